Source: an optimization exercise on an open RTL-to-GDS flow (aim: small area). Production flows keep margins and buffers that such runs may drop.
Function was checked by simulation only, so behaviour that the tests miss may differ from the original.
Order is by start time. A run may have started before the one above it ended, and the first run may already hold edits.
Some runs may be left out. An edit can pass the tests and still lose a function that they never use.
Power figures rest on the tool's default switching activity, not on a simulated workload.

--- design/flow/config.mk ---
export PLATFORM = sky130hd
export DESIGN_NAME = lagtester_video
export DESIGN_NICKNAME = lagtester_video
export VERILOG_FILES = /design/flow/design.v
export SDC_FILE = /design/flow/constraint.sdc
export NUM_CORES = 4
export LEC_CHECK = 0
export CAP_MARGIN = 20
export CORE_MARGIN = 2
export CORE_UTILIZATION = 40
export SLEW_MARGIN = 20
--- design/flow/constraint.sdc ---
create_clock -name core_clock -period 6.7 [get_ports {clock}]
set_input_delay 1.3400 -clock core_clock [delete_from_list [all_inputs] [get_ports {clock}]]
set_output_delay 1.3400 -clock core_clock [all_outputs]
set_load 0.01 [all_outputs]
--- design/flow/run.sh ---
#!/bin/bash
# synth_recipe.tcl (not shown) runs the flow's synth.tcl, then flattens the netlist and writes it again
# the make line also repeats each setting of config.mk as NAME=value (left out here)
make -C /OpenROAD-flow-scripts/flow DESIGN_CONFIG=/design/flow/config.mk WORK_HOME=/design/flow/orfs CLKGATE_MAP_FILE= SYNTH_SCRIPT=/design/flow/synth_recipe.tcl finish
--- design/flow/design.v ---
package my_types;
typedef struct packed {
    reg [7:0] id;
    reg [11:0] h_total;
    reg [11:0] h_active;
    reg [11:0] h_front_porch;
    reg [11:0] h_sync;
    reg [11:0] h_back_porch;
    reg h_sync_pol;
    reg [11:0] v_active;
    reg [11:0] v_front_porch;
    reg [11:0] v_sync;
    reg [11:0] v_total_1;
    reg [11:0] v_back_porch_1;
    reg [11:0] v_pxl_offset_1;
    reg [11:0] v_total_2;
    reg [11:0] v_back_porch_2;
    reg [11:0] v_pxl_offset_2;
    reg v_sync_pol;
    reg [11:0] h_field_start;
    reg [11:0] h_field_end;
    reg [11:0] v_field1_start;
    reg [11:0] v_field1_end;
    reg [11:0] v_field2_start;
    reg [11:0] v_field2_end;
    reg [11:0] v_field3_start;
    reg [11:0] v_field3_end;
    reg [3:0] h_res_divider;
    reg [3:0] v_res_divider;
    reg [11:0] h_res_start;
    reg [3:0] h_lag_divider;
    reg [3:0] v_lag_divider;
    reg [11:0] h_lag_start;
    reg [11:0] v_lag_start;
} VideoMode;
endpackage
module tmds_encoder(
           input clk,
           input DE,
           input [7:0]D,
           input C1,
           input C0,
           output reg[9:0] q_out
       );
parameter LEGACY_DVI_CONTROL_LUT = 0;
function [3:0] N0;
    input [7:0] d;
    integer i;
    begin
        N0 = 0;
        for (i = 0; i < 8; i = i +1)
            N0 = N0 + !d[i];
    end
endfunction
function [3:0] N1;
    input [7:0] d;
    integer i;
    begin
        N1 = 0;
        for (i = 0; i < 8; i = i +1)
            N1 = N1 + d[i];
    end
endfunction
reg signed [7:0] cnt_prev;
reg signed [7:0] cnt;
reg [8:0] q_m;
always @(*) begin
    if ( (N1(D) > 4) | (N1(D) == 4) & (D[0] == 0) ) begin
        q_m[0] =           D[0];
        q_m[1] = q_m[0] ~^ D[1];
        q_m[2] = q_m[1] ~^ D[2];
        q_m[3] = q_m[2] ~^ D[3];
        q_m[4] = q_m[3] ~^ D[4];
        q_m[5] = q_m[4] ~^ D[5];
        q_m[6] = q_m[5] ~^ D[6];
        q_m[7] = q_m[6] ~^ D[7];
        q_m[8] = 1'b0;
    end else begin
        q_m[0] =          D[0];
        q_m[1] = q_m[0] ^ D[1];
        q_m[2] = q_m[1] ^ D[2];
        q_m[3] = q_m[2] ^ D[3];
        q_m[4] = q_m[3] ^ D[4];
        q_m[5] = q_m[4] ^ D[5];
        q_m[6] = q_m[5] ^ D[6];
        q_m[7] = q_m[6] ^ D[7];
        q_m[8] = 1'b1;
    end  
end
always @(posedge clk) begin
    if (DE) begin
       if ((cnt_prev == 0) | (N1(q_m[7:0]) == N0(q_m[7:0]))) begin
            q_out[9]   <= ~q_m[8];
            q_out[8]   <=  q_m[8];
            q_out[7:0] <= q_m[8] ? q_m[7:0] : ~q_m[7:0];
            if (q_m[8] == 0) begin
                cnt = cnt_prev + (N0(q_m[7:0]) - N1(q_m[7:0]));
            end else begin
                cnt = cnt_prev + (N1(q_m[7:0]) - N0(q_m[7:0]));
            end  
      end  else begin
            if ( (cnt_prev > 0 & (N1(q_m[7:0]) > N0(q_m[7:0]))) |
                    (cnt_prev < 0 & (N0(q_m[7:0]) > N1(q_m[7:0]))) ) begin
                q_out[9] <= 1;
                q_out[8] <= q_m[8];
                q_out[7:0] <= ~q_m[7:0];
                cnt = cnt_prev + 2*q_m[8] + (N0(q_m[7:0]) - N1(q_m[7:0]));
            end else begin
                q_out[9] <= 0;
                q_out[8] <= q_m[8];
                q_out[7:0] <= q_m[7:0];
                cnt = cnt_prev - {~q_m[8], 1'b0} + (N1(q_m[7:0]) - N0(q_m[7:0]));
            end 
        end  
    end else begin
        cnt = 0;
        case ({C1, C0})
            2'b00: q_out <= 10'b1101010100;
            2'b01: q_out <= 10'b0010101011;
            2'b10: q_out <= 10'b0101010100;
            2'b11: q_out <= 10'b1010101011;
        endcase
    end  
  cnt_prev <= cnt;
end
endmodule
`timescale 1 ns / 1 ns
module char_rom (
    input clock,
    input [7:0] address,
    output [7:0] q
);
reg[7:0] q_reg;
reg[7:0] q_reg_2;
assign q = q_reg_2;
always @(posedge clock) begin
    case (address)
        0000: q_reg <= 8'b00000000;
        0001: q_reg <= 8'b00000000;
        0002: q_reg <= 8'b00111100;
        0003: q_reg <= 8'b01000010;
        0004: q_reg <= 8'b01000010;
        0005: q_reg <= 8'b01000110;
        0006: q_reg <= 8'b01001010;
        0007: q_reg <= 8'b01010010;
        0008: q_reg <= 8'b01100010;
        0009: q_reg <= 8'b01000010;
        0010: q_reg <= 8'b01000010;
        0011: q_reg <= 8'b01000010;
        0012: q_reg <= 8'b00111100;
        0013: q_reg <= 8'b00000000;
        0014: q_reg <= 8'b00000000;
        0015: q_reg <= 8'b00000000;
        0016: q_reg <= 8'b00000000;
        0017: q_reg <= 8'b00000000;
        0018: q_reg <= 8'b00011000;
        0019: q_reg <= 8'b00101000;
        0020: q_reg <= 8'b00001000;
        0021: q_reg <= 8'b00001000;
        0022: q_reg <= 8'b00001000;
        0023: q_reg <= 8'b00001000;
        0024: q_reg <= 8'b00001000;
        0025: q_reg <= 8'b00001000;
        0026: q_reg <= 8'b00001000;
        0027: q_reg <= 8'b00001000;
        0028: q_reg <= 8'b00111110;
        0029: q_reg <= 8'b00000000;
        0030: q_reg <= 8'b00000000;
        0031: q_reg <= 8'b00000000;
        0032: q_reg <= 8'b00000000;
        0033: q_reg <= 8'b00000000;
        0034: q_reg <= 8'b00111100;
        0035: q_reg <= 8'b01000010;
        0036: q_reg <= 8'b00000010;
        0037: q_reg <= 8'b00000010;
        0038: q_reg <= 8'b00000010;
        0039: q_reg <= 8'b00000010;
        0040: q_reg <= 8'b00111100;
        0041: q_reg <= 8'b01000000;
        0042: q_reg <= 8'b01000000;
        0043: q_reg <= 8'b01000000;
        0044: q_reg <= 8'b01111110;
        0045: q_reg <= 8'b00000000;
        0046: q_reg <= 8'b00000000;
        0047: q_reg <= 8'b00000000;
        0048: q_reg <= 8'b00000000;
        0049: q_reg <= 8'b00000000;
        0050: q_reg <= 8'b00111100;
        0051: q_reg <= 8'b01000010;
        0052: q_reg <= 8'b00000010;
        0053: q_reg <= 8'b00000010;
        0054: q_reg <= 8'b00001100;
        0055: q_reg <= 8'b00000010;
        0056: q_reg <= 8'b00000010;
        0057: q_reg <= 8'b00000010;
        0058: q_reg <= 8'b00000010;
        0059: q_reg <= 8'b01000010;
        0060: q_reg <= 8'b00111100;
        0061: q_reg <= 8'b00000000;
        0062: q_reg <= 8'b00000000;
        0063: q_reg <= 8'b00000000;
        0064: q_reg <= 8'b00000000;
        0065: q_reg <= 8'b00000000;
        0066: q_reg <= 8'b00001000;
        0067: q_reg <= 8'b00001000;
        0068: q_reg <= 8'b00011000;
        0069: q_reg <= 8'b00011000;
        0070: q_reg <= 8'b00101000;
        0071: q_reg <= 8'b00101000;
        0072: q_reg <= 8'b01001000;
        0073: q_reg <= 8'b01001000;
        0074: q_reg <= 8'b01111110;
        0075: q_reg <= 8'b00001000;
        0076: q_reg <= 8'b00001000;
        0077: q_reg <= 8'b00000000;
        0078: q_reg <= 8'b00000000;
        0079: q_reg <= 8'b00000000;
        0080: q_reg <= 8'b00000000;
        0081: q_reg <= 8'b00000000;
        0082: q_reg <= 8'b01111110;
        0083: q_reg <= 8'b01000000;
        0084: q_reg <= 8'b01000000;
        0085: q_reg <= 8'b01000000;
        0086: q_reg <= 8'b01111100;
        0087: q_reg <= 8'b00000010;
        0088: q_reg <= 8'b00000010;
        0089: q_reg <= 8'b00000010;
        0090: q_reg <= 8'b00000010;
        0091: q_reg <= 8'b01000010;
        0092: q_reg <= 8'b00111100;
        0093: q_reg <= 8'b00000000;
        0094: q_reg <= 8'b00000000;
        0095: q_reg <= 8'b00000000;
        0096: q_reg <= 8'b00000000;
        0097: q_reg <= 8'b00000000;
        0098: q_reg <= 8'b00111100;
        0099: q_reg <= 8'b01000000;
        0100: q_reg <= 8'b01000000;
        0101: q_reg <= 8'b01000000;
        0102: q_reg <= 8'b01111100;
        0103: q_reg <= 8'b01000010;
        0104: q_reg <= 8'b01000010;
        0105: q_reg <= 8'b01000010;
        0106: q_reg <= 8'b01000010;
        0107: q_reg <= 8'b01000010;
        0108: q_reg <= 8'b00111100;
        0109: q_reg <= 8'b00000000;
        0110: q_reg <= 8'b00000000;
        0111: q_reg <= 8'b00000000;
        0112: q_reg <= 8'b00000000;
        0113: q_reg <= 8'b00000000;
        0114: q_reg <= 8'b01111110;
        0115: q_reg <= 8'b00000010;
        0116: q_reg <= 8'b00000010;
        0117: q_reg <= 8'b00000100;
        0118: q_reg <= 8'b00000100;
        0119: q_reg <= 8'b00001000;
        0120: q_reg <= 8'b00001000;
        0121: q_reg <= 8'b00010000;
        0122: q_reg <= 8'b00010000;
        0123: q_reg <= 8'b00010000;
        0124: q_reg <= 8'b00010000;
        0125: q_reg <= 8'b00000000;
        0126: q_reg <= 8'b00000000;
        0127: q_reg <= 8'b00000000;
        0128: q_reg <= 8'b00000000;
        0129: q_reg <= 8'b00000000;
        0130: q_reg <= 8'b00111100;
        0131: q_reg <= 8'b01000010;
        0132: q_reg <= 8'b01000010;
        0133: q_reg <= 8'b01000010;
        0134: q_reg <= 8'b00111100;
        0135: q_reg <= 8'b01000010;
        0136: q_reg <= 8'b01000010;
        0137: q_reg <= 8'b01000010;
        0138: q_reg <= 8'b01000010;
        0139: q_reg <= 8'b01000010;
        0140: q_reg <= 8'b00111100;
        0141: q_reg <= 8'b00000000;
        0142: q_reg <= 8'b00000000;
        0143: q_reg <= 8'b00000000;
        0144: q_reg <= 8'b00000000;
        0145: q_reg <= 8'b00000000;
        0146: q_reg <= 8'b00111100;
        0147: q_reg <= 8'b01000010;
        0148: q_reg <= 8'b01000010;
        0149: q_reg <= 8'b01000010;
        0150: q_reg <= 8'b01000010;
        0151: q_reg <= 8'b01000010;
        0152: q_reg <= 8'b00111110;
        0153: q_reg <= 8'b00000010;
        0154: q_reg <= 8'b00000010;
        0155: q_reg <= 8'b00000010;
        0156: q_reg <= 8'b00111100;
        0157: q_reg <= 8'b00000000;
        0158: q_reg <= 8'b00000000;
        0159: q_reg <= 8'b00000000;
    endcase
    q_reg_2 <= q_reg;
end
endmodule
module lagdisplay(
    input clock,
    input [3:0] addr,
    output [WIDTH-1:0] q
);
    parameter WIDTH = 512;
    reg [WIDTH-1:0] q_reg;
    reg [WIDTH-1:0] q_reg_2;
    always @(posedge clock) begin
        case (addr)
        00: q_reg <= 512'b00000000000000000000000000000000000000000000000000000000000000000000000000000000000000000000000000000000000000000000000000000000000000000000000000000000000000000000000000000000000000000000000000000000000000000000000000000000000000000000000000000000000000000000000000000000000000000000000000000000000000000000000000000000000000000000000000000000000000000000000000000000000000000000000000000000000000000000000000000000000000000000000000000000000000000000000000000000000000000000000000000000000000000000000000000000;
        01: q_reg <= 512'b00000000000000000000000000000000000000000000000000000000000000000000000000000000000000000000000000000000000000000000000000000000000000000000000000000000000000000000000000000000000000000000000000000000000000000000000000000000000000000000000000000000000000000000000000000000000000000000000000000000000000000000000000000000000000000000000000000000000000000000000000000000000000000000000000000000000000000000000000000000000000000000000000000000000000000000000000000000000000000000000000000000000000000000000000000000;
        02: q_reg <= 512'b01000000000000000000000000000000000100000000000000000000000000000000000000000000000000000000000000000000000000000000000000000000000100000000000000000000000000000000000000000000000000000000000000000000000000000001000000000000000000000000000000000000000000000000000000000000000000000000000000000000000000000000000000000000000000000000000000000000000000000000000000000000000000000000000000000000000000000000000000000000000000000000000000000000000000000000000000000000000000000000000000000000000000000000000000000000;
        03: q_reg <= 512'b01000000000000000000000000000000000000000000000000000000000000000000000000000000000000000000000000000000000000000000000000000000000100000000000000000000000000000000000000000000000000000000000000000000000000000000000000000000000000100000000000000000000000000000000000000000000000000000000000000000000000000000000000000000000000000000001000000000000000000000000000000000000000000000000000000000000000000000000000000000000000000000000000000000000000000000000000000000000000000000000000000000000000000000000000000000;
        04: q_reg <= 512'b01000000000000000000000000000000000000000000000000000000000000000000000000000000000000000000000000000000000000000000000000000000000100000000000000000000000000000000000000000000000000000000000000000000000000000000000000000000000000100000000000000000000000000000000000000000000000000000000000000000000000000000000000000000000000000000001000000000000000000000000000000000000000000000000000000000000000000000000000000000000000000000000000000000000000000000000000000000000000000000000000000000000000000000000000000000;
        05: q_reg <= 512'b01000000001110000011110000000000001100000111100000000000011010000011100000000000000111000100010000011100000111000011100001111000001110000000000000000000000000000000000000000000000000000000000000000000011010000011000001111000000001000110100000111000010001000000000000000000000000000000000000000000000000000000000000000000000000000000010000000000000000000000000000000000000000000000000000000000001110000100010000111000000111000011100000111100001110000000000000000000000000000000000000000000000000000000000000000000;
        06: q_reg <= 512'b01000000000001000100010000000000000100000100010000000000010101000100000000010000001000000100010000100000001000000100010001000100000100000001000000000000000000000000000000000000000000000000000000000000010101000001000001000100000001000101010000000100001010000001000000000000000000000000000000000000000000000000000000000000000000000000010000000000000000000000000000000000000000000000000000000000000001000100010001000100001000000000010001000100010001000001000000000000000000000000000000000000000000000000000000000000;
        07: q_reg <= 512'b01000000000001000100010000000000000100000100010000000000010101000100000000000000001000000100010000100000001000000100010001000100000100000000000000000000001111100011111000111110000000000011111000111110010101000001000001000100000010000101010000000100001010000000000000000000001111100011111000111110000000000011111000111110000000000000100000000000001111100011111000111110000000000011111000111110000001000100010001000100001000000000010001000100010001000000000000000000001111100011111000111110000000000011111000111110;
        08: q_reg <= 512'b01000000001111000100010000000000000100000100010000000000010101000011100000000000001000000100010000100000001000000111100001000100000100000000000000000000000000000000000000000000000000000000000000000000010101000001000001000100000010000101010000111100000100000000000000000000000000000000000000000000000000000000000000000000000000000000100000000000000000000000000000000000000000000000000000000000001111000100010001111000001000000011110001000100011110000000000000000000000000000000000000000000000000000000000000000000;
        09: q_reg <= 512'b01000000010001000100010000000000000100000100010000000000010101000000010000000000001000000100010000100000001000000100000001000100000100000000000000000000000000000000000000000000000000000000000000000000010101000001000001000100000100000101010001000100000100000000000000000000000000000000000000000000000000000000000000000000000000000001000000000000000000000000000000000000000000000000000000000000010001000010100001000000001000000100010001000100010000000000000000000000000000000000000000000000000000000000000000000000;
        10: q_reg <= 512'b01000000010001000100010000000000000100000100010000000000010101000000010000000000001000000100010000100000001000000100000001000100000100000000000000000000000000000000000000000000000000000000000000000000010101000001000001000100000100000101010001000100001010000000000000000000000000000000000000000000000000000000000000000000000000000001000000000000000000000000000000000000000000000000000000000000010001000010100001000000001000000100010001000100010000000000000000000000000000000000000000000000000000000000000000000000;
        11: q_reg <= 512'b01000000010001000100010000000000000100000100010000000000010101000000010000000000001000000100010000100000001000000100000001000100000100000000000000000000000000000000000000000000000000000000000000000000010101000001000001000100001000000101010001000100001010000000000000000000000000000000000000000000000000000000000000000000000000000010000000000000000000000000000000000000000000000000000000000000010001000001000001000000001000000100010001000100010000000000000000000000000000000000000000000000000000000000000000000000;
        12: q_reg <= 512'b01111110001111000011110000000000001110000100010000000000010101000111100000010000000111000011100000100000001000000011110001000100000011000001000000000000000000000000000000000000000100000000000000000000010101000011100001000100001000000101010000111100010001000001000000000000000000000000000000000000000100000000000000000000000000000010000000000000000000000000000000000000000100000000000000000000001111000001000000111100001000000011110000111100001111000001000000000000000000000000000000000000000100000000000000000000;
        13: q_reg <= 512'b00000000000000000000010000000000000000000000000000000000000000000000000000000000000000000000000000000000000000000000000000000000000000000000000000000000000000000000000000000000000000000000000000000000000000000000000000000000000000000000000000000000000000000000000000000000000000000000000000000000000000000000000000000000000000000000000000000000000000000000000000000000000000000000000000000000000000000000000000000000000000000000000000000100000000000000000000000000000000000000000000000000000000000000000000000000;
        14: q_reg <= 512'b00000000000000000000010000000000000000000000000000000000000000000000000000000000000000000000000000000000000000000000000000000000000000000000000000000000000000000000000000000000000000000000000000000000000000000000000000000000000000000000000000000000000000000000000000000000000000000000000000000000000000000000000000000000000000000000000000000000000000000000000000000000000000000000000000000000000000000000000000000000000000000000000000000100000000000000000000000000000000000000000000000000000000000000000000000000;
        15: q_reg <= 512'b00000000000000000011100000000000000000000000000000000000000000000000000000000000000000000000000000000000000000000000000000000000000000000000000000000000000000000000000000000000000000000000000000000000000000000000000000000000000000000000000000000000000000000000000000000000000000000000000000000000000000000000000000000000000000000000000000000000000000000000000000000000000000000000000000000000000000000000000000000000000000000000000000111000000000000000000000000000000000000000000000000000000000000000000000000000;
        endcase
        q_reg_2 <= q_reg;
    end
    assign q = q_reg_2;
endmodule 
module resolution(
    input clock,
    input my_types::VideoMode videoMode,
    input [3:0] addr,
    output [12'd136-1:0] q
);
    reg [12'd136-1:0] q_reg;
    always @(posedge clock) begin
        case (addr)
            00: q_reg <= 0;
            01: q_reg <= 0;
            02: q_reg <= { 96'b111111100001000000000000000000000000000000111100000100000000000000000000000100000100000000000000, (videoMode.id[3] ? 32'b00000000000010000011110000111100 : (videoMode.id[2] ? 32'b00000000011111100011110000111100 : 32'b00011000001111000011110000111100)), (videoMode.id[0] ? 8'b00010000 : 8'b00000000 ) };
            03: q_reg <= { 96'b000100000000000000000000000000000000000001000010000100000000000000000000000100000100000000000000, (videoMode.id[3] ? 32'b00000000000010000100001001000010 : (videoMode.id[2] ? 32'b00000000000000100100001001000010 : 32'b00101000010000100100001001000010)), (videoMode.id[0] ? 8'b00000000 : 8'b00000000 ) };
            04: q_reg <= { 96'b000100000000000000000000000000000000000001000000000100000000000000000000000100000100000000000000, (videoMode.id[3] ? 32'b00000000000110000100001001000010 : (videoMode.id[2] ? 32'b00000000000000100000001001000010 : 32'b00001000010000100100001001000010)), (videoMode.id[0] ? 8'b00000000 : 8'b00000000 ) };
            05: q_reg <= { 96'b000100000011000001101000001110000000000001000000000100000011100001000100001110000111100000000000, (videoMode.id[3] ? 32'b00000000000110000100001001000110 : (videoMode.id[2] ? 32'b00000000000001000000001001000110 : 32'b00001000010001100100001001000110)), (videoMode.id[0] ? 8'b00110000 : 8'b01111000 ) };
            06: q_reg <= { 96'b000100000001000001010100010001000000000000111100000100000100010001000100000100000100010000000000, (videoMode.id[3] ? 32'b00000000001010000011110001001010 : (videoMode.id[2] ? 32'b00000000000001000000001001001010 : 32'b00001000010010100011110001001010)), (videoMode.id[0] ? 8'b00010000 : 8'b01000100 ) };
            07: q_reg <= { 96'b000100000001000001010100010001000000000000000010000100000100010001000100000100000100010000000000, (videoMode.id[3] ? 32'b00000000001010000100001001010010 : (videoMode.id[2] ? 32'b00000000000010000000001001010010 : 32'b00001000010100100100001001010010)), (videoMode.id[0] ? 8'b00010000 : 8'b01000100 ) };
            08: q_reg <= { 96'b000100000001000001010100011110000000000000000010000100000111100001000100000100000100010000000000, (videoMode.id[3] ? 32'b00000000010010000100001001100010 : (videoMode.id[2] ? 32'b00000000000010000011110001100010 : 32'b00001000011000100100001001100010)), (videoMode.id[0] ? 8'b00010000 : 8'b01000100 ) };
            09: q_reg <= { 96'b000100000001000001010100010000000000000000000010000100000100000001000100000100000100010000000000, (videoMode.id[3] ? 32'b00000000010010000100001001000010 : (videoMode.id[2] ? 32'b00000000000100000100000001000010 : 32'b00001000010000100100001001000010)), (videoMode.id[0] ? 8'b00010000 : 8'b01000100 ) };
            10: q_reg <= { 96'b000100000001000001010100010000000000000000000010000100000100000001000100000100000100010000000000, (videoMode.id[3] ? 32'b00000000011111100100001001000010 : (videoMode.id[2] ? 32'b00000000000100000100000001000010 : 32'b00001000010000100100001001000010)), (videoMode.id[0] ? 8'b00010000 : 8'b01000100 ) };
            11: q_reg <= { 96'b000100000001000001010100010000000000000001000010000100000100000001000100000100000100010000000000, (videoMode.id[3] ? 32'b00000000000010000100001001000010 : (videoMode.id[2] ? 32'b00000000000100000100000001000010 : 32'b00001000010000100100001001000010)), (videoMode.id[0] ? 8'b00010000 : 8'b01000100 ) };
            12: q_reg <= { 96'b000100000011100001010100001111000000000000111100000011000011110000111000000011000100010000000000, (videoMode.id[3] ? 32'b00000000000010000011110000111100 : (videoMode.id[2] ? 32'b00000000000100000111111000111100 : 32'b00111110001111000011110000111100)), (videoMode.id[0] ? 8'b00111000 : 8'b01111000 ) };
            13: q_reg <= { 128'b0, (videoMode.id[0] ? 8'b00000000 : 8'b01000000 ) };
            14: q_reg <= { 128'b0, (videoMode.id[0] ? 8'b00000000 : 8'b01000000 ) };
            15: q_reg <= { 128'b0, (videoMode.id[0] ? 8'b00000000 : 8'b01000000 ) };
        endcase
    end
    assign q = q_reg;
endmodule 
module video_config(
    input clock,
    input reset,
    input [7:0] data_in,
    output my_types::VideoMode videoMode
);
    localparam my_types::VideoMode VIDEO_MODE_480P = {
        8'b0000_1000,  
        12'd858,    
        12'd720,    
        12'd16,     
        12'd62,     
        12'd60,     
        1'b0,       
        12'd480,    
        12'd9,      
        12'd6,      
        12'd525,    
        12'd30,     
        12'd0,      
        12'd525,    
        12'd30,     
        12'd0,      
        1'b0,       
        12'd40,     
        12'd200,    
        12'd0,      
        12'd40,     
        12'd220,    
        12'd260,    
        12'd440,    
        12'd480,    
        4'd0,       
        4'd0,       
        12'd720 - 12'd136,    
        4'd1,       
        4'd1,       
        12'd110,    
        12'd50      
    };
    localparam my_types::VideoMode VIDEO_MODE_480I = {
        8'b0000_1001,  
        12'd1716,   
        12'd1440,   
        12'd38,     
        12'd124,    
        12'd114,    
        1'b0,       
        12'd240,    
        12'd4,      
        12'd3,      
        12'd262,    
        12'd15,     
        12'd0,      
        12'd263,    
        12'd16,     
        12'd858,    
        1'b0,       
        12'd80,     
        12'd400,    
        12'd0,      
        12'd20,     
        12'd110,    
        12'd130,    
        12'd220,    
        12'd240,    
        4'd1,       
        4'd0,       
        12'd720 - 12'd136,    
        4'd2,       
        4'd0,       
        12'd110,    
        12'd25      
    };
    localparam my_types::VideoMode VIDEO_MODE_720P = {
        8'b0000_0100,   
        12'd1650,   
        12'd1280,   
        12'd110,    
        12'd40,     
        12'd220,    
        1'b1,       
        12'd720,    
        12'd5,      
        12'd5,      
        12'd750,    
        12'd20,     
        12'd0,      
        12'd750,    
        12'd20,     
        12'd0,      
        1'b1,       
        12'd80,     
        12'd400,    
        12'd0,      
        12'd60,     
        12'd330,    
        12'd390,    
        12'd660,    
        12'd720,    
        4'd1,       
        4'd1,       
        12'd640 - 12'd136,    
        4'd2,       
        4'd2,       
        12'd110,    
        12'd60      
    };
    localparam my_types::VideoMode VIDEO_MODE_1080P = {
        8'b0000_0010,  
        12'd1100,   
        12'd960,    
        12'd44,     
        12'd22,     
        12'd74,     
        1'b1,       
        12'd1080,   
        12'd4,      
        12'd5,      
        12'd1125,   
        12'd36,     
        12'd0,      
        12'd1125,   
        12'd36,     
        12'd0,      
        1'b1,       
        12'd60,     
        12'd300,    
        12'd0,      
        12'd90,     
        12'd495,    
        12'd585,    
        12'd990,    
        12'd1080,   
        4'd0,       
        4'd1,       
        12'd960 - 12'd136,    
        4'd1,       
        4'd2,       
        12'd180,     
        12'd120     
    };
    localparam my_types::VideoMode VIDEO_MODE_1080I = {
        8'b0000_0011,  
        12'd2200,   
        12'd1920,   
        12'd88,     
        12'd44,     
        12'd148,    
        1'b1,       
        12'd540,    
        12'd2,      
        12'd5,      
        12'd562,    
        12'd15,     
        12'd0,      
        12'd563,    
        12'd16,     
        12'd1100,   
        1'b1,       
        12'd120,    
        12'd600,    
        12'd0,      
        12'd45,     
        12'd247,    
        12'd292,    
        12'd495,    
        12'd540,   
        4'd1,       
        4'd0,       
        12'd960 - 12'd136,    
        4'd2,       
        4'd1,       
        12'd180,     
        12'd60     
    };
    reg [7:0] data_in_reg;
    my_types::VideoMode videoMode_reg;
    assign videoMode = videoMode_reg;
    always @(posedge clock) begin
        data_in_reg <= data_in;
        if (reset) begin
            data_in_reg <= 8'd0;
            videoMode_reg <= VIDEO_MODE_1080P;
        end else if (data_in_reg != data_in) begin
            case (data_in)
                8'b0000_0010: videoMode_reg <= VIDEO_MODE_1080P;
                8'b0000_0011: videoMode_reg <= VIDEO_MODE_1080I;
                8'b0000_0100: videoMode_reg <= VIDEO_MODE_720P;
                8'b0000_1000: videoMode_reg <= VIDEO_MODE_480P;
                8'b0000_1001: videoMode_reg <= VIDEO_MODE_480I;
            endcase
        end
    end
endmodule
module timingsgen(
    input clock,
    input reset,
    input my_types::VideoMode videoMode,
    output reg [11:0] counterX,
    output reg [11:0] counterY,
    output reg [11:0] visible_counterX,
    output reg [11:0] visible_counterY,
    output reg hsync,
    output reg vsync,
    output reg de,
    output reg state
);
    always @(posedge clock) begin
        if (reset) begin
            counterX <= 0;
            counterY <= 0;
            state <= 0;
        end else if (counterX < videoMode.h_total - 1) begin
            counterX <= counterX + 1'b1;
        end else begin
            counterX <= 0;
            if (counterY < (state ? videoMode.v_total_2 : videoMode.v_total_1) - 1) begin
                counterY <= counterY + 1'b1;
            end else begin
                counterY <= 0;
                state <= ~state;
            end
        end
    end 
    always @(posedge clock) begin
        visible_counterX <= counterX + 1'b1   - (videoMode.h_sync + videoMode.h_back_porch);
        visible_counterY <= counterY - (videoMode.v_sync + (state ? videoMode.v_back_porch_2 : videoMode.v_back_porch_1));
    end
    always @(posedge clock) begin
        if (counterX < videoMode.h_sync) begin
            hsync <= videoMode.h_sync_pol;
        end else begin
            hsync <= ~videoMode.h_sync_pol;
        end
    end
    always @(posedge clock) begin
        if (counterY <= videoMode.v_sync) begin
            if (counterY == 0 && counterX < (state ? videoMode.v_pxl_offset_2 : videoMode.v_pxl_offset_1)
             || counterY == videoMode.v_sync && counterX >= (state ? videoMode.v_pxl_offset_2 : videoMode.v_pxl_offset_1)) begin
                vsync <= ~videoMode.v_sync_pol;
            end else begin
                vsync <= videoMode.v_sync_pol;
            end
        end else begin
            vsync <= ~videoMode.v_sync_pol;
        end
    end
    always @(posedge clock) begin
        if (counterX >= videoMode.h_sync + videoMode.h_back_porch
         && counterY >= videoMode.v_sync + (state ? videoMode.v_back_porch_2 : videoMode.v_back_porch_1)
         && counterX < videoMode.h_sync + videoMode.h_back_porch + videoMode.h_active
         && counterY < videoMode.v_sync + (state ? videoMode.v_back_porch_2 : videoMode.v_back_porch_1) + videoMode.v_active)
        begin
            de <= 1'b1;
        end else begin
            de <= 0;
        end
    end
endmodule
module textgen(
    input clock,
    input reset,
    input my_types::VideoMode videoMode,
    input [11:0] counterX,
    input [11:0] visible_counterX,
    input [11:0] visible_counterY,
    input [79:0] bcdcount,
    output [12'd136-1:0] resolution_line,
    output reg [512-1:0] lagdisplay_line_out 
);
    wire [512-1:0] lagdisplay_line;
    reg trigger_write_lag;
    reg [5:0] write_lag_counter;
    reg [3:0] resolution_addr;
    reg [3:0] lagdisplay_addr;
    reg [7:0] char_addr;
    reg [7:0] char_data;
    char_rom char_rom_inst(
        .clock(clock),
        .address(char_addr),
        .q(char_data)
    );
    resolution resolution(
        .clock(clock),
        .videoMode(videoMode),
        .addr(resolution_addr),
        .q(resolution_line)
    );
    lagdisplay lagdisplay(
        .clock(clock),
        .addr(lagdisplay_addr),
        .q(lagdisplay_line)
    );
    always @(posedge clock) begin
        if (reset) begin
            trigger_write_lag <= 0;
        end else case (counterX)
            0: begin
                resolution_addr <= (visible_counterY + 1'b1) >> videoMode.v_res_divider;
                lagdisplay_addr <= (visible_counterY + 1'b1 - videoMode.v_lag_start) >> videoMode.v_lag_divider;
            end
            2: begin
                trigger_write_lag <= 1;
            end
            3: begin
                trigger_write_lag <= 0;
            end
        endcase
    end
    task idwc;
        begin
            write_lag_counter <= write_lag_counter + 1'b1;
        end
    endtask
    always @(posedge clock) begin
        if (reset) begin
            write_lag_counter <= 6'd0;
        end else if (trigger_write_lag) begin
            write_lag_counter <= 0;
        end else begin
            case (write_lag_counter)
                0: begin
                    lagdisplay_line_out <= lagdisplay_line;
                    idwc();
                end
                1: begin
                    if (bcdcount[19:0] == 20'h9_99_99) begin
                        write_lag_counter <= write_lag_counter + 6'd9;
                    end else begin
                        idwc();
                    end
                end
                2: begin
                    char_addr <= lagdisplay_addr + (bcdcount[3:0] << 4);
                    idwc();
                end
                3: begin
                    char_addr <= lagdisplay_addr + (bcdcount[7:4] << 4);
                    idwc();
                end
                4: begin
                    char_addr <= lagdisplay_addr + (bcdcount[11:8] << 4);
                    idwc();
                end
                5: begin
                    lagdisplay_line_out[319:312] <= char_data;
                    char_addr <= lagdisplay_addr + (bcdcount[15:12] << 4);
                    idwc();
                end
                6: begin
                    lagdisplay_line_out[327:320] <= char_data;
                    char_addr <= lagdisplay_addr + (bcdcount[19:16] << 4);
                    idwc();
                end
                7: begin
                    lagdisplay_line_out[343:336] <= char_data;
                    idwc();
                end
                8: begin
                    lagdisplay_line_out[351:344] <= char_data;
                    idwc();
                end
                9: begin
                    lagdisplay_line_out[360:352] <= char_data;
                    idwc();
                end
                10: begin
                    if (bcdcount[39:20] == 20'h9_99_99) begin
                        write_lag_counter <= write_lag_counter + 6'd9;
                    end else begin
                        idwc();
                    end
                end
                11: begin
                    char_addr <= lagdisplay_addr + (bcdcount[23:20] << 4);
                    idwc();
                end
                12: begin
                    char_addr <= lagdisplay_addr + (bcdcount[27:24] << 4);
                    idwc();
                end
                13: begin
                    char_addr <= lagdisplay_addr + (bcdcount[31:28] << 4);
                    idwc();
                end
                14: begin
                    lagdisplay_line_out[199:192] <= char_data;
                    char_addr <= lagdisplay_addr + (bcdcount[35:32] << 4);
                    idwc();
                end
                15: begin
                    lagdisplay_line_out[207:200] <= char_data;
                    char_addr <= lagdisplay_addr + (bcdcount[39:36] << 4);
                    idwc();
                end
                16: begin
                    lagdisplay_line_out[223:216] <= char_data;
                    idwc();
                end
                17: begin
                    lagdisplay_line_out[231:224] <= char_data;
                    idwc();
                end
                18: begin
                    lagdisplay_line_out[239:232] <= char_data;
                    idwc();
                end
                19: begin
                    if (bcdcount[59:40] == 0) begin
                        write_lag_counter <= write_lag_counter + 6'd9;
                    end else begin
                        idwc();
                    end
                end
                20: begin
                    char_addr <= lagdisplay_addr + (bcdcount[43:40] << 4);
                    idwc();
                end
                21: begin
                    char_addr <= lagdisplay_addr + (bcdcount[47:44] << 4);
                    idwc();
                end
                22: begin
                    char_addr <= lagdisplay_addr + (bcdcount[51:48] << 4);
                    idwc();
                end
                23: begin
                    lagdisplay_line_out[127:120] <= char_data;
                    char_addr <= lagdisplay_addr + (bcdcount[55:52] << 4);
                    idwc();
                end
                24: begin
                    lagdisplay_line_out[136:128] <= char_data;
                    char_addr <= lagdisplay_addr + (bcdcount[59:56] << 4);
                    idwc();
                end
                25: begin
                    lagdisplay_line_out[151:144] <= char_data;
                    idwc();
                end
                26: begin
                    lagdisplay_line_out[159:152] <= char_data;
                    idwc();
                end
                27: begin
                    lagdisplay_line_out[167:160] <= char_data;
                    idwc();
                end
                28: begin
                    if (bcdcount[79:60] == 20'h9_99_99) begin
                        write_lag_counter <= write_lag_counter + 6'd9;
                    end else begin
                        idwc();
                    end
                end
                29: begin
                    char_addr <= lagdisplay_addr + (bcdcount[63:60] << 4);
                    idwc();
                end
                30: begin
                    char_addr <= lagdisplay_addr + (bcdcount[67:64] << 4);
                    idwc();
                end
                31: begin
                    char_addr <= lagdisplay_addr + (bcdcount[71:68] << 4);
                    idwc();
                end
                32: begin
                    lagdisplay_line_out[7:0] <= char_data;
                    char_addr <= lagdisplay_addr + (bcdcount[75:72] << 4);
                    idwc();
                end
                33: begin
                    lagdisplay_line_out[15:8] <= char_data;
                    char_addr <= lagdisplay_addr + (bcdcount[79:76] << 4);
                    idwc();
                end
                34: begin
                    lagdisplay_line_out[31:24] <= char_data;
                    idwc();
                end
                35: begin
                    lagdisplay_line_out[39:32] <= char_data;
                    idwc();
                end
                36: begin
                    lagdisplay_line_out[47:40] <= char_data;
                    idwc();
                end
            endcase
        end
    end 
endmodule
module videogen(
    input clock,
    input reset,
    input my_types::VideoMode videoMode,
    input [11:0] counterX,
    input [11:0] counterY,
    input [11:0] visible_counterX,
    input [11:0] visible_counterY,
    input [12'd136-1:0] resolution_line,
    input [512-1:0] lagdisplay_line,
    input state,
    output reg starttrigger,
    output reg [23:0] data
);
    reg [5:0] frameCounter;
    reg displayFields;
    reg [2:0] metaCounter;
    always @(posedge clock) begin
        if (reset) begin
            frameCounter <= 0;
            displayFields <= 0;
            metaCounter <= 0;
            starttrigger <= 0;
        end else if (counterX == videoMode.h_sync + videoMode.h_back_porch
         && counterY == videoMode.v_sync + (state ? videoMode.v_back_porch_2 : videoMode.v_back_porch_1)) begin
            if (frameCounter < 20 - 1 + metaCounter) begin
                frameCounter <= frameCounter + 1'b1;
            end else begin
                frameCounter <= 0;
            end
            if (frameCounter == 0) begin
                starttrigger <= 1;
                displayFields <= 1;
            end else if (frameCounter > 15 - 1) begin
                displayFields <= 0;
            end
            metaCounter <= metaCounter + 1'b1;
        end else begin
            starttrigger <= 0;
        end
    end
    reg [11:0] xpos;
    reg [11:0] ypos;
    reg [11:0] resolution_hpos;
    reg [11:0] lagdisplay_hpos1  ;
    reg [11:0] lagdisplay_hpos2  ;
    reg [11:0] lagdisplay_hpos3  ;
    reg [11:0] lagdisplay_hpos4;
    reg test_area;
    reg text_area1;
    reg text_area2;
    reg text_area3;
    reg text_area4;
    reg res_area;
    reg rpos;
    reg pos1;
    reg pos2;
    reg pos3;
    reg pos4;
    always @(posedge clock) begin
        xpos <= visible_counterX;
        ypos <= visible_counterY;
        test_area <= (displayFields && 
                   (xpos >= videoMode.h_field_start && xpos < videoMode.h_field_end && 
                   ((ypos >= videoMode.v_field1_start && ypos < videoMode.v_field1_end)
                 || (ypos >= videoMode.v_field2_start && ypos < videoMode.v_field2_end)
                 || (ypos >= videoMode.v_field3_start && ypos < videoMode.v_field3_end))));
         res_area <= (ypos < (12'd16 << videoMode.v_res_divider) 
                    && (xpos >> videoMode.h_res_divider) >= videoMode.h_res_start);
         text_area1 <= (ypos >= videoMode.v_lag_start
            && ypos < videoMode.v_lag_start + (12'd16 << videoMode.v_lag_divider)
            && (xpos >> videoMode.h_lag_divider) >= videoMode.h_lag_start
            && (xpos >> videoMode.h_lag_divider) < videoMode.h_lag_start + 80);
         text_area2 <= (ypos >= videoMode.v_lag_start + (12'd16 << videoMode.v_lag_divider)
            && ypos < videoMode.v_lag_start + (12'd32 << videoMode.v_lag_divider)
            && (xpos >> videoMode.h_lag_divider) >= videoMode.h_lag_start
            && (xpos >> videoMode.h_lag_divider) < videoMode.h_lag_start + 120);
          text_area3 <= (ypos >= videoMode.v_lag_start + (12'd32 << videoMode.v_lag_divider)
            && ypos < videoMode.v_lag_start + (12'd48 << videoMode.v_lag_divider)
            && (xpos >> videoMode.h_lag_divider) >= videoMode.h_lag_start
            && (xpos >> videoMode.h_lag_divider) < videoMode.h_lag_start + 192);
           text_area4 <=  (ypos >= videoMode.v_lag_start + (12'd48 << videoMode.v_lag_divider)
            && ypos < videoMode.v_lag_start + (12'd64 << videoMode.v_lag_divider)
            && (xpos >> videoMode.h_lag_divider) >= videoMode.h_lag_start
            && (xpos >> videoMode.h_lag_divider) < videoMode.h_lag_start + 120);
     resolution_hpos <= ((12'd136 - 1) - ((visible_counterX >> videoMode.h_res_divider) - videoMode.h_res_start));
     lagdisplay_hpos1 <= ((512 - 1) - ((visible_counterX >> videoMode.h_lag_divider) - videoMode.h_lag_start));
     lagdisplay_hpos2 <= ((512 - 1) - ((visible_counterX >> videoMode.h_lag_divider) - videoMode.h_lag_start))-80;
     lagdisplay_hpos3 <= ((512 - 1) - ((visible_counterX >> videoMode.h_lag_divider) - videoMode.h_lag_start))-200;
     lagdisplay_hpos4 <= ((512 - 1) - ((visible_counterX >> videoMode.h_lag_divider) - videoMode.h_lag_start))-392;
     rpos <= (resolution_hpos < 12'd136) ? resolution_line[resolution_hpos[7:0]] : 1'b0;
     pos1 <= (lagdisplay_hpos1 < 512) ? lagdisplay_line[lagdisplay_hpos1[8:0]] : 1'b0;
     pos2 <= (lagdisplay_hpos2 < 512) ? lagdisplay_line[lagdisplay_hpos2[8:0]] : 1'b0;
     pos3 <= (lagdisplay_hpos3 < 512) ? lagdisplay_line[lagdisplay_hpos3[8:0]] : 1'b0;
     pos4 <= (lagdisplay_hpos4 < 512) ? lagdisplay_line[lagdisplay_hpos4[8:0]] : 1'b0;
    end
    always @(posedge clock) begin
        if (test_area)
        begin
            data <= 24'hFF_FF_FF;
        end else if (res_area)  begin  
            if (rpos) begin
                data <= 24'hFF_FF_FF;
            end else begin
                data <= 0;
            end
        end else if (text_area1)
        begin
            if (pos1) begin
                data <= 24'hFF_FF_FF;
            end else begin
                data <= 0;
            end
        end else if (text_area2) begin
            if (pos2) begin
                data <= 24'hFF_FF_FF;
            end else begin
                data <= 0;
            end
        end else if (text_area3) begin
            if (pos3) begin
                data <= 24'hFF_FF_FF;
            end else begin
                data <= 0;
            end
        end else if (text_area4) begin
            if (pos4) begin
                data <= 24'hFF_FF_FF;
            end else begin
                data <= 0;
            end
        end else begin
            data <= 0;
        end
    end
endmodule
module video(
    input clock,
    input reset,
    input [7:0] config_data,
    input [79:0] bcdcount,
    output [7:0] red,
    output [7:0] green,
    output [7:0] blue,
    output de,
    output hsync,
    output vsync,
    output starttrigger
);
    wire [11:0] counterX;
    wire [11:0] counterY;
    wire [11:0] visible_counterX;
    wire [11:0] visible_counterY;
    wire [12'd136-1:0] resolution_line;
    wire [512-1:0] lagdisplay_line;
    wire state;
    my_types::VideoMode videoMode;
    video_config video_config(
        .clock(clock),
        .reset(reset),
        .data_in(config_data),
        .videoMode(videoMode)
    );
    timingsgen timingsgen(
        .clock(clock),
        .reset(reset),
        .videoMode(videoMode),
        .counterX(counterX),
        .counterY(counterY),
        .visible_counterX(visible_counterX),
        .visible_counterY(visible_counterY),
        .hsync(hsync),
        .vsync(vsync),
        .de(de),
        .state(state)
    );
    textgen textgen(
        .clock(clock),
        .reset(reset),
        .videoMode(videoMode),
        .counterX(counterX),
        .visible_counterX(visible_counterX),
        .visible_counterY(visible_counterY),
        .bcdcount(bcdcount),
        .resolution_line(resolution_line),
        .lagdisplay_line_out(lagdisplay_line)
    );
    videogen videogen(
        .clock(clock),
        .reset(reset),
        .videoMode(videoMode),
        .counterX(counterX),
        .counterY(counterY),
        .visible_counterX(visible_counterX),
        .visible_counterY(visible_counterY),
        .resolution_line(resolution_line),
        .lagdisplay_line(lagdisplay_line),
        .state(state),
        .starttrigger(starttrigger),
        .data({ red, green, blue })
    );
endmodule
module lagtester_video(
    input  wire        clock,
    input  wire        reset,
    input  wire [7:0]  config_data,
    input  wire [79:0] bcdcount,
    output wire [9:0]  tmds_red,
    output wire [9:0]  tmds_green,
    output wire [9:0]  tmds_blue,
    output wire        starttrigger
);
    wire [7:0] DVI_RED;
    wire [7:0] DVI_GREEN;
    wire [7:0] DVI_BLUE;
    wire DVI_DE;
    wire DVI_HSYNC;
    wire DVI_VSYNC;
    video video(
        .clock(clock),
        .reset(reset),
        .config_data(config_data),
        .bcdcount(bcdcount),
        .red(DVI_RED),
        .green(DVI_GREEN),
        .blue(DVI_BLUE),
        .de(DVI_DE),
        .hsync(DVI_HSYNC),
        .vsync(DVI_VSYNC),
        .starttrigger(starttrigger)
    );
    reg  [7:0] rgb_r;
    reg  [7:0] rgb_g;
    reg  [7:0] rgb_b;
    reg  rgb_de;
    reg  rgb_vs;
    reg  rgb_hs;
    always @ (posedge clock) begin
        rgb_r <= DVI_RED;
        rgb_g <= DVI_GREEN;
        rgb_b <= DVI_BLUE;
        rgb_de <= DVI_DE;
        rgb_vs <= DVI_VSYNC;
        rgb_hs <= DVI_HSYNC;
    end
    tmds_encoder tmsds_encoder_i0(clock, rgb_de, rgb_r,  1'b0,     1'b0,     tmds_red);
    tmds_encoder tmsds_encoder_i1(clock, rgb_de, rgb_g,  1'b0,     1'b0,     tmds_green);
    tmds_encoder tmsds_encoder_i2(clock, rgb_de, rgb_b,  rgb_vs, rgb_hs, tmds_blue);
endmodule
==> out/metrics.cfg, run 1 <==
[place]
port_buffers=120
dpl.hpwl_mm=61.8
placed_cell_area_mm2=0.0336
gp_congestion=0.911

[sta]
fin_skew_ns=0.0311
max_freq_mhz=216
layout_min_cycle_time_ns=4.62
finalCritPeriodShare_pct=69.0
drv_slew=0
tns_ns=0
slew_headroom_pct=28.1
worstMarginPinSlew_ns=1.08
finalHoldViolCount=0
rsz0062_at_grt=no
setup_viol=0

[critical_path]
worstSetupPathType=reg -> reg
cp_common_cell=a21oi_1
timing.rr.end=video.timingsgen.de
critPathTopFamily=compound AO/OA/AOI/OAI gates
path_max_fanout=9
cp.required_ns=7.23
cp_slowest_cell=dfxtp_1
slowest_delay_ns=0.54
worstSetupEndpointType=flip-flop
r2r_start=video.timingsgen.state
crit_path_start_kind=flip-flop
crit_buf_inv=1
r2r_cells=23
cp.arrival_ns=5.15
cp_cell_sequence=mux2i_1 -> inv_1 -> ha_1 -> a21o_1 -> a21oi_1 -> xnor2_1 -> ha_1 -> a21o_1 -> a21oi_1 -> o21bai_1 -> a21oi_1 -> nor2_1 -> nand2_1 -> xnor2_1 -> ha_1 -> a21oi_1 -> nor2b_1 -> o21ai_0 -> nand2_1 -> nor3_1 -> o41a_1 -> o41ai_1 -> nor3_1
reg2reg_slack_ns=2.08

[outcome]
status=no timing/DRC/antenna violations

[clocking]
clockBufferDepth=3
insertion_delay_ns=0.61
clock_sinks=486
ctsHoldBuffers=0
cts_buffers=54
clk_transition_reported_paths_ns=0.06
htreeDepth=2
cts-root-buf=clkbuf_16
ctsResizeCount=0
cts_tree=built
post_cts_buffers=0

[final_layout]
layout.nets=3925
fin_area_mm2=0.0354
drive_gt1_share_pct=6.24
antenna_cells=0
largest_reg_flops=144
synthToLayoutAreaGrowth_pct=11.8

[synth]
yosysMostFrequentCell=ha_1
synth_area_leaders=dfxtp_1 20%, edfxtp_1 16%, ha_1 13%, a21oi_1 3.6%, nand2_1 3.2%
synth_cell_type_count=96
muxShareOfSynthArea_pct=5.32
synth_seq_cells=486
async_flop_share_pct=0
synth_fa_ha_area_share_pct=13.6
postSynthAreaPerCell_um2=9.09
synth_edf_count=166
synthCells=3487
synth-xor-area-share_pct=5.07
synth_nets=3915
synth_top_area_cell=dfxtp_1
seq_area_frac_synth_pct=35.9
syn_area_mm2=0.0317
synth_top_cell_area_share_pct=20.2
synth_compound_area_share_pct=18.7
synth_ff_type=dfxtp_1
synthSimpleGateAreaFrac_pct=16.2
yosysWarnings=9
ys_top_cells_by_count=325 x ha_1, 320 x dfxtp_1, 271 x nand2_1
synth_top_family_by_area=compound AO/OA/AOI/OAI gates

[power_and_ir_drop]
comb_power_share_pct=27.0
switching_share_pct=33.4
power.share.sequential_pct=41.7
p_int_mw=6.45
p_clk_share_pct=31.3
ir_worst_vdd_mv=0.207
p_leak_nw=14.7
power.density_mw_per_mm2=273
p_sw_mw=3.23

[global_route]
grt.total_usage_pct=20.5
grt_pass1_vias=24300
grt_pass1_wl_mm=135
grt_max_degree=51
overflow=0
antenna_found_initial=0

[job]
max_cap_viol_count=0

[floorplanning]
core_mm2=0.0787
initial_core_util_pct=40.3
die_h_um=286
rows=103
fp.dieW_um=286
die_area_mm2=0.0815
ioPinCount=121

[worst_hold_path]
min_from=video.timingsgen.visible_counterY[10]
min_path_cells=0
hp-class=reg -> reg
hold_path_end=video.videogen.ypos[10]

[routing]
ant_nets=0
post-route-drc-count=0
vias_per_cell=5.56
drt_iter0_drc=2027
num_vias=25500
drt_wl_total_mm=85.1
firstDrtPassIters=6
wl_per_cell_um=18.6

[worst max path at each step]
stage | from | to | slack, ns | cells after the start
after global routing | video.timingsgen.state | video.timingsgen.de | 1.68 | 23
after detailed placement | video.timingsgen.state | video.timingsgen.de | 2.14 | 23
after floorplan | video.video_config.videoMode_reg[304] | video.videogen.lagdisplay_hpos2[11] | 2.54 | 17
after CTS | video.timingsgen.state | video.timingsgen.de | 2.13 | 23
final | video.timingsgen.state | video.timingsgen.de | 2.08 | 23
after global placement | video.timingsgen.state | video.timingsgen.de | 2.20 | 23
[power groups by stage]
stage	sequential (mW)	combinational, mW	clock [mW]
CTS	4.03	2.59	3.11
floorplan	3.83	2.02	0
global placement	4.08	2.58	0
finish	4.04	2.61	3.03
global route	4.09	2.87	3.23
detailed placement	4.09	2.58	0
[layer usage]
layer | global-route usage, % | part of all wire (%) | wire length [µm]
met4 | 5.62 | 2.5 | 2130
met2 | 33.3 | 45 | 38600
met5 | 0 | 0 | 0
met1 | 28.6 | 47 | 40000
met3 | 2.61 | 5.3 | 4480
[per-stage QoR]
stage / hold slack (ns) / power (mW) / std cells / worst slack, ns / util [%]
2_1_floorplan: 0.310 / 5.85 / 3487 / 2.54 / -
3_3_place_gp: 0.311 / 6.66 / 4491 / 2.20 / 42.7
3_5_place_dp: 0.312 / 6.67 / 4491 / 2.14 / 42.7
4_1_cts: 0.326 / 9.73 / 4589 / 2.13 / 45.0
5_1_grt: 0.326 / 10.2 / 4589 / 1.68 / 45.0
6_report: 0.325 / 9.68 / 4589 / 2.08 / 45.0
[placed cells by master (no fill, tap or decap), types with 18 or more instances in the layout]
cell and n:
a31oi_1 27, ha_1 325, nor2b_1 95, nor4_1 32, o21ai_0 187, nand4_1 42, a211oi_1 30, o21a_1 29
a21o_1 96, a22oi_1 33, xor2_1 67, xnor2_1 113, clkbuf_16 57, a21oi_1 226, o211ai_1 28, edfxtp_1 166
nor3_1 70, nand2b_1 61, inv_1 204, and3_1 22, nor2_1 255, mux4_2 18, buf_4 30, o21bai_1 31
nand3b_1 19, a221oi_1 27, dfxtp_1 316, nand2_1 271, and2_1 31, mux2_2 45, clkdlybuf4s50_1 119, mux2i_1 76
nand3_1 76
[area by class of cell]
| cell class | count | area, µm² |
|---|---|---|
| Inverter | 210 | 788 |
| Tap cell | 1050 | 1310 |
| Multi-Input combinational cell | 2595 | 18700 |
| Clock buffer | 73 | 1540 |
| Sequential cell | 486 | 11400 |
| Clock inverter | 25 | 282 |
| Timing Repair Buffer | 150 | 1420 |
| Fill cell | 7526 | 43300 |
[cell families after synthesis]
family / count (synthesis)
adders and majority gates: 338
muxes: 140
AOI/OAI and AO/OA: 896
DFF: 486
and+or+nand+nor: 1039
xor gates and xnor gates: 182
buffers and inverters: 406
==> run 2, diff against run 1 <==
==> design/flow/design.v (replaced) <==
module lagtester_video(
    input  wire        clock,
    input  wire        reset,
    input  wire [7:0]  config_data,
    input  wire [79:0] bcdcount,
    output wire [9:0]  tmds_red,
    output wire [9:0]  tmds_green,
    output wire [9:0]  tmds_blue,
    output wire        starttrigger
);
    localparam [2:0] P1080 = 3'd0, I1080 = 3'd1, P720 = 3'd2, P480 = 3'd3, I480 = 3'd4;
    function [7:0] digit_row(input [3:0] fa_code, input [3:0] fa_row);
        case ({fa_code, fa_row})
            8'd2: digit_row = 8'b00111100;
            8'd3: digit_row = 8'b01000010;
            8'd4: digit_row = 8'b01000010;
            8'd5: digit_row = 8'b01000110;
            8'd6: digit_row = 8'b01001010;
            8'd7: digit_row = 8'b01010010;
            8'd8: digit_row = 8'b01100010;
            8'd9: digit_row = 8'b01000010;
            8'd10: digit_row = 8'b01000010;
            8'd11: digit_row = 8'b01000010;
            8'd12: digit_row = 8'b00111100;
            8'd18: digit_row = 8'b00011000;
            8'd19: digit_row = 8'b00101000;
            8'd20: digit_row = 8'b00001000;
            8'd21: digit_row = 8'b00001000;
            8'd22: digit_row = 8'b00001000;
            8'd23: digit_row = 8'b00001000;
            8'd24: digit_row = 8'b00001000;
            8'd25: digit_row = 8'b00001000;
            8'd26: digit_row = 8'b00001000;
            8'd27: digit_row = 8'b00001000;
            8'd28: digit_row = 8'b00111110;
            8'd34: digit_row = 8'b00111100;
            8'd35: digit_row = 8'b01000010;
            8'd36: digit_row = 8'b00000010;
            8'd37: digit_row = 8'b00000010;
            8'd38: digit_row = 8'b00000010;
            8'd39: digit_row = 8'b00000010;
            8'd40: digit_row = 8'b00111100;
            8'd41: digit_row = 8'b01000000;
            8'd42: digit_row = 8'b01000000;
            8'd43: digit_row = 8'b01000000;
            8'd44: digit_row = 8'b01111110;
            8'd50: digit_row = 8'b00111100;
            8'd51: digit_row = 8'b01000010;
            8'd52: digit_row = 8'b00000010;
            8'd53: digit_row = 8'b00000010;
            8'd54: digit_row = 8'b00001100;
            8'd55: digit_row = 8'b00000010;
            8'd56: digit_row = 8'b00000010;
            8'd57: digit_row = 8'b00000010;
            8'd58: digit_row = 8'b00000010;
            8'd59: digit_row = 8'b01000010;
            8'd60: digit_row = 8'b00111100;
            8'd66: digit_row = 8'b00001000;
            8'd67: digit_row = 8'b00001000;
            8'd68: digit_row = 8'b00011000;
            8'd69: digit_row = 8'b00011000;
            8'd70: digit_row = 8'b00101000;
            8'd71: digit_row = 8'b00101000;
            8'd72: digit_row = 8'b01001000;
            8'd73: digit_row = 8'b01001000;
            8'd74: digit_row = 8'b01111110;
            8'd75: digit_row = 8'b00001000;
            8'd76: digit_row = 8'b00001000;
            8'd82: digit_row = 8'b01111110;
            8'd83: digit_row = 8'b01000000;
            8'd84: digit_row = 8'b01000000;
            8'd85: digit_row = 8'b01000000;
            8'd86: digit_row = 8'b01111100;
            8'd87: digit_row = 8'b00000010;
            8'd88: digit_row = 8'b00000010;
            8'd89: digit_row = 8'b00000010;
            8'd90: digit_row = 8'b00000010;
            8'd91: digit_row = 8'b01000010;
            8'd92: digit_row = 8'b00111100;
            8'd98: digit_row = 8'b00111100;
            8'd99: digit_row = 8'b01000000;
            8'd100: digit_row = 8'b01000000;
            8'd101: digit_row = 8'b01000000;
            8'd102: digit_row = 8'b01111100;
            8'd103: digit_row = 8'b01000010;
            8'd104: digit_row = 8'b01000010;
            8'd105: digit_row = 8'b01000010;
            8'd106: digit_row = 8'b01000010;
            8'd107: digit_row = 8'b01000010;
            8'd108: digit_row = 8'b00111100;
            8'd114: digit_row = 8'b01111110;
            8'd115: digit_row = 8'b00000010;
            8'd116: digit_row = 8'b00000010;
            8'd117: digit_row = 8'b00000100;
            8'd118: digit_row = 8'b00000100;
            8'd119: digit_row = 8'b00001000;
            8'd120: digit_row = 8'b00001000;
            8'd121: digit_row = 8'b00010000;
            8'd122: digit_row = 8'b00010000;
            8'd123: digit_row = 8'b00010000;
            8'd124: digit_row = 8'b00010000;
            8'd130: digit_row = 8'b00111100;
            8'd131: digit_row = 8'b01000010;
            8'd132: digit_row = 8'b01000010;
            8'd133: digit_row = 8'b01000010;
            8'd134: digit_row = 8'b00111100;
            8'd135: digit_row = 8'b01000010;
            8'd136: digit_row = 8'b01000010;
            8'd137: digit_row = 8'b01000010;
            8'd138: digit_row = 8'b01000010;
            8'd139: digit_row = 8'b01000010;
            8'd140: digit_row = 8'b00111100;
            8'd146: digit_row = 8'b00111100;
            8'd147: digit_row = 8'b01000010;
            8'd148: digit_row = 8'b01000010;
            8'd149: digit_row = 8'b01000010;
            8'd150: digit_row = 8'b01000010;
            8'd151: digit_row = 8'b01000010;
            8'd152: digit_row = 8'b00111110;
            8'd153: digit_row = 8'b00000010;
            8'd154: digit_row = 8'b00000010;
            8'd155: digit_row = 8'b00000010;
            8'd156: digit_row = 8'b00111100;
            8'd167: digit_row = 8'b00111110;
            8'd183: digit_row = 8'b00111110;
            8'd199: digit_row = 8'b00111110;
            8'd215: digit_row = 8'b00111110;
            8'd231: digit_row = 8'b00111110;
            8'd247: digit_row = 8'b00111110;
            default: digit_row = 8'b0;
        endcase
    endfunction
    function [7:0] lag_row(input [3:0] fb_row, input [5:0] fb_cell);
        case ({fb_row, fb_cell})
            10'd128: lag_row = 8'b01000000;
            10'd132: lag_row = 8'b00010000;
            10'd144: lag_row = 8'b00010000;
            10'd154: lag_row = 8'b00010000;
            10'd192: lag_row = 8'b01000000;
            10'd208: lag_row = 8'b00010000;
            10'd220: lag_row = 8'b00000010;
            10'd233: lag_row = 8'b00000010;
            10'd256: lag_row = 8'b01000000;
            10'd272: lag_row = 8'b00010000;
            10'd284: lag_row = 8'b00000010;
            10'd297: lag_row = 8'b00000010;
            10'd320: lag_row = 8'b01000000;
            10'd321: lag_row = 8'b00111000;
            10'd322: lag_row = 8'b00111100;
            10'd324: lag_row = 8'b00110000;
            10'd325: lag_row = 8'b01111000;
            10'd327: lag_row = 8'b01101000;
            10'd328: lag_row = 8'b00111000;
            10'd330: lag_row = 8'b00011100;
            10'd331: lag_row = 8'b01000100;
            10'd332: lag_row = 8'b00011100;
            10'd333: lag_row = 8'b00011100;
            10'd334: lag_row = 8'b00111000;
            10'd335: lag_row = 8'b01111000;
            10'd336: lag_row = 8'b00111000;
            10'd345: lag_row = 8'b01101000;
            10'd346: lag_row = 8'b00110000;
            10'd347: lag_row = 8'b01111000;
            10'd348: lag_row = 8'b00000100;
            10'd349: lag_row = 8'b01101000;
            10'd350: lag_row = 8'b00111000;
            10'd351: lag_row = 8'b01000100;
            10'd361: lag_row = 8'b00000100;
            10'd369: lag_row = 8'b00111000;
            10'd370: lag_row = 8'b01000100;
            10'd371: lag_row = 8'b00111000;
            10'd372: lag_row = 8'b00011100;
            10'd373: lag_row = 8'b00111000;
            10'd374: lag_row = 8'b00111100;
            10'd375: lag_row = 8'b00111000;
            10'd384: lag_row = 8'b01000000;
            10'd385: lag_row = 8'b00000100;
            10'd386: lag_row = 8'b01000100;
            10'd388: lag_row = 8'b00010000;
            10'd389: lag_row = 8'b01000100;
            10'd391: lag_row = 8'b01010100;
            10'd392: lag_row = 8'b01000000;
            10'd393: lag_row = 8'b00010000;
            10'd394: lag_row = 8'b00100000;
            10'd395: lag_row = 8'b01000100;
            10'd396: lag_row = 8'b00100000;
            10'd397: lag_row = 8'b00100000;
            10'd398: lag_row = 8'b01000100;
            10'd399: lag_row = 8'b01000100;
            10'd400: lag_row = 8'b00010000;
            10'd401: lag_row = 8'b00010000;
            10'd409: lag_row = 8'b01010100;
            10'd410: lag_row = 8'b00010000;
            10'd411: lag_row = 8'b01000100;
            10'd412: lag_row = 8'b00000100;
            10'd413: lag_row = 8'b01010100;
            10'd414: lag_row = 8'b00000100;
            10'd415: lag_row = 8'b00101000;
            10'd416: lag_row = 8'b00010000;
            10'd425: lag_row = 8'b00000100;
            10'd433: lag_row = 8'b00000100;
            10'd434: lag_row = 8'b01000100;
            10'd435: lag_row = 8'b01000100;
            10'd436: lag_row = 8'b00100000;
            10'd437: lag_row = 8'b00000100;
            10'd438: lag_row = 8'b01000100;
            10'd439: lag_row = 8'b01000100;
            10'd440: lag_row = 8'b00010000;
            10'd448: lag_row = 8'b01000000;
            10'd449: lag_row = 8'b00000100;
            10'd450: lag_row = 8'b01000100;
            10'd452: lag_row = 8'b00010000;
            10'd453: lag_row = 8'b01000100;
            10'd455: lag_row = 8'b01010100;
            10'd456: lag_row = 8'b01000000;
            10'd458: lag_row = 8'b00100000;
            10'd459: lag_row = 8'b01000100;
            10'd460: lag_row = 8'b00100000;
            10'd461: lag_row = 8'b00100000;
            10'd462: lag_row = 8'b01000100;
            10'd463: lag_row = 8'b01000100;
            10'd464: lag_row = 8'b00010000;
            10'd473: lag_row = 8'b01010100;
            10'd474: lag_row = 8'b00010000;
            10'd475: lag_row = 8'b01000100;
            10'd476: lag_row = 8'b00001000;
            10'd477: lag_row = 8'b01010100;
            10'd478: lag_row = 8'b00000100;
            10'd479: lag_row = 8'b00101000;
            10'd489: lag_row = 8'b00001000;
            10'd497: lag_row = 8'b00000100;
            10'd498: lag_row = 8'b01000100;
            10'd499: lag_row = 8'b01000100;
            10'd500: lag_row = 8'b00100000;
            10'd501: lag_row = 8'b00000100;
            10'd502: lag_row = 8'b01000100;
            10'd503: lag_row = 8'b01000100;
            10'd512: lag_row = 8'b01000000;
            10'd513: lag_row = 8'b00111100;
            10'd514: lag_row = 8'b01000100;
            10'd516: lag_row = 8'b00010000;
            10'd517: lag_row = 8'b01000100;
            10'd519: lag_row = 8'b01010100;
            10'd520: lag_row = 8'b00111000;
            10'd522: lag_row = 8'b00100000;
            10'd523: lag_row = 8'b01000100;
            10'd524: lag_row = 8'b00100000;
            10'd525: lag_row = 8'b00100000;
            10'd526: lag_row = 8'b01111000;
            10'd527: lag_row = 8'b01000100;
            10'd528: lag_row = 8'b00010000;
            10'd537: lag_row = 8'b01010100;
            10'd538: lag_row = 8'b00010000;
            10'd539: lag_row = 8'b01000100;
            10'd540: lag_row = 8'b00001000;
            10'd541: lag_row = 8'b01010100;
            10'd542: lag_row = 8'b00111100;
            10'd543: lag_row = 8'b00010000;
            10'd553: lag_row = 8'b00001000;
            10'd561: lag_row = 8'b00111100;
            10'd562: lag_row = 8'b01000100;
            10'd563: lag_row = 8'b01111000;
            10'd564: lag_row = 8'b00100000;
            10'd565: lag_row = 8'b00111100;
            10'd566: lag_row = 8'b01000100;
            10'd567: lag_row = 8'b01111000;
            10'd576: lag_row = 8'b01000000;
            10'd577: lag_row = 8'b01000100;
            10'd578: lag_row = 8'b01000100;
            10'd580: lag_row = 8'b00010000;
            10'd581: lag_row = 8'b01000100;
            10'd583: lag_row = 8'b01010100;
            10'd584: lag_row = 8'b00000100;
            10'd586: lag_row = 8'b00100000;
            10'd587: lag_row = 8'b01000100;
            10'd588: lag_row = 8'b00100000;
            10'd589: lag_row = 8'b00100000;
            10'd590: lag_row = 8'b01000000;
            10'd591: lag_row = 8'b01000100;
            10'd592: lag_row = 8'b00010000;
            10'd601: lag_row = 8'b01010100;
            10'd602: lag_row = 8'b00010000;
            10'd603: lag_row = 8'b01000100;
            10'd604: lag_row = 8'b00010000;
            10'd605: lag_row = 8'b01010100;
            10'd606: lag_row = 8'b01000100;
            10'd607: lag_row = 8'b00010000;
            10'd617: lag_row = 8'b00010000;
            10'd625: lag_row = 8'b01000100;
            10'd626: lag_row = 8'b00101000;
            10'd627: lag_row = 8'b01000000;
            10'd628: lag_row = 8'b00100000;
            10'd629: lag_row = 8'b01000100;
            10'd630: lag_row = 8'b01000100;
            10'd631: lag_row = 8'b01000000;
            10'd640: lag_row = 8'b01000000;
            10'd641: lag_row = 8'b01000100;
            10'd642: lag_row = 8'b01000100;
            10'd644: lag_row = 8'b00010000;
            10'd645: lag_row = 8'b01000100;
            10'd647: lag_row = 8'b01010100;
            10'd648: lag_row = 8'b00000100;
            10'd650: lag_row = 8'b00100000;
            10'd651: lag_row = 8'b01000100;
            10'd652: lag_row = 8'b00100000;
            10'd653: lag_row = 8'b00100000;
            10'd654: lag_row = 8'b01000000;
            10'd655: lag_row = 8'b01000100;
            10'd656: lag_row = 8'b00010000;
            10'd665: lag_row = 8'b01010100;
            10'd666: lag_row = 8'b00010000;
            10'd667: lag_row = 8'b01000100;
            10'd668: lag_row = 8'b00010000;
            10'd669: lag_row = 8'b01010100;
            10'd670: lag_row = 8'b01000100;
            10'd671: lag_row = 8'b00101000;
            10'd681: lag_row = 8'b00010000;
            10'd689: lag_row = 8'b01000100;
            10'd690: lag_row = 8'b00101000;
            10'd691: lag_row = 8'b01000000;
            10'd692: lag_row = 8'b00100000;
            10'd693: lag_row = 8'b01000100;
            10'd694: lag_row = 8'b01000100;
            10'd695: lag_row = 8'b01000000;
            10'd704: lag_row = 8'b01000000;
            10'd705: lag_row = 8'b01000100;
            10'd706: lag_row = 8'b01000100;
            10'd708: lag_row = 8'b00010000;
            10'd709: lag_row = 8'b01000100;
            10'd711: lag_row = 8'b01010100;
            10'd712: lag_row = 8'b00000100;
            10'd714: lag_row = 8'b00100000;
            10'd715: lag_row = 8'b01000100;
            10'd716: lag_row = 8'b00100000;
            10'd717: lag_row = 8'b00100000;
            10'd718: lag_row = 8'b01000000;
            10'd719: lag_row = 8'b01000100;
            10'd720: lag_row = 8'b00010000;
            10'd729: lag_row = 8'b01010100;
            10'd730: lag_row = 8'b00010000;
            10'd731: lag_row = 8'b01000100;
            10'd732: lag_row = 8'b00100000;
            10'd733: lag_row = 8'b01010100;
            10'd734: lag_row = 8'b01000100;
            10'd735: lag_row = 8'b00101000;
            10'd745: lag_row = 8'b00100000;
            10'd753: lag_row = 8'b01000100;
            10'd754: lag_row = 8'b00010000;
            10'd755: lag_row = 8'b01000000;
            10'd756: lag_row = 8'b00100000;
            10'd757: lag_row = 8'b01000100;
            10'd758: lag_row = 8'b01000100;
            10'd759: lag_row = 8'b01000000;
            10'd768: lag_row = 8'b01111110;
            10'd769: lag_row = 8'b00111100;
            10'd770: lag_row = 8'b00111100;
            10'd772: lag_row = 8'b00111000;
            10'd773: lag_row = 8'b01000100;
            10'd775: lag_row = 8'b01010100;
            10'd776: lag_row = 8'b01111000;
            10'd777: lag_row = 8'b00010000;
            10'd778: lag_row = 8'b00011100;
            10'd779: lag_row = 8'b00111000;
            10'd780: lag_row = 8'b00100000;
            10'd781: lag_row = 8'b00100000;
            10'd782: lag_row = 8'b00111100;
            10'd783: lag_row = 8'b01000100;
            10'd784: lag_row = 8'b00001100;
            10'd785: lag_row = 8'b00010000;
            10'd790: lag_row = 8'b00010000;
            10'd793: lag_row = 8'b01010100;
            10'd794: lag_row = 8'b00111000;
            10'd795: lag_row = 8'b01000100;
            10'd796: lag_row = 8'b00100000;
            10'd797: lag_row = 8'b01010100;
            10'd798: lag_row = 8'b00111100;
            10'd799: lag_row = 8'b01000100;
            10'd800: lag_row = 8'b00010000;
            10'd805: lag_row = 8'b00010000;
            10'd809: lag_row = 8'b00100000;
            10'd814: lag_row = 8'b00010000;
            10'd817: lag_row = 8'b00111100;
            10'd818: lag_row = 8'b00010000;
            10'd819: lag_row = 8'b00111100;
            10'd820: lag_row = 8'b00100000;
            10'd821: lag_row = 8'b00111100;
            10'd822: lag_row = 8'b00111100;
            10'd823: lag_row = 8'b00111100;
            10'd824: lag_row = 8'b00010000;
            10'd829: lag_row = 8'b00010000;
            10'd834: lag_row = 8'b00000100;
            10'd886: lag_row = 8'b00000100;
            10'd898: lag_row = 8'b00000100;
            10'd950: lag_row = 8'b00000100;
            10'd962: lag_row = 8'b00111000;
            10'd1014: lag_row = 8'b00111000;
            default: lag_row = 8'b0;
        endcase
    endfunction
    function [7:0] res_row(input [2:0] fc_mode, input [3:0] fc_row, input [4:0] fc_cell);
        case ({fc_mode, fc_row, fc_cell})
            12'd64: res_row = 8'b11111110;
            12'd65: res_row = 8'b00010000;
            12'd69: res_row = 8'b00111100;
            12'd70: res_row = 8'b00010000;
            12'd73: res_row = 8'b00010000;
            12'd74: res_row = 8'b01000000;
            12'd76: res_row = 8'b00011000;
            12'd77: res_row = 8'b00111100;
            12'd78: res_row = 8'b00111100;
            12'd79: res_row = 8'b00111100;
            12'd96: res_row = 8'b00010000;
            12'd101: res_row = 8'b01000010;
            12'd102: res_row = 8'b00010000;
            12'd105: res_row = 8'b00010000;
            12'd106: res_row = 8'b01000000;
            12'd108: res_row = 8'b00101000;
            12'd109: res_row = 8'b01000010;
            12'd110: res_row = 8'b01000010;
            12'd111: res_row = 8'b01000010;
            12'd128: res_row = 8'b00010000;
            12'd133: res_row = 8'b01000000;
            12'd134: res_row = 8'b00010000;
            12'd137: res_row = 8'b00010000;
            12'd138: res_row = 8'b01000000;
            12'd140: res_row = 8'b00001000;
            12'd141: res_row = 8'b01000010;
            12'd142: res_row = 8'b01000010;
            12'd143: res_row = 8'b01000010;
            12'd160: res_row = 8'b00010000;
            12'd161: res_row = 8'b00110000;
            12'd162: res_row = 8'b01101000;
            12'd163: res_row = 8'b00111000;
            12'd165: res_row = 8'b01000000;
            12'd166: res_row = 8'b00010000;
            12'd167: res_row = 8'b00111000;
            12'd168: res_row = 8'b01000100;
            12'd169: res_row = 8'b00111000;
            12'd170: res_row = 8'b01111000;
            12'd172: res_row = 8'b00001000;
            12'd173: res_row = 8'b01000110;
            12'd174: res_row = 8'b01000010;
            12'd175: res_row = 8'b01000110;
            12'd176: res_row = 8'b01111000;
            12'd192: res_row = 8'b00010000;
            12'd193: res_row = 8'b00010000;
            12'd194: res_row = 8'b01010100;
            12'd195: res_row = 8'b01000100;
            12'd197: res_row = 8'b00111100;
            12'd198: res_row = 8'b00010000;
            12'd199: res_row = 8'b01000100;
            12'd200: res_row = 8'b01000100;
            12'd201: res_row = 8'b00010000;
            12'd202: res_row = 8'b01000100;
            12'd204: res_row = 8'b00001000;
            12'd205: res_row = 8'b01001010;
            12'd206: res_row = 8'b00111100;
            12'd207: res_row = 8'b01001010;
            12'd208: res_row = 8'b01000100;
            12'd224: res_row = 8'b00010000;
            12'd225: res_row = 8'b00010000;
            12'd226: res_row = 8'b01010100;
            12'd227: res_row = 8'b01000100;
            12'd229: res_row = 8'b00000010;
            12'd230: res_row = 8'b00010000;
            12'd231: res_row = 8'b01000100;
            12'd232: res_row = 8'b01000100;
            12'd233: res_row = 8'b00010000;
            12'd234: res_row = 8'b01000100;
            12'd236: res_row = 8'b00001000;
            12'd237: res_row = 8'b01010010;
            12'd238: res_row = 8'b01000010;
            12'd239: res_row = 8'b01010010;
            12'd240: res_row = 8'b01000100;
            12'd256: res_row = 8'b00010000;
            12'd257: res_row = 8'b00010000;
            12'd258: res_row = 8'b01010100;
            12'd259: res_row = 8'b01111000;
            12'd261: res_row = 8'b00000010;
            12'd262: res_row = 8'b00010000;
            12'd263: res_row = 8'b01111000;
            12'd264: res_row = 8'b01000100;
            12'd265: res_row = 8'b00010000;
            12'd266: res_row = 8'b01000100;
            12'd268: res_row = 8'b00001000;
            12'd269: res_row = 8'b01100010;
            12'd270: res_row = 8'b01000010;
            12'd271: res_row = 8'b01100010;
            12'd272: res_row = 8'b01000100;
            12'd288: res_row = 8'b00010000;
            12'd289: res_row = 8'b00010000;
            12'd290: res_row = 8'b01010100;
            12'd291: res_row = 8'b01000000;
            12'd293: res_row = 8'b00000010;
            12'd294: res_row = 8'b00010000;
            12'd295: res_row = 8'b01000000;
            12'd296: res_row = 8'b01000100;
            12'd297: res_row = 8'b00010000;
            12'd298: res_row = 8'b01000100;
            12'd300: res_row = 8'b00001000;
            12'd301: res_row = 8'b01000010;
            12'd302: res_row = 8'b01000010;
            12'd303: res_row = 8'b01000010;
            12'd304: res_row = 8'b01000100;
            12'd320: res_row = 8'b00010000;
            12'd321: res_row = 8'b00010000;
            12'd322: res_row = 8'b01010100;
            12'd323: res_row = 8'b01000000;
            12'd325: res_row = 8'b00000010;
            12'd326: res_row = 8'b00010000;
            12'd327: res_row = 8'b01000000;
            12'd328: res_row = 8'b01000100;
            12'd329: res_row = 8'b00010000;
            12'd330: res_row = 8'b01000100;
            12'd332: res_row = 8'b00001000;
            12'd333: res_row = 8'b01000010;
            12'd334: res_row = 8'b01000010;
            12'd335: res_row = 8'b01000010;
            12'd336: res_row = 8'b01000100;
            12'd352: res_row = 8'b00010000;
            12'd353: res_row = 8'b00010000;
            12'd354: res_row = 8'b01010100;
            12'd355: res_row = 8'b01000000;
            12'd357: res_row = 8'b01000010;
            12'd358: res_row = 8'b00010000;
            12'd359: res_row = 8'b01000000;
            12'd360: res_row = 8'b01000100;
            12'd361: res_row = 8'b00010000;
            12'd362: res_row = 8'b01000100;
            12'd364: res_row = 8'b00001000;
            12'd365: res_row = 8'b01000010;
            12'd366: res_row = 8'b01000010;
            12'd367: res_row = 8'b01000010;
            12'd368: res_row = 8'b01000100;
            12'd384: res_row = 8'b00010000;
            12'd385: res_row = 8'b00111000;
            12'd386: res_row = 8'b01010100;
            12'd387: res_row = 8'b00111100;
            12'd389: res_row = 8'b00111100;
            12'd390: res_row = 8'b00001100;
            12'd391: res_row = 8'b00111100;
            12'd392: res_row = 8'b00111000;
            12'd393: res_row = 8'b00001100;
            12'd394: res_row = 8'b01000100;
            12'd396: res_row = 8'b00111110;
            12'd397: res_row = 8'b00111100;
            12'd398: res_row = 8'b00111100;
            12'd399: res_row = 8'b00111100;
            12'd400: res_row = 8'b01111000;
            12'd432: res_row = 8'b01000000;
            12'd464: res_row = 8'b01000000;
            12'd496: res_row = 8'b01000000;
            12'd576: res_row = 8'b11111110;
            12'd577: res_row = 8'b00010000;
            12'd581: res_row = 8'b00111100;
            12'd582: res_row = 8'b00010000;
            12'd585: res_row = 8'b00010000;
            12'd586: res_row = 8'b01000000;
            12'd588: res_row = 8'b00011000;
            12'd589: res_row = 8'b00111100;
            12'd590: res_row = 8'b00111100;
            12'd591: res_row = 8'b00111100;
            12'd592: res_row = 8'b00010000;
            12'd608: res_row = 8'b00010000;
            12'd613: res_row = 8'b01000010;
            12'd614: res_row = 8'b00010000;
            12'd617: res_row = 8'b00010000;
            12'd618: res_row = 8'b01000000;
            12'd620: res_row = 8'b00101000;
            12'd621: res_row = 8'b01000010;
            12'd622: res_row = 8'b01000010;
            12'd623: res_row = 8'b01000010;
            12'd640: res_row = 8'b00010000;
            12'd645: res_row = 8'b01000000;
            12'd646: res_row = 8'b00010000;
            12'd649: res_row = 8'b00010000;
            12'd650: res_row = 8'b01000000;
            12'd652: res_row = 8'b00001000;
            12'd653: res_row = 8'b01000010;
            12'd654: res_row = 8'b01000010;
            12'd655: res_row = 8'b01000010;
            12'd672: res_row = 8'b00010000;
            12'd673: res_row = 8'b00110000;
            12'd674: res_row = 8'b01101000;
            12'd675: res_row = 8'b00111000;
            12'd677: res_row = 8'b01000000;
            12'd678: res_row = 8'b00010000;
            12'd679: res_row = 8'b00111000;
            12'd680: res_row = 8'b01000100;
            12'd681: res_row = 8'b00111000;
            12'd682: res_row = 8'b01111000;
            12'd684: res_row = 8'b00001000;
            12'd685: res_row = 8'b01000110;
            12'd686: res_row = 8'b01000010;
            12'd687: res_row = 8'b01000110;
            12'd688: res_row = 8'b00110000;
            12'd704: res_row = 8'b00010000;
            12'd705: res_row = 8'b00010000;
            12'd706: res_row = 8'b01010100;
            12'd707: res_row = 8'b01000100;
            12'd709: res_row = 8'b00111100;
            12'd710: res_row = 8'b00010000;
            12'd711: res_row = 8'b01000100;
            12'd712: res_row = 8'b01000100;
            12'd713: res_row = 8'b00010000;
            12'd714: res_row = 8'b01000100;
            12'd716: res_row = 8'b00001000;
            12'd717: res_row = 8'b01001010;
            12'd718: res_row = 8'b00111100;
            12'd719: res_row = 8'b01001010;
            12'd720: res_row = 8'b00010000;
            12'd736: res_row = 8'b00010000;
            12'd737: res_row = 8'b00010000;
            12'd738: res_row = 8'b01010100;
            12'd739: res_row = 8'b01000100;
            12'd741: res_row = 8'b00000010;
            12'd742: res_row = 8'b00010000;
            12'd743: res_row = 8'b01000100;
            12'd744: res_row = 8'b01000100;
            12'd745: res_row = 8'b00010000;
            12'd746: res_row = 8'b01000100;
            12'd748: res_row = 8'b00001000;
            12'd749: res_row = 8'b01010010;
            12'd750: res_row = 8'b01000010;
            12'd751: res_row = 8'b01010010;
            12'd752: res_row = 8'b00010000;
            12'd768: res_row = 8'b00010000;
            12'd769: res_row = 8'b00010000;
            12'd770: res_row = 8'b01010100;
            12'd771: res_row = 8'b01111000;
            12'd773: res_row = 8'b00000010;
            12'd774: res_row = 8'b00010000;
            12'd775: res_row = 8'b01111000;
            12'd776: res_row = 8'b01000100;
            12'd777: res_row = 8'b00010000;
            12'd778: res_row = 8'b01000100;
            12'd780: res_row = 8'b00001000;
            12'd781: res_row = 8'b01100010;
            12'd782: res_row = 8'b01000010;
            12'd783: res_row = 8'b01100010;
            12'd784: res_row = 8'b00010000;
            12'd800: res_row = 8'b00010000;
            12'd801: res_row = 8'b00010000;
            12'd802: res_row = 8'b01010100;
            12'd803: res_row = 8'b01000000;
            12'd805: res_row = 8'b00000010;
            12'd806: res_row = 8'b00010000;
            12'd807: res_row = 8'b01000000;
            12'd808: res_row = 8'b01000100;
            12'd809: res_row = 8'b00010000;
            12'd810: res_row = 8'b01000100;
            12'd812: res_row = 8'b00001000;
            12'd813: res_row = 8'b01000010;
            12'd814: res_row = 8'b01000010;
            12'd815: res_row = 8'b01000010;
            12'd816: res_row = 8'b00010000;
            12'd832: res_row = 8'b00010000;
            12'd833: res_row = 8'b00010000;
            12'd834: res_row = 8'b01010100;
            12'd835: res_row = 8'b01000000;
            12'd837: res_row = 8'b00000010;
            12'd838: res_row = 8'b00010000;
            12'd839: res_row = 8'b01000000;
            12'd840: res_row = 8'b01000100;
            12'd841: res_row = 8'b00010000;
            12'd842: res_row = 8'b01000100;
            12'd844: res_row = 8'b00001000;
            12'd845: res_row = 8'b01000010;
            12'd846: res_row = 8'b01000010;
            12'd847: res_row = 8'b01000010;
            12'd848: res_row = 8'b00010000;
            12'd864: res_row = 8'b00010000;
            12'd865: res_row = 8'b00010000;
            12'd866: res_row = 8'b01010100;
            12'd867: res_row = 8'b01000000;
            12'd869: res_row = 8'b01000010;
            12'd870: res_row = 8'b00010000;
            12'd871: res_row = 8'b01000000;
            12'd872: res_row = 8'b01000100;
            12'd873: res_row = 8'b00010000;
            12'd874: res_row = 8'b01000100;
            12'd876: res_row = 8'b00001000;
            12'd877: res_row = 8'b01000010;
            12'd878: res_row = 8'b01000010;
            12'd879: res_row = 8'b01000010;
            12'd880: res_row = 8'b00010000;
            12'd896: res_row = 8'b00010000;
            12'd897: res_row = 8'b00111000;
            12'd898: res_row = 8'b01010100;
            12'd899: res_row = 8'b00111100;
            12'd901: res_row = 8'b00111100;
            12'd902: res_row = 8'b00001100;
            12'd903: res_row = 8'b00111100;
            12'd904: res_row = 8'b00111000;
            12'd905: res_row = 8'b00001100;
            12'd906: res_row = 8'b01000100;
            12'd908: res_row = 8'b00111110;
            12'd909: res_row = 8'b00111100;
            12'd910: res_row = 8'b00111100;
            12'd911: res_row = 8'b00111100;
            12'd912: res_row = 8'b00111000;
            12'd1088: res_row = 8'b11111110;
            12'd1089: res_row = 8'b00010000;
            12'd1093: res_row = 8'b00111100;
            12'd1094: res_row = 8'b00010000;
            12'd1097: res_row = 8'b00010000;
            12'd1098: res_row = 8'b01000000;
            12'd1101: res_row = 8'b01111110;
            12'd1102: res_row = 8'b00111100;
            12'd1103: res_row = 8'b00111100;
            12'd1120: res_row = 8'b00010000;
            12'd1125: res_row = 8'b01000010;
            12'd1126: res_row = 8'b00010000;
            12'd1129: res_row = 8'b00010000;
            12'd1130: res_row = 8'b01000000;
            12'd1133: res_row = 8'b00000010;
            12'd1134: res_row = 8'b01000010;
            12'd1135: res_row = 8'b01000010;
            12'd1152: res_row = 8'b00010000;
            12'd1157: res_row = 8'b01000000;
            12'd1158: res_row = 8'b00010000;
            12'd1161: res_row = 8'b00010000;
            12'd1162: res_row = 8'b01000000;
            12'd1165: res_row = 8'b00000010;
            12'd1166: res_row = 8'b00000010;
            12'd1167: res_row = 8'b01000010;
            12'd1184: res_row = 8'b00010000;
            12'd1185: res_row = 8'b00110000;
            12'd1186: res_row = 8'b01101000;
            12'd1187: res_row = 8'b00111000;
            12'd1189: res_row = 8'b01000000;
            12'd1190: res_row = 8'b00010000;
            12'd1191: res_row = 8'b00111000;
            12'd1192: res_row = 8'b01000100;
            12'd1193: res_row = 8'b00111000;
            12'd1194: res_row = 8'b01111000;
            12'd1197: res_row = 8'b00000100;
            12'd1198: res_row = 8'b00000010;
            12'd1199: res_row = 8'b01000110;
            12'd1200: res_row = 8'b01111000;
            12'd1216: res_row = 8'b00010000;
            12'd1217: res_row = 8'b00010000;
            12'd1218: res_row = 8'b01010100;
            12'd1219: res_row = 8'b01000100;
            12'd1221: res_row = 8'b00111100;
            12'd1222: res_row = 8'b00010000;
            12'd1223: res_row = 8'b01000100;
            12'd1224: res_row = 8'b01000100;
            12'd1225: res_row = 8'b00010000;
            12'd1226: res_row = 8'b01000100;
            12'd1229: res_row = 8'b00000100;
            12'd1230: res_row = 8'b00000010;
            12'd1231: res_row = 8'b01001010;
            12'd1232: res_row = 8'b01000100;
            12'd1248: res_row = 8'b00010000;
            12'd1249: res_row = 8'b00010000;
            12'd1250: res_row = 8'b01010100;
            12'd1251: res_row = 8'b01000100;
            12'd1253: res_row = 8'b00000010;
            12'd1254: res_row = 8'b00010000;
            12'd1255: res_row = 8'b01000100;
            12'd1256: res_row = 8'b01000100;
            12'd1257: res_row = 8'b00010000;
            12'd1258: res_row = 8'b01000100;
            12'd1261: res_row = 8'b00001000;
            12'd1262: res_row = 8'b00000010;
            12'd1263: res_row = 8'b01010010;
            12'd1264: res_row = 8'b01000100;
            12'd1280: res_row = 8'b00010000;
            12'd1281: res_row = 8'b00010000;
            12'd1282: res_row = 8'b01010100;
            12'd1283: res_row = 8'b01111000;
            12'd1285: res_row = 8'b00000010;
            12'd1286: res_row = 8'b00010000;
            12'd1287: res_row = 8'b01111000;
            12'd1288: res_row = 8'b01000100;
            12'd1289: res_row = 8'b00010000;
            12'd1290: res_row = 8'b01000100;
            12'd1293: res_row = 8'b00001000;
            12'd1294: res_row = 8'b00111100;
            12'd1295: res_row = 8'b01100010;
            12'd1296: res_row = 8'b01000100;
            12'd1312: res_row = 8'b00010000;
            12'd1313: res_row = 8'b00010000;
            12'd1314: res_row = 8'b01010100;
            12'd1315: res_row = 8'b01000000;
            12'd1317: res_row = 8'b00000010;
            12'd1318: res_row = 8'b00010000;
            12'd1319: res_row = 8'b01000000;
            12'd1320: res_row = 8'b01000100;
            12'd1321: res_row = 8'b00010000;
            12'd1322: res_row = 8'b01000100;
            12'd1325: res_row = 8'b00010000;
            12'd1326: res_row = 8'b01000000;
            12'd1327: res_row = 8'b01000010;
            12'd1328: res_row = 8'b01000100;
            12'd1344: res_row = 8'b00010000;
            12'd1345: res_row = 8'b00010000;
            12'd1346: res_row = 8'b01010100;
            12'd1347: res_row = 8'b01000000;
            12'd1349: res_row = 8'b00000010;
            12'd1350: res_row = 8'b00010000;
            12'd1351: res_row = 8'b01000000;
            12'd1352: res_row = 8'b01000100;
            12'd1353: res_row = 8'b00010000;
            12'd1354: res_row = 8'b01000100;
            12'd1357: res_row = 8'b00010000;
            12'd1358: res_row = 8'b01000000;
            12'd1359: res_row = 8'b01000010;
            12'd1360: res_row = 8'b01000100;
            12'd1376: res_row = 8'b00010000;
            12'd1377: res_row = 8'b00010000;
            12'd1378: res_row = 8'b01010100;
            12'd1379: res_row = 8'b01000000;
            12'd1381: res_row = 8'b01000010;
            12'd1382: res_row = 8'b00010000;
            12'd1383: res_row = 8'b01000000;
            12'd1384: res_row = 8'b01000100;
            12'd1385: res_row = 8'b00010000;
            12'd1386: res_row = 8'b01000100;
            12'd1389: res_row = 8'b00010000;
            12'd1390: res_row = 8'b01000000;
            12'd1391: res_row = 8'b01000010;
            12'd1392: res_row = 8'b01000100;
            12'd1408: res_row = 8'b00010000;
            12'd1409: res_row = 8'b00111000;
            12'd1410: res_row = 8'b01010100;
            12'd1411: res_row = 8'b00111100;
            12'd1413: res_row = 8'b00111100;
            12'd1414: res_row = 8'b00001100;
            12'd1415: res_row = 8'b00111100;
            12'd1416: res_row = 8'b00111000;
            12'd1417: res_row = 8'b00001100;
            12'd1418: res_row = 8'b01000100;
            12'd1421: res_row = 8'b00010000;
            12'd1422: res_row = 8'b01111110;
            12'd1423: res_row = 8'b00111100;
            12'd1424: res_row = 8'b01111000;
            12'd1456: res_row = 8'b01000000;
            12'd1488: res_row = 8'b01000000;
            12'd1520: res_row = 8'b01000000;
            12'd1600: res_row = 8'b11111110;
            12'd1601: res_row = 8'b00010000;
            12'd1605: res_row = 8'b00111100;
            12'd1606: res_row = 8'b00010000;
            12'd1609: res_row = 8'b00010000;
            12'd1610: res_row = 8'b01000000;
            12'd1613: res_row = 8'b00001000;
            12'd1614: res_row = 8'b00111100;
            12'd1615: res_row = 8'b00111100;
            12'd1632: res_row = 8'b00010000;
            12'd1637: res_row = 8'b01000010;
            12'd1638: res_row = 8'b00010000;
            12'd1641: res_row = 8'b00010000;
            12'd1642: res_row = 8'b01000000;
            12'd1645: res_row = 8'b00001000;
            12'd1646: res_row = 8'b01000010;
            12'd1647: res_row = 8'b01000010;
            12'd1664: res_row = 8'b00010000;
            12'd1669: res_row = 8'b01000000;
            12'd1670: res_row = 8'b00010000;
            12'd1673: res_row = 8'b00010000;
            12'd1674: res_row = 8'b01000000;
            12'd1677: res_row = 8'b00011000;
            12'd1678: res_row = 8'b01000010;
            12'd1679: res_row = 8'b01000010;
            12'd1696: res_row = 8'b00010000;
            12'd1697: res_row = 8'b00110000;
            12'd1698: res_row = 8'b01101000;
            12'd1699: res_row = 8'b00111000;
            12'd1701: res_row = 8'b01000000;
            12'd1702: res_row = 8'b00010000;
            12'd1703: res_row = 8'b00111000;
            12'd1704: res_row = 8'b01000100;
            12'd1705: res_row = 8'b00111000;
            12'd1706: res_row = 8'b01111000;
            12'd1709: res_row = 8'b00011000;
            12'd1710: res_row = 8'b01000010;
            12'd1711: res_row = 8'b01000110;
            12'd1712: res_row = 8'b01111000;
            12'd1728: res_row = 8'b00010000;
            12'd1729: res_row = 8'b00010000;
            12'd1730: res_row = 8'b01010100;
            12'd1731: res_row = 8'b01000100;
            12'd1733: res_row = 8'b00111100;
            12'd1734: res_row = 8'b00010000;
            12'd1735: res_row = 8'b01000100;
            12'd1736: res_row = 8'b01000100;
            12'd1737: res_row = 8'b00010000;
            12'd1738: res_row = 8'b01000100;
            12'd1741: res_row = 8'b00101000;
            12'd1742: res_row = 8'b00111100;
            12'd1743: res_row = 8'b01001010;
            12'd1744: res_row = 8'b01000100;
            12'd1760: res_row = 8'b00010000;
            12'd1761: res_row = 8'b00010000;
            12'd1762: res_row = 8'b01010100;
            12'd1763: res_row = 8'b01000100;
            12'd1765: res_row = 8'b00000010;
            12'd1766: res_row = 8'b00010000;
            12'd1767: res_row = 8'b01000100;
            12'd1768: res_row = 8'b01000100;
            12'd1769: res_row = 8'b00010000;
            12'd1770: res_row = 8'b01000100;
            12'd1773: res_row = 8'b00101000;
            12'd1774: res_row = 8'b01000010;
            12'd1775: res_row = 8'b01010010;
            12'd1776: res_row = 8'b01000100;
            12'd1792: res_row = 8'b00010000;
            12'd1793: res_row = 8'b00010000;
            12'd1794: res_row = 8'b01010100;
            12'd1795: res_row = 8'b01111000;
            12'd1797: res_row = 8'b00000010;
            12'd1798: res_row = 8'b00010000;
            12'd1799: res_row = 8'b01111000;
            12'd1800: res_row = 8'b01000100;
            12'd1801: res_row = 8'b00010000;
            12'd1802: res_row = 8'b01000100;
            12'd1805: res_row = 8'b01001000;
            12'd1806: res_row = 8'b01000010;
            12'd1807: res_row = 8'b01100010;
            12'd1808: res_row = 8'b01000100;
            12'd1824: res_row = 8'b00010000;
            12'd1825: res_row = 8'b00010000;
            12'd1826: res_row = 8'b01010100;
            12'd1827: res_row = 8'b01000000;
            12'd1829: res_row = 8'b00000010;
            12'd1830: res_row = 8'b00010000;
            12'd1831: res_row = 8'b01000000;
            12'd1832: res_row = 8'b01000100;
            12'd1833: res_row = 8'b00010000;
            12'd1834: res_row = 8'b01000100;
            12'd1837: res_row = 8'b01001000;
            12'd1838: res_row = 8'b01000010;
            12'd1839: res_row = 8'b01000010;
            12'd1840: res_row = 8'b01000100;
            12'd1856: res_row = 8'b00010000;
            12'd1857: res_row = 8'b00010000;
            12'd1858: res_row = 8'b01010100;
            12'd1859: res_row = 8'b01000000;
            12'd1861: res_row = 8'b00000010;
            12'd1862: res_row = 8'b00010000;
            12'd1863: res_row = 8'b01000000;
            12'd1864: res_row = 8'b01000100;
            12'd1865: res_row = 8'b00010000;
            12'd1866: res_row = 8'b01000100;
            12'd1869: res_row = 8'b01111110;
            12'd1870: res_row = 8'b01000010;
            12'd1871: res_row = 8'b01000010;
            12'd1872: res_row = 8'b01000100;
            12'd1888: res_row = 8'b00010000;
            12'd1889: res_row = 8'b00010000;
            12'd1890: res_row = 8'b01010100;
            12'd1891: res_row = 8'b01000000;
            12'd1893: res_row = 8'b01000010;
            12'd1894: res_row = 8'b00010000;
            12'd1895: res_row = 8'b01000000;
            12'd1896: res_row = 8'b01000100;
            12'd1897: res_row = 8'b00010000;
            12'd1898: res_row = 8'b01000100;
            12'd1901: res_row = 8'b00001000;
            12'd1902: res_row = 8'b01000010;
            12'd1903: res_row = 8'b01000010;
            12'd1904: res_row = 8'b01000100;
            12'd1920: res_row = 8'b00010000;
            12'd1921: res_row = 8'b00111000;
            12'd1922: res_row = 8'b01010100;
            12'd1923: res_row = 8'b00111100;
            12'd1925: res_row = 8'b00111100;
            12'd1926: res_row = 8'b00001100;
            12'd1927: res_row = 8'b00111100;
            12'd1928: res_row = 8'b00111000;
            12'd1929: res_row = 8'b00001100;
            12'd1930: res_row = 8'b01000100;
            12'd1933: res_row = 8'b00001000;
            12'd1934: res_row = 8'b00111100;
            12'd1935: res_row = 8'b00111100;
            12'd1936: res_row = 8'b01111000;
            12'd1968: res_row = 8'b01000000;
            12'd2000: res_row = 8'b01000000;
            12'd2032: res_row = 8'b01000000;
            12'd2112: res_row = 8'b11111110;
            12'd2113: res_row = 8'b00010000;
            12'd2117: res_row = 8'b00111100;
            12'd2118: res_row = 8'b00010000;
            12'd2121: res_row = 8'b00010000;
            12'd2122: res_row = 8'b01000000;
            12'd2125: res_row = 8'b00001000;
            12'd2126: res_row = 8'b00111100;
            12'd2127: res_row = 8'b00111100;
            12'd2128: res_row = 8'b00010000;
            12'd2144: res_row = 8'b00010000;
            12'd2149: res_row = 8'b01000010;
            12'd2150: res_row = 8'b00010000;
            12'd2153: res_row = 8'b00010000;
            12'd2154: res_row = 8'b01000000;
            12'd2157: res_row = 8'b00001000;
            12'd2158: res_row = 8'b01000010;
            12'd2159: res_row = 8'b01000010;
            12'd2176: res_row = 8'b00010000;
            12'd2181: res_row = 8'b01000000;
            12'd2182: res_row = 8'b00010000;
            12'd2185: res_row = 8'b00010000;
            12'd2186: res_row = 8'b01000000;
            12'd2189: res_row = 8'b00011000;
            12'd2190: res_row = 8'b01000010;
            12'd2191: res_row = 8'b01000010;
            12'd2208: res_row = 8'b00010000;
            12'd2209: res_row = 8'b00110000;
            12'd2210: res_row = 8'b01101000;
            12'd2211: res_row = 8'b00111000;
            12'd2213: res_row = 8'b01000000;
            12'd2214: res_row = 8'b00010000;
            12'd2215: res_row = 8'b00111000;
            12'd2216: res_row = 8'b01000100;
            12'd2217: res_row = 8'b00111000;
            12'd2218: res_row = 8'b01111000;
            12'd2221: res_row = 8'b00011000;
            12'd2222: res_row = 8'b01000010;
            12'd2223: res_row = 8'b01000110;
            12'd2224: res_row = 8'b00110000;
            12'd2240: res_row = 8'b00010000;
            12'd2241: res_row = 8'b00010000;
            12'd2242: res_row = 8'b01010100;
            12'd2243: res_row = 8'b01000100;
            12'd2245: res_row = 8'b00111100;
            12'd2246: res_row = 8'b00010000;
            12'd2247: res_row = 8'b01000100;
            12'd2248: res_row = 8'b01000100;
            12'd2249: res_row = 8'b00010000;
            12'd2250: res_row = 8'b01000100;
            12'd2253: res_row = 8'b00101000;
            12'd2254: res_row = 8'b00111100;
            12'd2255: res_row = 8'b01001010;
            12'd2256: res_row = 8'b00010000;
            12'd2272: res_row = 8'b00010000;
            12'd2273: res_row = 8'b00010000;
            12'd2274: res_row = 8'b01010100;
            12'd2275: res_row = 8'b01000100;
            12'd2277: res_row = 8'b00000010;
            12'd2278: res_row = 8'b00010000;
            12'd2279: res_row = 8'b01000100;
            12'd2280: res_row = 8'b01000100;
            12'd2281: res_row = 8'b00010000;
            12'd2282: res_row = 8'b01000100;
            12'd2285: res_row = 8'b00101000;
            12'd2286: res_row = 8'b01000010;
            12'd2287: res_row = 8'b01010010;
            12'd2288: res_row = 8'b00010000;
            12'd2304: res_row = 8'b00010000;
            12'd2305: res_row = 8'b00010000;
            12'd2306: res_row = 8'b01010100;
            12'd2307: res_row = 8'b01111000;
            12'd2309: res_row = 8'b00000010;
            12'd2310: res_row = 8'b00010000;
            12'd2311: res_row = 8'b01111000;
            12'd2312: res_row = 8'b01000100;
            12'd2313: res_row = 8'b00010000;
            12'd2314: res_row = 8'b01000100;
            12'd2317: res_row = 8'b01001000;
            12'd2318: res_row = 8'b01000010;
            12'd2319: res_row = 8'b01100010;
            12'd2320: res_row = 8'b00010000;
            12'd2336: res_row = 8'b00010000;
            12'd2337: res_row = 8'b00010000;
            12'd2338: res_row = 8'b01010100;
            12'd2339: res_row = 8'b01000000;
            12'd2341: res_row = 8'b00000010;
            12'd2342: res_row = 8'b00010000;
            12'd2343: res_row = 8'b01000000;
            12'd2344: res_row = 8'b01000100;
            12'd2345: res_row = 8'b00010000;
            12'd2346: res_row = 8'b01000100;
            12'd2349: res_row = 8'b01001000;
            12'd2350: res_row = 8'b01000010;
            12'd2351: res_row = 8'b01000010;
            12'd2352: res_row = 8'b00010000;
            12'd2368: res_row = 8'b00010000;
            12'd2369: res_row = 8'b00010000;
            12'd2370: res_row = 8'b01010100;
            12'd2371: res_row = 8'b01000000;
            12'd2373: res_row = 8'b00000010;
            12'd2374: res_row = 8'b00010000;
            12'd2375: res_row = 8'b01000000;
            12'd2376: res_row = 8'b01000100;
            12'd2377: res_row = 8'b00010000;
            12'd2378: res_row = 8'b01000100;
            12'd2381: res_row = 8'b01111110;
            12'd2382: res_row = 8'b01000010;
            12'd2383: res_row = 8'b01000010;
            12'd2384: res_row = 8'b00010000;
            12'd2400: res_row = 8'b00010000;
            12'd2401: res_row = 8'b00010000;
            12'd2402: res_row = 8'b01010100;
            12'd2403: res_row = 8'b01000000;
            12'd2405: res_row = 8'b01000010;
            12'd2406: res_row = 8'b00010000;
            12'd2407: res_row = 8'b01000000;
            12'd2408: res_row = 8'b01000100;
            12'd2409: res_row = 8'b00010000;
            12'd2410: res_row = 8'b01000100;
            12'd2413: res_row = 8'b00001000;
            12'd2414: res_row = 8'b01000010;
            12'd2415: res_row = 8'b01000010;
            12'd2416: res_row = 8'b00010000;
            12'd2432: res_row = 8'b00010000;
            12'd2433: res_row = 8'b00111000;
            12'd2434: res_row = 8'b01010100;
            12'd2435: res_row = 8'b00111100;
            12'd2437: res_row = 8'b00111100;
            12'd2438: res_row = 8'b00001100;
            12'd2439: res_row = 8'b00111100;
            12'd2440: res_row = 8'b00111000;
            12'd2441: res_row = 8'b00001100;
            12'd2442: res_row = 8'b01000100;
            12'd2445: res_row = 8'b00001000;
            12'd2446: res_row = 8'b00111100;
            12'd2447: res_row = 8'b00111100;
            12'd2448: res_row = 8'b00111000;
            default: res_row = 8'b0;
        endcase
    endfunction
    reg [2:0] mode, mode_p, mode_pp;
    always @(posedge clock) begin
        if (reset) mode <= P1080;
        else case (config_data)
            8'h02: mode <= P1080;
            8'h03: mode <= I1080;
            8'h04: mode <= P720;
            8'h08: mode <= P480;
            8'h09: mode <= I480;
            default: ;
        endcase
        mode_p <= mode;
        mode_pp <= mode_p;
    end
    reg [11:0] cx;
    reg [10:0] cy;
    reg        state;
    reg [11:0] h_total_m1, h_sync, hsbp, hsbp_ha, v_sync, vsbp, vsbp_va, v_total_m1, pxl_off;
    reg        pol;
    reg [11:0] h_field_start, h_field_end;
    reg [11:0] vf1e, vf2s, vf2e, vf3s, vf3e;
    reg [11:0] res_x, res_y, lag_x0, lag_x1, lag_x2, lag_x3;
    reg [11:0] lag_y0, lag_y1, lag_y2, lag_y3, lag_y4;
    always @(*) begin
        case (mode)
            I1080: begin
                h_total_m1 = 2199; h_sync = 44; hsbp = 192; hsbp_ha = 2112; pol = 1;
                v_sync = 5; vsbp = state ? 21 : 20; vsbp_va = state ? 561 : 560;
                v_total_m1 = state ? 562 : 561; pxl_off = state ? 1100 : 0;
                h_field_start = 120; h_field_end = 600;
                vf1e = 45; vf2s = 247; vf2e = 292; vf3s = 495; vf3e = 540;
                res_x = 824 << 1; res_y = 16;
                lag_x0 = 180 << 2; lag_x1 = 260 << 2; lag_x2 = 300 << 2; lag_x3 = 372 << 2;
                lag_y0 = 60; lag_y1 = 60 + 32; lag_y2 = 60 + 64; lag_y3 = 60 + 96; lag_y4 = 60 + 128;
            end
            P720: begin
                h_total_m1 = 1649; h_sync = 40; hsbp = 260; hsbp_ha = 1540; pol = 1;
                v_sync = 5; vsbp = 25; vsbp_va = 745;
                v_total_m1 = 749; pxl_off = 0;
                h_field_start = 80; h_field_end = 400;
                vf1e = 60; vf2s = 330; vf2e = 390; vf3s = 660; vf3e = 720;
                res_x = 504 << 1; res_y = 32;
                lag_x0 = 110 << 2; lag_x1 = 190 << 2; lag_x2 = 230 << 2; lag_x3 = 302 << 2;
                lag_y0 = 60; lag_y1 = 60 + 64; lag_y2 = 60 + 128; lag_y3 = 60 + 192; lag_y4 = 60 + 256;
            end
            P480: begin
                h_total_m1 = 857; h_sync = 62; hsbp = 122; hsbp_ha = 842; pol = 0;
                v_sync = 6; vsbp = 36; vsbp_va = 516;
                v_total_m1 = 524; pxl_off = 0;
                h_field_start = 40; h_field_end = 200;
                vf1e = 40; vf2s = 220; vf2e = 260; vf3s = 440; vf3e = 480;
                res_x = 584; res_y = 16;
                lag_x0 = 110 << 1; lag_x1 = 190 << 1; lag_x2 = 230 << 1; lag_x3 = 302 << 1;
                lag_y0 = 50; lag_y1 = 50 + 32; lag_y2 = 50 + 64; lag_y3 = 50 + 96; lag_y4 = 50 + 128;
            end
            I480: begin
                h_total_m1 = 1715; h_sync = 124; hsbp = 238; hsbp_ha = 1678; pol = 0;
                v_sync = 3; vsbp = state ? 19 : 18; vsbp_va = state ? 259 : 258;
                v_total_m1 = state ? 262 : 261; pxl_off = state ? 858 : 0;
                h_field_start = 80; h_field_end = 400;
                vf1e = 20; vf2s = 110; vf2e = 130; vf3s = 220; vf3e = 240;
                res_x = 584 << 1; res_y = 16;
                lag_x0 = 110 << 2; lag_x1 = 190 << 2; lag_x2 = 230 << 2; lag_x3 = 302 << 2;
                lag_y0 = 25; lag_y1 = 25 + 16; lag_y2 = 25 + 32; lag_y3 = 25 + 48; lag_y4 = 25 + 64;
            end
            default: begin  
                h_total_m1 = 1099; h_sync = 22; hsbp = 96; hsbp_ha = 1056; pol = 1;
                v_sync = 5; vsbp = 41; vsbp_va = 1121;
                v_total_m1 = 1124; pxl_off = 0;
                h_field_start = 60; h_field_end = 300;
                vf1e = 90; vf2s = 495; vf2e = 585; vf3s = 990; vf3e = 1080;
                res_x = 824; res_y = 32;
                lag_x0 = 180 << 1; lag_x1 = 260 << 1; lag_x2 = 300 << 1; lag_x3 = 372 << 1;
                lag_y0 = 120; lag_y1 = 120 + 64; lag_y2 = 120 + 128; lag_y3 = 120 + 192; lag_y4 = 120 + 256;
            end
        endcase
    end
    always @(posedge clock) begin
        if (reset) begin
            cx <= 0;
            cy <= 0;
            state <= 0;
        end else if (cx < h_total_m1) begin
            cx <= cx + 1'b1;
        end else begin
            cx <= 0;
            if (cy < v_total_m1) begin
                cy <= cy + 1'b1;
            end else begin
                cy <= 0;
                state <= ~state;
            end
        end
    end
    reg hs1, vs1, de1, hs2, vs2, de2;
    always @(posedge clock) begin
        hs1 <= (cx < h_sync) ? pol : ~pol;
        if (cy <= v_sync && ((cy == 0 && cx < pxl_off) || (cy == v_sync && cx >= pxl_off)))
            vs1 <= ~pol;
        else if (cy <= v_sync)
            vs1 <= pol;
        else
            vs1 <= ~pol;
        de1 <= cx >= hsbp && cx < hsbp_ha && cy >= vsbp && cy < vsbp_va;
        hs2 <= hs1;
        vs2 <= vs1;
        de2 <= de1;
    end
    reg [4:0] frame_cnt;
    reg       fields_on;
    reg [2:0] meta_cnt;
    reg       trig;
    assign starttrigger = trig;
    always @(posedge clock) begin
        if (reset) begin
            frame_cnt <= 0;
            fields_on <= 0;
            meta_cnt <= 0;
            trig <= 0;
        end else if (cx == hsbp && cy == vsbp) begin
            if (frame_cnt < 19 + meta_cnt)
                frame_cnt <= frame_cnt + 1'b1;
            else
                frame_cnt <= 0;
            if (frame_cnt == 0) begin
                trig <= 1;
                fields_on <= 1;
            end else if (frame_cnt > 14) begin
                fields_on <= 0;
            end
            meta_cnt <= meta_cnt + 1'b1;
        end else begin
            trig <= 0;
        end
    end
    reg [3:0] res_addr, lag_addr;
    reg [11:0] vsbp_p;
    always @(*) begin
        case (mode_p)
            I1080: vsbp_p = state ? 21 : 20;
            P720:  vsbp_p = 25;
            P480:  vsbp_p = 36;
            I480:  vsbp_p = state ? 19 : 18;
            default: vsbp_p = 41;
        endcase
    end
    wire [11:0] line_y = {1'b0, cy} - vsbp_p;
    wire [11:0] lag_line_y = line_y - lag_y0;
    always @(posedge clock) begin
        if (!reset && cx == 0) begin
            case (mode)
                P1080, P720: res_addr <= line_y[4:1];
                default:     res_addr <= line_y[3:0];
            endcase
            case (mode)
                P1080, P720: lag_addr <= lag_line_y[5:2];
                I480:        lag_addr <= lag_line_y[3:0];
                default:     lag_addr <= lag_line_y[4:1];
            endcase
        end
    end
    reg [1:0] fld;
    reg [3:0] ph;
    reg [79:0] dg;
    wire [19:0] fval = bcdcount[fld*20 +: 20];
    wire finvalid = (fld == 2) ? (fval == 20'h0) : (fval == 20'h99999);
    always @(posedge clock) begin
        if (cx == 4) begin
            fld <= 0;
            ph <= 0;
        end else if (ph == 0) begin
            if (finvalid) begin
                fld <= fld + 1'b1;
                if (fld == 3) ph <= 15;
            end else begin
                ph <= 1;
            end
        end else if (ph == 8) begin
            fld <= fld + 1'b1;
            ph <= (fld == 3) ? 4'd15 : 4'd0;
        end else if (ph < 8) begin
            ph <= ph + 1'b1;
        end
    end
    genvar gf, gd;
    generate
        for (gf = 0; gf < 4; gf = gf + 1) begin : g_f
            for (gd = 0; gd < 5; gd = gd + 1) begin : g_d
                always @(posedge clock) begin
                    if (fld == gf && ph == gd + 1)
                        dg[(gf*5+gd)*4 +: 4] <= bcdcount[gf*20 + gd*4 +: 4];
                    else if (gd == 0 && fld == gf && ph == 0 && finvalid)
                        dg[(gf*5+gd)*4 +: 4] <= 4'hf;
                end
            end
        end
    endgenerate
    reg [11:0] hsbp_pp, vsbp_pp;
    always @(*) begin
        case (mode_pp)
            I1080: begin hsbp_pp = 192; vsbp_pp = state ? 21 : 20; end
            P720:  begin hsbp_pp = 260; vsbp_pp = 25; end
            P480:  begin hsbp_pp = 122; vsbp_pp = 36; end
            I480:  begin hsbp_pp = 238; vsbp_pp = state ? 19 : 18; end
            default: begin hsbp_pp = 96; vsbp_pp = 41; end
        endcase
    end
    wire [11:0] x = cx - 1'b1 - hsbp_pp;
    wire [11:0] y = {1'b0, cy} - vsbp_pp;
    wire test_area = fields_on && x >= h_field_start && x < h_field_end &&
        (y < vf1e || (y >= vf2s && y < vf2e) || (y >= vf3s && y < vf3e));
    wire res_area = y < res_y && x >= res_x;
    wire row0 = y >= lag_y0 && y < lag_y1;
    wire row1 = y >= lag_y1 && y < lag_y2;
    wire row2 = y >= lag_y2 && y < lag_y3;
    wire row3 = y >= lag_y3 && y < lag_y4;
    wire text_area = x >= lag_x0 && (
        (row0 && x < lag_x1) || (row1 && x < lag_x2) ||
        (row2 && x < lag_x3) || (row3 && x < lag_x2));
    reg [11:0] rq;
    always @(*) begin
        case (mode_p)
            I1080: rq = (x >> 1) - 824;
            P720:  rq = (x >> 1) - 504;
            P480:  rq = x - 584;
            I480:  rq = (x >> 1) - 584;
            default: rq = x - 824;
        endcase
    end
    wire [7:0] res_bits = res_row(mode_p, res_addr, rq[7:3]);
    wire res_pix = rq < 136 && res_bits[~rq[2:0]];
    reg [11:0] lp;
    always @(*) begin
        case (mode_p)
            I1080: lp = (x >> 2) - 180;
            P720:  lp = (x >> 2) - 110;
            P480:  lp = (x >> 1) - 110;
            I480:  lp = (x >> 2) - 110;
            default: lp = (x >> 1) - 180;
        endcase
    end
    wire [11:0] lq = lp + (row0 ? 12'd0 : row1 ? 12'd80 : row2 ? 12'd200 : 12'd392);
    wire [5:0] lcell = lq[8:3];
    reg        is_slot;
    reg [4:0]  slot;
    always @(*) begin
        is_slot = 1;
        case (lcell)
            24: slot = 0;  23: slot = 1;  21: slot = 2;  20: slot = 3;  19: slot = 4;
            39: slot = 5;  38: slot = 6;  36: slot = 7;  35: slot = 8;  34: slot = 9;
            48: slot = 10; 47: slot = 11; 45: slot = 12; 44: slot = 13; 43: slot = 14;
            63: slot = 15; 62: slot = 16; 60: slot = 17; 59: slot = 18; 58: slot = 19;
            default: begin slot = 0; is_slot = 0; end
        endcase
    end
    wire [3:0] sdig = dg[slot*4 +: 4];
    reg  [3:0] sd0;
    always @(*) begin
        case (lcell)
            24, 23, 21, 20, 19: sd0 = dg[3:0];
            39, 38, 36, 35, 34: sd0 = dg[23:20];
            48, 47, 45, 44, 43: sd0 = dg[43:40];
            default:            sd0 = dg[63:60];
        endcase
    end
    wire [3:0] code = (sd0 == 4'hf) ? 4'hf : sdig;
    wire [7:0] lag_bits = is_slot ? digit_row(code, lag_addr) : lag_row(lag_addr, lcell);
    wire lag_pix = lq < 512 && lag_bits[~lq[2:0]];
    wire pix = test_area || (res_area ? res_pix : (text_area && lag_pix));
    reg pix3, pix4, pix5;
    always @(posedge clock) begin
        pix3 <= pix;
        pix4 <= pix3;
        pix5 <= pix4;
    end
    reg signed [3:0] disp;
    reg o_de, o_a, o_b, o_c;
    always @(posedge clock) begin
        if (!de2)
            disp <= 0;
        else if (disp == 0)
            disp <= -4;
        else if (disp < 0)
            disp <= disp + (pix5 ? 4'sd3 : 4'sd5);
        else
            disp <= disp - 4'sd4;
        o_de <= de2;
        o_a <= de2 ? pix5 : hs2;
        o_b <= de2 ? disp[3] : hs2;
        o_c <= de2 ? (pix5 ^ disp[3]) : ~(vs2 ^ hs2);
    end
    wire [9:0] sym_rg = {~o_de | o_c, ~(o_de & o_a),
                         o_de & o_b, ~o_de | o_b, o_de & o_b, ~o_de | o_b,
                         o_de & o_b, ~o_de | o_b, o_de & o_b, o_de & o_b};
    assign tmds_red = sym_rg;
    assign tmds_green = sym_rg;
    wire o_bx = ~(o_b ^ o_de);
    assign tmds_blue = {o_c, ~o_a, o_b, o_bx, o_b, o_bx, o_b, o_bx, o_b, o_b};
endmodule
==> run 2 against run 1 <==
  * The run now fails in 1_2_yosys
==> out/metrics.cfg, run 2 <==
[outcome]
status=did not finish
error=ERROR: TCL interpreter returned an error: Source files actually used in the design:
stop_stage=1_2_yosys

[synth]
yosysWarnings=1

==> run 3, diff against run 2 <==
--- a/design/flow/config.mk
+++ b/design/flow/config.mk
@@ -11 +11,2 @@
 export SLEW_MARGIN = 20
+export SYNTH_MEMORY_MAX_BITS = 16384
==> run 3 against run 2 <==
  * The layout now fails its checks (setup timing)
==> out/metrics.cfg, run 3 <==
[synth]
yosysMostFrequentCell=ha_1
ys_top_cells_by_count=236 x ha_1, 225 x nor2_1, 199 x nand2_1
synth_cell_type_count=103
postSynthAreaPerCell_um2=7.85
synth_nets=2770
synth_area_leaders=ha_1 15%, edfxtp_1 14%, dfxtp_1 6.9%, a21oi_1 4.9%, o21ai_0 4.5%
syn_area_mm2=0.0191
synth_ff_type=edfxtp_1
synth_seq_cells=154
async_flop_share_pct=0
synth_top_cell_area_share_pct=15.4
seq_area_frac_synth_pct=20.7
synthCells=2436
yosysWarnings=1
synth_top_area_cell=ha_1
synth_edf_count=88

[routing]
wl_per_cell_um=22.2
firstDrtPassIters=6
num_vias=21400
drt_iter0_drc=2320
drt_wl_total_mm=79.1
ant_nets=0
vias_per_cell=6.01
post-route-drc-count=0

[final_layout]
antenna_cells=0
final_common_cell=buf_4
layout.nets=3273
drive_gt1_share_pct=22.2
largest-register=dg
synthToLayoutAreaGrowth_pct=31.4
largest_reg_flops=80
fin_area_mm2=0.0251
mostFrequentLayoutCells=494 x buf_4, 234 x ha_1, 221 x nor2_1

[outcome]
checkFailReasons=setup timing
status=failed layout checks

[clocking]
cts-root-buf=clkbuf_16
cts_tree=built
clockBufferDepth=2
insertion_delay_ns=0.48
cts_buffers=17
clk_transition_reported_paths_ns=0.08
ctsHoldBuffers=0
htreeDepth=4
clock_sinks=154

[sta]
rsz0062_at_grt=yes
drv_slew=0
finalHoldViolCount=0
worstMarginPinSlew_ns=1.10
fin_skew_ns=0.0145
setup_viol=1
worst_slack_ns=-1.70
tns_ns=-1.70
finalCritPeriodShare_pct=125
slew_headroom_pct=25.6
layout_min_cycle_time_ns=8.40
max_freq_mhz=119

[floorplanning]
fp.dieW_um=223
die_area_mm2=0.0496
core_mm2=0.0474
initial_core_util_pct=40.3
ioPinCount=121
die_h_um=223
rows=80

[critical_path]
slowest_delay_ns=0.53
worstSetupEndpointType=flip-flop
cp.required_ns=7.07
crit_path_start_kind=flip-flop
path_max_fanout=10
cp.arrival_ns=8.77
worstSetupPathType=reg -> reg
cp_slowest_cell=or4_4

[global_route]
grt_max_degree=34
overflow=0
antenna_found_initial=0
grt_pass1_vias=20900
grt_pass1_wl_mm=122
grt.total_usage_pct=31.6

[power_and_ir_drop]
ir_worst_vdd_mv=0.318
power.density_mw_per_mm2=254
p_leak_nw=11.0

[job]
max_cap_viol_count=0

[place]
gp_congestion=1.00
placed_cell_area_mm2=0.0243
dpl.hpwl_mm=63.9
port_buffers=120

[worst_hold_path]
hp-class=reg -> reg

## run 3: area by class of cell
cell class | instances | area, µm²
clock buffers | 17 | 425
clock inverters | 15 | 181
fillers | 4565 | 22300
inverters | 116 | 448
multi-input cells | 2031 | 14400
flip-flops and latches | 154 | 3970
well taps | 615 | 769
repair buffers | 619 | 4990
## run 3: cells by family (layout without fill, tap and decap cells)
logic type,after synthesis,after routing,share of synthesized area [%]
and+or+nand+nor,879,879,22.7
AOI/OAI and AO/OA,759,759,26.4
buffers and inverters,251,767,5.81
adders and majority gates,244,244,16.3
muxes,49,49,3.56
xor gates and xnor gates,100,100,4.58
DFF,154,154,20.7
## run 3: path summary, 6_finish.rpt
| kind | from | end | slack, ns | depth (start not counted) |
|---|---|---|---|---|
| setup / recovery | mode_pp[0] | pix3 | -1.70 | 40 |
| hold reg to reg | hs1 | hs2 | 0.34 | 0 |
| hold / removal | hs1 | hs2 | 0.34 | 0 |
| setup reg to reg | mode_pp[0] | pix3 | -1.70 | 40 |
## run 3: power by group
group | total (mW) | internal (mW) | switching (mW)
clock | 1.02 | 0.533 | 0.489
sequential | 1.12 | 1.04 | 0.0729
combinational | 4.26 | 1.90 | 2.36
## run 3: through the flow
stage / cells / hold WS [ns] / total power [mW] / util [%] / setup WS (ns)
after global placement: 3522 / 0.312 / 5.15 / 51.1 / -1.67
final: 3567 / 0.337 / 6.40 / 53.0 / -1.70
after CTS: 3555 / 0.342 / 6.18 / 52.5 / -1.63
after detailed placement: 3522 / 0.323 / 5.13 / 51.1 / -1.80
after floorplan: 2436 / 0.310 / 3.33 / - / -1.28
after global routing: 3567 / 0.342 / 6.76 / 53.0 / -2.10
## run 3: critical path: cells and delay by family (launching register included)
family / cells / cell delay (ns)
AO/OA/AOI/OAI: 19 / 3.55
XOR/XNOR: 1 / 0.15
adder cells (fa/ha/maj): 3 / 0.82
buffers and inverters: 6 / 0.77
flip-flops: 1 / 0.33
AND/OR/NAND/NOR: 11 / 2.67
## run 3: metal layers
metal  track usage (%)  vias to the layer above  wire, µm  part of all wire (%)
met1              43.2                    10200     35100                    44
li1                  -                    10100         -                     -
met2              51.2                      974     35800                    45
met4              11.8                        0      2920                   3.7
met3              3.76                      190      5180                   6.5
met5                 0                        -         0                     0
## run 3: repair_timing
item,in CTS,in global routing
buffers inserted,1,12
pin swaps,3,17
setup endpoints to repair,1,1
hold endpoints to repair,0,0
gates resized for setup,8,40
==> run 4, diff against run 3 <==
==> design/flow/design.v (replaced) <==
module lagtester_video(
    input  wire        clock,
    input  wire        reset,
    input  wire [7:0]  config_data,
    input  wire [79:0] bcdcount,
    output wire [9:0]  tmds_red,
    output wire [9:0]  tmds_green,
    output wire [9:0]  tmds_blue,
    output wire        starttrigger
);
    localparam [2:0] P1080 = 3'd0, I1080 = 3'd1, P720 = 3'd2, P480 = 3'd3, I480 = 3'd4;
    function glyph_bit(input [5:0] fa_gid, input [3:0] fa_row, input [2:0] fa_col);
        reg [7:0] w;
        begin
        case ({fa_gid, fa_row})
            10'd2: w = 8'b00111100;
            10'd3: w = 8'b01000010;
            10'd4: w = 8'b01000010;
            10'd5: w = 8'b01000110;
            10'd6: w = 8'b01001010;
            10'd7: w = 8'b01010010;
            10'd8: w = 8'b01100010;
            10'd9: w = 8'b01000010;
            10'd10: w = 8'b01000010;
            10'd11: w = 8'b01000010;
            10'd12: w = 8'b00111100;
            10'd18: w = 8'b00011000;
            10'd19: w = 8'b00101000;
            10'd20: w = 8'b00001000;
            10'd21: w = 8'b00001000;
            10'd22: w = 8'b00001000;
            10'd23: w = 8'b00001000;
            10'd24: w = 8'b00001000;
            10'd25: w = 8'b00001000;
            10'd26: w = 8'b00001000;
            10'd27: w = 8'b00001000;
            10'd28: w = 8'b00111110;
            10'd34: w = 8'b00111100;
            10'd35: w = 8'b01000010;
            10'd36: w = 8'b00000010;
            10'd37: w = 8'b00000010;
            10'd38: w = 8'b00000010;
            10'd39: w = 8'b00000010;
            10'd40: w = 8'b00111100;
            10'd41: w = 8'b01000000;
            10'd42: w = 8'b01000000;
            10'd43: w = 8'b01000000;
            10'd44: w = 8'b01111110;
            10'd50: w = 8'b00111100;
            10'd51: w = 8'b01000010;
            10'd52: w = 8'b00000010;
            10'd53: w = 8'b00000010;
            10'd54: w = 8'b00001100;
            10'd55: w = 8'b00000010;
            10'd56: w = 8'b00000010;
            10'd57: w = 8'b00000010;
            10'd58: w = 8'b00000010;
            10'd59: w = 8'b01000010;
            10'd60: w = 8'b00111100;
            10'd66: w = 8'b00001000;
            10'd67: w = 8'b00001000;
            10'd68: w = 8'b00011000;
            10'd69: w = 8'b00011000;
            10'd70: w = 8'b00101000;
            10'd71: w = 8'b00101000;
            10'd72: w = 8'b01001000;
            10'd73: w = 8'b01001000;
            10'd74: w = 8'b01111110;
            10'd75: w = 8'b00001000;
            10'd76: w = 8'b00001000;
            10'd82: w = 8'b01111110;
            10'd83: w = 8'b01000000;
            10'd84: w = 8'b01000000;
            10'd85: w = 8'b01000000;
            10'd86: w = 8'b01111100;
            10'd87: w = 8'b00000010;
            10'd88: w = 8'b00000010;
            10'd89: w = 8'b00000010;
            10'd90: w = 8'b00000010;
            10'd91: w = 8'b01000010;
            10'd92: w = 8'b00111100;
            10'd98: w = 8'b00111100;
            10'd99: w = 8'b01000000;
            10'd100: w = 8'b01000000;
            10'd101: w = 8'b01000000;
            10'd102: w = 8'b01111100;
            10'd103: w = 8'b01000010;
            10'd104: w = 8'b01000010;
            10'd105: w = 8'b01000010;
            10'd106: w = 8'b01000010;
            10'd107: w = 8'b01000010;
            10'd108: w = 8'b00111100;
            10'd114: w = 8'b01111110;
            10'd115: w = 8'b00000010;
            10'd116: w = 8'b00000010;
            10'd117: w = 8'b00000100;
            10'd118: w = 8'b00000100;
            10'd119: w = 8'b00001000;
            10'd120: w = 8'b00001000;
            10'd121: w = 8'b00010000;
            10'd122: w = 8'b00010000;
            10'd123: w = 8'b00010000;
            10'd124: w = 8'b00010000;
            10'd130: w = 8'b00111100;
            10'd131: w = 8'b01000010;
            10'd132: w = 8'b01000010;
            10'd133: w = 8'b01000010;
            10'd134: w = 8'b00111100;
            10'd135: w = 8'b01000010;
            10'd136: w = 8'b01000010;
            10'd137: w = 8'b01000010;
            10'd138: w = 8'b01000010;
            10'd139: w = 8'b01000010;
            10'd140: w = 8'b00111100;
            10'd146: w = 8'b00111100;
            10'd147: w = 8'b01000010;
            10'd148: w = 8'b01000010;
            10'd149: w = 8'b01000010;
            10'd150: w = 8'b01000010;
            10'd151: w = 8'b01000010;
            10'd152: w = 8'b00111110;
            10'd153: w = 8'b00000010;
            10'd154: w = 8'b00000010;
            10'd155: w = 8'b00000010;
            10'd156: w = 8'b00111100;
            10'd178: w = 8'b01000000;
            10'd179: w = 8'b01000000;
            10'd180: w = 8'b01000000;
            10'd181: w = 8'b01000000;
            10'd182: w = 8'b01000000;
            10'd183: w = 8'b01000000;
            10'd184: w = 8'b01000000;
            10'd185: w = 8'b01000000;
            10'd186: w = 8'b01000000;
            10'd187: w = 8'b01000000;
            10'd188: w = 8'b01111110;
            10'd197: w = 8'b00111000;
            10'd198: w = 8'b00000100;
            10'd199: w = 8'b00000100;
            10'd200: w = 8'b00111100;
            10'd201: w = 8'b01000100;
            10'd202: w = 8'b01000100;
            10'd203: w = 8'b01000100;
            10'd204: w = 8'b00111100;
            10'd213: w = 8'b00111100;
            10'd214: w = 8'b01000100;
            10'd215: w = 8'b01000100;
            10'd216: w = 8'b01000100;
            10'd217: w = 8'b01000100;
            10'd218: w = 8'b01000100;
            10'd219: w = 8'b01000100;
            10'd220: w = 8'b00111100;
            10'd221: w = 8'b00000100;
            10'd222: w = 8'b00000100;
            10'd223: w = 8'b00111000;
            10'd226: w = 8'b00010000;
            10'd229: w = 8'b00110000;
            10'd230: w = 8'b00010000;
            10'd231: w = 8'b00010000;
            10'd232: w = 8'b00010000;
            10'd233: w = 8'b00010000;
            10'd234: w = 8'b00010000;
            10'd235: w = 8'b00010000;
            10'd236: w = 8'b00111000;
            10'd247: w = 8'b00111110;
            10'd261: w = 8'b01111000;
            10'd262: w = 8'b01000100;
            10'd263: w = 8'b01000100;
            10'd264: w = 8'b01000100;
            10'd265: w = 8'b01000100;
            10'd266: w = 8'b01000100;
            10'd267: w = 8'b01000100;
            10'd268: w = 8'b01000100;
            10'd277: w = 8'b01101000;
            10'd278: w = 8'b01010100;
            10'd279: w = 8'b01010100;
            10'd280: w = 8'b01010100;
            10'd281: w = 8'b01010100;
            10'd282: w = 8'b01010100;
            10'd283: w = 8'b01010100;
            10'd284: w = 8'b01010100;
            10'd293: w = 8'b00111000;
            10'd294: w = 8'b01000000;
            10'd295: w = 8'b01000000;
            10'd296: w = 8'b00111000;
            10'd297: w = 8'b00000100;
            10'd298: w = 8'b00000100;
            10'd299: w = 8'b00000100;
            10'd300: w = 8'b01111000;
            10'd310: w = 8'b00010000;
            10'd316: w = 8'b00010000;
            10'd325: w = 8'b00011100;
            10'd326: w = 8'b00100000;
            10'd327: w = 8'b00100000;
            10'd328: w = 8'b00100000;
            10'd329: w = 8'b00100000;
            10'd330: w = 8'b00100000;
            10'd331: w = 8'b00100000;
            10'd332: w = 8'b00011100;
            10'd341: w = 8'b01000100;
            10'd342: w = 8'b01000100;
            10'd343: w = 8'b01000100;
            10'd344: w = 8'b01000100;
            10'd345: w = 8'b01000100;
            10'd346: w = 8'b01000100;
            10'd347: w = 8'b01000100;
            10'd348: w = 8'b00111000;
            10'd357: w = 8'b00011100;
            10'd358: w = 8'b00100000;
            10'd359: w = 8'b00100000;
            10'd360: w = 8'b00100000;
            10'd361: w = 8'b00100000;
            10'd362: w = 8'b00100000;
            10'd363: w = 8'b00100000;
            10'd364: w = 8'b00100000;
            10'd373: w = 8'b00111000;
            10'd374: w = 8'b01000100;
            10'd375: w = 8'b01000100;
            10'd376: w = 8'b01111000;
            10'd377: w = 8'b01000000;
            10'd378: w = 8'b01000000;
            10'd379: w = 8'b01000000;
            10'd380: w = 8'b00111100;
            10'd386: w = 8'b00010000;
            10'd387: w = 8'b00010000;
            10'd388: w = 8'b00010000;
            10'd389: w = 8'b00111000;
            10'd390: w = 8'b00010000;
            10'd391: w = 8'b00010000;
            10'd392: w = 8'b00010000;
            10'd393: w = 8'b00010000;
            10'd394: w = 8'b00010000;
            10'd395: w = 8'b00010000;
            10'd396: w = 8'b00001100;
            10'd412: w = 8'b00010000;
            10'd419: w = 8'b00000010;
            10'd420: w = 8'b00000010;
            10'd421: w = 8'b00000100;
            10'd422: w = 8'b00000100;
            10'd423: w = 8'b00001000;
            10'd424: w = 8'b00001000;
            10'd425: w = 8'b00010000;
            10'd426: w = 8'b00010000;
            10'd427: w = 8'b00100000;
            10'd428: w = 8'b00100000;
            10'd437: w = 8'b01000100;
            10'd438: w = 8'b00101000;
            10'd439: w = 8'b00101000;
            10'd440: w = 8'b00010000;
            10'd441: w = 8'b00010000;
            10'd442: w = 8'b00101000;
            10'd443: w = 8'b00101000;
            10'd444: w = 8'b01000100;
            10'd453: w = 8'b01000100;
            10'd454: w = 8'b01000100;
            10'd455: w = 8'b01000100;
            10'd456: w = 8'b01000100;
            10'd457: w = 8'b00101000;
            10'd458: w = 8'b00101000;
            10'd459: w = 8'b00010000;
            10'd460: w = 8'b00010000;
            10'd466: w = 8'b11111110;
            10'd467: w = 8'b00010000;
            10'd468: w = 8'b00010000;
            10'd469: w = 8'b00010000;
            10'd470: w = 8'b00010000;
            10'd471: w = 8'b00010000;
            10'd472: w = 8'b00010000;
            10'd473: w = 8'b00010000;
            10'd474: w = 8'b00010000;
            10'd475: w = 8'b00010000;
            10'd476: w = 8'b00010000;
            10'd482: w = 8'b00111100;
            10'd483: w = 8'b01000010;
            10'd484: w = 8'b01000000;
            10'd485: w = 8'b01000000;
            10'd486: w = 8'b00111100;
            10'd487: w = 8'b00000010;
            10'd488: w = 8'b00000010;
            10'd489: w = 8'b00000010;
            10'd490: w = 8'b00000010;
            10'd491: w = 8'b01000010;
            10'd492: w = 8'b00111100;
            10'd498: w = 8'b00010000;
            10'd499: w = 8'b00010000;
            10'd500: w = 8'b00010000;
            10'd501: w = 8'b00010000;
            10'd502: w = 8'b00010000;
            10'd503: w = 8'b00010000;
            10'd504: w = 8'b00010000;
            10'd505: w = 8'b00010000;
            10'd506: w = 8'b00010000;
            10'd507: w = 8'b00010000;
            10'd508: w = 8'b00001100;
            10'd514: w = 8'b01000000;
            10'd515: w = 8'b01000000;
            10'd516: w = 8'b01000000;
            10'd517: w = 8'b01111000;
            10'd518: w = 8'b01000100;
            10'd519: w = 8'b01000100;
            10'd520: w = 8'b01000100;
            10'd521: w = 8'b01000100;
            10'd522: w = 8'b01000100;
            10'd523: w = 8'b01000100;
            10'd524: w = 8'b01000100;
            10'd533: w = 8'b01111000;
            10'd534: w = 8'b01000100;
            10'd535: w = 8'b01000100;
            10'd536: w = 8'b01000100;
            10'd537: w = 8'b01000100;
            10'd538: w = 8'b01000100;
            10'd539: w = 8'b01000100;
            10'd540: w = 8'b01111000;
            10'd541: w = 8'b01000000;
            10'd542: w = 8'b01000000;
            10'd543: w = 8'b01000000;
            default: w = 8'b0;
        endcase
        glyph_bit = w[~fa_col];
        end
    endfunction
    function [5:0] lag_glyph(input [5:0] fb_cell);
        case (fb_cell)
            6'd0: lag_glyph = 6'd11;
            6'd1: lag_glyph = 6'd12;
            6'd2: lag_glyph = 6'd13;
            6'd3: lag_glyph = 6'd10;
            6'd4: lag_glyph = 6'd14;
            6'd5: lag_glyph = 6'd16;
            6'd6: lag_glyph = 6'd10;
            6'd7: lag_glyph = 6'd17;
            6'd8: lag_glyph = 6'd18;
            6'd9: lag_glyph = 6'd19;
            6'd10: lag_glyph = 6'd20;
            6'd11: lag_glyph = 6'd21;
            6'd12: lag_glyph = 6'd22;
            6'd13: lag_glyph = 6'd22;
            6'd14: lag_glyph = 6'd23;
            6'd15: lag_glyph = 6'd16;
            6'd16: lag_glyph = 6'd24;
            6'd17: lag_glyph = 6'd19;
            6'd18: lag_glyph = 6'd10;
            6'd19: lag_glyph = 6'd15;
            6'd20: lag_glyph = 6'd15;
            6'd21: lag_glyph = 6'd15;
            6'd22: lag_glyph = 6'd25;
            6'd23: lag_glyph = 6'd15;
            6'd24: lag_glyph = 6'd15;
            6'd25: lag_glyph = 6'd17;
            6'd26: lag_glyph = 6'd14;
            6'd27: lag_glyph = 6'd16;
            6'd28: lag_glyph = 6'd26;
            6'd29: lag_glyph = 6'd17;
            6'd30: lag_glyph = 6'd12;
            6'd31: lag_glyph = 6'd27;
            6'd32: lag_glyph = 6'd19;
            6'd33: lag_glyph = 6'd10;
            6'd34: lag_glyph = 6'd15;
            6'd35: lag_glyph = 6'd15;
            6'd36: lag_glyph = 6'd15;
            6'd37: lag_glyph = 6'd25;
            6'd38: lag_glyph = 6'd15;
            6'd39: lag_glyph = 6'd15;
            6'd40: lag_glyph = 6'd10;
            6'd41: lag_glyph = 6'd26;
            6'd42: lag_glyph = 6'd10;
            6'd43: lag_glyph = 6'd15;
            6'd44: lag_glyph = 6'd15;
            6'd45: lag_glyph = 6'd15;
            6'd46: lag_glyph = 6'd25;
            6'd47: lag_glyph = 6'd15;
            6'd48: lag_glyph = 6'd15;
            6'd49: lag_glyph = 6'd12;
            6'd50: lag_glyph = 6'd28;
            6'd51: lag_glyph = 6'd23;
            6'd52: lag_glyph = 6'd22;
            6'd53: lag_glyph = 6'd12;
            6'd54: lag_glyph = 6'd13;
            6'd55: lag_glyph = 6'd23;
            6'd56: lag_glyph = 6'd19;
            6'd57: lag_glyph = 6'd10;
            6'd58: lag_glyph = 6'd15;
            6'd59: lag_glyph = 6'd15;
            6'd60: lag_glyph = 6'd15;
            6'd61: lag_glyph = 6'd25;
            6'd62: lag_glyph = 6'd15;
            6'd63: lag_glyph = 6'd15;
        endcase
    endfunction
    function [5:0] res_glyph(input [2:0] fc_mode, input [4:0] fc_cell);
        case (fc_cell)
            5'd0: res_glyph = 6'd29;
            5'd1: res_glyph = 6'd14;
            5'd2: res_glyph = 6'd17;
            5'd3: res_glyph = 6'd23;
            5'd4: res_glyph = 6'd10;
            5'd5: res_glyph = 6'd30;
            5'd6: res_glyph = 6'd31;
            5'd7: res_glyph = 6'd23;
            5'd8: res_glyph = 6'd21;
            5'd9: res_glyph = 6'd24;
            5'd10: res_glyph = 6'd32;
            5'd11: res_glyph = 6'd10;
            5'd12: case (fc_mode)
                I1080: res_glyph = 6'd1;
                P720: res_glyph = 6'd10;
                P480: res_glyph = 6'd10;
                I480: res_glyph = 6'd10;
                default: res_glyph = 6'd1;
            endcase
            5'd13: case (fc_mode)
                I1080: res_glyph = 6'd0;
                P720: res_glyph = 6'd7;
                P480: res_glyph = 6'd4;
                I480: res_glyph = 6'd4;
                default: res_glyph = 6'd0;
            endcase
            5'd14: case (fc_mode)
                I1080: res_glyph = 6'd8;
                P720: res_glyph = 6'd2;
                P480: res_glyph = 6'd8;
                I480: res_glyph = 6'd8;
                default: res_glyph = 6'd8;
            endcase
            5'd15: res_glyph = 6'd0;
            5'd16: case (fc_mode)
                I1080: res_glyph = 6'd14;
                P720: res_glyph = 6'd33;
                P480: res_glyph = 6'd33;
                I480: res_glyph = 6'd14;
                default: res_glyph = 6'd33;
            endcase
            default: res_glyph = 6'd10;
        endcase
    endfunction
    function ge12(input [11:0] v, input [11:0] c);
        integer i;
        reg gt, eq;
        begin
            gt = 0;
            eq = 1;
            for (i = 11; i >= 0; i = i - 1) begin
                gt = gt | (eq & v[i] & ~c[i]);
                eq = eq & (v[i] ~^ c[i]);
            end
            ge12 = gt | eq;
        end
    endfunction
    function gem(input [2:0] m, input [11:0] v,
                 input [11:0] c0, input [11:0] c1, input [11:0] c2, input [11:0] c3, input [11:0] c4);
        case (m)
            I1080:   gem = ge12(v, c1);
            P720:    gem = ge12(v, c2);
            P480:    gem = ge12(v, c3);
            I480:    gem = ge12(v, c4);
            default: gem = ge12(v, c0);
        endcase
    endfunction
    function eqm(input [2:0] m, input [11:0] v,
                 input [11:0] c0, input [11:0] c1, input [11:0] c2, input [11:0] c3, input [11:0] c4);
        case (m)
            I1080:   eqm = v == c1;
            P720:    eqm = v == c2;
            P480:    eqm = v == c3;
            I480:    eqm = v == c4;
            default: eqm = v == c0;
        endcase
    endfunction
    reg [2:0] mode, mode_p, mode_pp;
    always @(posedge clock) begin
        if (reset) mode <= P1080;
        else case (config_data)
            8'h02: mode <= P1080;
            8'h03: mode <= I1080;
            8'h04: mode <= P720;
            8'h08: mode <= P480;
            8'h09: mode <= I480;
            default: ;
        endcase
        mode_p <= mode;
        mode_pp <= mode_p;
    end
    reg [11:0] cx;
    reg [10:0] cy;
    reg        state;
    wire [11:0] cy12 = {1'b0, cy};
    wire x_end = gem(mode, cx, 1099, 2199, 1649, 857, 1715);
    wire y_end = state ? gem(mode, cy12, 1124, 562, 749, 524, 262)
                       : gem(mode, cy12, 1124, 561, 749, 524, 261);
    always @(posedge clock) begin
        if (reset) begin
            cx <= 0;
            cy <= 0;
            state <= 0;
        end else if (!x_end) begin
            cx <= cx + 1'b1;
        end else begin
            cx <= 0;
            if (!y_end) begin
                cy <= cy + 1'b1;
            end else begin
                cy <= 0;
                state <= ~state;
            end
        end
    end
    wire pol = mode == P1080 || mode == I1080 || mode == P720;
    wire hsync_on = !gem(mode, cx, 22, 44, 40, 62, 124);
    wire in_vsync = !gem(mode, cy12, 6, 6, 6, 7, 4);               
    wire at_vsync = eqm(mode, cy12, 5, 5, 5, 6, 3);                
    wire before_off = state && (mode == I1080 ? !ge12(cx, 1100) :
                                mode == I480  ? !ge12(cx, 858) : 1'b0);
    wire vsync_off = (cy == 0 && before_off) || (at_vsync && !before_off);
    wire vsync_on = in_vsync && !vsync_off;
    wire de_x = gem(mode, cx, 96, 192, 260, 122, 238) && !gem(mode, cx, 1056, 2112, 1540, 842, 1678);
    wire de_y = state ? gem(mode, cy12, 41, 21, 25, 36, 19) && !gem(mode, cy12, 1121, 561, 745, 516, 259)
                      : gem(mode, cy12, 41, 20, 25, 36, 18) && !gem(mode, cy12, 1121, 560, 745, 516, 258);
    reg hs1, vs1, de1, hs2, vs2, de2;
    always @(posedge clock) begin
        hs1 <= hsync_on ~^ pol;
        vs1 <= vsync_on ~^ pol;
        de1 <= de_x && de_y;
        hs2 <= hs1;
        vs2 <= vs1;
        de2 <= de1;
    end
    reg [4:0] frame_cnt;
    reg       fields_on;
    reg [2:0] meta_cnt;
    reg       trig;
    assign starttrigger = trig;
    wire frame_start = eqm(mode, cx, 96, 192, 260, 122, 238) &&
        (state ? eqm(mode, cy12, 41, 21, 25, 36, 19) : eqm(mode, cy12, 41, 20, 25, 36, 18));
    always @(posedge clock) begin
        if (reset) begin
            frame_cnt <= 0;
            fields_on <= 0;
            meta_cnt <= 0;
            trig <= 0;
        end else if (frame_start) begin
            if (frame_cnt < 19 + meta_cnt)
                frame_cnt <= frame_cnt + 1'b1;
            else
                frame_cnt <= 0;
            if (frame_cnt == 0) begin
                trig <= 1;
                fields_on <= 1;
            end else if (frame_cnt > 14) begin
                fields_on <= 0;
            end
            meta_cnt <= meta_cnt + 1'b1;
        end else begin
            trig <= 0;
        end
    end
    reg [3:0] res_addr, lag_addr;
    reg [5:0] vsbp_p, vls;
    always @(*) begin
        case (mode_p)
            I1080: vsbp_p = state ? 21 : 20;
            P720:  vsbp_p = 25;
            P480:  vsbp_p = 36;
            I480:  vsbp_p = state ? 19 : 18;
            default: vsbp_p = 41;
        endcase
        case (mode)
            I1080: vls = 60;
            P720:  vls = 60;
            P480:  vls = 50;
            I480:  vls = 25;
            default: vls = 120 - 64;
        endcase
    end
    wire [5:0] line_y = cy[5:0] - vsbp_p;
    wire [5:0] lag_line_y = line_y - vls;
    always @(posedge clock) begin
        if (!reset && cx == 0) begin
            case (mode)
                P1080, P720: res_addr <= line_y[4:1];
                default:     res_addr <= line_y[3:0];
            endcase
            case (mode)
                P1080, P720: lag_addr <= lag_line_y[5:2];
                I480:        lag_addr <= lag_line_y[3:0];
                default:     lag_addr <= lag_line_y[4:1];
            endcase
        end
    end
    reg [1:0] fld;
    reg [3:0] ph;
    reg [79:0] dg;
    wire [3:0] fnone = {bcdcount[79:60] == 20'h99999, bcdcount[59:40] == 20'h0,
                        bcdcount[39:20] == 20'h99999, bcdcount[19:0] == 20'h99999};
    wire finvalid = fnone[fld];
    always @(posedge clock) begin
        if (cx == 4) begin
            fld <= 0;
            ph <= 0;
        end else if (ph == 0) begin
            if (finvalid) begin
                fld <= fld + 1'b1;
                if (fld == 3) ph <= 15;
            end else begin
                ph <= 1;
            end
        end else if (ph == 8) begin
            fld <= fld + 1'b1;
            ph <= (fld == 3) ? 4'd15 : 4'd0;
        end else if (ph < 8) begin
            ph <= ph + 1'b1;
        end
    end
    genvar gf, gd;
    generate
        for (gf = 0; gf < 4; gf = gf + 1) begin : g_f
            for (gd = 0; gd < 5; gd = gd + 1) begin : g_d
                always @(posedge clock) begin
                    if (fld == gf && ph == gd + 1)
                        dg[(gf*5+gd)*4 +: 4] <= bcdcount[gf*20 + gd*4 +: 4];
                    else if (gd == 0 && fld == gf && ph == 0 && finvalid)
                        dg[(gf*5+gd)*4 +: 4] <= 4'hf;
                end
            end
        end
    endgenerate
    reg [11:0] kx;
    reg [5:0]  vsbp_pp;
    always @(*) begin
        case (mode_pp)
            I1080: begin kx = -12'd193; vsbp_pp = state ? 21 : 20; end
            P720:  begin kx = -12'd261; vsbp_pp = 25; end
            P480:  begin kx = -12'd123; vsbp_pp = 36; end
            I480:  begin kx = -12'd239; vsbp_pp = state ? 19 : 18; end
            default: begin kx = -12'd97; vsbp_pp = 41; end
        endcase
    end
    wire [11:0] x = cx + kx;
    wire [11:0] y = cy12 - vsbp_pp;
    wire test_area = fields_on &&
        gem(mode, x, 60, 120, 80, 40, 80) && !gem(mode, x, 300, 600, 400, 200, 400) &&
        (!gem(mode, y, 90, 45, 60, 40, 20) ||
         (gem(mode, y, 495, 247, 330, 220, 110) && !gem(mode, y, 585, 292, 390, 260, 130)) ||
         (gem(mode, y, 990, 495, 660, 440, 220) && !gem(mode, y, 1080, 540, 720, 480, 240)));
    wire res_area = !gem(mode, y, 32, 16, 32, 16, 16) && gem(mode, x, 824, 1648, 1008, 584, 1168);
    wire yr0 = gem(mode, y, 120, 60, 60, 50, 25);
    wire yr1 = gem(mode, y, 184, 92, 124, 82, 41);
    wire yr2 = gem(mode, y, 248, 124, 188, 114, 57);
    wire yr3 = gem(mode, y, 312, 156, 252, 146, 73);
    wire yr4 = gem(mode, y, 376, 188, 316, 178, 89);
    wire row0 = yr0 && !yr1;
    wire row1 = yr1 && !yr2;
    wire row2 = yr2 && !yr3;
    wire row3 = yr3 && !yr4;
    wire xl1 = gem(mode, x, 520, 1040, 760, 380, 760);
    wire xl2 = gem(mode, x, 600, 1200, 920, 460, 920);
    wire xl3 = gem(mode, x, 744, 1488, 1208, 604, 1208);
    wire text_area = gem(mode, x, 360, 720, 440, 220, 440) &&
        ((row0 && !xl1) || (row1 && !xl2) || (row2 && !xl3) || (row3 && !xl2));
    wire rhalf = !(mode_p == P1080 || mode_p == P480);
    wire [7:0] rx = rhalf ? x[8:1] : x[7:0];
    wire res_in = gem(mode_p, x, 824, 1648, 1008, 584, 1168) && !gem(mode_p, x, 960, 1920, 1280, 720, 1440);
    wire lquarter = !(mode_p == P1080 || mode_p == P480);
    wire lwide = mode_p == P1080 || mode_p == I1080;
    wire [10:0] xs = lquarter ? {1'b0, x[11:2]} : x[11:1];
    reg  [11:0] ld;
    always @(*) begin
        case ({lwide, row0, row1, row2})
            4'b1100: ld = 12'd0 - 12'd180;
            4'b1010: ld = 12'd80 - 12'd180;
            4'b1001: ld = 12'd200 - 12'd180;
            4'b1000: ld = 12'd392 - 12'd180;
            4'b0100: ld = 12'd0 - 12'd110;
            4'b0010: ld = 12'd80 - 12'd110;
            4'b0001: ld = 12'd200 - 12'd110;
            default: ld = 12'd392 - 12'd110;
        endcase
    end
    wire [11:0] lq = {1'b0, xs} + ld;
    wire [5:0] lcell = lq[8:3];
    reg [4:0] rc0;
    always @(*) begin
        case (mode_p)
            P720:       rc0 = 504 >> 3;
            P480, I480: rc0 = 584 >> 3;
            default:    rc0 = 824 >> 3;
        endcase
    end
    wire [4:0] rcell = rx[7:3] - rc0;
    reg       sa_test, sa_res, sa_valid;
    reg [5:0] sa_cell;
    reg [2:0] sa_col;
    always @(posedge clock) begin
        sa_test <= test_area;
        sa_res <= res_area;
        sa_valid <= res_area ? res_in : (text_area && lq[11:9] == 0);
        sa_cell <= res_area ? {1'b0, rcell} : lcell;
        sa_col <= res_area ? rx[2:0] : lq[2:0];
    end
    reg  [3:0] sdig, sd0;
    always @(*) begin
        case (sa_cell)
            24: sdig = dg[3:0];   23: sdig = dg[7:4];   21: sdig = dg[11:8];  20: sdig = dg[15:12]; 19: sdig = dg[19:16];
            39: sdig = dg[23:20]; 38: sdig = dg[27:24]; 36: sdig = dg[31:28]; 35: sdig = dg[35:32]; 34: sdig = dg[39:36];
            48: sdig = dg[43:40]; 47: sdig = dg[47:44]; 45: sdig = dg[51:48]; 44: sdig = dg[55:52]; 43: sdig = dg[59:56];
            63: sdig = dg[63:60]; 62: sdig = dg[67:64]; 60: sdig = dg[71:68]; 59: sdig = dg[75:72]; 58: sdig = dg[79:76];
            default: sdig = 4'hf;
        endcase
        case (sa_cell)
            24, 23, 21, 20, 19: sd0 = dg[3:0];
            39, 38, 36, 35, 34: sd0 = dg[23:20];
            48, 47, 45, 44, 43: sd0 = dg[43:40];
            default:            sd0 = dg[63:60];
        endcase
    end
    wire [5:0] lgid = lag_glyph(sa_cell);
    wire [5:0] lag_gid = (lgid == 15) ? {2'b00, sdig | {4{sd0 == 4'hf}}} : lgid;
    wire [5:0] gid = sa_res ? res_glyph(mode_pp, sa_cell[4:0]) : lag_gid;
    wire [3:0] grow = sa_res ? res_addr : lag_addr;
    wire gbit = glyph_bit(gid, grow, sa_col);
    wire pix = sa_test || (sa_valid && gbit);
    reg pix4, pix5;
    always @(posedge clock) begin
        pix4 <= pix;
        pix5 <= pix4;
    end
    reg signed [3:0] disp;
    reg o_de, o_a, o_b, o_c;
    always @(posedge clock) begin
        if (!de2)
            disp <= 0;
        else if (disp == 0)
            disp <= -4;
        else if (disp < 0)
            disp <= disp + (pix5 ? 4'sd3 : 4'sd5);
        else
            disp <= disp - 4'sd4;
        o_de <= de2;
        o_a <= de2 ? pix5 : hs2;
        o_b <= de2 ? disp[3] : hs2;
        o_c <= de2 ? (pix5 ^ disp[3]) : ~(vs2 ^ hs2);
    end
    wire [9:0] sym_rg = {~o_de | o_c, ~(o_de & o_a),
                         o_de & o_b, ~o_de | o_b, o_de & o_b, ~o_de | o_b,
                         o_de & o_b, ~o_de | o_b, o_de & o_b, o_de & o_b};
    wire o_bx = ~(o_b ^ o_de);
    assign tmds_red = sym_rg;
    assign tmds_green = sym_rg;
    assign tmds_blue = {o_c, ~o_a, o_b, o_bx, o_b, o_bx, o_b, o_bx, o_b, o_b};
endmodule
--- a/design/flow/config.mk
+++ b/design/flow/config.mk
@@ -7,2 +7,3 @@
 export LEC_CHECK = 0
+export ABC_AREA = 1
 export CAP_MARGIN = 20
==> run 4 against run 3 <==
  * The run now finishes clean
  * Highest routed layer unchanged
  * Worst hold slack got worse by 0.0075 ns
  * Non-clock buffer count down 465
  * Die area is 18% lower
  * Largest cell class unchanged
  * First-iteration DRC count shrank 37%
  * Flip-flop and latch count is 11 higher
  * Combinational power down 51%
==> out/metrics.cfg, run 4 <==
[power_and_ir_drop]
power.share.sequential_pct=28.2
p_sw_mw=1.97
power.density_mw_per_mm2=241
comb_power_share_pct=48.0
p_leak_nw=7.95
ir_worst_vdd_mv=0.189
p_int_mw=2.34
switching_share_pct=45.7
p_clk_share_pct=23.7

[critical_path]
path_max_fanout=8
cp.arrival_ns=6.60
worstSetupEndpointType=flip-flop
worstSetupPathType=reg -> reg
crit_path_start_kind=flip-flop
cp.required_ns=7.15
cp_common_cell=nand2_1
cp_slowest_cell=fa_1
slowest_delay_ns=0.40

[clocking]
clk_transition_reported_paths_ns=0.08
clock_sinks=165
ctsHoldBuffers=0
cts-root-buf=clkbuf_16
cts_buffers=17
cts_tree=built
clockBufferDepth=2
insertion_delay_ns=0.50
htreeDepth=4

[final_layout]
drive_gt1_share_pct=6.16
final_common_cell=nand2_1
largest-register=dg
fin_area_mm2=0.0179
layout.nets=2754
largest_reg_flops=80
mostFrequentLayoutCells=668 x nand2_1, 352 x nor2_1, 289 x inv_1
antenna_cells=0
synthToLayoutAreaGrowth_pct=14.8

[synth]
seq_area_frac_synth_pct=26.8
postSynthAreaPerCell_um2=6.25
synth_top_area_cell=edfxtp_1
synth_ff_type=edfxtp_1
synth_nets=2670
yosysWarnings=1
syn_area_mm2=0.0156
synth_area_leaders=edfxtp_1 17%, nand2_1 16%, dfxtp_1 9.9%, nor2_1 8.6%, inv_1 7.0%
synth_seq_cells=165
synth_cell_type_count=61
synth_edf_count=88
synthCells=2501
yosysMostFrequentCell=nand2_1
ys_top_cells_by_count=670 x nand2_1, 356 x nor2_1, 291 x inv_1
synth_top_cell_area_share_pct=16.9
async_flop_share_pct=0

[floorplanning]
initial_core_util_pct=40.4
fp.dieW_um=202
rows=72
core_mm2=0.0386
ioPinCount=121
die_area_mm2=0.0407
die_h_um=202

[place]
port_buffers=120
placed_cell_area_mm2=0.0172
dpl.hpwl_mm=45.2
gp_congestion=0.990

[routing]
post-route-drc-count=0
vias_per_cell=5.61
drt_iter0_drc=1458
wl_per_cell_um=18.1
firstDrtPassIters=8
num_vias=17500
drt_wl_total_mm=56.5
ant_nets=0

[sta]
finalHoldViolCount=0
setup_viol=0
fin_skew_ns=0.0419
worstMarginPinSlew_ns=0.934
layout_min_cycle_time_ns=6.15
tns_ns=0
finalCritPeriodShare_pct=91.9
drv_slew=0
max_freq_mhz=162
slew_headroom_pct=37.1

[global_route]
grt_pass1_vias=16800
antenna_found_initial=0
grt.total_usage_pct=27.6
grt_pass1_wl_mm=88.9
overflow=0
grt_max_degree=43

[job]
max_cap_viol_count=0

[worst_hold_path]
hp-class=reg -> reg

[outcome]
status=no timing/DRC/antenna violations

run 4: cell type report:
cell class	count	area, µm²
fill	4106	20700
multi-input combinational	1929	9850
sequential	165	4190
timing repair buffer	154	1460
inverter	318	1190
tap	518	648
clock buffer	19	443
clock inverter	13	161
run 4: power by group through the flow:
stage	Sequential, mW	Combinational (mW)	Clock, mW
final	1.22	2.07	1.02
after global routing	1.23	2.34	1.08
after CTS	1.22	2.03	1.04
after detailed placement	1.24	2.02	0
after global placement	1.24	2.01	0
after floorplan	1.20	1.54	0
run 4: final timing paths:
path | from | to | slack [ns] | cells past startpoint
setup reg to reg | mode_pp[1] | sa_valid | 0.55 | 47
hold reg to reg | vs1 | vs2 | 0.33 | 0
setup / recovery | mode_pp[1] | sa_valid | 0.55 | 47
hold / removal | vs1 | vs2 | 0.33 | 0
run 4: cells by family (layout without fill, tap and decap cells):
group                    count (synthesis)  after routing  synth area share, %
flip-flops                             165            165                 26.8
XOR/XNOR                                34             34                 1.95
adder cells (fa/ha/maj)                 79             79                 6.66
AO/OA/AOI/OAI                          386            386                 14.4
AND/OR/NAND/NOR                       1429           1430                 39.2
buffers and inverters                  408            504                 10.9
run 4: per-stage QoR:
| step | instances | hold WS [ns] | setup slack [ns] | total power, mW | util [%] |
|---|---|---|---|---|---|
| after floorplan | 2501 | 0.310 | 1.01 | 2.73 | - |
| after global placement | 3078 | 0.314 | 0.340 | 3.25 | 44.5 |
| after detailed placement | 3078 | 0.313 | 0.139 | 3.26 | 44.5 |
| after CTS | 3110 | 0.329 | 0.145 | 4.29 | 46.0 |
| after global routing | 3116 | 0.339 | -0.0741 | 4.64 | 46.4 |
| final | 3116 | 0.329 | 0.546 | 4.32 | 46.4 |
run 4: repair_timing:
action                                  4_1_cts  5_1_grt
endpoints found under the setup margin        0        2
gates resized for setup                       0       28
setup buffers                                 0        5
run 4: worst max-delay path, delay by kind of cell (launching register included):
kind | cells | cell delay, ns
AND/OR/NAND/NOR | 28 | 3.02
buffers and inverters | 7 | 0.63
adder cells (fa/ha/maj) | 3 | 0.83
flip-flops | 1 | 0.36
AO/OA/AOI/OAI | 9 | 1.24
run 4: metal layers:
| metal | share of wire [%] | wire, µm | GRT usage (%) | vias to the layer above |
|---|---|---|---|---|
| li1 | - | - | - | 8449 |
| met1 | 43 | 24400 | 36.6 | 8099 |
| met2 | 46 | 25900 | 44.7 | 791 |
| met3 | 7.5 | 4240 | 3.85 | 150 |
| met4 | 3.5 | 2000 | 12.1 | 0 |
| met5 | 0 | 0 | 0 | - |
==> run 5, diff against run 4 <==
--- a/design/flow/design.v
+++ b/design/flow/design.v
@@ -625,15 +625,18 @@
     endgenerate
-    reg [11:0] kx;
-    reg [5:0]  vsbp_pp;
+    reg [11:0] hsbp_p;
+    reg [5:0]  vsbp_p2;
     always @(*) begin
-        case (mode_pp)
-            I1080: begin kx = -12'd193; vsbp_pp = state ? 21 : 20; end
-            P720:  begin kx = -12'd261; vsbp_pp = 25; end
-            P480:  begin kx = -12'd123; vsbp_pp = 36; end
-            I480:  begin kx = -12'd239; vsbp_pp = state ? 19 : 18; end
-            default: begin kx = -12'd97; vsbp_pp = 41; end
+        case (mode_p)
+            I1080: begin hsbp_p = 192; vsbp_p2 = state ? 21 : 20; end
+            P720:  begin hsbp_p = 260; vsbp_p2 = 25; end
+            P480:  begin hsbp_p = 122; vsbp_p2 = 36; end
+            I480:  begin hsbp_p = 238; vsbp_p2 = state ? 19 : 18; end
+            default: begin hsbp_p = 96; vsbp_p2 = 41; end
         endcase
     end
-    wire [11:0] x = cx + kx;
-    wire [11:0] y = cy12 - vsbp_pp;
+    reg [11:0] x, y;
+    always @(posedge clock) begin
+        x <= cx - hsbp_p;
+        y <= cy12 - vsbp_p2;
+    end
     wire test_area = fields_on &&
==> design/flow/flow/run.sh (new file) <==
#!/bin/bash
# Layout flow: the standard synthesis, its combinational logic re-mapped for
# area (flip-flops untouched), then the standard layout steps, with 1x port
# buffers. Each tool's output goes to a log of its own in this folder.
set -euo pipefail
W=$(pwd)
F=$W/flow
R=$W/orfs/results/${FLOW_PLATFORM}/lagtester_video/base
YOSYS=$(command -v yosys || echo "$FLOW_HOME/../tools/install/yosys/bin/yosys")

# 1. standard synthesis
bash standard.sh synth > "$W/step1_synth.log" 2>&1

# 2. re-map the combinational logic
cp "$R/1_2_yosys.v" "$W/std_synth.v"
REMAP_LIB="$FLOW_HOME/platforms/${FLOW_PLATFORM}/lib/sky130_fd_sc_hd__tt_025C_1v80.lib" \
REMAP_DONT_USE="$F/dont_use.txt" REMAP_SCRIPT="$F/remap.abc" \
REMAP_IN="$W/std_synth.v" REMAP_OUT="$W/remap.v" REMAP_REPORT="$W/remap_stat.txt" \
  "$YOSYS" -c "$F/remap.tcl" > "$W/step2_remap.log" 2>&1
"$YOSYS" -p "read_liberty -lib $FLOW_HOME/platforms/${FLOW_PLATFORM}/lib/sky130_fd_sc_hd__tt_025C_1v80.lib; read_verilog $W/remap.v; hierarchy -check -top ${FLOW_TOP}; check -assert -mapped" > "$W/step2_check.log" 2>&1
cp "$W/remap.v" "$R/1_2_yosys.v"
rm -f "$R/1_synth.odb" "$R/1_synth.sdc"

# 3. the standard layout from the re-mapped netlist; ports get 1x buffers
BUFFER_PORTS_ARGS="-buffer_cell sky130_fd_sc_hd__buf_1" bash standard.sh finish > "$W/step3_layout.log" 2>&1
test -f "$W/out/final.def"
==> design/flow/flow/dont_use.txt (new file) <==
sky130_fd_sc_hd__lpflow_bleeder_1
sky130_fd_sc_hd__lpflow_clkbufkapwr_1
sky130_fd_sc_hd__lpflow_clkbufkapwr_16
sky130_fd_sc_hd__lpflow_clkbufkapwr_2
sky130_fd_sc_hd__lpflow_clkbufkapwr_4
sky130_fd_sc_hd__lpflow_clkbufkapwr_8
sky130_fd_sc_hd__lpflow_clkinvkapwr_1
sky130_fd_sc_hd__lpflow_clkinvkapwr_16
sky130_fd_sc_hd__lpflow_clkinvkapwr_2
sky130_fd_sc_hd__lpflow_clkinvkapwr_4
sky130_fd_sc_hd__lpflow_clkinvkapwr_8
sky130_fd_sc_hd__lpflow_decapkapwr_12
sky130_fd_sc_hd__lpflow_decapkapwr_3
sky130_fd_sc_hd__lpflow_decapkapwr_4
sky130_fd_sc_hd__lpflow_decapkapwr_6
sky130_fd_sc_hd__lpflow_decapkapwr_8
sky130_fd_sc_hd__lpflow_inputiso0n_1
sky130_fd_sc_hd__lpflow_inputiso0p_1
sky130_fd_sc_hd__lpflow_inputiso1n_1
sky130_fd_sc_hd__lpflow_inputiso1p_1
sky130_fd_sc_hd__lpflow_inputisolatch_1
sky130_fd_sc_hd__lpflow_isobufsrc_1
sky130_fd_sc_hd__lpflow_isobufsrc_16
sky130_fd_sc_hd__lpflow_isobufsrc_2
sky130_fd_sc_hd__lpflow_isobufsrc_4
sky130_fd_sc_hd__lpflow_isobufsrc_8
sky130_fd_sc_hd__lpflow_isobufsrckapwr_16
sky130_fd_sc_hd__lpflow_lsbuf_lh_hl_isowell_tap_1
sky130_fd_sc_hd__lpflow_lsbuf_lh_hl_isowell_tap_2
sky130_fd_sc_hd__lpflow_lsbuf_lh_hl_isowell_tap_4
sky130_fd_sc_hd__lpflow_lsbuf_lh_isowell_4
sky130_fd_sc_hd__lpflow_lsbuf_lh_isowell_tap_1
sky130_fd_sc_hd__lpflow_lsbuf_lh_isowell_tap_2
sky130_fd_sc_hd__lpflow_lsbuf_lh_isowell_tap_4
sky130_fd_sc_hd__probe_p_8
sky130_fd_sc_hd__probec_p_8
==> design/flow/flow/remap.abc (new file) <==
strash
&get -n
&deepsyn -T 60
&put
dch -f
amap
==> design/flow/flow/remap.tcl (new file) <==
# Re-maps the combinational logic of the standard synthesis netlist for area.
# Every flip-flop instance of the netlist is kept as it is (same name, same
# cell), so the registers stay those of the standard synthesis.
yosys -import
set lib $::env(REMAP_LIB)
set top $::env(FLOW_TOP)
set dont_use {}
foreach c [split [string trim [read [open $::env(REMAP_DONT_USE)]]] "\n"] {
  lappend dont_use -dont_use $c
}
read_liberty -wb -ignore_miss_func $lib
read_verilog -sv $::env(REMAP_IN)
hierarchy -top $top
# keep the flip-flops (and any other sequential cell) as cell instances
blackbox =sky130_fd_sc_hd__*df* =sky130_fd_sc_hd__*dl* =sky130_fd_sc_hd__*sdf*
flatten -wb
opt_clean
tee -o $::env(REMAP_REPORT).before stat -liberty $lib
abc -script $::env(REMAP_SCRIPT) -liberty $lib {*}$dont_use
opt_clean -purge
hilomap -singleton -hicell sky130_fd_sc_hd__conb_1 HI -locell sky130_fd_sc_hd__conb_1 LO
insbuf -buf sky130_fd_sc_hd__buf_1 A X
opt_clean -purge
tee -o $::env(REMAP_REPORT) stat -liberty $lib
select $top
write_verilog -noattr -nohex -nodec -selected $::env(REMAP_OUT)
==> design/flow/standard.sh (new file) <==
#!/bin/bash
# synth_recipe.tcl (not shown) runs the flow's synth.tcl, then flattens the netlist and writes it again
# the make line also repeats each setting of config.mk as NAME=value (left out here)
make -C /OpenROAD-flow-scripts/flow DESIGN_CONFIG=/design/flow/config.mk WORK_HOME=/design/flow/orfs CLKGATE_MAP_FILE= SYNTH_SCRIPT=/design/flow/synth_recipe.tcl "${@:-finish}"
removed: design/flow/run.sh
==> run 5 against run 4 <==
  * Still clean on timing, DRC and antenna
  * First-iteration DRC count rose by 31%
  * Maximum frequency rose by 2.6%
  * Design area fell by 23%
  * Critical path depth fell by 15
  * Cell count fell by 29%
  * Clock power hardly changed
  * Global-route usage grew 2.1 points
  * Register-to-register slack improved by 0.16 ns
  * Flip-flop and latch count is 24 higher
  * Via count shrank 22%
  * Sequential share of layout area is 11 points higher
  * Critical endpoint unchanged
  * Largest power group unchanged
  * Highest routed layer unchanged
==> out/metrics.cfg, run 5 <==
[clocking]
insertion_delay_ns=0.47
htreeDepth=4
post_cts_buffers=0
clockBufferDepth=2
cts-root-buf=clkbuf_16
clock_sinks=189
cts_tree=built
cts_buffers=17
clk_transition_reported_paths_ns=0.07

[floorplanning]
rows=63
core_mm2=0.0296
fp.dieW_um=177
initial_core_util_pct=40.6
die_h_um=177
ioPinCount=121
die_area_mm2=0.0315

[final_layout]
final_common_cell=nor2_1
drive_gt1_share_pct=3.92
fillers=3071
largest_reg_flops=80
largest-register=dg
synthToLayoutAreaGrowth_pct=14.3
antenna_cells=0
stdcell_count=2227
register_area_mm2=0.00466
mostFrequentLayoutCells=428 x nor2_1, 194 x clkinv_1, 130 x nand2_1
multi_input_area_mm2=0.00655
layout.nets=1914

[routing]
vias_per_cell=6.14
wl_met3_mm=3.79
topRoutingLayerUsed=met4
drt_iter0_drc=1906
wl_met2_mm=21.6
m1WireLength_mm=18.7
post-route-drc-count=0
drt_wl_total_mm=46.6
ant_nets=0
firstDrtPassIters=6
wl_per_cell_um=20.9
num_vias=13700

[sta]
layout_min_cycle_time_ns=6.00
finalHoldViolCount=0
slew_headroom_pct=35.0
rsz0062_at_grt=no
worst_slack_ns=0.703
drv_slew=0
finalCritPeriodShare_pct=89.5
max_freq_mhz=167
tns_ns=0
setup_viol=0
worstMarginPinSlew_ns=0.965
fin_skew_ns=0.0141

[power_and_ir_drop]
ir_worst_vdd_mv=0.190
p_leak_nw=4.42
power.density_mw_per_mm2=289

[critical_path]
timing.rr.end=sa_valid
worstSetupPathType=reg -> reg
cp.arrival_ns=6.33
r2r_cells=32
path_max_fanout=12
r2r_start=mode_p[0]
cp.required_ns=7.04
cp_slowest_cell=dfxtp_1
crit_path_start_kind=flip-flop
setup.worst_path.start=mode_p[0]
worstSetupEndpointType=flip-flop
reg2reg_slack_ns=0.70
cp_common_cell=nor2_1
slowest_delay_ns=0.44

[job]
max_cap_viol_count=0

[global_route]
grt_pass1_vias=12800
overflow=0
antenna_found_initial=0
grt.total_usage_pct=29.7
grt_max_degree=24
grt_pass1_wl_mm=71.9

[worst_hold_path]
min_path_cells=0
hold_path_end=vs2
hp-class=reg -> reg
min_from=vs1

[place]
port_buffers=120
placed_cells=2195
dpl.hpwl_mm=36.2
gp_congestion=1.02
pre_cts_slack_ns=0.586

[outcome]
status=no timing/DRC/antenna violations

[synth]
postSynthAreaPerCell_um2=7.19
syn_area_mm2=0.0120
yosysWarnings=1
synth_nets=1761
synthCells=1671

==> run 5: changes by cell type in the layout (fill, tap and decap cells not counted), sizes merged, moves of 33 or more <==
cell           delta
inv             -317
clkinv          +195
nand4            -52
nor3             +46
nand2           -551
nand3           -183
clkdlybuf4s50   -120
o21ai            -43
nor2             +59
ha               -72
buf             +124
o22ai            +33
==> run 5: where the power goes <==
part / total [mW] / internal [mW] / switching (mW)
Combinational: 1.59 / 0.503 / 1.09
Clock: 1.01 / 0.499 / 0.509
Sequential: 1.37 / 1.29 / 0.0800
==> run 5: worst max path at each step <==
stage                to  slack [ns]
2_1_floorplan      pix4        0.39
3_3_place_gp   sa_valid        0.71
3_5_place_dp   sa_valid        0.59
4_1_cts        sa_valid        0.54
5_1_grt        sa_valid        0.01
6_report       sa_valid        0.70
==> run 5: area by class of cell <==
type | instances | area share [%]
sequential | 189 | 33.9
inverter | 194 | 5.30
clock buffer | 18 | 3.20
tap | 390 | 3.55
clock inverter | 14 | 0.993
multi-input combinational | 1264 | 47.7
timing repair buffer | 158 | 5.35
==> run 5: repair_timing <==
action                                  CTS  global route
gates resized for setup                   0             1
endpoints found under the setup margin    0             1
hold buffers                              0             0
==> run 5: metrics by stage <==
stage | utilization, % | total power [mW] | hold WS [ns] | cell area (µm²)
after floorplan | - | 2.36 | 0.310 | 12000
after global placement | 44.4 | 2.97 | 0.312 | 13200
after detailed placement | 44.4 | 2.91 | 0.313 | 13200
after CTS | 46.3 | 3.91 | 0.330 | 13700
after global routing | 46.4 | 4.16 | 0.344 | 13700
final | 46.4 | 3.97 | 0.329 | 13700
==> run 5: critical path: cells and delay by family (launching register included) <==
kind                   cells  cell delay (ns)
AND/OR/NAND/NOR           19             3.33
AO/OA/AOI/OAI             10             1.32
buffers and inverters      3             0.75
flip-flops                 1             0.44
==> run 5: per-layer routing <==
metal  up-vias  GRT usage (%)
met5         -              0
met4         0           15.9
met3       184           4.63
met2       834           49.1
met1      6257           37.2
li1       6407              -
==> run 6, diff against run 5 <==
--- a/design/flow/config.mk
+++ b/design/flow/config.mk
@@ -8,6 +8,7 @@
 export ABC_AREA = 1
-export CAP_MARGIN = 20
+export CAP_MARGIN = 0
 export CORE_MARGIN = 2
 export CORE_UTILIZATION = 40
-export SLEW_MARGIN = 20
+export CTS_BUF_LIST = sky130_fd_sc_hd__clkbuf_8
+export SLEW_MARGIN = 0
 export SYNTH_MEMORY_MAX_BITS = 16384
==> run 6 against run 5 <==
  * Synthesized cell count did not move
  * Global-route usage is 0.075 points lower
  * Still clean
  * Count of clock-buffer cells in the layout unchanged
  * Register-to-register slack worse by 0.03 ns
  * Largest cell class unchanged
  * Worst hold slack better by 0.0057 ns
  * Combinational power about the same
  * Maximum frequency down 0.55%
  * Non-clock buffer count did not move
  * Clock power is 26% lower
  * Design area is 1.4% lower
  * Highest routed layer unchanged
  * Die area unchanged
  * Area after synthesis did not move
==> out/metrics.cfg, run 6 <==
[outcome]
status=no timing/DRC/antenna violations

[global_route]
grt.total_usage_pct=29.6
grt_pass1_vias=12800
antenna_found_initial=0
grt_pass1_wl_mm=71.8
overflow=0
grt_max_degree=24

[critical_path]
path_max_fanout=12
crit_path_start_kind=flip-flop
slowest_delay_ns=0.45
worstSetupEndpointType=flip-flop
worstSetupPathType=reg -> reg
cp_slowest_cell=dfxtp_1
cp_common_cell=nor2_1
cp.required_ns=7.08
cp.arrival_ns=6.41

[final_layout]
largest_reg_flops=80
mostFrequentLayoutCells=428 x nor2_1, 194 x clkinv_1, 130 x nand2_1
fillers=3088
drive_gt1_share_pct=3.92
largest-register=dg
layout.nets=1914
synthToLayoutAreaGrowth_pct=12.7
final_common_cell=nor2_1
antenna_cells=0

[sta]
tns_ns=0
finalCritPeriodShare_pct=90.0
hold_ws_ns=0.335
worstMarginPinSlew_ns=0.906
layout_min_cycle_time_ns=6.03
setup_viol=0
slew_headroom_pct=39.0
drv_slew=0
fin_skew_ns=0.0204
max_freq_mhz=166
rsz0062_at_grt=no
finalHoldViolCount=0

[routing]
post-route-drc-count=0
m1WireLength_mm=18.5
vias_per_cell=6.15
topRoutingLayerUsed=met4
drt_wl_total_mm=46.4
drt_iter0_drc=1952
wl_per_cell_um=20.8
firstDrtPassIters=6
wl_met2_mm=21.4
ant_nets=0
wl_met3_mm=3.75
num_vias=13700

[place]
dpl.hpwl_mm=36.2
port_buffers=120
gp_congestion=1.02

[clocking]
clk_transition_reported_paths_ns=0.10
ctsHoldBuffers=0
htreeDepth=4
cts_buffers=17
clockBufferDepth=2
cts_tree=built
insertion_delay_ns=0.51
clock_sinks=189
cts-root-buf=clkbuf_8

[floorplanning]
die_h_um=177
fp.dieW_um=177
core_mm2=0.0296
initial_core_util_pct=40.6
rows=63
ioPinCount=121
die_area_mm2=0.0315

[synth]
postSynthAreaPerCell_um2=7.19
yosysWarnings=1
synth_nets=1761
synthCells=1671
syn_area_mm2=0.0120

[power_and_ir_drop]
power.density_mw_per_mm2=274
p_leak_nw=4.33
ir_worst_vdd_mv=0.164

[job]
max_cap_viol_count=0

[worst_hold_path]
hp-class=reg -> reg

## run 6: changes by cell type in the layout (fill, tap and decap cells not counted)
cell       delta
clkbuf_8     +17
clkbuf_16    -17
## run 6: stage by stage
stage / util (%) / cell area, µm² / total power, mW / instances / worst slack, ns
2_1_floorplan: - / 12000 / 2.36 / 1671 / 0.391
3_3_place_gp: 44.4 / 13200 / 2.97 / 2195 / 0.712
3_5_place_dp: 44.4 / 13200 / 2.91 / 2195 / 0.586
4_1_cts: 45.7 / 13500 / 3.65 / 2227 / 0.540
5_1_grt: 45.7 / 13500 / 3.91 / 2227 / 0.00758
6_report: 45.7 / 13500 / 3.71 / 2227 / 0.669
## run 6: final cells by class
| cell class | instances | area [µm²] | share of cell area [%] |
|---|---|---|---|
| tap | 390 | 488 | 3.60 |
| timing repair buffer | 158 | 736 | 5.43 |
| sequential | 189 | 4660 | 34.4 |
| clock buffer | 18 | 248 | 1.83 |
| inverter | 194 | 728 | 5.37 |
| clock inverter | 14 | 136 | 1.01 |
| multi-input combinational | 1264 | 6550 | 48.3 |
## run 6: path summary, 6_finish.rpt
path | startpoint | to | slack (ns) | depth (start not counted)
worst max-delay path | mode_p[0] | sa_valid | 0.67 | 32
worst min-delay path | hs1 | hs2 | 0.33 | 0
worst max register to register | mode_p[0] | sa_valid | 0.67 | 32
worst min register to register | hs1 | hs2 | 0.33 | 0
## run 6: worst max-delay path, delay by kind of cell, from the launching register on
family          cells  cell delay [ns]
compound gates     10             1.34
buf+inv             3             0.76
flops               1             0.45
simple gates       19             3.33
## run 6: per-layer routing
layer	vias to the layer above	track usage (%)
met5	-	0
met4	0	16.6
met3	201	4.35
met2	841	48.5
met1	6255	37.3
li1	6399	-
## run 6: where the power goes
group          switching [mW]  internal, mW
Sequential             0.0799          1.29
Combinational            1.08         0.503
Clock                   0.473         0.280
## run 6: repair_timing
| item | CTS | global route |
|---|---|---|
| setup buffers | 0 | 0 |
| setup endpoints to repair | 0 | 1 |
| resized for setup | 0 | 1 |
| endpoints found under the hold margin | 0 | 0 |
==> run 7, diff against run 6 <==
--- a/design/flow/config.mk
+++ b/design/flow/config.mk
@@ -11,3 +11,3 @@
 export CORE_UTILIZATION = 40
-export CTS_BUF_LIST = sky130_fd_sc_hd__clkbuf_8
+export GPL_TIMING_DRIVEN = 0
 export SLEW_MARGIN = 0
==> run 7 against run 6 <==
  * Combinational power is essentially flat
  * Cell count is essentially flat
  * First-iteration DRC count is 12% lower
  * Maximum frequency is 5.9% lower
  * Sequential share of layout area down 0.71 points
  * Clock skew fell by 0.0046 ns
  * Global-route usage down 0.42 points
  * Critical path type unchanged
  * Critical endpoint is now pix4
==> out/metrics.cfg, run 7 <==
[outcome]
status=no timing/DRC/antenna violations

[final_layout]
fin_area_mm2=0.0139
final_common_cell=nor2_1
final_core_util_pct=46.8
largest_reg_flops=80
drive_gt1_share_pct=4.46
antenna_cells=0
synthToLayoutAreaGrowth_pct=15.3
largest-register=dg
fillers=3104
mostFrequentLayoutCells=418 x nor2_1, 184 x clkinv_1, 144 x buf_1
layout.nets=1916

[power_and_ir_drop]
power.density_mw_per_mm2=292
p_clk_share_pct=27.0
p_int_mw=2.34
power_mw=4.04
switching_share_pct=42.1
ir_worst_vdd_mv=0.208
comb_power_share_pct=38.5
p_leak_nw=4.41
p_sw_mw=1.70
power.share.sequential_pct=34.5

[critical_path]
crit_path_start_kind=flip-flop
cp_slowest_cell=dfxtp_4
slowest_delay_ns=0.51
worstSetupPathType=reg -> reg
cp_common_cell=nor3_1
worstSetupEndpointType=flip-flop
path_max_fanout=20
cp.arrival_ns=6.74
cp.required_ns=7.03

[place]
dpl.hpwl_mm=35.2
placed_cell_area_mm2=0.0130
gp_congestion=0.990
port_buffers=120
pre_cts_slack_ns=-1.16

[global_route]
use_met1_pct=37.4
grt-busiest-layer=met2
grt_max_degree=21
grtUsageMet3_pct=4.54
antenna_found_initial=0
grt_pass1_vias=12600
grt.met2_usage_pct=47.9
grt_pass1_wl_mm=71.1
overflow=0
grt.total_usage_pct=29.2

[sta]
max_freq_mhz=156
setup_viol=0
worst_slack_ns=0.289
finalHoldViolCount=0
drv_slew=0
finalCritPeriodShare_pct=95.7
rsz0062_at_grt=yes
worstMarginPinSlew_ns=1.08
hold_ws_ns=0.331
layout_min_cycle_time_ns=6.41
fin_skew_ns=0.0158
slew_headroom_pct=27.4

[clocking]
ctsHoldBuffers=0
cts_tree=built
clock_sinks=189
clk_transition_reported_paths_ns=0.07
insertion_delay_ns=0.46
htreeDepth=4
clockBufferDepth=2
cts_buffers=17
cts-root-buf=clkbuf_16

[job]
max_cap_viol_count=0

[floorplanning]
fp.dieW_um=177
die_area_mm2=0.0315
core_mm2=0.0296
rows=63
initial_core_util_pct=40.6
ioPinCount=121
die_h_um=177

[synth]
yosysWarnings=1
synthCells=1671
postSynthAreaPerCell_um2=7.19
synth_nets=1761
syn_area_mm2=0.0120

[worst_hold_path]
hp-class=reg -> reg

[routing]
drt_wl_total_mm=45.7
wl_per_cell_um=20.5
num_vias=13700
drt_iter0_drc=1719
post-route-drc-count=0
vias_per_cell=6.15
firstDrtPassIters=7
ant_nets=0

## run 7: changes by cell type in the layout (fill, tap and decap cells not counted), sizes merged
cell,change
inv,+6
clkinv,-7
clkbuf,-1
bufinv,+2
buf,+2
## run 7: critical path, delay by kind of cell, from the launching register on
family / cells / cell delay [ns]
AND/OR/NAND/NOR: 15 / 3.03
AO/OA/AOI/OAI: 8 / 1.78
buffers and inverters: 5 / 0.96
flip-flops: 1 / 0.51
## run 7: per-stage QoR
| stage | TNS, ns | instances |
|---|---|---|
| after floorplan | 0 | 1671 |
| after CTS | 0 | 2215 |
| after global routing | -0.0240 | 2229 |
| after global placement | -12.76 | 2181 |
| after detailed placement | -2.18 | 2183 |
| final | 0 | 2229 |
## run 7: what timing repair did
action / CTS / global route
hold endpoints to repair: 0 / 0
gates cloned: 0 / 0
gates resized for setup: 15 / 29
endpoints found under the setup margin: 4 / 4
setup buffers: 0 / 14
pin swaps: 0 / 4
## run 7: path summary, 6_finish.rpt
kind | cells after the start | slack [ns] | start | endpoint
worst min register to register | 0 | 0.33 | de1 | de2
worst max register to register | 28 | 0.29 | sa_cell[3] | pix4
worst max-delay path | 28 | 0.29 | sa_cell[3] | pix4
worst min-delay path | 0 | 0.33 | de1 | de2
## run 7: layout make-up
| type | count | area (µm²) | area share, % |
|---|---|---|---|
| sequential | 189 | 4670 | 33.7 |
| multi-input combinational | 1264 | 6640 | 47.9 |
| clock buffer | 17 | 425 | 3.07 |
| tap | 390 | 488 | 3.52 |
| inverter | 194 | 757 | 5.46 |
| timing repair buffer | 136 | 578 | 4.17 |
| clock inverter | 15 | 214 | 1.54 |
| buffer | 24 | 90.1 | 0.650 |
## run 7: per-layer routing
metal | wire, µm | share of wire, %
met4 | 2220 | 4.8
met2 | 21000 | 46
met3 | 3640 | 7.9
met5 | 0 | 0
met1 | 18900 | 41
## run 7: power by group through the flow
stage | combinational [mW] | clock [mW] | sequential [mW]
after floorplan | 0.991 | 0 | 1.37
after global placement | 1.48 | 0 | 1.41
after detailed placement | 1.44 | 0 | 1.41
after CTS | 1.46 | 1.11 | 1.39
after global routing | 1.67 | 1.16 | 1.40
final | 1.56 | 1.09 | 1.40
==> run 8, diff against run 7 <==
--- a/design/flow/design.v
+++ b/design/flow/design.v
@@ -469,12 +469,16 @@
     reg [2:0] mode, mode_p, mode_pp;
-    always @(posedge clock) begin
-        if (reset) mode <= P1080;
+    reg [2:0] mode_d;
+    always @(*) begin
+        if (reset) mode_d = P1080;
         else case (config_data)
-            8'h02: mode <= P1080;
-            8'h03: mode <= I1080;
-            8'h04: mode <= P720;
-            8'h08: mode <= P480;
-            8'h09: mode <= I480;
-            default: ;
+            8'h02: mode_d = P1080;
+            8'h03: mode_d = I1080;
+            8'h04: mode_d = P720;
+            8'h08: mode_d = P480;
+            8'h09: mode_d = I480;
+            default: mode_d = mode;
         endcase
+    end
+    always @(posedge clock) begin
+        mode <= mode_d;
         mode_p <= mode;
@@ -636,22 +640,29 @@
     end
-    reg [11:0] x, y;
+    wire [11:0] yn = cy12 - vsbp_p2;
+    wire yn_test = !gem(mode_d, yn, 90, 45, 60, 40, 20) ||
+         (gem(mode_d, yn, 495, 247, 330, 220, 110) && !gem(mode_d, yn, 585, 292, 390, 260, 130)) ||
+         (gem(mode_d, yn, 990, 495, 660, 440, 220) && !gem(mode_d, yn, 1080, 540, 720, 480, 240));
+    wire yn_res = !gem(mode_d, yn, 32, 16, 32, 16, 16);
+    wire yr0 = gem(mode_d, yn, 120, 60, 60, 50, 25);
+    wire yr1 = gem(mode_d, yn, 184, 92, 124, 82, 41);
+    wire yr2 = gem(mode_d, yn, 248, 124, 188, 114, 57);
+    wire yr3 = gem(mode_d, yn, 312, 156, 252, 146, 73);
+    wire yr4 = gem(mode_d, yn, 376, 188, 316, 178, 89);
+    reg [11:0] x;
+    reg y_test, y_res, y_text;
+    reg [1:0] y_row;
     always @(posedge clock) begin
         x <= cx - hsbp_p;
-        y <= cy12 - vsbp_p2;
-    end
-    wire test_area = fields_on &&
-        gem(mode, x, 60, 120, 80, 40, 80) && !gem(mode, x, 300, 600, 400, 200, 400) &&
-        (!gem(mode, y, 90, 45, 60, 40, 20) ||
-         (gem(mode, y, 495, 247, 330, 220, 110) && !gem(mode, y, 585, 292, 390, 260, 130)) ||
-         (gem(mode, y, 990, 495, 660, 440, 220) && !gem(mode, y, 1080, 540, 720, 480, 240)));
-    wire res_area = !gem(mode, y, 32, 16, 32, 16, 16) && gem(mode, x, 824, 1648, 1008, 584, 1168);
-    wire yr0 = gem(mode, y, 120, 60, 60, 50, 25);
-    wire yr1 = gem(mode, y, 184, 92, 124, 82, 41);
-    wire yr2 = gem(mode, y, 248, 124, 188, 114, 57);
-    wire yr3 = gem(mode, y, 312, 156, 252, 146, 73);
-    wire yr4 = gem(mode, y, 376, 188, 316, 178, 89);
-    wire row0 = yr0 && !yr1;
-    wire row1 = yr1 && !yr2;
-    wire row2 = yr2 && !yr3;
-    wire row3 = yr3 && !yr4;
+        y_test <= yn_test;
+        y_res <= yn_res;
+        y_text <= yr0 && !yr4;
+        y_row <= !yr1 ? 2'd0 : !yr2 ? 2'd1 : !yr3 ? 2'd2 : 2'd3;
+    end
+    wire row0 = y_text && y_row == 0;
+    wire row1 = y_text && y_row == 1;
+    wire row2 = y_text && y_row == 2;
+    wire row3 = y_text && y_row == 3;
+    wire test_area = fields_on && y_test &&
+        gem(mode, x, 60, 120, 80, 40, 80) && !gem(mode, x, 300, 600, 400, 200, 400);
+    wire res_area = y_res && gem(mode, x, 824, 1648, 1008, 584, 1168);
     wire xl1 = gem(mode, x, 520, 1040, 760, 380, 760);
==> design/flow/flow/run.sh (replaced) <==
#!/bin/bash
# Layout flow: the standard synthesis, its combinational logic re-mapped for
# area (flip-flops untouched), then the standard layout steps, with 1x port
# buffers. Each tool's output goes to a log of its own in this folder.
set -euo pipefail
W=$(pwd)
F=$W/flow
R=$W/orfs/results/${FLOW_PLATFORM}/lagtester_video/base
LIB=$FLOW_HOME/platforms/${FLOW_PLATFORM}/lib/sky130_fd_sc_hd__tt_025C_1v80.lib
YOSYS=$(command -v yosys || echo "$FLOW_HOME/../tools/install/yosys/bin/yosys")

# 1. standard synthesis
bash standard.sh synth > "$W/step1_synth.log" 2>&1

# 2. re-map the combinational logic; keep it only if it is a clean netlist of
#    library cells that yosys proves equivalent to the standard one
cp "$R/1_2_yosys.v" "$W/std_synth.v"
use=std_synth.v
if REMAP_LIB="$LIB" REMAP_DONT_USE="$F/dont_use.txt" REMAP_SCRIPT="$F/remap.abc" \
     REMAP_IN="$W/std_synth.v" REMAP_OUT="$W/remap.v" REMAP_REPORT="$W/remap_stat.txt" \
     "$YOSYS" -c "$F/remap.tcl" > "$W/step2_remap.log" 2>&1 &&
   "$YOSYS" -p "read_liberty -lib $LIB; read_verilog $W/remap.v; hierarchy -check -top ${FLOW_TOP}; check -assert -mapped" \
     > "$W/step2_check.log" 2>&1 &&
   "$YOSYS" -p "read_liberty -wb -ignore_miss_func $LIB; read_verilog $W/std_synth.v; rename ${FLOW_TOP} gold; read_verilog $W/remap.v; rename ${FLOW_TOP} gate; hierarchy -check; flatten -wb -noscopeinfo gold gate; opt_clean; equiv_make gold gate equiv; hierarchy -top equiv; equiv_simple -undef; equiv_induct -undef; equiv_status -assert" \
     > "$W/step2_equiv.log" 2>&1; then
  use=remap.v
fi
echo "netlist used for the layout: $use" > "$W/step2_result.txt"
if [[ $use == remap.v ]]; then
  cp "$W/remap.v" "$R/1_2_yosys.v"
  rm -f "$R/1_synth.odb" "$R/1_synth.sdc"
fi

# 3. the standard layout from that netlist; ports get 1x buffers
BUFFER_PORTS_ARGS="-buffer_cell sky130_fd_sc_hd__buf_1" bash standard.sh finish > "$W/step3_layout.log" 2>&1
test -f "$W/out/final.def"
--- a/design/flow/config.mk
+++ b/design/flow/config.mk
@@ -8,7 +8,6 @@
 export ABC_AREA = 1
-export CAP_MARGIN = 0
+export CAP_MARGIN = 20
 export CORE_MARGIN = 2
 export CORE_UTILIZATION = 40
-export GPL_TIMING_DRIVEN = 0
-export SLEW_MARGIN = 0
+export SLEW_MARGIN = 20
 export SYNTH_MEMORY_MAX_BITS = 16384
==> run 8 against run 7 <==
  * Non-clock buffer count is 8 higher
  * First-iteration DRC count is 20% lower
  * Flip-flop and latch count is 7 lower
  * Register-to-register slack better by 0.32 ns
  * Area after synthesis is 0.77% lower
  * Via count hardly changed
  * Critical path type unchanged
  * Critical endpoint unchanged
==> out/metrics.cfg, run 8 <==
[power_and_ir_drop]
power.density_mw_per_mm2=304
comb_power_share_pct=43.9
p_clk_share_pct=24.6
p_leak_nw=4.41
power.share.sequential_pct=31.4
ir_worst_vdd_mv=0.193
p_sw_mw=1.83
p_int_mw=2.35
switching_share_pct=43.8

[sta]
drv_slew=0
slew_headroom_pct=28.6
finalCritPeriodShare_pct=90.9
setup_viol=0
fin_skew_ns=0.0212
layout_min_cycle_time_ns=6.09
rsz0062_at_grt=no
tns_ns=0
finalHoldViolCount=0
max_freq_mhz=164
worstMarginPinSlew_ns=1.06

[place]
placed_cell_area_mm2=0.0131
port_buffers=120
dpl.hpwl_mm=36.5
gp_congestion=0.997

[global_route]
grt_pass1_vias=12800
overflow=0
grt_pass1_wl_mm=72.3
grt_max_degree=23
antenna_found_initial=0
grt.total_usage_pct=29.7

[critical_path]
crit_buf_inv=4
critPathTopFamily=simple AND/OR/NAND/NOR gates
path_max_fanout=11
worstSetupEndpointType=flip-flop
setup.worst_path.start=sa_cell[2]
cp.required_ns=7.11
cp_common_cell=nor2_1
endpoint=pix4
cp_cell_sequence=clkinv_1 -> nor2_1 -> clkinv_1 -> o22ai_1 -> o41ai_1 -> or3_1 -> or3_1 -> nor4_1 -> o32ai_2 -> buf_4 -> o21ai_0 -> nor2_1 -> nor2_1 -> nor2_1 -> a2111oi_0 -> o31ai_1 -> a21oi_1 -> o21ai_0 -> nand2_1 -> clkinv_1 -> o31a_1 -> nand2b_1 -> nand2b_1
worstSetupPathType=reg -> reg
reg2reg_slack_ns=0.61
cp_slowest_cell=nor2_1
crit_cells=23
r2r_cells=23
slowest_delay_ns=0.69
timing.rr.end=pix4
r2r_start=sa_cell[2]
crit_path_start_kind=flip-flop
cp.arrival_ns=6.50

[routing]
drt_wl_total_mm=46.3
post-route-drc-count=0
num_vias=13700
vias_per_cell=6.20
firstDrtPassIters=6
wl_per_cell_um=20.9
ant_nets=0
drt_iter0_drc=1379

[synth]
syn_area_mm2=0.0119
yosysWarnings=1
postSynthAreaPerCell_um2=7.24
synth_nets=1738
synthCells=1648

[clocking]
clk_transition_reported_paths_ns=0.08
cts-root-buf=clkbuf_16
cts_buffers=17
clockBufferDepth=2
cts_tree=built
post_cts_buffers=0
ctsResizeCount=0
clock_sinks=182
htreeDepth=4
ctsHoldBuffers=0
insertion_delay_ns=0.46

[final_layout]
antenna_cells=0
fin_area_mm2=0.0137
largest-register=dg
layout.nets=1901
final_common_cell=nor2_1
drive_gt1_share_pct=4.50
largest_reg_flops=80
mostFrequentLayoutCells=394 x nor2_1, 196 x clkinv_1, 128 x nand2_1
synthToLayoutAreaGrowth_pct=15.3

[floorplanning]
ioPinCount=121
initial_core_util_pct=40.5
fp.dieW_um=177
die_h_um=177
core_mm2=0.0295
die_area_mm2=0.0312
rows=63

[worst_hold_path]
min_from=vs1
hp-class=reg -> reg

[job]
max_cap_viol_count=0

[outcome]
status=no timing/DRC/antenna violations

## run 8: changes by cell type in the layout (fill, tap and decap cells not counted), sizes merged, moves of 7 or more
cell	change
clkinv	+8
o21a	+8
nor2	-34
a311oi	+9
dfxtp	-7
a21oi	-10
buf	+8
nor4	-7
## run 8: how the worst min path moves through the flow
stage           to  slack, ns  cells after the start
6_report       vs2       0.33                      0
5_1_grt        vs2       0.34                      0
4_1_cts        vs2       0.33                      0
3_5_place_dp   hs2       0.31                      0
3_3_place_gp   hs2       0.31                      0
2_1_floorplan  de2       0.31                      0
## run 8: area by class of cell
class                   instances  area (µm²)
fillers                      3011       15700
well taps                     390         488
inverters                     195         732
repair buffers                168         811
multi-input cells            1247        6600
flip-flops and latches        182        4520
clock buffers                  17         425
clock inverters                15         171
## run 8: per-stage QoR
stage                     hold slack (ns)  cells  setup slack (ns)  utilization (%)  total power [mW]
final                               0.331   2214             0.607             46.6              4.18
after floorplan                     0.310   1648             0.793                -              2.42
after CTS                           0.333   2214             0.616             46.6              4.12
after global placement              0.313   2182             0.770             44.6              3.15
after global routing                0.338   2214            0.0295             46.6              4.40
after detailed placement            0.315   2182             0.654             44.6              3.09
## run 8: worst reg2reg max path: cells and delay by family, from the launching register on
kind / cells / cell delay, ns
simple gates: 10 / 2.51
compound gates: 9 / 2.20
buf+inv: 4 / 1.02
flops: 1 / 0.34
## run 8: power groups by stage
stage / Clock, mW / Sequential, mW / Combinational, mW
floorplan: 0 / 1.31 / 1.11
global placement: 0 / 1.34 / 1.81
detailed placement: 0 / 1.34 / 1.75
CTS: 1.05 / 1.31 / 1.77
global route: 1.09 / 1.32 / 1.98
finish: 1.03 / 1.31 / 1.84
## run 8: layer usage
metal  track usage (%)  share of wire, %  vias up  routed length (µm)
met5                 0                 0        -                   0
met4              10.5               3.5        0                1610
met2              50.1                48      746               22100
met3              3.65               7.1      118                3310
met1              39.3                42     6445               19300
li1                  -                 -     6412                   -
==> run 9, diff against run 8 <==
--- a/design/flow/flow/run.sh
+++ b/design/flow/flow/run.sh
@@ -33,3 +33,5 @@
 
-# 3. the standard layout from that netlist; ports get 1x buffers
+# 3. the standard layout from that netlist; ports get 1x buffers, and the
+#    clock tree no dummy loads
+CTS_ARGS="-sink_clustering_enable -repair_clock_nets -dont_use_dummy_load" \
 BUFFER_PORTS_ARGS="-buffer_cell sky130_fd_sc_hd__buf_1" bash standard.sh finish > "$W/step3_layout.log" 2>&1
==> run 9 against run 8 <==
  * Still clean
  * Synthesized cell count increased by 0.61%
  * Worst hold slack got worse by 0.0051 ns
  * Clock power decreased by 19%
  * Critical path depth increased by 7
  * Critical path type unchanged
==> out/metrics.cfg, run 9 <==
[clocking]
insertion_delay_ns=0.46
post_cts_buffers=0
clock_sinks=182
cts_buffers=17
cts-root-buf=clkbuf_16
ctsHoldBuffers=0
clockBufferDepth=2
htreeDepth=4
ctsResizeCount=0
cts_tree=built
clk_transition_reported_paths_ns=0.06

[routing]
num_vias=13700
vias_per_cell=6.23
wl_per_cell_um=21.2
firstDrtPassIters=6
ant_nets=0
post-route-drc-count=0
drt_iter0_drc=1771
drt_wl_total_mm=46.7

[synth]
yosysWarnings=1
postSynthAreaPerCell_um2=7.22
synthCells=1658
syn_area_mm2=0.0120
synth_nets=1748

[critical_path]
cp_common_cell=nor2_1
cp.required_ns=7.02
cp.arrival_ns=6.41
crit_path_start_kind=flip-flop
slowest_delay_ns=0.62
worstSetupPathType=reg -> reg
path_max_fanout=14
worstSetupEndpointType=flip-flop
cp_slowest_cell=dfxtp_1

[global_route]
antenna_found_initial=0
grt_pass1_wl_mm=72.2
overflow=0
grt_max_degree=23
grt.total_usage_pct=29.9
grt_pass1_vias=12700

[outcome]
status=no timing/DRC/antenna violations

[place]
dpl.hpwl_mm=36.8
placed_cells=2186
gp_congestion=0.996
port_buffers=120

[sta]
drv_slew=0
layout_min_cycle_time_ns=6.08
setup_viol=0
rsz0062_at_grt=no
finalCritPeriodShare_pct=90.8
tns_ns=0
fin_skew_ns=0.0309
finalHoldViolCount=0
worstMarginPinSlew_ns=1.09
max_freq_mhz=164
slew_headroom_pct=26.7

[floorplanning]
ioPinCount=121
die_area_mm2=0.0313
rows=63
core_mm2=0.0296
fp.dieW_um=177
initial_core_util_pct=40.5
die_h_um=177

[final_layout]
drive_gt1_share_pct=3.25
final_common_cell=nor2_1
stdcell_count=2203
antenna_cells=0
largest-register=dg
synthToLayoutAreaGrowth_pct=13.3
layout.nets=1905
mostFrequentLayoutCells=395 x nor2_1, 200 x clkinv_1, 135 x nand2_1
largest_reg_flops=80

[power_and_ir_drop]
p_leak_nw=4.39
power.density_mw_per_mm2=241
ir_worst_vdd_mv=0.186

[job]
max_cap_viol_count=0

[worst_hold_path]
hp-class=reg -> reg

run 9: cell types whose count changed in the layout (fill, tap and decap cells not counted), sizes merged, moves of 6 or more:
| cell | previous run | this run |
|---|---|---|
| or3 | 27 | 33 |
| nand4 | 15 | 5 |
| inv | 9 | 0 |
| buf | 168 | 162 |
| nor3 | 87 | 74 |
| o22ai | 41 | 48 |
| o32a | 10 | 3 |
| o32ai | 7 | 14 |
| nand2 | 128 | 135 |
| a2111oi | 10 | 17 |
run 9: layer usage:
layer	GRT usage [%]	up-vias	wire, µm
met5	0	-	0
met4	15.4	0	2250
met3	5.33	166	3790
met2	47.6	812	21400
met1	38.7	6373	19200
li1	-	6363	-
run 9: final cells by class:
class | count | area [µm²]
flip-flops and latches | 182 | 4520
well taps | 390 | 488
clock buffers | 17 | 425
repair buffers | 162 | 766
inverters | 200 | 751
fillers | 3098 | 16000
multi-input cells | 1252 | 6610
run 9: metrics by stage:
stage | hold WS (ns) | util (%) | worst slack [ns] | power [mW] | instance area, µm²
after detailed placement | 0.312 | 44.5 | 0.782 | 2.40 | 13100
after global placement | 0.313 | 44.5 | 0.916 | 2.43 | 13100
after CTS | 0.326 | 45.9 | 0.775 | 3.24 | 13600
final | 0.325 | 45.9 | 0.617 | 3.27 | 13600
after global routing | 0.330 | 45.9 | 0.00283 | 3.42 | 13600
after floorplan | 0.310 | - | 0.579 | 1.99 | 12000
run 9: path summary, 6_finish.rpt:
path                    from    to  slack, ns  cells past startpoint
setup / recovery  sa_cell[1]  pix4       0.62                     30
hold / removal           hs1   hs2       0.33                      0
setup reg to reg  sa_cell[1]  pix4       0.62                     30
hold reg to reg          hs1   hs2       0.33                      0
run 9: power by group:
group,internal (mW),total (mW),switching [mW]
clock network,0.441,0.837,0.396
registers,1.24,1.30,0.0603
logic,0.348,1.13,0.781
run 9: critical path: cells and delay by family, from the launching register on:
| kind | cells | cell delay [ns] |
|---|---|---|
| AO/OA/AOI/OAI | 11 | 2.32 |
| AND/OR/NAND/NOR | 13 | 1.98 |
| buffers and inverters | 6 | 1.05 |
| flip-flops | 1 | 0.62 |
==> run 10, diff against run 9 <==
--- a/design/flow/design.v
+++ b/design/flow/design.v
@@ -11,310 +11,467 @@
     localparam [2:0] P1080 = 3'd0, I1080 = 3'd1, P720 = 3'd2, P480 = 3'd3, I480 = 3'd4;
-    function glyph_bit(input [5:0] fa_gid, input [3:0] fa_row, input [2:0] fa_col);
-        reg [7:0] w;
-        begin
+    function [3:0] glyph_l(input [5:0] fa_gid, input [3:0] fa_row);
+        case ({fa_gid, fa_row})
+            10'd2: glyph_l = 4'b0011;
+            10'd3: glyph_l = 4'b0100;
+            10'd4: glyph_l = 4'b0100;
+            10'd5: glyph_l = 4'b0100;
+            10'd6: glyph_l = 4'b0100;
+            10'd7: glyph_l = 4'b0101;
+            10'd8: glyph_l = 4'b0110;
+            10'd9: glyph_l = 4'b0100;
+            10'd10: glyph_l = 4'b0100;
+            10'd11: glyph_l = 4'b0100;
+            10'd12: glyph_l = 4'b0011;
+            10'd18: glyph_l = 4'b0001;
+            10'd19: glyph_l = 4'b0010;
+            10'd28: glyph_l = 4'b0011;
+            10'd34: glyph_l = 4'b0011;
+            10'd35: glyph_l = 4'b0100;
+            10'd40: glyph_l = 4'b0011;
+            10'd41: glyph_l = 4'b0100;
+            10'd42: glyph_l = 4'b0100;
+            10'd43: glyph_l = 4'b0100;
+            10'd44: glyph_l = 4'b0111;
+            10'd50: glyph_l = 4'b0011;
+            10'd51: glyph_l = 4'b0100;
+            10'd59: glyph_l = 4'b0100;
+            10'd60: glyph_l = 4'b0011;
+            10'd68: glyph_l = 4'b0001;
+            10'd69: glyph_l = 4'b0001;
+            10'd70: glyph_l = 4'b0010;
+            10'd71: glyph_l = 4'b0010;
+            10'd72: glyph_l = 4'b0100;
+            10'd73: glyph_l = 4'b0100;
+            10'd74: glyph_l = 4'b0111;
+            10'd82: glyph_l = 4'b0111;
+            10'd83: glyph_l = 4'b0100;
+            10'd84: glyph_l = 4'b0100;
+            10'd85: glyph_l = 4'b0100;
+            10'd86: glyph_l = 4'b0111;
+            10'd91: glyph_l = 4'b0100;
+            10'd92: glyph_l = 4'b0011;
+            10'd98: glyph_l = 4'b0011;
+            10'd99: glyph_l = 4'b0100;
+            10'd100: glyph_l = 4'b0100;
+            10'd101: glyph_l = 4'b0100;
+            10'd102: glyph_l = 4'b0111;
+            10'd103: glyph_l = 4'b0100;
+            10'd104: glyph_l = 4'b0100;
+            10'd105: glyph_l = 4'b0100;
+            10'd106: glyph_l = 4'b0100;
+            10'd107: glyph_l = 4'b0100;
+            10'd108: glyph_l = 4'b0011;
+            10'd114: glyph_l = 4'b0111;
+            10'd121: glyph_l = 4'b0001;
+            10'd122: glyph_l = 4'b0001;
+            10'd123: glyph_l = 4'b0001;
+            10'd124: glyph_l = 4'b0001;
+            10'd130: glyph_l = 4'b0011;
+            10'd131: glyph_l = 4'b0100;
+            10'd132: glyph_l = 4'b0100;
+            10'd133: glyph_l = 4'b0100;
+            10'd134: glyph_l = 4'b0011;
+            10'd135: glyph_l = 4'b0100;
+            10'd136: glyph_l = 4'b0100;
+            10'd137: glyph_l = 4'b0100;
+            10'd138: glyph_l = 4'b0100;
+            10'd139: glyph_l = 4'b0100;
+            10'd140: glyph_l = 4'b0011;
+            10'd146: glyph_l = 4'b0011;
+            10'd147: glyph_l = 4'b0100;
+            10'd148: glyph_l = 4'b0100;
+            10'd149: glyph_l = 4'b0100;
+            10'd150: glyph_l = 4'b0100;
+            10'd151: glyph_l = 4'b0100;
+            10'd152: glyph_l = 4'b0011;
+            10'd156: glyph_l = 4'b0011;
+            10'd178: glyph_l = 4'b0100;
+            10'd179: glyph_l = 4'b0100;
+            10'd180: glyph_l = 4'b0100;
+            10'd181: glyph_l = 4'b0100;
+            10'd182: glyph_l = 4'b0100;
+            10'd183: glyph_l = 4'b0100;
+            10'd184: glyph_l = 4'b0100;
+            10'd185: glyph_l = 4'b0100;
+            10'd186: glyph_l = 4'b0100;
+            10'd187: glyph_l = 4'b0100;
+            10'd188: glyph_l = 4'b0111;
+            10'd197: glyph_l = 4'b0011;
+            10'd200: glyph_l = 4'b0011;
+            10'd201: glyph_l = 4'b0100;
+            10'd202: glyph_l = 4'b0100;
+            10'd203: glyph_l = 4'b0100;
+            10'd204: glyph_l = 4'b0011;
+            10'd213: glyph_l = 4'b0011;
+            10'd214: glyph_l = 4'b0100;
+            10'd215: glyph_l = 4'b0100;
+            10'd216: glyph_l = 4'b0100;
+            10'd217: glyph_l = 4'b0100;
+            10'd218: glyph_l = 4'b0100;
+            10'd219: glyph_l = 4'b0100;
+            10'd220: glyph_l = 4'b0011;
+            10'd223: glyph_l = 4'b0011;
+            10'd226: glyph_l = 4'b0001;
+            10'd229: glyph_l = 4'b0011;
+            10'd230: glyph_l = 4'b0001;
+            10'd231: glyph_l = 4'b0001;
+            10'd232: glyph_l = 4'b0001;
+            10'd233: glyph_l = 4'b0001;
+            10'd234: glyph_l = 4'b0001;
+            10'd235: glyph_l = 4'b0001;
+            10'd236: glyph_l = 4'b0011;
+            10'd247: glyph_l = 4'b0011;
+            10'd261: glyph_l = 4'b0111;
+            10'd262: glyph_l = 4'b0100;
+            10'd263: glyph_l = 4'b0100;
+            10'd264: glyph_l = 4'b0100;
+            10'd265: glyph_l = 4'b0100;
+            10'd266: glyph_l = 4'b0100;
+            10'd267: glyph_l = 4'b0100;
+            10'd268: glyph_l = 4'b0100;
+            10'd277: glyph_l = 4'b0110;
+            10'd278: glyph_l = 4'b0101;
+            10'd279: glyph_l = 4'b0101;
+            10'd280: glyph_l = 4'b0101;
+            10'd281: glyph_l = 4'b0101;
+            10'd282: glyph_l = 4'b0101;
+            10'd283: glyph_l = 4'b0101;
+            10'd284: glyph_l = 4'b0101;
+            10'd293: glyph_l = 4'b0011;
+            10'd294: glyph_l = 4'b0100;
+            10'd295: glyph_l = 4'b0100;
+            10'd296: glyph_l = 4'b0011;
+            10'd300: glyph_l = 4'b0111;
+            10'd310: glyph_l = 4'b0001;
+            10'd316: glyph_l = 4'b0001;
+            10'd325: glyph_l = 4'b0001;
+            10'd326: glyph_l = 4'b0010;
+            10'd327: glyph_l = 4'b0010;
+            10'd328: glyph_l = 4'b0010;
+            10'd329: glyph_l = 4'b0010;
+            10'd330: glyph_l = 4'b0010;
+            10'd331: glyph_l = 4'b0010;
+            10'd332: glyph_l = 4'b0001;
+            10'd341: glyph_l = 4'b0100;
+            10'd342: glyph_l = 4'b0100;
+            10'd343: glyph_l = 4'b0100;
+            10'd344: glyph_l = 4'b0100;
+            10'd345: glyph_l = 4'b0100;
+            10'd346: glyph_l = 4'b0100;
+            10'd347: glyph_l = 4'b0100;
+            10'd348: glyph_l = 4'b0011;
+            10'd357: glyph_l = 4'b0001;
+            10'd358: glyph_l = 4'b0010;
+            10'd359: glyph_l = 4'b0010;
+            10'd360: glyph_l = 4'b0010;
+            10'd361: glyph_l = 4'b0010;
+            10'd362: glyph_l = 4'b0010;
+            10'd363: glyph_l = 4'b0010;
+            10'd364: glyph_l = 4'b0010;
+            10'd373: glyph_l = 4'b0011;
+            10'd374: glyph_l = 4'b0100;
+            10'd375: glyph_l = 4'b0100;
+            10'd376: glyph_l = 4'b0111;
+            10'd377: glyph_l = 4'b0100;
+            10'd378: glyph_l = 4'b0100;
+            10'd379: glyph_l = 4'b0100;
+            10'd380: glyph_l = 4'b0011;
+            10'd386: glyph_l = 4'b0001;
+            10'd387: glyph_l = 4'b0001;
+            10'd388: glyph_l = 4'b0001;
+            10'd389: glyph_l = 4'b0011;
+            10'd390: glyph_l = 4'b0001;
+            10'd391: glyph_l = 4'b0001;
+            10'd392: glyph_l = 4'b0001;
+            10'd393: glyph_l = 4'b0001;
+            10'd394: glyph_l = 4'b0001;
+            10'd395: glyph_l = 4'b0001;
+            10'd412: glyph_l = 4'b0001;
+            10'd425: glyph_l = 4'b0001;
+            10'd426: glyph_l = 4'b0001;
+            10'd427: glyph_l = 4'b0010;
+            10'd428: glyph_l = 4'b0010;
+            10'd437: glyph_l = 4'b0100;
+            10'd438: glyph_l = 4'b0010;
+            10'd439: glyph_l = 4'b0010;
+            10'd440: glyph_l = 4'b0001;
+            10'd441: glyph_l = 4'b0001;
+            10'd442: glyph_l = 4'b0010;
+            10'd443: glyph_l = 4'b0010;
+            10'd444: glyph_l = 4'b0100;
+            10'd453: glyph_l = 4'b0100;
+            10'd454: glyph_l = 4'b0100;
+            10'd455: glyph_l = 4'b0100;
+            10'd456: glyph_l = 4'b0100;
+            10'd457: glyph_l = 4'b0010;
+            10'd458: glyph_l = 4'b0010;
+            10'd459: glyph_l = 4'b0001;
+            10'd460: glyph_l = 4'b0001;
+            10'd466: glyph_l = 4'b1111;
+            10'd467: glyph_l = 4'b0001;
+            10'd468: glyph_l = 4'b0001;
+            10'd469: glyph_l = 4'b0001;
+            10'd470: glyph_l = 4'b0001;
+            10'd471: glyph_l = 4'b0001;
+            10'd472: glyph_l = 4'b0001;
+            10'd473: glyph_l = 4'b0001;
+            10'd474: glyph_l = 4'b0001;
+            10'd475: glyph_l = 4'b0001;
+            10'd476: glyph_l = 4'b0001;
+            10'd482: glyph_l = 4'b0011;
+            10'd483: glyph_l = 4'b0100;
+            10'd484: glyph_l = 4'b0100;
+            10'd485: glyph_l = 4'b0100;
+            10'd486: glyph_l = 4'b0011;
+            10'd491: glyph_l = 4'b0100;
+            10'd492: glyph_l = 4'b0011;
+            10'd498: glyph_l = 4'b0001;
+            10'd499: glyph_l = 4'b0001;
+            10'd500: glyph_l = 4'b0001;
+            10'd501: glyph_l = 4'b0001;
+            10'd502: glyph_l = 4'b0001;
+            10'd503: glyph_l = 4'b0001;
+            10'd504: glyph_l = 4'b0001;
+            10'd505: glyph_l = 4'b0001;
+            10'd506: glyph_l = 4'b0001;
+            10'd507: glyph_l = 4'b0001;
+            10'd514: glyph_l = 4'b0100;
+            10'd515: glyph_l = 4'b0100;
+            10'd516: glyph_l = 4'b0100;
+            10'd517: glyph_l = 4'b0111;
+            10'd518: glyph_l = 4'b0100;
+            10'd519: glyph_l = 4'b0100;
+            10'd520: glyph_l = 4'b0100;
+            10'd521: glyph_l = 4'b0100;
+            10'd522: glyph_l = 4'b0100;
+            10'd523: glyph_l = 4'b0100;
+            10'd524: glyph_l = 4'b0100;
+            10'd533: glyph_l = 4'b0111;
+            10'd534: glyph_l = 4'b0100;
+            10'd535: glyph_l = 4'b0100;
+            10'd536: glyph_l = 4'b0100;
+            10'd537: glyph_l = 4'b0100;
+            10'd538: glyph_l = 4'b0100;
+            10'd539: glyph_l = 4'b0100;
+            10'd540: glyph_l = 4'b0111;
+            10'd541: glyph_l = 4'b0100;
+            10'd542: glyph_l = 4'b0100;
+            10'd543: glyph_l = 4'b0100;
+            default: glyph_l = 4'b0;
+        endcase
+    endfunction
+    function [3:0] glyph_r(input [5:0] fa_gid, input [3:0] fa_row);
         case ({fa_gid, fa_row})
-            10'd2: w = 8'b00111100;
-            10'd3: w = 8'b01000010;
-            10'd4: w = 8'b01000010;
-            10'd5: w = 8'b01000110;
-            10'd6: w = 8'b01001010;
-            10'd7: w = 8'b01010010;
-            10'd8: w = 8'b01100010;
-            10'd9: w = 8'b01000010;
-            10'd10: w = 8'b01000010;
-            10'd11: w = 8'b01000010;
-            10'd12: w = 8'b00111100;
-            10'd18: w = 8'b00011000;
-            10'd19: w = 8'b00101000;
-            10'd20: w = 8'b00001000;
-            10'd21: w = 8'b00001000;
-            10'd22: w = 8'b00001000;
-            10'd23: w = 8'b00001000;
-            10'd24: w = 8'b00001000;
-            10'd25: w = 8'b00001000;
-            10'd26: w = 8'b00001000;
-            10'd27: w = 8'b00001000;
-            10'd28: w = 8'b00111110;
-            10'd34: w = 8'b00111100;
-            10'd35: w = 8'b01000010;
-            10'd36: w = 8'b00000010;
-            10'd37: w = 8'b00000010;
-            10'd38: w = 8'b00000010;
-            10'd39: w = 8'b00000010;
-            10'd40: w = 8'b00111100;
-            10'd41: w = 8'b01000000;
-            10'd42: w = 8'b01000000;
-            10'd43: w = 8'b01000000;
-            10'd44: w = 8'b01111110;
-            10'd50: w = 8'b00111100;
-            10'd51: w = 8'b01000010;
-            10'd52: w = 8'b00000010;
-            10'd53: w = 8'b00000010;
-            10'd54: w = 8'b00001100;
-            10'd55: w = 8'b00000010;
-            10'd56: w = 8'b00000010;
-            10'd57: w = 8'b00000010;
-            10'd58: w = 8'b00000010;
-            10'd59: w = 8'b01000010;
-            10'd60: w = 8'b00111100;
-            10'd66: w = 8'b00001000;
-            10'd67: w = 8'b00001000;
-            10'd68: w = 8'b00011000;
-            10'd69: w = 8'b00011000;
-            10'd70: w = 8'b00101000;
-            10'd71: w = 8'b00101000;
-            10'd72: w = 8'b01001000;
-            10'd73: w = 8'b01001000;
-            10'd74: w = 8'b01111110;
-            10'd75: w = 8'b00001000;
-            10'd76: w = 8'b00001000;
-            10'd82: w = 8'b01111110;
-            10'd83: w = 8'b01000000;
-            10'd84: w = 8'b01000000;
-            10'd85: w = 8'b01000000;
-            10'd86: w = 8'b01111100;
-            10'd87: w = 8'b00000010;
-            10'd88: w = 8'b00000010;
-            10'd89: w = 8'b00000010;
-            10'd90: w = 8'b00000010;
-            10'd91: w = 8'b01000010;
-            10'd92: w = 8'b00111100;
-            10'd98: w = 8'b00111100;
-            10'd99: w = 8'b01000000;
-            10'd100: w = 8'b01000000;
-            10'd101: w = 8'b01000000;
-            10'd102: w = 8'b01111100;
-            10'd103: w = 8'b01000010;
-            10'd104: w = 8'b01000010;
-            10'd105: w = 8'b01000010;
-            10'd106: w = 8'b01000010;
-            10'd107: w = 8'b01000010;
-            10'd108: w = 8'b00111100;
-            10'd114: w = 8'b01111110;
-            10'd115: w = 8'b00000010;
-            10'd116: w = 8'b00000010;
-            10'd117: w = 8'b00000100;
-            10'd118: w = 8'b00000100;
-            10'd119: w = 8'b00001000;
-            10'd120: w = 8'b00001000;
-            10'd121: w = 8'b00010000;
-            10'd122: w = 8'b00010000;
-            10'd123: w = 8'b00010000;
-            10'd124: w = 8'b00010000;
-            10'd130: w = 8'b00111100;
-            10'd131: w = 8'b01000010;
-            10'd132: w = 8'b01000010;
-            10'd133: w = 8'b01000010;
-            10'd134: w = 8'b00111100;
-            10'd135: w = 8'b01000010;
-            10'd136: w = 8'b01000010;
-            10'd137: w = 8'b01000010;
-            10'd138: w = 8'b01000010;
-            10'd139: w = 8'b01000010;
-            10'd140: w = 8'b00111100;
-            10'd146: w = 8'b00111100;
-            10'd147: w = 8'b01000010;
-            10'd148: w = 8'b01000010;
-            10'd149: w = 8'b01000010;
-            10'd150: w = 8'b01000010;
-            10'd151: w = 8'b01000010;
-            10'd152: w = 8'b00111110;
-            10'd153: w = 8'b00000010;
-            10'd154: w = 8'b00000010;
-            10'd155: w = 8'b00000010;
-            10'd156: w = 8'b00111100;
-            10'd178: w = 8'b01000000;
-            10'd179: w = 8'b01000000;
-            10'd180: w = 8'b01000000;
-            10'd181: w = 8'b01000000;
-            10'd182: w = 8'b01000000;
-            10'd183: w = 8'b01000000;
-            10'd184: w = 8'b01000000;
-            10'd185: w = 8'b01000000;
-            10'd186: w = 8'b01000000;
-            10'd187: w = 8'b01000000;
-            10'd188: w = 8'b01111110;
-            10'd197: w = 8'b00111000;
-            10'd198: w = 8'b00000100;
-            10'd199: w = 8'b00000100;
-            10'd200: w = 8'b00111100;
-            10'd201: w = 8'b01000100;
-            10'd202: w = 8'b01000100;
-            10'd203: w = 8'b01000100;
-            10'd204: w = 8'b00111100;
-            10'd213: w = 8'b00111100;
-            10'd214: w = 8'b01000100;
-            10'd215: w = 8'b01000100;
-            10'd216: w = 8'b01000100;
-            10'd217: w = 8'b01000100;
-            10'd218: w = 8'b01000100;
-            10'd219: w = 8'b01000100;
-            10'd220: w = 8'b00111100;
-            10'd221: w = 8'b00000100;
-            10'd222: w = 8'b00000100;
-            10'd223: w = 8'b00111000;
-            10'd226: w = 8'b00010000;
-            10'd229: w = 8'b00110000;
-            10'd230: w = 8'b00010000;
-            10'd231: w = 8'b00010000;
-            10'd232: w = 8'b00010000;
-            10'd233: w = 8'b00010000;
-            10'd234: w = 8'b00010000;
-            10'd235: w = 8'b00010000;
-            10'd236: w = 8'b00111000;
-            10'd247: w = 8'b00111110;
-            10'd261: w = 8'b01111000;
-            10'd262: w = 8'b01000100;
-            10'd263: w = 8'b01000100;
-            10'd264: w = 8'b01000100;
-            10'd265: w = 8'b01000100;
-            10'd266: w = 8'b01000100;
-            10'd267: w = 8'b01000100;
-            10'd268: w = 8'b01000100;
-            10'd277: w = 8'b01101000;
-            10'd278: w = 8'b01010100;
-            10'd279: w = 8'b01010100;
-            10'd280: w = 8'b01010100;
-            10'd281: w = 8'b01010100;
-            10'd282: w = 8'b01010100;
-            10'd283: w = 8'b01010100;
-            10'd284: w = 8'b01010100;
-            10'd293: w = 8'b00111000;
-            10'd294: w = 8'b01000000;
-            10'd295: w = 8'b01000000;
-            10'd296: w = 8'b00111000;
-            10'd297: w = 8'b00000100;
-            10'd298: w = 8'b00000100;
-            10'd299: w = 8'b00000100;
-            10'd300: w = 8'b01111000;
-            10'd310: w = 8'b00010000;
-            10'd316: w = 8'b00010000;
-            10'd325: w = 8'b00011100;
-            10'd326: w = 8'b00100000;
-            10'd327: w = 8'b00100000;
-            10'd328: w = 8'b00100000;
-            10'd329: w = 8'b00100000;
-            10'd330: w = 8'b00100000;
-            10'd331: w = 8'b00100000;
-            10'd332: w = 8'b00011100;
-            10'd341: w = 8'b01000100;
-            10'd342: w = 8'b01000100;
-            10'd343: w = 8'b01000100;
-            10'd344: w = 8'b01000100;
-            10'd345: w = 8'b01000100;
-            10'd346: w = 8'b01000100;
-            10'd347: w = 8'b01000100;
-            10'd348: w = 8'b00111000;
-            10'd357: w = 8'b00011100;
-            10'd358: w = 8'b00100000;
-            10'd359: w = 8'b00100000;
-            10'd360: w = 8'b00100000;
-            10'd361: w = 8'b00100000;
-            10'd362: w = 8'b00100000;
-            10'd363: w = 8'b00100000;
-            10'd364: w = 8'b00100000;
-            10'd373: w = 8'b00111000;
-            10'd374: w = 8'b01000100;
-            10'd375: w = 8'b01000100;
-            10'd376: w = 8'b01111000;
-            10'd377: w = 8'b01000000;
-            10'd378: w = 8'b01000000;
-            10'd379: w = 8'b01000000;
-            10'd380: w = 8'b00111100;
-            10'd386: w = 8'b00010000;
-            10'd387: w = 8'b00010000;
-            10'd388: w = 8'b00010000;
-            10'd389: w = 8'b00111000;
-            10'd390: w = 8'b00010000;
-            10'd391: w = 8'b00010000;
-            10'd392: w = 8'b00010000;
-            10'd393: w = 8'b00010000;
-            10'd394: w = 8'b00010000;
-            10'd395: w = 8'b00010000;
-            10'd396: w = 8'b00001100;
-            10'd412: w = 8'b00010000;
-            10'd419: w = 8'b00000010;
-            10'd420: w = 8'b00000010;
-            10'd421: w = 8'b00000100;
-            10'd422: w = 8'b00000100;
-            10'd423: w = 8'b00001000;
-            10'd424: w = 8'b00001000;
-            10'd425: w = 8'b00010000;
-            10'd426: w = 8'b00010000;
-            10'd427: w = 8'b00100000;
-            10'd428: w = 8'b00100000;
-            10'd437: w = 8'b01000100;
-            10'd438: w = 8'b00101000;
-            10'd439: w = 8'b00101000;
-            10'd440: w = 8'b00010000;
-            10'd441: w = 8'b00010000;
-            10'd442: w = 8'b00101000;
-            10'd443: w = 8'b00101000;
-            10'd444: w = 8'b01000100;
-            10'd453: w = 8'b01000100;
-            10'd454: w = 8'b01000100;
-            10'd455: w = 8'b01000100;
-            10'd456: w = 8'b01000100;
-            10'd457: w = 8'b00101000;
-            10'd458: w = 8'b00101000;
-            10'd459: w = 8'b00010000;
-            10'd460: w = 8'b00010000;
-            10'd466: w = 8'b11111110;
-            10'd467: w = 8'b00010000;
-            10'd468: w = 8'b00010000;
-            10'd469: w = 8'b00010000;
-            10'd470: w = 8'b00010000;
-            10'd471: w = 8'b00010000;
-            10'd472: w = 8'b00010000;
-            10'd473: w = 8'b00010000;
-            10'd474: w = 8'b00010000;
-            10'd475: w = 8'b00010000;
-            10'd476: w = 8'b00010000;
-            10'd482: w = 8'b00111100;
-            10'd483: w = 8'b01000010;
-            10'd484: w = 8'b01000000;
-            10'd485: w = 8'b01000000;
-            10'd486: w = 8'b00111100;
-            10'd487: w = 8'b00000010;
-            10'd488: w = 8'b00000010;
-            10'd489: w = 8'b00000010;
-            10'd490: w = 8'b00000010;
-            10'd491: w = 8'b01000010;
-            10'd492: w = 8'b00111100;
-            10'd498: w = 8'b00010000;
-            10'd499: w = 8'b00010000;
-            10'd500: w = 8'b00010000;
-            10'd501: w = 8'b00010000;
-            10'd502: w = 8'b00010000;
-            10'd503: w = 8'b00010000;
-            10'd504: w = 8'b00010000;
-            10'd505: w = 8'b00010000;
-            10'd506: w = 8'b00010000;
-            10'd507: w = 8'b00010000;
-            10'd508: w = 8'b00001100;
-            10'd514: w = 8'b01000000;
-            10'd515: w = 8'b01000000;
-            10'd516: w = 8'b01000000;
-            10'd517: w = 8'b01111000;
-            10'd518: w = 8'b01000100;
-            10'd519: w = 8'b01000100;
-            10'd520: w = 8'b01000100;
-            10'd521: w = 8'b01000100;
-            10'd522: w = 8'b01000100;
-            10'd523: w = 8'b01000100;
-            10'd524: w = 8'b01000100;
-            10'd533: w = 8'b01111000;
-            10'd534: w = 8'b01000100;
-            10'd535: w = 8'b01000100;
-            10'd536: w = 8'b01000100;
-            10'd537: w = 8'b01000100;
-            10'd538: w = 8'b01000100;
-            10'd539: w = 8'b01000100;
-            10'd540: w = 8'b01111000;
-            10'd541: w = 8'b01000000;
-            10'd542: w = 8'b01000000;
-            10'd543: w = 8'b01000000;
-            default: w = 8'b0;
+            10'd2: glyph_r = 4'b1100;
+            10'd3: glyph_r = 4'b0010;
+            10'd4: glyph_r = 4'b0010;
+            10'd5: glyph_r = 4'b0110;
+            10'd6: glyph_r = 4'b1010;
+            10'd7: glyph_r = 4'b0010;
+            10'd8: glyph_r = 4'b0010;
+            10'd9: glyph_r = 4'b0010;
+            10'd10: glyph_r = 4'b0010;
+            10'd11: glyph_r = 4'b0010;
+            10'd12: glyph_r = 4'b1100;
+            10'd18: glyph_r = 4'b1000;
+            10'd19: glyph_r = 4'b1000;
+            10'd20: glyph_r = 4'b1000;
+            10'd21: glyph_r = 4'b1000;
+            10'd22: glyph_r = 4'b1000;
+            10'd23: glyph_r = 4'b1000;
+            10'd24: glyph_r = 4'b1000;
+            10'd25: glyph_r = 4'b1000;
+            10'd26: glyph_r = 4'b1000;
+            10'd27: glyph_r = 4'b1000;
+            10'd28: glyph_r = 4'b1110;
+            10'd34: glyph_r = 4'b1100;
+            10'd35: glyph_r = 4'b0010;
+            10'd36: glyph_r = 4'b0010;
+            10'd37: glyph_r = 4'b0010;
+            10'd38: glyph_r = 4'b0010;
+            10'd39: glyph_r = 4'b0010;
+            10'd40: glyph_r = 4'b1100;
+            10'd44: glyph_r = 4'b1110;
+            10'd50: glyph_r = 4'b1100;
+            10'd51: glyph_r = 4'b0010;
+            10'd52: glyph_r = 4'b0010;
+            10'd53: glyph_r = 4'b0010;
+            10'd54: glyph_r = 4'b1100;
+            10'd55: glyph_r = 4'b0010;
+            10'd56: glyph_r = 4'b0010;
+            10'd57: glyph_r = 4'b0010;
+            10'd58: glyph_r = 4'b0010;
+            10'd59: glyph_r = 4'b0010;
+            10'd60: glyph_r = 4'b1100;
+            10'd66: glyph_r = 4'b1000;
+            10'd67: glyph_r = 4'b1000;
+            10'd68: glyph_r = 4'b1000;
+            10'd69: glyph_r = 4'b1000;
+            10'd70: glyph_r = 4'b1000;
+            10'd71: glyph_r = 4'b1000;
+            10'd72: glyph_r = 4'b1000;
+            10'd73: glyph_r = 4'b1000;
+            10'd74: glyph_r = 4'b1110;
+            10'd75: glyph_r = 4'b1000;
+            10'd76: glyph_r = 4'b1000;
+            10'd82: glyph_r = 4'b1110;
+            10'd86: glyph_r = 4'b1100;
+            10'd87: glyph_r = 4'b0010;
+            10'd88: glyph_r = 4'b0010;
+            10'd89: glyph_r = 4'b0010;
+            10'd90: glyph_r = 4'b0010;
+            10'd91: glyph_r = 4'b0010;
+            10'd92: glyph_r = 4'b1100;
+            10'd98: glyph_r = 4'b1100;
+            10'd102: glyph_r = 4'b1100;
+            10'd103: glyph_r = 4'b0010;
+            10'd104: glyph_r = 4'b0010;
+            10'd105: glyph_r = 4'b0010;
+            10'd106: glyph_r = 4'b0010;
+            10'd107: glyph_r = 4'b0010;
+            10'd108: glyph_r = 4'b1100;
+            10'd114: glyph_r = 4'b1110;
+            10'd115: glyph_r = 4'b0010;
+            10'd116: glyph_r = 4'b0010;
+            10'd117: glyph_r = 4'b0100;
+            10'd118: glyph_r = 4'b0100;
+            10'd119: glyph_r = 4'b1000;
+            10'd120: glyph_r = 4'b1000;
+            10'd130: glyph_r = 4'b1100;
+            10'd131: glyph_r = 4'b0010;
+            10'd132: glyph_r = 4'b0010;
+            10'd133: glyph_r = 4'b0010;
+            10'd134: glyph_r = 4'b1100;
+            10'd135: glyph_r = 4'b0010;
+            10'd136: glyph_r = 4'b0010;
+            10'd137: glyph_r = 4'b0010;
+            10'd138: glyph_r = 4'b0010;
+            10'd139: glyph_r = 4'b0010;
+            10'd140: glyph_r = 4'b1100;
+            10'd146: glyph_r = 4'b1100;
+            10'd147: glyph_r = 4'b0010;
+            10'd148: glyph_r = 4'b0010;
+            10'd149: glyph_r = 4'b0010;
+            10'd150: glyph_r = 4'b0010;
+            10'd151: glyph_r = 4'b0010;
+            10'd152: glyph_r = 4'b1110;
+            10'd153: glyph_r = 4'b0010;
+            10'd154: glyph_r = 4'b0010;
+            10'd155: glyph_r = 4'b0010;
+            10'd156: glyph_r = 4'b1100;
+            10'd188: glyph_r = 4'b1110;
+            10'd197: glyph_r = 4'b1000;
+            10'd198: glyph_r = 4'b0100;
+            10'd199: glyph_r = 4'b0100;
+            10'd200: glyph_r = 4'b1100;
+            10'd201: glyph_r = 4'b0100;
+            10'd202: glyph_r = 4'b0100;
+            10'd203: glyph_r = 4'b0100;
+            10'd204: glyph_r = 4'b1100;
+            10'd213: glyph_r = 4'b1100;
+            10'd214: glyph_r = 4'b0100;
+            10'd215: glyph_r = 4'b0100;
+            10'd216: glyph_r = 4'b0100;
+            10'd217: glyph_r = 4'b0100;
+            10'd218: glyph_r = 4'b0100;
+            10'd219: glyph_r = 4'b0100;
+            10'd220: glyph_r = 4'b1100;
+            10'd221: glyph_r = 4'b0100;
+            10'd222: glyph_r = 4'b0100;
+            10'd223: glyph_r = 4'b1000;
+            10'd236: glyph_r = 4'b1000;
+            10'd247: glyph_r = 4'b1110;
+            10'd261: glyph_r = 4'b1000;
+            10'd262: glyph_r = 4'b0100;
+            10'd263: glyph_r = 4'b0100;
+            10'd264: glyph_r = 4'b0100;
+            10'd265: glyph_r = 4'b0100;
+            10'd266: glyph_r = 4'b0100;
+            10'd267: glyph_r = 4'b0100;
+            10'd268: glyph_r = 4'b0100;
+            10'd277: glyph_r = 4'b1000;
+            10'd278: glyph_r = 4'b0100;
+            10'd279: glyph_r = 4'b0100;
+            10'd280: glyph_r = 4'b0100;
+            10'd281: glyph_r = 4'b0100;
+            10'd282: glyph_r = 4'b0100;
+            10'd283: glyph_r = 4'b0100;
+            10'd284: glyph_r = 4'b0100;
+            10'd293: glyph_r = 4'b1000;
+            10'd296: glyph_r = 4'b1000;
+            10'd297: glyph_r = 4'b0100;
+            10'd298: glyph_r = 4'b0100;
+            10'd299: glyph_r = 4'b0100;
+            10'd300: glyph_r = 4'b1000;
+            10'd325: glyph_r = 4'b1100;
+            10'd332: glyph_r = 4'b1100;
+            10'd341: glyph_r = 4'b0100;
+            10'd342: glyph_r = 4'b0100;
+            10'd343: glyph_r = 4'b0100;
+            10'd344: glyph_r = 4'b0100;
+            10'd345: glyph_r = 4'b0100;
+            10'd346: glyph_r = 4'b0100;
+            10'd347: glyph_r = 4'b0100;
+            10'd348: glyph_r = 4'b1000;
+            10'd357: glyph_r = 4'b1100;
+            10'd373: glyph_r = 4'b1000;
+            10'd374: glyph_r = 4'b0100;
+            10'd375: glyph_r = 4'b0100;
+            10'd376: glyph_r = 4'b1000;
+            10'd380: glyph_r = 4'b1100;
+            10'd389: glyph_r = 4'b1000;
+            10'd396: glyph_r = 4'b1100;
+            10'd419: glyph_r = 4'b0010;
+            10'd420: glyph_r = 4'b0010;
+            10'd421: glyph_r = 4'b0100;
+            10'd422: glyph_r = 4'b0100;
+            10'd423: glyph_r = 4'b1000;
+            10'd424: glyph_r = 4'b1000;
+            10'd437: glyph_r = 4'b0100;
+            10'd438: glyph_r = 4'b1000;
+            10'd439: glyph_r = 4'b1000;
+            10'd442: glyph_r = 4'b1000;
+            10'd443: glyph_r = 4'b1000;
+            10'd444: glyph_r = 4'b0100;
+            10'd453: glyph_r = 4'b0100;
+            10'd454: glyph_r = 4'b0100;
+            10'd455: glyph_r = 4'b0100;
+            10'd456: glyph_r = 4'b0100;
+            10'd457: glyph_r = 4'b1000;
+            10'd458: glyph_r = 4'b1000;
+            10'd466: glyph_r = 4'b1110;
+            10'd482: glyph_r = 4'b1100;
+            10'd483: glyph_r = 4'b0010;
+            10'd486: glyph_r = 4'b1100;
+            10'd487: glyph_r = 4'b0010;
+            10'd488: glyph_r = 4'b0010;
+            10'd489: glyph_r = 4'b0010;
+            10'd490: glyph_r = 4'b0010;
+            10'd491: glyph_r = 4'b0010;
+            10'd492: glyph_r = 4'b1100;
+            10'd508: glyph_r = 4'b1100;
+            10'd517: glyph_r = 4'b1000;
+            10'd518: glyph_r = 4'b0100;
+            10'd519: glyph_r = 4'b0100;
+            10'd520: glyph_r = 4'b0100;
+            10'd521: glyph_r = 4'b0100;
+            10'd522: glyph_r = 4'b0100;
+            10'd523: glyph_r = 4'b0100;
+            10'd524: glyph_r = 4'b0100;
+            10'd533: glyph_r = 4'b1000;
+            10'd534: glyph_r = 4'b0100;
+            10'd535: glyph_r = 4'b0100;
+            10'd536: glyph_r = 4'b0100;
+            10'd537: glyph_r = 4'b0100;
+            10'd538: glyph_r = 4'b0100;
+            10'd539: glyph_r = 4'b0100;
+            10'd540: glyph_r = 4'b1000;
+            default: glyph_r = 4'b0;
         endcase
-        glyph_bit = w[~fa_col];
+    endfunction
+    function glyph_bit(input [5:0] fa_gid, input [3:0] fa_row, input [2:0] fa_col);
+        reg [3:0] w;
+        begin
+            w = fa_col[2] ? glyph_r(fa_gid, fa_row) : glyph_l(fa_gid, fa_row);
+            glyph_bit = w[~fa_col[1:0]];
         end
--- a/design/flow/config.mk
+++ b/design/flow/config.mk
@@ -12,2 +12 @@
 export SLEW_MARGIN = 20
-export SYNTH_MEMORY_MAX_BITS = 16384
==> run 10 against run 9 <==
  * Clock power decreased by 2%
  * Via count decreased by 1.9%
  * First-iteration DRC count increased by 3.6%
  * Non-clock buffer count decreased by 8
  * Flip-flop and latch count unchanged
  * Cell count decreased by 1.0%
  * Die area decreased by 0.97%
  * Wire length decreased by 1.6%
  * Critical path type unchanged
  * Critical endpoint unchanged
==> out/metrics.cfg, run 10 <==
[outcome]
status=no timing/DRC/antenna violations

[final_layout]
largest-register=dg
drive_gt1_share_pct=2.90
multi_input_area_mm2=0.00649
antenna_cells=0
fillers=3055
layout.nets=1883
fin_area_mm2=0.0134
stdcell_count=2181
synthToLayoutAreaGrowth_pct=12.9
mostFrequentLayoutCells=404 x nor2_1, 203 x clkinv_1, 128 x nand2_1
register_area_mm2=0.00452
largest_reg_flops=80
final_common_cell=nor2_1
final_core_util_pct=45.5

[worst_hold_path]
min_path_cells=0
hp-class=reg -> reg
min_from=de1

[clocking]
cts_buffers=17
htreeDepth=4
cts-root-buf=clkbuf_16
clockBufferDepth=2
insertion_delay_ns=0.45
clock_sinks=182
clk_transition_reported_paths_ns=0.06
ctsHoldBuffers=0
cts_tree=built

[critical_path]
r2r_cells=28
crit_path_start_kind=flip-flop
cp.required_ns=7.02
setup.worst_path.start=sa_cell[4]
worstSetupEndpointType=flip-flop
path_max_fanout=12
slowest_delay_ns=0.58
cp_slowest_cell=dfxtp_1
cp_common_cell=nor2_1
cp.arrival_ns=6.33
r2r_start=sa_cell[4]
worstSetupPathType=reg -> reg

[sta]
setup_viol=0
finalCritPeriodShare_pct=89.7
worst_slack_ns=0.690
drv_slew=0
finalHoldViolCount=0
rsz0062_at_grt=no
layout_min_cycle_time_ns=6.01
slew_headroom_pct=22.6
tns_ns=0
hold_ws_ns=0.334
max_freq_mhz=166
worstMarginPinSlew_ns=1.15
fin_skew_ns=0.0300

[global_route]
grt_pass1_wl_mm=70.4
grt_max_degree=22
antenna_found_initial=0
overflow=0
grt.total_usage_pct=29.3
grt_pass1_vias=12200

[place]
dpl.hpwl_mm=36.5
placed_cells=2164
pre_cts_slack_ns=0.762
gp_congestion=1.04
placed_cell_area_mm2=0.0130
port_buffers=120

[routing]
wl_per_cell_um=21.1
num_vias=13500
drt_iter0_drc=1835
vias_per_cell=6.17
ant_nets=0
drt_wl_total_mm=46.0
post-route-drc-count=0
firstDrtPassIters=6

[synth]
synthCells=1644
postSynthAreaPerCell_um2=7.21
synth_nets=1734
syn_area_mm2=0.0119
yosysWarnings=1

[floorplanning]
die_area_mm2=0.0310
fp.dieW_um=176
initial_core_util_pct=40.3
core_mm2=0.0294
ioPinCount=121
rows=63
die_h_um=176

[power_and_ir_drop]
p_leak_nw=4.21
power.density_mw_per_mm2=245
power_mw=3.28
ir_worst_vdd_mv=0.214

[job]
max_cap_viol_count=0

## run 10: metal layers
layer / wire (µm) / share of wire (%) / global-route usage (%)
met5: 0 / 0 / 0
met4: 1860 / 4.1 / 11.7
met3: 4200 / 9.1 / 5.96
met2: 20600 / 45 / 46.4
met1: 19300 / 42 / 39.4
## run 10: worst paths after layout
kind / end / slack [ns]
setup / recovery: pix4 / 0.69
hold / removal: de2 / 0.33
setup reg to reg: pix4 / 0.69
hold reg to reg: de2 / 0.33
## run 10: power breakdown
group          switching [mW]  total [mW]  internal [mW]  leakage (nW)
clock                   0.377       0.818          0.441         0.209
sequential             0.0763        1.33           1.25          1.53
combinational           0.775        1.13          0.359          2.47
## run 10: worst max-delay path, delay by kind of cell, from the launching register on
family,cells,cell delay (ns)
DFF,1,0.58
and+or+nand+nor,17,2.60
AOI/OAI and AO/OA,8,1.72
buffers and inverters,3,0.96
## run 10: cell type report
type	count	share of cell area, %
multi-input combinational	1235	48.4
sequential	182	33.8
inverter	203	5.69
timing repair buffer	154	5.27
tap	390	3.64
clock buffer	17	3.18
## run 10: what timing repair did
| action | 4_1_cts | 5_1_grt |
|---|---|---|
| endpoints found under the setup margin | 0 | 1 |
| buffers inserted | 0 | 0 |
| gates resized for setup | 0 | 1 |
==> run 11, diff against run 10 <==
--- a/design/flow/design.v
+++ b/design/flow/design.v
@@ -625,3 +625,3 @@
     endfunction
-    reg [2:0] mode, mode_p, mode_pp;
+    reg [2:0] mode, mode_p;
     reg [2:0] mode_d;
@@ -641,3 +641,2 @@
         mode_p <= mode;
-        mode_pp <= mode_p;
     end
@@ -678,8 +677,9 @@
                       : gem(mode, cy12, 41, 20, 25, 36, 18) && !gem(mode, cy12, 1121, 560, 745, 516, 258);
-    reg hs1, vs1, de1, hs2, vs2, de2;
+    reg hp1, vs1, de1, hp2, vs2, de2;
+    wire pix;
     always @(posedge clock) begin
-        hs1 <= hsync_on ~^ pol;
+        hp1 <= (de_x && de_y) ? pix : hsync_on ~^ pol;
         vs1 <= vsync_on ~^ pol;
         de1 <= de_x && de_y;
-        hs2 <= hs1;
+        hp2 <= hp1;
         vs2 <= vs1;
@@ -866,3 +866,3 @@
         sa_valid <= res_area ? res_in : (text_area && lq[11:9] == 0);
-        sa_cell <= res_area ? {1'b0, rcell} : lcell;
+        sa_cell <= res_area ? res_glyph(mode_p, rcell) : lcell;
         sa_col <= res_area ? rx[2:0] : lq[2:0];
@@ -887,11 +887,6 @@
     wire [5:0] lag_gid = (lgid == 15) ? {2'b00, sdig | {4{sd0 == 4'hf}}} : lgid;
-    wire [5:0] gid = sa_res ? res_glyph(mode_pp, sa_cell[4:0]) : lag_gid;
+    wire [5:0] gid = sa_res ? sa_cell : lag_gid;
     wire [3:0] grow = sa_res ? res_addr : lag_addr;
     wire gbit = glyph_bit(gid, grow, sa_col);
-    wire pix = sa_test || (sa_valid && gbit);
-    reg pix4, pix5;
-    always @(posedge clock) begin
-        pix4 <= pix;
-        pix5 <= pix4;
-    end
+    assign pix = sa_test || (sa_valid && gbit);
     reg signed [3:0] disp;
@@ -904,3 +899,3 @@
         else if (disp < 0)
-            disp <= disp + (pix5 ? 4'sd3 : 4'sd5);
+            disp <= disp + (hp2 ? 4'sd3 : 4'sd5);
         else
@@ -908,5 +903,5 @@
         o_de <= de2;
-        o_a <= de2 ? pix5 : hs2;
-        o_b <= de2 ? disp[3] : hs2;
-        o_c <= de2 ? (pix5 ^ disp[3]) : ~(vs2 ^ hs2);
+        o_a <= hp2;
+        o_b <= de2 ? disp[3] : hp2;
+        o_c <= de2 ? (hp2 ^ disp[3]) : ~(vs2 ^ hp2);
     end
==> run 11 against run 10 <==
  * Power down 5.5%
  * Worst hold slack about the same
  * Utilization is 0.79 points higher
  * Wire length grew 5.1%
  * Clock power increased by 0.7%
  * Die area up 2.3%
  * Maximum frequency is 2.0% lower
  * Count of clock-buffer cells in the layout stayed put
  * Sequential share of layout area fell by 1.0 points
  * Critical path type unchanged
  * Largest cell class unchanged
==> out/metrics.cfg, run 11 <==
[final_layout]
synthToLayoutAreaGrowth_pct=13.8
fin_area_mm2=0.0138
mostFrequentLayoutCells=408 x nor2_1, 212 x clkinv_1, 138 x nand2_1
largest_reg_flops=80
register_area_mm2=0.00452
drive_gt1_share_pct=3.81
antenna_cells=0
largest-register=dg
layout.nets=1954
final_common_cell=nor2_1
final_core_util_pct=46.3
fillers=3048
multi_input_area_mm2=0.00675

[sta]
tns_ns=0
finalCritPeriodShare_pct=91.5
hold_ws_ns=0.334
layout_min_cycle_time_ns=6.13
drv_slew=0
setup_viol=0
fin_skew_ns=0.0300
worstMarginPinSlew_ns=0.980
slew_headroom_pct=34.2
finalHoldViolCount=0
max_freq_mhz=163

[place]
port_buffers=120
gp_congestion=0.963
placed_cell_area_mm2=0.0134
dpl.hpwl_mm=38.1

[synth]
syn_area_mm2=0.0121
yosysWarnings=1
postSynthAreaPerCell_um2=7.14
synthCells=1699
synth_nets=1789

[critical_path]
crit_buf_inv=8
endpoint=lgid[0]
worstSetupEndpointType=flip-flop
r2r_cells=35
crit_path_start_kind=flip-flop
timing.rr.end=lgid[0]
critPathTopFamily=compound AO/OA/AOI/OAI gates
slowest_delay_ns=0.35
setup.worst_path.start=mode_p[1]
cp.arrival_ns=6.45
path_max_fanout=6
cp_slowest_cell=dfxtp_1
worstSetupPathType=reg -> reg
r2r_start=mode_p[1]
crit_cells=35
cp.required_ns=7.02
reg2reg_slack_ns=0.57
cp_common_cell=nor2_1

[global_route]
grt_max_degree=22
grt_pass1_wl_mm=74.2
overflow=0
grt_pass1_vias=13100
grt.total_usage_pct=30.6
antenna_found_initial=0

[routing]
post-route-drc-count=0
num_vias=13900
drt_wl_total_mm=48.3
ant_nets=0
wl_per_cell_um=21.5
firstDrtPassIters=6
drt_iter0_drc=1440
vias_per_cell=6.18

[clocking]
cts_tree=built
clockBufferDepth=2
cts_buffers=17
insertion_delay_ns=0.45
htreeDepth=4
clock_sinks=182
clk_transition_reported_paths_ns=0.07
cts-root-buf=clkbuf_16

[floorplanning]
die_area_mm2=0.0317
ioPinCount=121
rows=63
core_mm2=0.0298
die_h_um=178
initial_core_util_pct=40.7
fp.dieW_um=178

[power_and_ir_drop]
comb_power_share_pct=30.9
p_sw_mw=1.11
p_clk_share_pct=26.6
switching_share_pct=35.9
power.share.sequential_pct=42.6
p_int_mw=1.99
ir_worst_vdd_mv=0.210
power.density_mw_per_mm2=225
p_leak_nw=4.38

[worst_hold_path]
min_from=de1
hp-class=reg -> reg

[job]
max_cap_viol_count=0

[outcome]
status=no timing/DRC/antenna violations

[run 11: changes by cell type in the layout (fill, tap and decap cells not counted), sizes merged, moves of 8 or more]
cell	previous run	this run
nor3	75	96
nand3	40	31
o41ai	2	10
a2111oi	7	17
buf	154	170
nand2	129	138
a31oi	33	41
a211oi	37	25
nor2b	5	20
o21ai	120	111
clkinv	203	212
[run 11: how the worst min path moves through the flow]
stage               cells past startpoint  endpoint  slack (ns)
floorplan                               0       de2        0.31
global placement                        0       de2        0.32
detailed placement                      0       de2        0.32
CTS                                     0       vs2        0.34
global route                            0       vs2        0.35
finish                                  0       de2        0.33
[run 11: worst reg2reg max path: cells and delay by family, from the launching register on]
kind	cells	cell delay [ns]
AO/OA/AOI/OAI	12	2.37
AND/OR/NAND/NOR	15	1.99
buffers and inverters	8	1.30
flip-flops	1	0.35
[run 11: power groups by stage]
| stage | sequential [mW] | clock, mW | combinational (mW) |
|---|---|---|---|
| final | 1.32 | 0.824 | 0.957 |
| after global routing | 1.33 | 0.885 | 1.03 |
| after CTS | 1.32 | 0.842 | 0.919 |
| after detailed placement | 1.34 | 0 | 0.913 |
| after global placement | 1.34 | 0 | 0.942 |
| after floorplan | 1.31 | 0 | 0.565 |
[run 11: final cells by class]
type                       instances  area share [%]
timing repair buffer             170            5.98
clock buffer                      17            3.08
tap                              390            3.53
sequential                       182            32.8
multi-input combinational       1281            48.9
inverter                         212            5.76
[run 11: stage by stage]
| step | power, mW | worst slack (ns) | std cells |
|---|---|---|---|
| 6_report | 3.10 | 0.567 | 2252 |
| 3_3_place_gp | 2.28 | 0.0977 | 2234 |
| 3_5_place_dp | 2.25 | 0.483 | 2234 |
| 4_1_cts | 3.08 | 0.393 | 2251 |
| 5_1_grt | 3.24 | -0.0715 | 2252 |
| 2_1_floorplan | 1.88 | 0.503 | 1699 |
[run 11: layer usage]
layer | track usage, % | vias to the layer above | wire (µm)
met3 | 4.65 | 177 | 3580
met5 | 0 | - | 0
li1 | - | 6524 | -
met2 | 52.5 | 810 | 22900
met1 | 38.4 | 6408 | 19700
met4 | 12.8 | 0 | 2220
[run 11: what timing repair did]
item / 4_1_cts / 5_1_grt
gates resized for setup: 0 / 4
endpoints found under the setup margin: 0 / 3
hold buffers: 0 / 0
buffers inserted: 0 / 1

[afterwards: timing with drivers on the ports]
No port has a modelled driver above. Below, the same layouts with a new extraction and two added sets of constraints.
Step 1 assumes that a clkbuf_16 drives the clock port and a buf_2 every other input.
Step 2, shift: input delay + t, output delay - t, t = (earliest + latest rising clock arrival at the registers) / 2. This alone moves slack from input paths to output paths.
Slacks: no drivers / after step 1 / after step 2; pairs: no drivers / after step 1.
| run | t (ns) | setup slack, ns | worst setup path at the end |
|---|---|---|---|
| run 1 | 0.661 | 2.080 / 2.080 / 2.080 | register to register |
| run 3 | 0.528 | -1.701 / -1.701 / -1.701 | register to register |
| run 4 | 0.530 | 0.546 / 0.546 / 0.546 | register to register |
| run 5 | 0.510 | 0.703 / 0.703 / 0.703 | register to register |
| run 6 | 0.551 | 0.669 / 0.669 / 0.669 | register to register |
| run 7 | 0.501 | 0.289 / 0.289 / 0.289 | register to register |
| run 8 | 0.498 | 0.607 / 0.607 / 0.607 | register to register |
| run 9 | 0.494 | 0.617 / 0.617 / 0.617 | register to register |
| run 10 | 0.485 | 0.690 / 0.690 / 0.690 | register to register |
| run 11 | 0.490 | 0.567 / 0.567 / 0.567 | register to register |
